Background: an optimization exercise with open tools, aiming at small area. Do not read the settings as production practice. RTL that was checked went through simulation tests only; none was proved equivalent to the original. Runs are listed by start time; runs that overlapped did not see each other's results, and the first one shown may already differ from the original design. The series may have gaps, and a smaller design here may also do less where the tests do not look. The RTL of runs 1 to 3, 6, 7, 9 and 12 was laid out without a check of its function. Power and IR drop assume default switching activity.

File: flow/run.sh
#!/bin/bash
# synth_recipe.tcl (not shown) runs the flow's synth.tcl, then flattens the netlist and writes it again
# the make line also repeats each setting of config.mk as NAME=value (left out here)
make -C /OpenROAD-flow-scripts/flow DESIGN_CONFIG=/design/flow/config.mk WORK_HOME=/design/flow/orfs CLKGATE_MAP_FILE= SYNTH_SCRIPT=/design/flow/synth_recipe.tcl finish
File: flow/config.mk
export PLATFORM = sky130hd
export DESIGN_NAME = printer_core
export DESIGN_NICKNAME = printer_core
export VERILOG_FILES = /design/flow/design.v
export SDC_FILE = /design/flow/constraint.sdc
export NUM_CORES = 4
export LEC_CHECK = 0
export CAP_MARGIN = 20
export CORE_MARGIN = 2
export CORE_UTILIZATION = 40
export SLEW_MARGIN = 20
File: flow/constraint.sdc
create_clock -name core_clock -period 10.0 [get_ports {clk}]
set_input_delay 2.0000 -clock core_clock [delete_from_list [all_inputs] [get_ports {clk}]]
set_output_delay 2.0000 -clock core_clock [all_outputs]
set_load 0.01 [all_outputs]
File: flow/design.v
module printer_core(
	input	wire			clk,
	input	wire			rst,
	input	wire	[9:0]	flags_out,
	input	wire	[9:0]	configuration_1,
	input	wire	[31:0]	stepper_1_speed,
	input	wire	[31:0]	stepper_2_speed,
	input	wire	[31:0]	stepper_3_speed,
	input	wire	[31:0]	stepper_4_speed,
	input	wire	[31:0]	stepper_1_steps_out,
	input	wire	[31:0]	stepper_2_steps_out,
	input	wire	[31:0]	stepper_3_steps_out,
	input	wire	[31:0]	stepper_4_steps_out,
	input	wire	[11:0]	temp_bed_bottom,
	input	wire	[11:0]	temp_bed_upper,
	input	wire	[11:0]	temp_e1_bottom,
	input	wire	[11:0]	temp_e1_upper,
	input	wire	[5:0]	endstop_raw,	 
	input	wire	[11:0]	temp_e1,
	input	wire	[11:0]	temp_bed,
	output	wire	[2:0]	flags_in,
	output	wire	[5:0]	end_stop,
	output	wire	[31:0]	stepper_1_steps_in,
	output	wire	[31:0]	stepper_2_steps_in,
	output	wire	[31:0]	stepper_3_steps_in,
	output	wire	[31:0]	stepper_4_steps_in,
	output	wire	[3:0]	step,
	output	wire	[3:0]	dir,
	output	wire	[3:0]	enable,
	output	wire			heater_bed,
	output	wire			heater_e1
);
	reg		[9:0]	flags_read;
	always @(posedge clk)
	begin
		if (rst)
			flags_read <= 10'd0;
		else
			flags_read <= flags_out;
	end
	wire	[0:5]	es;
	endstop_filter ef1(.clk(clk), .rst(rst), .in(endstop_raw[0] ^ configuration_1[0]), .out(es[0]));
	endstop_filter ef2(.clk(clk), .rst(rst), .in(endstop_raw[1] ^ configuration_1[1]), .out(es[1]));
	endstop_filter ef3(.clk(clk), .rst(rst), .in(endstop_raw[2] ^ configuration_1[2]), .out(es[2]));
	endstop_filter ef4(.clk(clk), .rst(rst), .in(endstop_raw[3] ^ configuration_1[3]), .out(es[3]));
	endstop_filter ef5(.clk(clk), .rst(rst), .in(endstop_raw[4] ^ configuration_1[4]), .out(es[4]));
	endstop_filter ef6(.clk(clk), .rst(rst), .in(endstop_raw[5] ^ configuration_1[5]), .out(es[5]));
	assign end_stop = {es[5], es[4], es[3], es[2], es[1], es[0]};
	wire	[31:0]	s1 = configuration_1[6] ? (32'd0 - stepper_1_steps_out) : stepper_1_steps_out;
	wire	[31:0]	s2 = configuration_1[7] ? (32'd0 - stepper_2_steps_out) : stepper_2_steps_out;
	wire	[31:0]	s3 = configuration_1[8] ? (32'd0 - stepper_3_steps_out) : stepper_3_steps_out;
	wire	[31:0]	s4 = configuration_1[9] ? (32'd0 - stepper_4_steps_out) : stepper_4_steps_out;
	stepper_controller stepper_controller1(
		.clk(clk),
		.rst(rst),
		.stepper_step_in_1(s1),
		.stepper_speed_1(stepper_1_speed),
		.stepper_step_in_2(s2),
		.stepper_speed_2(stepper_2_speed),
		.stepper_step_in_3(s3),
		.stepper_speed_3(stepper_3_speed),
		.stepper_step_in_4(s4),
		.stepper_speed_4(stepper_4_speed),
		.stepper_enable(flags_read[0]),
		.xmin(es[0]),
		.xmax(es[1]),
		.ymin(es[2]),
		.ymax(es[3]),
		.zmin(es[4]),
		.zmax(es[5]),
		.homex(flags_read[2]),
		.homey(flags_read[3]),
		.homez(flags_read[4]),
		.start_driving(flags_read[1]),
		.start_homing(flags_read[5]),
		.step_signal_1(step[0]),
		.enable_1(enable[0]),
		.dir_1(dir[0]),
		.step_signal_2(step[1]),
		.enable_2(enable[1]),
		.dir_2(dir[1]),
		.step_signal_3(step[2]),
		.enable_3(enable[2]),
		.dir_3(dir[2]),
		.step_signal_4(step[3]),
		.enable_4(enable[3]),
		.dir_4(dir[3]),
		.steppers_driving(flags_in[0]),
		.stepper_step_out_1(stepper_1_steps_in),
		.stepper_step_out_2(stepper_2_steps_in),
		.stepper_step_out_3(stepper_3_steps_in),
		.stepper_step_out_4(stepper_4_steps_in));
	heater_control heater_bed_control(
		.clk(clk),
		.rst(rst),
		.temp(temp_bed),
		.temp_bottom(temp_bed_bottom),
		.temp_upper(temp_bed_upper),
		.control(flags_read[7:6]),
		.enable_heater(heater_bed));
	heater_control heater_e1_control(
		.clk(clk),
		.rst(rst),
		.temp(temp_e1),
		.temp_bottom(temp_e1_bottom),
		.temp_upper(temp_e1_upper),
		.control(flags_read[9:8]),
		.enable_heater(heater_e1));
	assign flags_in[1] = heater_bed;
	assign flags_in[2] = heater_e1;
endmodule
module stepper_controller(
						input 	wire 				clk,
						input		wire				rst, 
						input		wire	[31:0]	stepper_step_in_1,						
						input		wire	[31:0]	stepper_speed_1,
						input		wire	[31:0]	stepper_step_in_2,						
						input		wire	[31:0]	stepper_speed_2,
						input		wire	[31:0]	stepper_step_in_3,						
						input		wire	[31:0]	stepper_speed_3,
						input		wire	[31:0]	stepper_step_in_4,						
						input		wire	[31:0]	stepper_speed_4,
						input		wire				stepper_enable,
						input		wire				xmin,
						input		wire				xmax,
						input		wire				ymin,
						input		wire				ymax,
						input		wire				zmin,
						input		wire				zmax,
						input		wire				homex,
						input		wire				homey,
						input		wire				homez,
						input		wire 				start_driving,
						input		wire 				start_homing,
						output 	wire 				step_signal_1,
						output 	wire 				enable_1,
						output	wire				dir_1,
						output 	wire 				step_signal_2,
						output 	wire 				enable_2,
						output	wire				dir_2,
						output 	wire 				step_signal_3,
						output 	wire 				enable_3,
						output	wire				dir_3,
						output 	wire 				step_signal_4,
						output 	wire 				enable_4,
						output	wire				dir_4,
						output	wire				steppers_driving,
						output 	wire 	[31:0] 	stepper_step_out_1,
						output 	wire 	[31:0] 	stepper_step_out_2,
						output 	wire 	[31:0] 	stepper_step_out_3,
						output 	wire 	[31:0] 	stepper_step_out_4);
	wire dir_1_h;
	wire dir_2_h;
	wire dir_3_h;
	wire dir_1_d;
	wire dir_2_d;
	wire dir_3_d;
	wire dir_4_d;
	wire step_signal_1_h;
	wire step_signal_2_h;
	wire step_signal_3_h;
	wire step_signal_1_d;
	wire step_signal_2_d;
	wire step_signal_3_d;
	wire step_signal_4_d;
	wire steppers_driv_h;
	wire steppers_driv_d;
	wire steppers_driv_xy;
	wire steppers_driv_z;
	wire steppers_driv_e;
	assign steppers_driv_d = steppers_driv_xy | steppers_driv_z | steppers_driv_e;
	assign step_signal_1 		= (start_driving ^ start_homing) & ((start_driving & step_signal_1_d) | (start_homing & step_signal_1_h));
	assign enable_1 				= ~stepper_enable;
	assign dir_1 					= (start_driving ^ start_homing) & ((start_driving & dir_1_d) 			 | (start_homing & dir_1_h));
	assign step_signal_2 		= (start_driving ^ start_homing) & ((start_driving & step_signal_2_d) | (start_homing & step_signal_2_h));
	assign enable_2 				= ~stepper_enable;
	assign dir_2 					= (start_driving ^ start_homing) & ((start_driving & dir_2_d) 			 | (start_homing & dir_2_h));
	assign step_signal_3 		= (start_driving ^ start_homing) & ((start_driving & step_signal_3_d) | (start_homing & step_signal_3_h));
	assign enable_3 				= ~stepper_enable;
	assign dir_3 					= (start_driving ^ start_homing) & ((start_driving & dir_3_d) 			 | (start_homing & dir_3_h));
	assign step_signal_4 		= (start_driving ^ start_homing) & (start_driving & step_signal_4_d);
	assign enable_4 				= ~stepper_enable;
	assign dir_4 					= (start_driving ^ start_homing) & (start_driving & dir_4_d);
	assign steppers_driving 	= (start_driving ^ start_homing) & ((start_driving & steppers_driv_d) | (start_homing & steppers_driv_h));
	home_g28 home( .clk(clk), .rst(rst), 					
						.stepper_speed_1(stepper_speed_1),					
						.stepper_speed_2(stepper_speed_2),
						.stepper_speed_3(stepper_speed_3),
						.xmin(xmin),
						.ymin(ymin),
						.zmin(zmin),		
						.homex(homex),
						.homey(homey),
						.homez(homez),
						.start_driving(start_homing),
						.step_signal_1(step_signal_1_h),
						.dir_1(dir_1_h),
						.step_signal_2(step_signal_2_h),
						.dir_2(dir_2_h),
						.step_signal_3(step_signal_3_h),
						.dir_3(dir_3_h),
						.steppers_driving(steppers_driv_h));
	stepper_corexy_new corexy( .clk(clk), .rst(rst), 
										.stepper_step_in_1(stepper_step_in_1),						
										.stepper_speed_1(stepper_speed_1),
										.stepper_step_in_2(stepper_step_in_2),						
										.stepper_speed_2(stepper_speed_2),
										.xmin(xmin),
										.xmax(xmax),
										.ymin(ymin),
										.ymax(ymax),
										.start_driving(start_driving),
										.step_signal_1(step_signal_1_d), 
										.dir_1(dir_1_d),
										.step_signal_2(step_signal_2_d), 
										.dir_2(dir_2_d),
										.steppers_driving(steppers_driv_xy),
										.stepper_step_out_1(stepper_step_out_1),
										.stepper_step_out_2(stepper_step_out_2));
	stepper_z z(	.clk(clk), .rst(rst), 
						.stepper_step_in(stepper_step_in_3),						
						.stepper_speed(stepper_speed_3),
						.zmin(zmin),
						.zmax(zmax),
						.start_driving(start_driving),
						.step_signal(step_signal_3_d),
						.direction(dir_3_d),
						.stepper_driving(steppers_driv_z),
						.stepper_step_out(stepper_step_out_3));
	stepper_extruder e1( .clk(clk), .rst(rst), 
							.stepper_step_in(stepper_step_in_4),						
							.stepper_speed(stepper_speed_4),
							.start_driving(start_driving),
							.step_signal(step_signal_4_d), 
							.dir(dir_4_d),
							.stepper_driving(steppers_driv_e),
							.stepper_step_out(stepper_step_out_4));
endmodule
 module stepper_corexy_new(
						input 	wire 				clk,
						input		wire				rst, 
						input		wire	[31:0]	stepper_step_in_1,						
						input		wire	[31:0]	stepper_speed_1,
						input		wire	[31:0]	stepper_step_in_2,						
						input		wire	[31:0]	stepper_speed_2,
						input		wire				xmin,
						input		wire				xmax,
						input		wire				ymin,
						input		wire				ymax,
						input		wire 				start_driving,
						output 	wire 				step_signal_1, 
						output	wire				dir_1,
						output 	wire 				step_signal_2, 
						output	wire				dir_2,
						output	wire				steppers_driving,
						output 	wire 	[31:0] 	stepper_step_out_1,
						output 	wire 	[31:0] 	stepper_step_out_2);
	reg [30:0] 	n_1;
	reg [31:0] 	m_1;
	reg [30:0] 	n_2;
	reg [31:0] 	m_2;
	reg 			signal_1;
	reg 			signal_2;	
	reg 			direction_1;
	reg 			direction_2;		
	reg			stepper_driving_reg_1;
	reg			stepper_driving_reg_2;
	reg [31:0]	stepper_step_1;
	reg [31:0]	stepper_step_2;	
	reg [31:0]	stepper_speed_reg_1;
	reg [31:0]	stepper_speed_reg_2;
	reg [31:0]	recount;
	reg			f;
	reg [1:0]	x;  
	reg [1:0]	y;  
	assign steppers_driving = stepper_driving_reg_1 | stepper_driving_reg_2;	
	assign step_signal_1 = signal_1;	
	assign step_signal_2 = signal_2;	
	assign dir_1 = direction_1;
	assign dir_2 = direction_2;
	assign stepper_step_out_1 = stepper_step_1;
	assign stepper_step_out_2 = stepper_step_2;
	always @(posedge clk)
	if (rst)
	begin
		n_1 = 0; m_1 = 0; n_2 = 0; m_2 = 0; signal_1 = 0; signal_2 = 0; direction_1 = 0; direction_2 = 0; stepper_driving_reg_1 = 0; stepper_driving_reg_2 = 0; stepper_step_1 = 0; stepper_step_2 = 0; stepper_speed_reg_1 = 0; stepper_speed_reg_2 = 0; f = 0; x = 0; y = 0;
	end
	else
	begin	
		if (~stepper_driving_reg_1 & ~stepper_driving_reg_2)
		begin
			if (f == 0)
				if (start_driving == 1'b1)
					if ((stepper_step_in_1[30:0] != 0) | (stepper_step_in_2[30:0] != 0))
					begin
						stepper_step_1 = stepper_step_in_1;
						stepper_step_2 = stepper_step_in_2;
						stepper_speed_reg_1 = stepper_speed_1;
						stepper_speed_reg_2 = stepper_speed_2;
						stepper_driving_reg_1 = (stepper_step_in_1[30:0] != 0);
						stepper_driving_reg_2 = (stepper_step_in_2[30:0] != 0);
						signal_1 = (stepper_step_in_1[30:0] != 0);	
						signal_2 = (stepper_step_in_2[30:0] != 0);	
						n_1 = stepper_step_1[30:0];
						n_2 = stepper_step_2[30:0];
						direction_1 = stepper_step_1[31];
						direction_2 = stepper_step_2[31];
						if (stepper_step_1[31])
							n_1 = ~n_1 + 1;
						m_1 = stepper_speed_reg_1 - 1;
						if (stepper_step_2[31])
							n_2 = ~n_2 + 1;
						m_2 = stepper_speed_reg_2 - 1;
						f = 1;					
						if ((direction_1 == 0) & (direction_2 == 0))
						begin
							x = 2;
							if (n_1 > n_2)
								y = 2;
							else 
							begin
								if (n_1 == n_2)
									y = 0;
								else
									y = 1;
							end
						end
						if ((direction_1 == 0) & (direction_2 == 1))
						begin
							y = 2;
							if (n_1 > n_2)
								x = 2;
							else 
							begin
								if (n_1 == n_2)
									x = 0;
								else
									x = 1;
							end
						end
						if ((direction_1 == 1) & (direction_2 == 0))
						begin
							y = 1;
							if (n_2 > n_1)
								x = 2;
							else 
							begin
								if (n_1 == n_2)
									x = 0;
								else
									x = 1;
							end
						end
						if ((direction_1 == 1) & (direction_2 == 1))
						begin
							x = 1;
							if (n_2 > n_1)
								y = 2;
							else 
							begin
								if (n_1 == n_2)
									y = 0;
								else
									y = 1;
							end
						end
					end
		end
		else
		begin	
			if (((xmin & (x != 1)) | (xmax & (x != 2)) | (!xmin & !xmax)) & ((ymin & (y != 1)) | (ymax & (y != 2)) | (!ymin & !ymax)))
			begin
				if (stepper_driving_reg_1)
				begin
					if (n_1 != 0)
					begin
						if (m_1 != 0)
							m_1 = m_1 - 1;
						else
							begin
								signal_1 = ~signal_1;
								m_1 = stepper_speed_reg_1 - 1;
								if (signal_1 == 0)
									n_1 = n_1 - 1;
								if (direction_1 == 1'b0)
									stepper_step_1 = {direction_1, n_1};
								else
									stepper_step_1 = {direction_1, ~n_1 + 1};
							end				
					end
					else
					begin
						if (signal_1 == 1)
							n_1 = n_1 - 1;
						signal_1 = 1'b0;
						stepper_driving_reg_1 = 1'b0;
						if (direction_1 == 1'b0)
							stepper_step_1 = {direction_1, n_1};
						else
							stepper_step_1 = {direction_1, ~n_1 + 1};
					end
				end
				if (stepper_driving_reg_2)
				begin
					if (n_2 != 0)
					begin
						if (m_2 != 0)
							m_2 = m_2 - 1;
						else
							begin
								signal_2 = ~signal_2;
								m_2 = stepper_speed_reg_2 - 1;
								if (signal_2 == 0)
									n_2 = n_2 - 1;
								if (direction_2 == 1'b0)
									stepper_step_2 = {direction_2, n_2};
								else
									stepper_step_2 = {direction_2, ~n_2 + 1};
							end
					end
					else
					begin
						if (signal_2 == 1)
							n_2 = n_2 - 1;
						signal_2 = 1'b0;
						stepper_driving_reg_2 = 1'b0;
						if (direction_2 == 1'b0)
							stepper_step_2 = {direction_2, n_2};
						else
							stepper_step_2 = {direction_2, ~n_2 + 1};
					end
				end
			end
			else
			begin
				if (signal_1 == 1)
					n_1 = n_1 - 1;
				signal_1 = 1'b0;
				stepper_driving_reg_1 = 1'b0;
				if (direction_1 == 1'b0)
					stepper_step_1 = {direction_1, n_1};
				else
					stepper_step_1 = {direction_1, ~n_1 + 1};
				if (signal_2 == 1)
					n_2 = n_2 - 1;
				signal_2 = 1'b0;
				stepper_driving_reg_2 = 1'b0;
				if (direction_2 == 1'b0)
					stepper_step_2 = {direction_2, n_2};
				else
					stepper_step_2 = {direction_2, ~n_2 + 1};
			end
		end	
		if (start_driving == 0)
		begin
			f = 0;
			stepper_driving_reg_1 = 1'b0;
			stepper_driving_reg_2 = 1'b0;
			signal_1 = 1'b0;	
			signal_2 = 1'b0;
		end
	end
endmodule
 module stepper_z(
						input 	wire 				clk,
						input		wire				rst, 
						input		wire	[31:0]	stepper_step_in,						
						input		wire	[31:0]	stepper_speed,
						input		wire				zmin,
						input		wire				zmax,
						input		wire 				start_driving,
						output 	wire 				step_signal, 
						output	wire				direction,
						output	wire				stepper_driving,
						output 	wire 	[31:0] 	stepper_step_out);
	reg [31:0] 	m;	
	reg 			signal;	
	reg [30:0] 	n;	
	reg			stepper_driving_reg; 
	reg [31:0]	stepper_step;
	reg			f;
	assign stepper_driving = stepper_driving_reg;	
	assign step_signal = signal;	
	assign direction = stepper_step[31];	
	assign stepper_step_out = stepper_step;
	always @(posedge clk)
	if (rst)
	begin
		m = 0; signal = 0; n = 0; stepper_driving_reg = 0; stepper_step = 0; f = 0;
	end
	else
	begin		
		if (~stepper_driving_reg)
		begin
			if (f == 0)
				if (start_driving == 1'b1)
					if (stepper_step_in[30:0] != 0 & ((~zmin & ~zmax) | (zmin & (direction == 0)) | (zmax & (direction == 1))))
					begin
						stepper_step = stepper_step_in;
						stepper_driving_reg = 1'b1;
						signal = 1'b1;					
						n = stepper_step[30:0];
						if (stepper_step[31] == 1'b1)
							n = ~n + 1;
						m = stepper_speed - 1;
						f = 1;
					end
		end
		else
		begin		
			if (n != 0 & ((~zmin & ~zmax) | (zmin & (direction == 0)) | (zmax & (direction == 1))))
			begin
				if (m != 0)
					m = m - 1;
				else
				begin
					signal = ~signal;
					m = stepper_speed - 1;
					if (signal == 0)
						n = n - 1;
					if (stepper_step[31] == 1'b0)
						stepper_step = {stepper_step[31], n};
					else
						stepper_step = {stepper_step[31], ~n + 1};
				end				
			end
			else
			begin
				if (signal == 1)
					n = n - 1;
				signal = 1'b0;
				stepper_driving_reg = 1'b0;
				if (stepper_step[31] == 1'b0)
					stepper_step = {stepper_step[31], n};
				else
					stepper_step = {stepper_step[31], ~n + 1};
			end
		end
		if (start_driving == 0)
		begin
			f = 0;
			stepper_driving_reg = 1'b0;
			signal = 1'b0;
		end
	end
endmodule
 module stepper_extruder(
						input 	wire 				clk,
						input		wire				rst, 
						input		wire	[31:0]	stepper_step_in,						
						input		wire	[31:0]	stepper_speed,
						input		wire 				start_driving,
						output 	wire 				step_signal, 
						output	wire				dir,
						output	wire				stepper_driving,
						output 	wire 	[31:0] 	stepper_step_out);
	reg [31:0] 	m;
	reg 			signal;	
	reg [30:0] 	n;	
	reg			stepper_driving_reg; 
	reg [31:0]	stepper_step;
	reg			f;
	assign stepper_driving = stepper_driving_reg;	
	assign step_signal = signal;	
	assign dir = stepper_step[31];	
	assign stepper_step_out = stepper_step;
	always @(posedge clk)
	if (rst)
	begin
		m = 0; signal = 0; n = 0; stepper_driving_reg = 0; stepper_step = 0; f = 0;
	end
	else
	begin		
		if (~stepper_driving_reg)
		begin
			if (f == 0)
				if (start_driving == 1'b1)
					if (stepper_step_in[30:0] != 0)
					begin
						stepper_step = stepper_step_in;
						stepper_driving_reg = 1'b1;
						signal = 1'b1;					
						n = stepper_step[30:0];
						if (stepper_step[31] == 1'b1)
							n = ~n + 1;
						m = stepper_speed - 1;
						f = 1;
					end
		end
		else
		begin		
			if (n != 0)
			begin
				if (m != 0)
					m = m - 1;
				else
					begin
						signal = ~signal;
						m = stepper_speed - 1;
						if (signal == 0)
							n = n - 1;
						if (stepper_step[31] == 1'b0)
							stepper_step = {stepper_step[31], n};
						else
							stepper_step = {stepper_step[31], ~n + 1};
					end
			end
			else
			begin
				if (signal == 1)
					n = n - 1;
				signal = 1'b0;
				stepper_driving_reg = 1'b0;
				if (stepper_step[31] == 1'b0)
					stepper_step = {stepper_step[31], n};
				else
					stepper_step = {stepper_step[31], ~n + 1};
			end
		end
		if (start_driving == 0)
		begin
			f = 0;
			stepper_driving_reg = 1'b0;
			signal = 1'b0;	
		end
	end
endmodule
module home_g28(
						input 	wire 				clk,
						input		wire				rst, 					
						input		wire	[31:0]	stepper_speed_1,					
						input		wire	[31:0]	stepper_speed_2,
						input		wire	[31:0]	stepper_speed_3,
						input		wire				stepper_enable,
						input		wire				xmin,
						input		wire				ymin,
						input		wire				zmin,
						input		wire				homex,
						input		wire				homey,
						input		wire				homez,
						input		wire 				start_driving,
						output 	wire 				step_signal_1,
						output	wire				dir_1,
						output 	wire 				step_signal_2,
						output	wire				dir_2,
						output 	wire 				step_signal_3,
						output	wire				dir_3,
						output	wire				steppers_driving);
	reg [31:0] m1;
	reg [31:0] m2;
	reg [31:0] m3;
	reg [31:0] n1;
	reg [31:0] n2;
	reg [31:0] n3;
	reg [1:0] f;
	reg dir1;
	reg dir2;
	reg dir3;
	reg signal_1;
	reg signal_2;
	reg signal_3;
	assign dir_1 = dir1;
	assign dir_2 = dir2;
	assign dir_3 = dir3;
	assign step_signal_1 = signal_1;	
	assign step_signal_2 = signal_2;	
	assign step_signal_3 = signal_3;	
	assign steppers_driving = start_driving & (homex & !xmin | homey & !ymin | homez & !zmin);
	always @(posedge clk)
	if (rst)
	begin
		dir3 = 0; m3 = 0; n3 = 0; signal_3 = 0;
	end
	else
	begin		
		if (start_driving == 1)
		begin
			dir3 = 1;
			if (!zmin & homez)
			begin
				if (m3 == 0)
				begin
					m3 = stepper_speed_3;
					n3 = (m3 / 2);
					signal_3 = 1;
				end
				else
				begin
					m3 = m3 - 1;
					if (n3 == 0)
						signal_3 = 0;
					else
						n3 = n3 - 1;
				end
			end
			else
			begin
				m3 = 0;
				n3 = 0;
				signal_3 = 0;
			end
		end
	end
	always @(posedge clk)
	if (rst)
	begin
		f = 0; m1 = 0; m2 = 0; n1 = 0; n2 = 0; dir1 = 0; dir2 = 0; signal_1 = 0; signal_2 = 0;
	end
	else
	begin
		if (start_driving == 1)
		begin
			if (!xmin & !ymin & homex & homey)
			begin
				if (f != 0)
				begin
					f = 0;
					m1 = 0;
					m2 = 0;
					dir1 = 1;
					dir2 = 0;
					signal_1 = 0;
					signal_2 = 0;
				end			
				if (m1 == 0)
				begin
					m1 = stepper_speed_1;
					n1 = (m1 / 2);
					signal_1 = 1;
				end
				else
				begin
					m1 = m1 - 1;
					if (n1 == 0)
						signal_1 = 0;
					else
						n1 = n1 - 1;
				end
				signal_2 = 0;
			end
			else
			begin
				if (!xmin & homex)
				begin
					if (f != 1)
					begin
						f = 1;
						m1 = 0;
						m2 = 0;
						dir1 = 1;
						dir2 = 1;
						signal_1 = 0;
						signal_2 = 0;
					end
					if (m1 == 0)
					begin
						m1 = stepper_speed_1;
						n1 = (m1 / 2);
						signal_1 = 1;
					end
					else
					begin
						m1 = m1 - 1;
						if (n1 == 0)
							signal_1 = 0;
						else
							n1 = n1 - 1;
					end
					if (m2 == 0)
					begin
						m2 = stepper_speed_2;
						n2 = (m2 / 2);
						signal_2 = 1;
					end
					else
					begin
						m2 = m2 - 1;
						if (n2 == 0)
							signal_2 = 0;
						else
							n2 = n2 - 1;
					end
				end
				else
				begin
					if (!ymin & homey)
					begin
						if (f != 2)
						begin
							f = 2;
							m1 = 0;
							m2 = 0;
							dir1 = 1;
							dir2 = 0;
							signal_1 = 0;
							signal_2 = 0;
						end
						if (m1 == 0)
						begin
							m1 = stepper_speed_1;
							n1 = (m1 / 2);
							signal_1 = 1;
						end
						else
						begin
							m1 = m1 - 1;
							if (n1 == 0)
								signal_1 = 0;
							else
								n1 = n1 - 1;
						end
						if (m2 == 0)
						begin
							m2 = stepper_speed_2;
							n2 = (m2 / 2);
							signal_2 = 1;
						end
						else
						begin
							m2 = m2 - 1;
							if (n2 == 0)
								signal_2 = 0;
							else
								n2 = n2 - 1;
						end
					end
					else
					begin
						m1 = 0;
						m2 = 0;
						n1 = 0;
						n2 = 0;
						signal_1 = 0;
						signal_2 = 0;
					end
				end
			end
		end
	end
endmodule
module heater_control(	input 	wire 				clk,
						input		wire				rst,
								input		wire	[11:0]	temp,
								input 	wire	[11:0]	temp_bottom,
								input		wire	[11:0]	temp_upper,
								input		wire	[1:0]		control,
								output	wire				enable_heater);
	reg en;
	reg f;
	wire [11:0] temp_filter;
	assign enable_heater = en;
	analog_filter #(16) filter_1( .clk(clk), .rst(rst),
											.signal_in(temp),
											.signal_out(temp_filter));
	always @(posedge clk)
	if (rst)
	begin
		en = 1'b0; f = 1'b1;
	end
	else
	begin
		if (control[0] == 1'b0)
			f = 1'b1;
		if (control[0] == 1'b1)  
		begin
			if (f == 1'b1)
				if (temp_filter <= temp_upper)
				begin
					en = 1'b0;
					f = 1'b0;
				end
				else
					en = 1'b1;
		end
		else 
		begin 
			if (control[1] == 1'b1)  
			begin
				if (temp_filter <= temp_upper)
					en = 1'b0;
				else
					if (temp_filter >= temp_bottom)
						en = 1'b1;
			end
			else
				en = 1'b0;
		end
	end
endmodule
module analog_filter #(parameter samples = 5)(
							input 	wire				clk,
						input		wire				rst,
							input 	wire	[11:0]	signal_in,
							output	wire	[11:0]	signal_out);
	reg	[11:0] 				history [samples - 1:0];
	reg	[15:0] 				num;
	reg	[15:0] 				i;
	reg 	[11 + samples:0] 	out, out1;
	always @(posedge clk)
	if (rst)
	begin
		for (i = 0; i < samples; i = i + 1) history[i] = 0; num = 0; out <= 0;
	end
	else
	begin
		history[num] = signal_in;
		if (num < samples - 1)
			num = num + 1;
		else
			num = 0;
		out1 = 0;
		for(i = 0; i < samples; i = i + 1)
		begin
			out1 = out1 + history[i];
		end
		out <= out1 / samples;
	end
	assign	signal_out = out[11:0];
endmodule
module endstop_filter(	input 	wire	clk,
						input		wire				rst,
								input		wire	in,
								output	reg	out);
	reg [31:0] 	k;
	reg 			prev;
	always @(posedge clk)
	if (rst)
	begin
		out <= 1'b0; k = 0; prev = 0;
	end
	else
	begin
		if (in != out)
		begin
			if (k < 10000)
			begin
				if (in == prev)
					k = k + 1;
			end
			else
			begin
				if (k == 10000)
					out <= prev;
			end
		end
		else
			k = 0;		
		prev = in;
	end
endmodule
==> summary.txt, run 1 <==
Outcome
  – Status: complete, no violations

Synthesis
  – Mapped Cells: 10885
  – Sequential-to-total area share from yosys stat: 30.2%
  – Post-synth cell types: around 110
  – Async SR Flop Fraction: 0%
  – Post-Syn Area: 0.0872 mm^2
  – Synth Flop Type: dfxtp_1
  – Synthesized area per cell: 8.01 um^2
  – Synth Register Bits: between 1000 and 1500
  – Post-synth EDFFs: 0
  – Ys Warns: 9

Cells and area
  – Ratio of cells with drive above 1 in the final layout: under 10%
  – Area grow syn2layout: 14.6%
  – Non-Filler Cell Area, Final: 0.0999 mm^2
  – Nets: between 10000 and 15000
  – Post-Layout Cell Count: 13975
  – Final Util: 46.1%

Clock network
  – Max Buffers Root-to-Sink: 3
  – # clock sinks: 1314
  – Reg clk slew, reported paths: 0.06 ns
  – H-tree Lvls: 4
  – Setup Fix Bufs, Post-CTS: 0
  – Post-CTS Resized: 0
  – CTS tree: built
  – Clock Latency Late Sink: 0.82 ns
  – Clock root cell: clkbuf_16
  – Cts-stage hold buffer count: 0
  – Num CTS Buffers: 159

Power and ir drop
  – Internal: between 10 and 15 mW
  – Switching power: ~5.3 mW
  – Total power: around 16 mW
  – Sequential power share: 36.3%
  – Combinational share of power: around a quarter
  – Peak supply drop: 0.199 mV
  – PD cells: about 160 mW/mm^2
  – Switching part of the total: 33.2%
  – Clk pwr share: 39.3%
  – Leakage power: between 30 and 40 nW

STA
  – Final setup margin: about 2 ns
  – Final slew viol count: 0
  – Final period demand of the worst path: 7.95 ns
  – FMAX: roughly 0.13 GHz
  – Worst Skew: approximately 0.052 ns
  – Worst hold slack: ~0.45 ns
  – RSZ-0062 raised after global routing: false
  – Setup Viol. Count Final: 0
  – Setup TNS: 0 ns
  – Slew margin rel.: roughly 25%
  – Slew @ Worst Pin: 1.10 ns
  – Final Hold Fails: 0
  – Tcrit/Tclk final: 79.5%

Route
  – Total Routed Length: about 290000 um
  – Antenna viol nets, final: 0
  – Drt first pass iters: 6
  – Initial drt markers: 7010
  – Drt drc: 0
  – Post-DR wirelength/cell: between 20 and 25 um
  – Vias per cell: 5.78
  – Via Count: 80834

Floorplanning
  – Initial Util: roughly two fifths
  – # rows: 171
  – DIE AREA: around 0.22 mm^2
  – Die H: 471 um
  – Die width: around 470 um
  – IO Pins: ~500
  – Core Footprint: about 0.22 mm^2

Global route
  – Largest net degree at the start of global routing: 189
  – GRT Util Overall: 25.2%
  – Wire length of the first global-routing pass: 451000 um
  – Vias in the first global route: approximately 78000
  – Grt ovf: 0
  – Initial antenna violation count: 30

Setup path
  – CP delay by family, top: adder cells
  – CP Class: reg2reg
  – Crit path DAT: roughly 8.6 ns
  – Crit path capture type: flip-flop
  – R2R Setup Slk: 2.05 ns
  – Crit path max fanout: 8
  – Critical-path top delay cell: a21oi_1
  – Crit path top cell by count: fa_1
  – WP buf/inv: 4
  – Startpoint types: flip-flop
  – Required @ worst endpoint: 10.65 ns
  – Max incr delay on CP: 0.56 ns
  – Worst path cell trace: inv_1 > ha_1 > or3_1 > a21oi_1 > buf_4 > mux2_2 > fa_1 > inv_1 > fa_1 > fa_1 > inv_1 > fa_1 > fa_1 > fa_1 > ha_1 > nand3_1 > o21bai_1 > a21oi_1 > nor2b_1 > o31a_1 > o41a_1 > a311o_1 > xnor2_1 > nor2_1

Min path
  – Worst Hold Class: reg2reg

Placed design
  – DP Wirelength: 207000 um
  – Post-Place Setup Slack: 1.48 ns
  – Dpl cells: ~14000
  – PortBufs: 506
  – Post-DP Area: 0.0942 mm^2
  – Placer congestion estimate: 0.948

Flow run
  – Max cap viols: 0
-- power by group through the flow --
stage | Clock, mW | Combinational (mW) | Sequential (mW)
floorplan | 0 | 2.62 | 5.75
global placement | 0 | 3.75 | 5.84
detailed placement | 0 | 3.80 | 5.85
CTS | 6.39 | 3.82 | 5.74
global route | 6.59 | 4.24 | 5.78
finish | 6.22 | 3.87 | 5.74
-- cells by family after synthesis --
family / after synthesis / share of synthesized area (%)
and+or+nand+nor: 4093 / 22.7
AOI/OAI and AO/OA: 2516 / 18.6
DFF: 1314 / 30.2
buffers and inverters: 1283 / 5.79
xor gates and xnor gates: 742 / 7.46
adders and majority gates: 502 / 10.0
muxes: 434 / 5.24
other: 1 / 0.00430
-- per-layer routing --
metal  routed length (um)  vias to the layer above  global-route usage (%)
li1                     -                    38495                       -
met1               127000                    38975                    33.8
met2               133000                     2860                    40.8
met3                20200                      494                    4.08
met4                 9250                       10                    8.87
met5                   67                        -                       0
-- worst register-to-register path, delay by kind of cell (launching register included) --
family                   cells  cell delay, ns
flip-flops                   1            0.40
adder cells (fa/ha/maj)      8            3.55
AO/OA/AOI/OAI                6            2.00
AND/OR/NAND/NOR              4            0.73
XOR/XNOR                     1            0.14
buffers and inverters        4            0.57
multiplexers                 1            0.40
-- worst paths after layout --
check                                    start                                 end  cells past startpoint
max reg2reg  heater_e1_control.filter_1.num[0]  heater_e1_control.filter_1.out[10]                     24
min                              flags_read[6]                heater_bed_control.f                      1
max          heater_e1_control.filter_1.num[0]  heater_e1_control.filter_1.out[10]                     24
min reg2reg                      flags_read[6]                heater_bed_control.f                      1
-- final cells by class --
| type | instances | area (um^2) |
|---|---|---|
| multi-input cells | 8311 | 56200 |
| clock buffers | 221 | 4560 |
| clock inverters | 72 | 1050 |
| fillers | 21250 | 117000 |
| well taps | 2854 | 3570 |
| diodes | 18 | 45.0 |
| repair buffers | 659 | 6240 |
| flip-flops and latches | 1314 | 26300 |
| inverters | 526 | 1980 |
-- cell usage after synthesis, drive strengths merged, types with 111 or more instances --
| cell type | n | area, um^2 |
|---|---|---|
| mux2i | 257 | 2570 |
| nand4 | 113 | 726 |
| dfxtp | 1314 | 26300 |
| o31ai | 111 | 833 |
| and2 | 260 | 1630 |
| clkbuf | 616 | 2320 |
| fa | 326 | 6530 |
| xor2 | 317 | 2780 |
| inv | 526 | 1970 |
| nor2 | 1318 | 4950 |
| buf | 141 | 753 |
| xnor2 | 425 | 3720 |
| and3 | 120 | 751 |
| mux2 | 177 | 1990 |
| a21oi | 689 | 3450 |
| nand3 | 215 | 1080 |
| o21ai | 606 | 3040 |
| a211oi | 227 | 1730 |
| nand2 | 923 | 3470 |
| ha | 176 | 2200 |
| or3 | 144 | 906 |
| a31oi | 120 | 751 |
| nor3 | 378 | 1900 |
| nor4 | 204 | 1320 |
-- placed cells by master (no fill, tap or decap), types with 222 or more instances in the layout --
cell type / synthesis / final
a211oi_1: 222 / 222
a21oi_1: 689 / 684
and2_1: 259 / 259
clkdlybuf4s50_1: 0 / 505
dfxtp_1: 1314 / 1311
fa_1: 326 / 326
inv_1: 525 / 523
mux2i_1: 257 / 257
nand2_1: 922 / 921
nor2_1: 1317 / 1311
nor3_1: 376 / 376
o21ai_0: 590 / 589
xnor2_1: 425 / 418
xor2_1: 316 / 316
==> run 2: changes to the inputs <==
==> flow/design.v (replaced) <==
module printer_core(
	input	wire			clk,
	input	wire			rst,
	input	wire	[9:0]	flags_out,
	input	wire	[9:0]	configuration_1,
	input	wire	[31:0]	stepper_1_speed,
	input	wire	[31:0]	stepper_2_speed,
	input	wire	[31:0]	stepper_3_speed,
	input	wire	[31:0]	stepper_4_speed,
	input	wire	[31:0]	stepper_1_steps_out,
	input	wire	[31:0]	stepper_2_steps_out,
	input	wire	[31:0]	stepper_3_steps_out,
	input	wire	[31:0]	stepper_4_steps_out,
	input	wire	[11:0]	temp_bed_bottom,
	input	wire	[11:0]	temp_bed_upper,
	input	wire	[11:0]	temp_e1_bottom,
	input	wire	[11:0]	temp_e1_upper,
	input	wire	[5:0]	endstop_raw,	 
	input	wire	[11:0]	temp_e1,
	input	wire	[11:0]	temp_bed,
	output	wire	[2:0]	flags_in,
	output	wire	[5:0]	end_stop,
	output	wire	[31:0]	stepper_1_steps_in,
	output	wire	[31:0]	stepper_2_steps_in,
	output	wire	[31:0]	stepper_3_steps_in,
	output	wire	[31:0]	stepper_4_steps_in,
	output	wire	[3:0]	step,
	output	wire	[3:0]	dir,
	output	wire	[3:0]	enable,
	output	wire			heater_bed,
	output	wire			heater_e1
);
	reg		[9:0]	flags_read;
	always @(posedge clk)
		if (rst)
			flags_read <= 10'd0;
		else
			flags_read <= flags_out;
	wire	[5:0]	es;
	endstop_filter ef1(.clk(clk), .rst(rst), .in(endstop_raw[0] ^ configuration_1[0]), .out(es[0]));
	endstop_filter ef2(.clk(clk), .rst(rst), .in(endstop_raw[1] ^ configuration_1[1]), .out(es[1]));
	endstop_filter ef3(.clk(clk), .rst(rst), .in(endstop_raw[2] ^ configuration_1[2]), .out(es[2]));
	endstop_filter ef4(.clk(clk), .rst(rst), .in(endstop_raw[3] ^ configuration_1[3]), .out(es[3]));
	endstop_filter ef5(.clk(clk), .rst(rst), .in(endstop_raw[4] ^ configuration_1[4]), .out(es[4]));
	endstop_filter ef6(.clk(clk), .rst(rst), .in(endstop_raw[5] ^ configuration_1[5]), .out(es[5]));
	assign end_stop = es;
	wire	[31:0]	s1, s2, s3, s4;
	ripple_cneg #(32) neg1(.a(stepper_1_steps_out), .neg(configuration_1[6]), .y(s1));
	ripple_cneg #(32) neg2(.a(stepper_2_steps_out), .neg(configuration_1[7]), .y(s2));
	ripple_cneg #(32) neg3(.a(stepper_3_steps_out), .neg(configuration_1[8]), .y(s3));
	ripple_cneg #(32) neg4(.a(stepper_4_steps_out), .neg(configuration_1[9]), .y(s4));
	stepper_controller stepper_controller1(
		.clk(clk), .rst(rst),
		.stepper_step_in_1(s1), .stepper_speed_1(stepper_1_speed),
		.stepper_step_in_2(s2), .stepper_speed_2(stepper_2_speed),
		.stepper_step_in_3(s3), .stepper_speed_3(stepper_3_speed),
		.stepper_step_in_4(s4), .stepper_speed_4(stepper_4_speed),
		.stepper_enable(flags_read[0]),
		.xmin(es[0]), .xmax(es[1]), .ymin(es[2]), .ymax(es[3]), .zmin(es[4]), .zmax(es[5]),
		.homex(flags_read[2]), .homey(flags_read[3]), .homez(flags_read[4]),
		.start_driving(flags_read[1]), .start_homing(flags_read[5]),
		.step(step), .dir(dir), .enable(enable),
		.steppers_driving(flags_in[0]),
		.stepper_step_out_1(stepper_1_steps_in),
		.stepper_step_out_2(stepper_2_steps_in),
		.stepper_step_out_3(stepper_3_steps_in),
		.stepper_step_out_4(stepper_4_steps_in));
	reg		[4:0]	samples;
	wire	[4:0]	samples_inc;
	ripple_inc #(5) samples_cnt(.a(samples), .en(!samples[4]), .y(samples_inc));
	always @(posedge clk)
		if (rst)
			samples <= 5'd0;
		else
			samples <= samples_inc;
	heater_control heater_bed_control(
		.clk(clk), .rst(rst), .full(samples[4]),
		.temp(temp_bed), .temp_bottom(temp_bed_bottom), .temp_upper(temp_bed_upper),
		.control(flags_read[7:6]), .enable_heater(heater_bed));
	heater_control heater_e1_control(
		.clk(clk), .rst(rst), .full(samples[4]),
		.temp(temp_e1), .temp_bottom(temp_e1_bottom), .temp_upper(temp_e1_upper),
		.control(flags_read[9:8]), .enable_heater(heater_e1));
	assign flags_in[1] = heater_bed;
	assign flags_in[2] = heater_e1;
endmodule
module ripple_inc #(parameter W = 32) (
	input	wire	[W-1:0]	a,
	input	wire			en,
	output	wire	[W-1:0]	y);
	wire	[W:0]	c;
	assign c[0] = en;
	genvar i;
	generate for (i = 0; i < W; i = i + 1) begin : g
		assign y[i] = a[i] ^ c[i];
		assign c[i+1] = c[i] & a[i];
	end endgenerate
endmodule
module ripple_dec #(parameter W = 32) (
	input	wire	[W-1:0]	a,
	input	wire			en,
	output	wire	[W-1:0]	y);
	wire	[W:0]	c;
	assign c[0] = en;
	genvar i;
	generate for (i = 0; i < W; i = i + 1) begin : g
		assign y[i] = a[i] ^ c[i];
		assign c[i+1] = c[i] & !a[i];
	end endgenerate
endmodule
module ripple_updn #(parameter W = 32) (
	input	wire	[W-1:0]	a,
	input	wire			en,
	input	wire			down,
	output	wire	[W-1:0]	y);
	wire	[W:0]	c;
	assign c[0] = en;
	genvar i;
	generate for (i = 0; i < W; i = i + 1) begin : g
		assign y[i] = a[i] ^ c[i];
		assign c[i+1] = c[i] & (a[i] ^ down);
	end endgenerate
endmodule
module ripple_cneg #(parameter W = 32) (
	input	wire	[W-1:0]	a,
	input	wire			neg,
	output	wire	[W-1:0]	y);
	wire	[W:0]	o;
	assign o[0] = 1'b0;
	genvar i;
	generate for (i = 0; i < W; i = i + 1) begin : g
		assign y[i] = a[i] ^ (neg & o[i]);
		assign o[i+1] = o[i] | a[i];
	end endgenerate
endmodule
module ripple_gt #(parameter W = 32) (
	input	wire	[W-1:0]	a,
	input	wire	[W-1:0]	b,
	output	wire			gt);
	wire	[W:0]	g;
	assign g[0] = 1'b0;
	genvar i;
	generate for (i = 0; i < W; i = i + 1) begin : g_
		assign g[i+1] = (a[i] & !b[i]) | (!(a[i] ^ b[i]) & g[i]);
	end endgenerate
	assign gt = g[W];
endmodule
module stepper_controller(
	input	wire			clk,
	input	wire			rst,
	input	wire	[31:0]	stepper_step_in_1,
	input	wire	[31:0]	stepper_speed_1,
	input	wire	[31:0]	stepper_step_in_2,
	input	wire	[31:0]	stepper_speed_2,
	input	wire	[31:0]	stepper_step_in_3,
	input	wire	[31:0]	stepper_speed_3,
	input	wire	[31:0]	stepper_step_in_4,
	input	wire	[31:0]	stepper_speed_4,
	input	wire			stepper_enable,
	input	wire			xmin,
	input	wire			xmax,
	input	wire			ymin,
	input	wire			ymax,
	input	wire			zmin,
	input	wire			zmax,
	input	wire			homex,
	input	wire			homey,
	input	wire			homez,
	input	wire			start_driving,
	input	wire			start_homing,
	output	wire	[3:0]	step,
	output	wire	[3:0]	dir,
	output	wire	[3:0]	enable,
	output	wire			steppers_driving,
	output	wire	[31:0]	stepper_step_out_1,
	output	wire	[31:0]	stepper_step_out_2,
	output	wire	[31:0]	stepper_step_out_3,
	output	wire	[31:0]	stepper_step_out_4);
	wire	[2:0]	step_h, dir_h;
	wire	[3:0]	step_d, dir_d;
	wire			driv_h, driv_xy, driv_z, driv_e;
	wire	drive = start_driving & !start_homing;
	wire	home  = start_homing & !start_driving;
	assign step = drive ? step_d : (home ? {1'b0, step_h} : 4'd0);
	assign dir  = drive ? dir_d  : (home ? {1'b0, dir_h}  : 4'd0);
	assign enable = {4{!stepper_enable}};
	assign steppers_driving = drive ? (driv_xy | driv_z | driv_e) : (home & driv_h);
	home_g28 home_blk(.clk(clk), .rst(rst),
		.stepper_speed_1(stepper_speed_1), .stepper_speed_2(stepper_speed_2), .stepper_speed_3(stepper_speed_3),
		.xmin(xmin), .ymin(ymin), .zmin(zmin),
		.homex(homex), .homey(homey), .homez(homez),
		.start_driving(start_homing),
		.step_signal(step_h), .dir(dir_h), .steppers_driving(driv_h));
	stepper_corexy_new corexy(.clk(clk), .rst(rst),
		.stepper_step_in_1(stepper_step_in_1), .stepper_speed_1(stepper_speed_1),
		.stepper_step_in_2(stepper_step_in_2), .stepper_speed_2(stepper_speed_2),
		.xmin(xmin), .xmax(xmax), .ymin(ymin), .ymax(ymax),
		.start_driving(start_driving),
		.step_signal_1(step_d[0]), .dir_1(dir_d[0]),
		.step_signal_2(step_d[1]), .dir_2(dir_d[1]),
		.steppers_driving(driv_xy),
		.stepper_step_out_1(stepper_step_out_1),
		.stepper_step_out_2(stepper_step_out_2));
	stepper_z z(.clk(clk), .rst(rst),
		.stepper_step_in(stepper_step_in_3), .stepper_speed(stepper_speed_3),
		.zmin(zmin), .zmax(zmax),
		.start_driving(start_driving),
		.step_signal(step_d[2]), .direction(dir_d[2]),
		.stepper_driving(driv_z), .stepper_step_out(stepper_step_out_3));
	stepper_extruder e1(.clk(clk), .rst(rst),
		.stepper_step_in(stepper_step_in_4), .stepper_speed(stepper_speed_4),
		.start_driving(start_driving),
		.step_signal(step_d[3]), .dir(dir_d[3]),
		.stepper_driving(driv_e), .stepper_step_out(stepper_step_out_4));
endmodule
module stepper_corexy_new(
	input	wire			clk,
	input	wire			rst,
	input	wire	[31:0]	stepper_step_in_1,
	input	wire	[31:0]	stepper_speed_1,
	input	wire	[31:0]	stepper_step_in_2,
	input	wire	[31:0]	stepper_speed_2,
	input	wire			xmin,
	input	wire			xmax,
	input	wire			ymin,
	input	wire			ymax,
	input	wire			start_driving,
	output	wire			step_signal_1,
	output	wire			dir_1,
	output	wire			step_signal_2,
	output	wire			dir_2,
	output	wire			steppers_driving,
	output	wire	[31:0]	stepper_step_out_1,
	output	wire	[31:0]	stepper_step_out_2);
	reg		[31:0]	r_1, r_2;
	reg		[31:0]	c_1, c_2;
	reg		[31:0]	speed_1, speed_2;
	reg				signal_1, signal_2;
	reg				driving_1, driving_2;
	reg				direction_1, direction_2;
	reg				f;
	reg				x_minus, x_plus, y_minus, y_plus;	 
	assign steppers_driving = driving_1 | driving_2;
	assign step_signal_1 = signal_1;
	assign step_signal_2 = signal_2;
	assign dir_1 = direction_1;
	assign dir_2 = direction_2;
	assign stepper_step_out_1 = r_1;
	assign stepper_step_out_2 = r_2;
	wire	nz_in_1 = |stepper_step_in_1[30:0];
	wire	nz_in_2 = |stepper_step_in_2[30:0];
	wire	load = !driving_1 & !driving_2 & !f & start_driving & (nz_in_1 | nz_in_2);
	wire	d_1 = stepper_step_in_1[31];
	wire	d_2 = stepper_step_in_2[31];
	wire	[30:0]	n_1, n_2;
	wire	gt;
	ripple_cneg #(31) neg_1(.a(stepper_step_in_1[30:0]), .neg(d_1), .y(n_1));
	ripple_cneg #(31) neg_2(.a(stepper_step_in_2[30:0]), .neg(d_2), .y(n_2));
	ripple_gt #(31) cmp(.a(n_1), .b(n_2), .gt(gt));
	wire	eq = n_1 == n_2;
	wire	s_plus  = d_1 ? (!gt & !eq) : gt;
	wire	s_minus = d_1 ? gt : (!gt & !eq);
	wire	s_on_y = (d_1 == d_2);
	wire	ok = ((xmin & !x_minus) | (xmax & !x_plus) | (!xmin & !xmax)) &
				 ((ymin & !y_minus) | (ymax & !y_plus) | (!ymin & !ymax));
	wire	[31:0]	c_1_inc, c_2_inc;
	ripple_inc #(32) c_1_cnt(.a(c_1), .en(1'b1), .y(c_1_inc));
	ripple_inc #(32) c_2_cnt(.a(c_2), .en(1'b1), .y(c_2_inc));
	wire	due_1 = (c_1_inc == speed_1);
	wire	due_2 = (c_2_inc == speed_2);
	wire	run_1 = ok & (|r_1[30:0]);
	wire	run_2 = ok & (|r_2[30:0]);
	wire	done_1 = driving_1 & signal_1 & (!run_1 | due_1) | !ok & signal_1;
	wire	done_2 = driving_2 & signal_2 & (!run_2 | due_2) | !ok & signal_2;
	wire	[31:0]	r_1_step, r_2_step;
	ripple_updn #(32) r_1_cnt(.a(r_1), .en(done_1), .down(!direction_1), .y(r_1_step));
	ripple_updn #(32) r_2_cnt(.a(r_2), .en(done_2), .down(!direction_2), .y(r_2_step));
	wire	active = driving_1 | driving_2;
	wire	clear_1 = active & !ok & !(|r_1[30:0]);
	wire	clear_2 = active & !ok & !(|r_2[30:0]);
	always @(posedge clk)
	begin
		c_1 <= (load | due_1) ? 32'd0 : c_1_inc;
		c_2 <= (load | due_2) ? 32'd0 : c_2_inc;
		if (load)
		begin
			speed_1 <= stepper_speed_1;
			speed_2 <= stepper_speed_2;
		end
		if (rst)
		begin
			r_1 <= 32'd0; r_2 <= 32'd0;
			signal_1 <= 1'b0; signal_2 <= 1'b0;
			driving_1 <= 1'b0; driving_2 <= 1'b0;
			direction_1 <= 1'b0; direction_2 <= 1'b0;
			f <= 1'b0;
			x_minus <= 1'b0; x_plus <= 1'b0; y_minus <= 1'b0; y_plus <= 1'b0;
		end
		else
		begin
			r_1 <= load ? stepper_step_in_1 : {r_1_step[31] & !clear_1, r_1_step[30:0]};
			r_2 <= load ? stepper_step_in_2 : {r_2_step[31] & !clear_2, r_2_step[30:0]};
			if (load)
			begin
				driving_1 <= nz_in_1;
				driving_2 <= nz_in_2;
				signal_1 <= nz_in_1;
				signal_2 <= nz_in_2;
				direction_1 <= d_1;
				direction_2 <= d_2;
				f <= 1'b1;
				x_plus  <= s_on_y ? !d_1 : s_plus;
				x_minus <= s_on_y ?  d_1 : s_minus;
				y_plus  <= s_on_y ? s_plus  : !d_1;
				y_minus <= s_on_y ? s_minus : d_1;
			end
			else if (active)
			begin
				if (driving_1)
				begin
					if (!run_1)
					begin
						signal_1 <= 1'b0;
						driving_1 <= 1'b0;
					end
					else if (due_1)
						signal_1 <= !signal_1;
				end
				if (driving_2)
				begin
					if (!run_2)
					begin
						signal_2 <= 1'b0;
						driving_2 <= 1'b0;
					end
					else if (due_2)
						signal_2 <= !signal_2;
				end
				if (!ok)
				begin
					signal_1 <= 1'b0; driving_1 <= 1'b0;
					signal_2 <= 1'b0; driving_2 <= 1'b0;
				end
			end
			if (!start_driving)
			begin
				f <= 1'b0;
				driving_1 <= 1'b0; driving_2 <= 1'b0;
				signal_1 <= 1'b0; signal_2 <= 1'b0;
			end
		end
	end
endmodule
module stepper_z(
	input	wire			clk,
	input	wire			rst,
	input	wire	[31:0]	stepper_step_in,
	input	wire	[31:0]	stepper_speed,
	input	wire			zmin,
	input	wire			zmax,
	input	wire			start_driving,
	output	wire			step_signal,
	output	wire			direction,
	output	wire			stepper_driving,
	output	wire	[31:0]	stepper_step_out);
	reg		[31:0]	r;
	reg		[31:0]	m;
	reg				signal;
	reg				driving;
	reg				f;
	assign stepper_driving = driving;
	assign step_signal = signal;
	assign direction = r[31];
	assign stepper_step_out = r;
	wire	es_ok = (!zmin & !zmax) | (zmin & !r[31]) | (zmax & r[31]);
	wire	load = !driving & !f & start_driving & (|stepper_step_in[30:0]) & es_ok;
	wire	run = (|r[30:0]) & es_ok;
	wire	due = (m == 32'd1);
	wire	done = driving & signal & (!run | due);
	wire	[31:0]	m_dec, r_step;
	ripple_dec #(32) m_cnt(.a(m), .en(1'b1), .y(m_dec));
	ripple_updn #(32) r_cnt(.a(r), .en(done), .down(!r[31]), .y(r_step));
	always @(posedge clk)
	begin
		m <= (load | due) ? stepper_speed : m_dec;
		if (rst)
		begin
			r <= 32'd0; signal <= 1'b0; driving <= 1'b0; f <= 1'b0;
		end
		else
		begin
			r <= load ? stepper_step_in : r_step;
			if (load)
			begin
				driving <= 1'b1;
				signal <= 1'b1;
				f <= 1'b1;
			end
			else if (driving)
			begin
				if (run)
				begin
					if (due)
						signal <= !signal;
				end
				else
				begin
					signal <= 1'b0;
					driving <= 1'b0;
				end
			end
			if (!start_driving)
			begin
				f <= 1'b0;
				driving <= 1'b0;
				signal <= 1'b0;
			end
		end
	end
endmodule
module stepper_extruder(
	input	wire			clk,
	input	wire			rst,
	input	wire	[31:0]	stepper_step_in,
	input	wire	[31:0]	stepper_speed,
	input	wire			start_driving,
	output	wire			step_signal,
	output	wire			dir,
	output	wire			stepper_driving,
	output	wire	[31:0]	stepper_step_out);
	reg		[31:0]	r;
	reg		[31:0]	m;
	reg				signal;
	reg				driving;
	reg				f;
	assign stepper_driving = driving;
	assign step_signal = signal;
	assign dir = r[31];
	assign stepper_step_out = r;
	wire	es_ok = 1'b1;
	wire	load = !driving & !f & start_driving & (|stepper_step_in[30:0]) & es_ok;
	wire	run = (|r[30:0]) & es_ok;
	wire	due = (m == 32'd1);
	wire	done = driving & signal & (!run | due);
	wire	[31:0]	m_dec, r_step;
	ripple_dec #(32) m_cnt(.a(m), .en(1'b1), .y(m_dec));
	ripple_updn #(32) r_cnt(.a(r), .en(done), .down(!r[31]), .y(r_step));
	always @(posedge clk)
	begin
		m <= (load | due) ? stepper_speed : m_dec;
		if (rst)
		begin
			r <= 32'd0; signal <= 1'b0; driving <= 1'b0; f <= 1'b0;
		end
		else
		begin
			r <= load ? stepper_step_in : r_step;
			if (load)
			begin
				driving <= 1'b1;
				signal <= 1'b1;
				f <= 1'b1;
			end
			else if (driving)
			begin
				if (run)
				begin
					if (due)
						signal <= !signal;
				end
				else
				begin
					signal <= 1'b0;
					driving <= 1'b0;
				end
			end
			if (!start_driving)
			begin
				f <= 1'b0;
				driving <= 1'b0;
				signal <= 1'b0;
			end
		end
	end
endmodule
module home_g28(
	input	wire			clk,
	input	wire			rst,
	input	wire	[31:0]	stepper_speed_1,
	input	wire	[31:0]	stepper_speed_2,
	input	wire	[31:0]	stepper_speed_3,
	input	wire			xmin,
	input	wire			ymin,
	input	wire			zmin,
	input	wire			homex,
	input	wire			homey,
	input	wire			homez,
	input	wire			start_driving,
	output	wire	[2:0]	step_signal,
	output	wire	[2:0]	dir,
	output	wire			steppers_driving);
	reg		[1:0]	f;
	reg				dir1, dir3;
	assign dir = {dir3, (f == 2'd1), dir1};
	assign steppers_driving = start_driving & (homex & !xmin | homey & !ymin | homez & !zmin);
	wire	both  = !xmin & !ymin & homex & homey;
	wire	xonly = !both & !xmin & homex;
	wire	yonly = !both & !xonly & !ymin & homey;
	wire	[1:0]	mode = xonly ? 2'd1 : (yonly ? 2'd2 : 2'd0);
	wire	active = both | xonly | yonly;
	wire	change = active & (f != mode);	 
	always @(posedge clk)
		if (rst)
		begin
			f <= 2'd0; dir1 <= 1'b0; dir3 <= 1'b0;
		end
		else if (start_driving)
		begin
			dir3 <= 1'b1;
			if (change)
			begin
				f <= mode;
				dir1 <= 1'b1;
			end
		end
	home_axis axis1(.clk(clk), .rst(rst), .speed(stepper_speed_1),
		.run(start_driving & active), .restart(change),
		.clear(start_driving & !active), .mute(1'b0), .signal(step_signal[0]));
	home_axis axis2(.clk(clk), .rst(rst), .speed(stepper_speed_2),
		.run(start_driving & (xonly | yonly)), .restart(change),
		.clear(start_driving & (!active | (both & change))),
		.mute(start_driving & both), .signal(step_signal[1]));
	home_axis axis3(.clk(clk), .rst(rst), .speed(stepper_speed_3),
		.run(start_driving & !zmin & homez), .restart(1'b0),
		.clear(start_driving & !(!zmin & homez)), .mute(1'b0), .signal(step_signal[2]));
endmodule
module home_axis(
	input	wire			clk,
	input	wire			rst,
	input	wire	[31:0]	speed,
	input	wire			run,
	input	wire			restart,
	input	wire			clear,
	input	wire			mute,
	output	reg				signal);
	reg		[31:0]	m;
	reg		[30:0]	n;
	reg				z;
	wire	reload = run & (restart | z | (m == 32'd0));
	wire	count = run & !reload;
	wire	n_zero = (n == 31'd0);
	wire	[31:0]	m_dec;
	wire	[30:0]	n_dec;
	ripple_dec #(32) m_cnt(.a(m), .en(count), .y(m_dec));
	ripple_dec #(31) n_cnt(.a(n), .en(count & !n_zero), .y(n_dec));
	always @(posedge clk)
	begin
		m <= reload ? speed : m_dec;
		n <= reload ? speed[31:1] : n_dec;
		if (rst)
		begin
			z <= 1'b1; signal <= 1'b0;
		end
		else if (reload)
		begin
			z <= 1'b0; signal <= 1'b1;
		end
		else if (count)
		begin
			if (n_zero)
				signal <= 1'b0;
		end
		else if (clear)
		begin
			z <= 1'b1; signal <= 1'b0;
		end
		else if (mute)
			signal <= 1'b0;
	end
endmodule
module heater_control(
	input	wire			clk,
	input	wire			rst,
	input	wire			full,
	input	wire	[11:0]	temp,
	input	wire	[11:0]	temp_bottom,
	input	wire	[11:0]	temp_upper,
	input	wire	[1:0]	control,
	output	wire			enable_heater);
	reg en;
	reg f;
	wire [11:0] temp_filter;
	assign enable_heater = en;
	analog_filter filter_1(.clk(clk), .rst(rst), .full(full),
		.signal_in(temp), .signal_out(temp_filter));
	wire above, below;
	ripple_gt #(12) cmp_upper(.a(temp_filter), .b(temp_upper), .gt(above));
	ripple_gt #(12) cmp_bottom(.a(temp_bottom), .b(temp_filter), .gt(below));
	wire reached = !above;		 
	always @(posedge clk)
		if (rst)
		begin
			en <= 1'b0; f <= 1'b1;
		end
		else if (control[0])		 
		begin
			if (f)
			begin
				en <= !reached;
				f <= !reached;
			end
		end
		else
		begin
			f <= 1'b1;
			if (control[1])			 
			begin
				if (reached)
					en <= 1'b0;
				else if (!below)		 
					en <= 1'b1;
			end
			else
				en <= 1'b0;
		end
endmodule
module analog_filter(
	input	wire			clk,
	input	wire			rst,
	input	wire			full,
	input	wire	[11:0]	signal_in,
	output	wire	[11:0]	signal_out);
	reg		[191:0]	history;
	reg		[15:0]	sum;
	wire	[15:0]	x = sum;
	wire	[15:0]	y = {4'd0, signal_in};
	wire	[15:0]	z = {4'hf, ~(history[191:180] & {12{full}})};
	wire	[15:0]	s = x ^ y ^ z;
	wire	[16:0]	k = {(x & y) | (z & (x ^ y)), 1'b1};
	wire	[16:0]	c;
	wire	[15:0]	next;
	assign c[0] = 1'b0;
	genvar i;
	generate for (i = 0; i < 16; i = i + 1) begin : g
		assign next[i] = s[i] ^ k[i] ^ c[i];
		assign c[i+1] = (s[i] & k[i]) | (c[i] & (s[i] ^ k[i]));
	end endgenerate
	always @(posedge clk)
	begin
		history <= {history[179:0], signal_in};
		if (rst)
			sum <= 16'd0;
		else
			sum <= next;
	end
	assign signal_out = sum[15:4];
endmodule
module endstop_filter(
	input	wire	clk,
	input	wire	rst,
	input	wire	in,
	output	reg		out);
	reg		[13:0]	k;
	reg				prev;
	wire	full = (k == 14'd10000);
	wire	[13:0]	k_inc;
	ripple_inc #(14) k_cnt(.a(k), .en(!full & (in == prev)), .y(k_inc));
	always @(posedge clk)
		if (rst)
		begin
			out <= 1'b0; k <= 14'd0; prev <= 1'b0;
		end
		else
		begin
			prev <= in;
			k <= (in == out) ? 14'd0 : k_inc;
			if ((in != out) & full)
				out <= prev;
		end
endmodule
==> run 2 against run 1 <==
Net effect: clock power decreased by 32%; synthesized cell count decreased by 57%; wire length decreased by 57%; largest cell class unchanged; first-iteration DRC count decreased by 68%; total power decreased by 30%; register-to-register slack got worse by 0.74 ns; hold slack got worse by 0.15 ns; core utilization increased by 3.1 points; non-clock buffer count decreased by 122.
==> summary.txt, run 2 <==
Placed design
  – PortBufs: approximately 500
  – DP Wirelength: between 90000 and 100000 um
  – Post-DP Area: between 0.05 and 0.06 mm^2
  – Placer congestion estimate: around 0.88
  – Dpl cells: about 6500

Cells and area
  – Ratio of cells with drive above 1 in the final layout: 5.44%
  – Area grow syn2layout: 22.0%
  – Non-Filler Cell Area, Final: 0.0571 mm^2
  – Commonest non-fill, non-tap cell in the layout: dfxtp_1
  – Most frequent cells in the layout: dfxtp_1, clkdlybuf4s50_1, ha_1
  – Nets: 5998
  – Post-Layout Cell Count: 6756
  – # fillers: between 10000 and 15000

STA
  – Slew margin rel.: approximately a quarter
  – Final slew viol count: 0
  – Setup TNS: 0 ns
  – RSZ-0062 raised after global routing: false
  – Worst Skew: between 0.06 and 0.07 ns
  – Final period demand of the worst path: 8.70 ns
  – Slew @ Worst Pin: approximately 1.1 ns
  – Tcrit/Tclk final: between 80 and 90%
  – Final Hold Fails: 0
  – Setup Viol. Count Final: 0
  – FMAX: approximately 0.11 GHz

Synthesis
  – Post-synth EDFFs: 64
  – Mapped Cells: 4682
  – Commonest cells in the netlist: dfxtp_1, ha_1, inv_1, nor2_1, xnor2_1
  – Sequential-to-total area share from yosys stat: 47.0%
  – Post-synth cell types: 97
  – Synth Register Bits: 1067
  – Synthesized area per cell: 10.0 um^2
  – Async SR Flop Fraction: 0%
  – Post-Syn Area: 0.0468 mm^2
  – Most frequent cell after synthesis: dfxtp_1
  – Synth area leaders: dfxtp_1, ha_1, xnor2_1
  – Synth Flop Type: dfxtp_1
  – Synth top area share: 42.9%
  – Ys Warns: 9
  – Synth area leader: dfxtp_1

Global route
  – Initial antenna violation count: 21
  – Grt ovf: 0
  – Largest net degree at the start of global routing: 97
  – GRT Util Overall: 20.8%
  – Wire length of the first global-routing pass: 195000 um
  – Vias in the first global route: approximately 33000

Setup path
  – Crit path top cell by count: ha_1
  – CP delay by family, top: adder cells
  – Required @ worst endpoint: ~11 ns
  – Startpoint types: flip-flop
  – CP Class: reg2reg
  – Crit path DAT: 9.27 ns
  – Critical-path top delay cell: a21oi_1
  – Crit path max fanout: 17
  – WP buf/inv: 1
  – Crit path capture type: flip-flop
  – Max incr delay on CP: 0.69 ns

Outcome
  – Status: complete, no violations

Floorplanning
  – Initial Util: 40.3%
  – Die H: 346 um
  – Die width: 346 um
  – DIE AREA: 0.120 mm^2
  – IO Pins: 507
  – # rows: 125
  – Core Footprint: between 0.1 and 0.15 mm^2

Route
  – Met1 wire length: 56500 um
  – Vias per cell: 5.06
  – Via Count: 34157
  – WL met3: 8970 um
  – WL met2: 57700 um
  – Antenna viol nets, final: 0
  – Drt drc: 0
  – Total Routed Length: 126000 um
  – Max Used Layer: met5
  – Initial drt markers: 2265
  – Post-DR wirelength/cell: approximately 19 um
  – Drt first pass iters: 5

Clock network
  – Num CTS Buffers: 112
  – Clock root cell: clkbuf_16
  – Max Buffers Root-to-Sink: 3
  – Setup Fix Bufs, Post-CTS: 0
  – Clock Latency Late Sink: 0.74 ns
  – Cts-stage hold buffer count: 0
  – Post-CTS Resized: 0
  – H-tree Lvls: 3
  – CTS tree: built
  – # clock sinks: between 1000 and 1500
  – Reg clk slew, reported paths: 0.06 ns

Power and ir drop
  – PD cells: 193 mW/mm^2
  – Peak supply drop: 0.172 mV
  – Leakage power: 25.1 nW
  – Total power: 11.0 mW

Flow run
  – Max cap viols: 0

Min path
  – Worst Hold Class: reg2reg
-- run 2: changes by cell type in the layout (fill, tap and decap cells not counted), sizes merged, moves of 274 or more --
| cell | previous run | this run |
|---|---|---|
| nor2 | 1318 | 363 |
| ha | 176 | 462 |
| fa | 326 | 52 |
| nor3 | 378 | 79 |
| a21oi | 689 | 283 |
| o21ai | 606 | 160 |
| nand2 | 923 | 170 |
| dfxtp | 1314 | 1003 |
-- run 2: cell type report --
class,instances,area [um^2],area share (%)
Antenna cell,9,22.5,0.0394
Clock buffer,156,3230,5.65
Clock inverter,53,611,1.07
Inverter,391,1470,2.57
Multi-Input combinational cell,3019,22600,39.5
Sequential cell,1067,22000,38.5
Tap cell,1524,1910,3.34
Timing Repair Buffer,537,5300,9.27
-- run 2: logic make-up after synthesis --
group,Yosys count,share of synthesized area [%]
multiplexers,15,0.331
buffers and inverters,596,4.98
XOR/XNOR,423,7.91
AO/OA/AOI/OAI,762,10.4
adder cells (fa/ha/maj),514,14.6
AND/OR/NAND/NOR,1305,14.9
flip-flops,1067,47.0
-- run 2: worst paths after layout --
path | from | to | slack [ns] | cells past startpoint
worst max register to register | stepper_controller1.corexy.c_1[0] | stepper_controller1.corexy.r_1[18] | 1.30 | 38
worst min-delay path | heater_bed_control.filter_1.history[147] | heater_bed_control.filter_1.history[159] | 0.30 | 0
worst min register to register | heater_bed_control.filter_1.history[147] | heater_bed_control.filter_1.history[159] | 0.30 | 0
worst max-delay path | stepper_controller1.corexy.c_1[0] | stepper_controller1.corexy.r_1[18] | 1.30 | 38
-- run 2: power by group --
group	internal, mW	switching [mW]
registers	4.74	0.274
clock network	2.44	1.80
logic	0.856	0.932
-- run 2: metrics by stage --
step	worst slack [ns]	hold WS [ns]	util [%]
2_1_floorplan	1.89	0.310	-
3_3_place_gp	1.08	0.310	45.8
3_5_place_dp	1.04	0.312	45.8
4_1_cts	1.27	0.306	49.1
5_1_grt	0.800	0.325	49.1
6_report	1.30	0.301	49.2
-- run 2: metal layers --
layer / track usage (%) / up-vias
li1: - / 17087
met4: 5.74 / 26
met5: 0 / -
met2: 33.8 / 751
met3: 5.54 / 178
met1: 27.2 / 16115
==> run 3: changes to the inputs <==
--- a/flow/config.mk
+++ b/flow/config.mk
@@ -9,3 +9,4 @@
 export CORE_MARGIN = 2
 export CORE_UTILIZATION = 40
+export CTS_BUF_LIST = sky130_fd_sc_hd__clkbuf_4
 export SLEW_MARGIN = 20
==> run 3 against run 2 <==
Net effect: synthesized area unchanged; die area did not move; non-clock buffer count stayed put; design area decreased by 0.52%; final cell count rose by 4.2%; critical path depth is the same; critical path type unchanged; largest cell class unchanged; largest power group unchanged; highest routed layer unchanged.
==> summary.txt, run 3 <==
Setup path
  – Startpoint types: flip-flop
  – Crit. Startpoint: stepper_controller1.corexy.c_1[0]
  – Critical-path top delay cell: a21oi_1
  – Crit path DAT: 9.76 ns
  – CP Class: reg2reg
  – R2R cell count: 38
  – Worst r2r src: stepper_controller1.corexy.c_1[0]
  – Required @ worst endpoint: around 11 ns
  – R2R Setup Slk: 1.25 ns
  – Crit path max fanout: 17
  – RR Endpoint: stepper_controller1.corexy.r_1[18]
  – Crit path top cell by count: ha_1
  – Worst setup endpoint: stepper_controller1.corexy.r_1[18]
  – Max incr delay on CP: 0.70 ns
  – Crit path capture type: flip-flop

Route
  – Antenna viol nets, final: 0
  – Initial drt markers: 2013
  – Vias per cell: 5.00
  – Drt drc: 0
  – Drt first pass iters: 5
  – Via Count: 35189
  – Post-DR wirelength/cell: 18.1 um
  – Total Routed Length: 128000 um

STA
  – RSZ-0062 raised after global routing: false
  – Final setup margin: roughly 1.2 ns
  – Setup TNS: 0 ns
  – Tcrit/Tclk final: around 88%
  – Worst Skew: 0.112 ns
  – Slew @ Worst Pin: between 1 and 1.5 ns
  – Setup Viol. Count Final: 0
  – Final Hold Fails: 0
  – FMAX: 0.114 GHz
  – Final period demand of the worst path: 8.75 ns
  – Slew margin rel.: 24.3%
  – Final slew viol count: 0

Placed design
  – Post-Place Setup Slack: just over 1 ns
  – Placer congestion estimate: 0.878
  – DP Wirelength: about 96000 um
  – PortBufs: 506

Clock network
  – Reg clk slew, reported paths: ~0.060 ns
  – Setup Fix Bufs, Post-CTS: 0
  – H-tree Lvls: 5
  – Num CTS Buffers: 301
  – CTS tree: built
  – Post-CTS Resized: 0
  – # clock sinks: 1067
  – Clock Latency Late Sink: 1.21 ns
  – Cts-stage hold buffer count: 0
  – Max Buffers Root-to-Sink: 4
  – Clock root cell: clkbuf_4

Synthesis
  – Synthesized area per cell: 10.0 um^2
  – Async SR Flop Fraction: 0%
  – Post-synth EDFFs: 64
  – Ys Warns: 9
  – Commonest cells in the netlist: dfxtp_1, ha_1, inv_1, nor2_1, xnor2_1
  – Most frequent cell after synthesis: dfxtp_1
  – Sequential-to-total area share from yosys stat: 47.0%
  – Synth area leaders: dfxtp_1, ha_1, xnor2_1
  – Post-synth cell types: 97
  – Synth top area share: 42.9%
  – Synth area leader: dfxtp_1
  – Synth Register Bits: 1067
  – Mapped Cells: 4682
  – Post-Syn Area: ~0.047 mm^2
  – Synth Flop Type: dfxtp_1

Cells and area
  – Most frequent cells in the layout: dfxtp_1, clkdlybuf4s50_1, ha_1
  – Area grow syn2layout: 21.4%
  – Nets: 6187
  – Commonest non-fill, non-tap cell in the layout: dfxtp_1
  – Ratio of cells with drive above 1 in the final layout: between 9 and 10%
  – # fillers: 10926
  – Final Util: between 40% and 50%

Floorplanning
  – Core Footprint: 0.116 mm^2
  – # rows: 125
  – Die width: 346 um
  – Initial Util: 40.3%
  – IO Pins: 507
  – Die H: 346 um
  – DIE AREA: 0.120 mm^2

Outcome
  – Status: complete, no violations

Global route
  – Initial antenna violation count: 24
  – Vias in the first global route: 35044
  – Wire length of the first global-routing pass: 198000 um
  – GRT Util Overall: a little over a fifth
  – Grt ovf: 0
  – Largest net degree at the start of global routing: 97

Power and ir drop
  – Peak supply drop: 0.153 mV
  – PD cells: 186 mW/mm^2
  – Leakage power: approximately 25 nW

Min path
  – Worst Hold Class: reg2reg

Flow run
  – Max cap viols: 0
run 3: area by class of cell:
class | count | area [um^2] | area share (%)
antenna | 15 | 37.5 | 0.0660
clock buffer | 425 | 3190 | 5.61
clock inverter | 65 | 338 | 0.594
inverter | 391 | 1470 | 2.59
multi-input combinational | 3019 | 22600 | 39.7
sequential | 1067 | 22000 | 38.7
tap | 1524 | 1910 | 3.36
timing repair buffer | 537 | 5300 | 9.32
run 3: power breakdown:
group	internal (mW)	switching, mW	total [mW]
Sequential	4.74	0.274	5.02
Clock	2.02	1.76	3.78
Combinational	0.855	0.932	1.79
Total	7.61	2.97	10.6
run 3: worst min path at each step:
stage | to | cells after the start | slack, ns | start
after floorplan | heater_bed_control.filter_1.history[100] | 0 | 0.31 | heater_bed_control.filter_1.history[88]
after global placement | heater_e1_control.filter_1.history[19] | 0 | 0.31 | heater_e1_control.filter_1.history[7]
after detailed placement | heater_bed_control.filter_1.history[13] | 0 | 0.31 | heater_bed_control.filter_1.history[1]
after CTS | heater_e1_control.filter_1.history[105] | 0 | 0.28 | heater_e1_control.filter_1.history[93]
after global routing | heater_e1_control.filter_1.history[105] | 0 | 0.27 | heater_e1_control.filter_1.history[93]
final | heater_e1_control.filter_1.history[105] | 0 | 0.29 | heater_e1_control.filter_1.history[93]
run 3: routing by layer:
metal,wire (um),track usage (%)
met4,2670,6.67
met5,214,0
met1,56100,26.7
met2,58400,33.8
met3,10300,7.71
run 3: stage by stage:
| stage | total power [mW] | instances | cell area [um^2] | hold WS [ns] |
|---|---|---|---|---|
| after floorplan | 6.23 | 4682 | 46800 | 0.310 |
| after global placement | 6.85 | 6538 | 53300 | 0.310 |
| after detailed placement | 6.90 | 6538 | 53300 | 0.312 |
| after CTS | 10.8 | 7028 | 56800 | 0.276 |
| after global routing | 11.3 | 7034 | 56800 | 0.274 |
| final | 10.6 | 7043 | 56800 | 0.286 |
run 3: logic make-up (layout without fill, tap and decap cells):
kind of cell | count (synthesis) | count (layout) | synth area share, %
buf+inv | 596 | 1418 | 4.98
xor+xnor | 423 | 423 | 7.91
flops | 1067 | 1067 | 47.0
fa+ha+maj | 514 | 514 | 14.6
other cells | 0 | 15 | 0
mux | 15 | 15 | 0.331
compound gates | 762 | 762 | 10.4
simple gates | 1305 | 1305 | 14.9
run 3: critical path, delay by kind of cell (launching register included):
| family | cells | cell delay (ns) |
|---|---|---|
| compound gates | 2 | 0.82 |
| xor+xnor | 1 | 0.14 |
| fa+ha+maj | 30 | 6.08 |
| buf+inv | 1 | 0.24 |
| flops | 1 | 0.33 |
| simple gates | 4 | 0.97 |
==> run 4: changes to the inputs <==
--- a/flow/design.v
+++ b/flow/design.v
@@ -45,15 +45,11 @@
 	endstop_filter ef6(.clk(clk), .rst(rst), .in(endstop_raw[5] ^ configuration_1[5]), .out(es[5]));
 	assign end_stop = es;
-	wire	[31:0]	s1, s2, s3, s4;
-	ripple_cneg #(32) neg1(.a(stepper_1_steps_out), .neg(configuration_1[6]), .y(s1));
-	ripple_cneg #(32) neg2(.a(stepper_2_steps_out), .neg(configuration_1[7]), .y(s2));
-	ripple_cneg #(32) neg3(.a(stepper_3_steps_out), .neg(configuration_1[8]), .y(s3));
-	ripple_cneg #(32) neg4(.a(stepper_4_steps_out), .neg(configuration_1[9]), .y(s4));
 	stepper_controller stepper_controller1(
 		.clk(clk), .rst(rst),
-		.stepper_step_in_1(s1), .stepper_speed_1(stepper_1_speed),
-		.stepper_step_in_2(s2), .stepper_speed_2(stepper_2_speed),
-		.stepper_step_in_3(s3), .stepper_speed_3(stepper_3_speed),
-		.stepper_step_in_4(s4), .stepper_speed_4(stepper_4_speed),
+		.stepper_step_in_1(stepper_1_steps_out), .stepper_speed_1(stepper_1_speed),
+		.stepper_step_in_2(stepper_2_steps_out), .stepper_speed_2(stepper_2_speed),
+		.stepper_step_in_3(stepper_3_steps_out), .stepper_speed_3(stepper_3_speed),
+		.stepper_step_in_4(stepper_4_steps_out), .stepper_speed_4(stepper_4_speed),
+		.negate(configuration_1[9:6]),
 		.stepper_enable(flags_read[0]),
 		.xmin(es[0]), .xmax(es[1]), .ymin(es[2]), .ymax(es[3]), .zmin(es[4]), .zmax(es[5]),
@@ -122,4 +118,24 @@
 	end endgenerate
 endmodule
+module step_count(
+	input	wire	[31:0]	q,
+	input	wire	[31:0]	x,
+	input	wire			load,
+	input	wire			neg,
+	input	wire			done,
+	output	wire	[31:0]	q_next,
+	output	wire			dir_next);
+	wire	[31:0]	a = load ? x : q;
+	wire	[32:0]	b;
+	wire	[31:0]	t;
+	assign b[0] = load ? neg : done;
+	genvar i;
+	generate for (i = 0; i < 32; i = i + 1) begin : g
+		assign t[i] = a[i] ^ b[i];
+		assign b[i+1] = b[i] & !a[i];
+	end endgenerate
+	assign q_next = t ^ {32{load & t[31]}};
+	assign dir_next = t[31] ^ neg;
+endmodule
 module ripple_cneg #(parameter W = 32) (
 	input	wire	[W-1:0]	a,
@@ -157,4 +173,5 @@
 	input	wire	[31:0]	stepper_step_in_4,
 	input	wire	[31:0]	stepper_speed_4,
+	input	wire	[3:0]	negate,
 	input	wire			stepper_enable,
 	input	wire			xmin,
@@ -193,6 +210,6 @@
 		.step_signal(step_h), .dir(dir_h), .steppers_driving(driv_h));
 	stepper_corexy_new corexy(.clk(clk), .rst(rst),
-		.stepper_step_in_1(stepper_step_in_1), .stepper_speed_1(stepper_speed_1),
-		.stepper_step_in_2(stepper_step_in_2), .stepper_speed_2(stepper_speed_2),
+		.stepper_step_in_1(stepper_step_in_1), .negate_1(negate[0]), .stepper_speed_1(stepper_speed_1),
+		.stepper_step_in_2(stepper_step_in_2), .negate_2(negate[1]), .stepper_speed_2(stepper_speed_2),
 		.xmin(xmin), .xmax(xmax), .ymin(ymin), .ymax(ymax),
 		.start_driving(start_driving),
@@ -203,5 +220,5 @@
 		.stepper_step_out_2(stepper_step_out_2));
 	stepper_z z(.clk(clk), .rst(rst),
-		.stepper_step_in(stepper_step_in_3), .stepper_speed(stepper_speed_3),
+		.stepper_step_in(stepper_step_in_3), .negate(negate[2]), .stepper_speed(stepper_speed_3),
 		.zmin(zmin), .zmax(zmax),
 		.start_driving(start_driving),
@@ -209,5 +226,5 @@
 		.stepper_driving(driv_z), .stepper_step_out(stepper_step_out_3));
 	stepper_extruder e1(.clk(clk), .rst(rst),
-		.stepper_step_in(stepper_step_in_4), .stepper_speed(stepper_speed_4),
+		.stepper_step_in(stepper_step_in_4), .negate(negate[3]), .stepper_speed(stepper_speed_4),
 		.start_driving(start_driving),
 		.step_signal(step_d[3]), .dir(dir_d[3]),
@@ -218,6 +235,8 @@
 	input	wire			rst,
 	input	wire	[31:0]	stepper_step_in_1,
+	input	wire			negate_1,
 	input	wire	[31:0]	stepper_speed_1,
 	input	wire	[31:0]	stepper_step_in_2,
+	input	wire			negate_2,
 	input	wire	[31:0]	stepper_speed_2,
 	input	wire			xmin,
@@ -233,5 +252,5 @@
 	output	wire	[31:0]	stepper_step_out_1,
 	output	wire	[31:0]	stepper_step_out_2);
-	reg		[31:0]	r_1, r_2;
+	reg		[31:0]	q_1, q_2;		 
 	reg		[31:0]	c_1, c_2;
 	reg		[31:0]	speed_1, speed_2;
@@ -239,4 +258,6 @@
 	reg				driving_1, driving_2;
 	reg				direction_1, direction_2;
+	wire	[31:0]	r_1 = q_1 ^ {32{direction_1}};
+	wire	[31:0]	r_2 = q_2 ^ {32{direction_2}};
 	reg				f;
 	reg				x_minus, x_plus, y_minus, y_plus;	 
@@ -251,12 +272,23 @@
 	wire	nz_in_2 = |stepper_step_in_2[30:0];
 	wire	load = !driving_1 & !driving_2 & !f & start_driving & (nz_in_1 | nz_in_2);
-	wire	d_1 = stepper_step_in_1[31];
-	wire	d_2 = stepper_step_in_2[31];
-	wire	[30:0]	n_1, n_2;
-	wire	gt;
-	ripple_cneg #(31) neg_1(.a(stepper_step_in_1[30:0]), .neg(d_1), .y(n_1));
-	ripple_cneg #(31) neg_2(.a(stepper_step_in_2[30:0]), .neg(d_2), .y(n_2));
-	ripple_gt #(31) cmp(.a(n_1), .b(n_2), .gt(gt));
-	wire	eq = n_1 == n_2;
+	wire	[30:0]	a_1 = stepper_step_in_1[30:0];
+	wire	[30:0]	a_2 = stepper_step_in_2[30:0];
+	wire	b_1 = stepper_step_in_1[31] & nz_in_1;
+	wire	b_2 = stepper_step_in_2[31] & nz_in_2;
+	wire	d_1 = stepper_step_in_1[31] ^ (negate_1 & nz_in_1);
+	wire	d_2 = stepper_step_in_2[31] ^ (negate_2 & nz_in_2);
+	wire	same = (b_1 == b_2);
+	wire	[30:0]	p = a_2 ^ {31{same}};
+	wire	[30:0]	h = a_1 ^ p;
+	wire	[31:0]	g;
+	assign g[0] = same;
+	genvar i;
+	generate for (i = 0; i < 31; i = i + 1) begin : cmp
+		assign g[i+1] = (a_1[i] & p[i]) | (h[i] & g[i]);
+	end endgenerate
+	wire	[30:0]	k = {a_1[29:0] | p[29:0], same};
+	wire	eq = &(h ~^ k);
+	wire	[31:0]	carry = g;
+	wire	gt = b_1 ? !carry[31] : (carry[31] & !eq);
 	wire	s_plus  = d_1 ? (!gt & !eq) : gt;
 	wire	s_minus = d_1 ? gt : (!gt & !eq);
@@ -267,13 +299,16 @@
 	ripple_inc #(32) c_1_cnt(.a(c_1), .en(1'b1), .y(c_1_inc));
 	ripple_inc #(32) c_2_cnt(.a(c_2), .en(1'b1), .y(c_2_inc));
-	wire	due_1 = (c_1_inc == speed_1);
-	wire	due_2 = (c_2_inc == speed_2);
+	wire	due_1 = (c_1 == speed_1);
+	wire	due_2 = (c_2 == speed_2);
 	wire	run_1 = ok & (|r_1[30:0]);
 	wire	run_2 = ok & (|r_2[30:0]);
 	wire	done_1 = driving_1 & signal_1 & (!run_1 | due_1) | !ok & signal_1;
 	wire	done_2 = driving_2 & signal_2 & (!run_2 | due_2) | !ok & signal_2;
-	wire	[31:0]	r_1_step, r_2_step;
-	ripple_updn #(32) r_1_cnt(.a(r_1), .en(done_1), .down(!direction_1), .y(r_1_step));
-	ripple_updn #(32) r_2_cnt(.a(r_2), .en(done_2), .down(!direction_2), .y(r_2_step));
+	wire	[31:0]	q_1_next, q_2_next;
+	wire			dir_1_next, dir_2_next;
+	step_count r_1_cnt(.q(q_1), .x(stepper_step_in_1), .load(load), .neg(negate_1),
+		.done(done_1), .q_next(q_1_next), .dir_next(dir_1_next));
+	step_count r_2_cnt(.q(q_2), .x(stepper_step_in_2), .load(load), .neg(negate_2),
+		.done(done_2), .q_next(q_2_next), .dir_next(dir_2_next));
 	wire	active = driving_1 | driving_2;
 	wire	clear_1 = active & !ok & !(|r_1[30:0]);
@@ -281,6 +316,6 @@
 	always @(posedge clk)
 	begin
-		c_1 <= (load | due_1) ? 32'd0 : c_1_inc;
-		c_2 <= (load | due_2) ? 32'd0 : c_2_inc;
+		c_1 <= (load | due_1) ? 32'd1 : c_1_inc;
+		c_2 <= (load | due_2) ? 32'd1 : c_2_inc;
 		if (load)
 		begin
@@ -290,5 +325,5 @@
 		if (rst)
 		begin
-			r_1 <= 32'd0; r_2 <= 32'd0;
+			q_1 <= 32'd0; q_2 <= 32'd0;
 			signal_1 <= 1'b0; signal_2 <= 1'b0;
 			driving_1 <= 1'b0; driving_2 <= 1'b0;
@@ -299,6 +334,6 @@
 		else
 		begin
-			r_1 <= load ? stepper_step_in_1 : {r_1_step[31] & !clear_1, r_1_step[30:0]};
-			r_2 <= load ? stepper_step_in_2 : {r_2_step[31] & !clear_2, r_2_step[30:0]};
+			q_1 <= {clear_1 ? direction_1 : q_1_next[31], q_1_next[30:0]};
+			q_2 <= {clear_2 ? direction_2 : q_2_next[31], q_2_next[30:0]};
 			if (load)
 			begin
@@ -307,6 +342,6 @@
 				signal_1 <= nz_in_1;
 				signal_2 <= nz_in_2;
-				direction_1 <= d_1;
-				direction_2 <= d_2;
+				direction_1 <= dir_1_next;
+				direction_2 <= dir_2_next;
 				f <= 1'b1;
 				x_plus  <= s_on_y ? !d_1 : s_plus;
@@ -356,4 +391,5 @@
 	input	wire			rst,
 	input	wire	[31:0]	stepper_step_in,
+	input	wire			negate,
 	input	wire	[31:0]	stepper_speed,
 	input	wire			zmin,
@@ -364,5 +400,7 @@
 	output	wire			stepper_driving,
 	output	wire	[31:0]	stepper_step_out);
-	reg		[31:0]	r;
+	reg		[31:0]	q;
+	reg				q_dir;
+	wire	[31:0]	r = q ^ {32{q_dir}};
 	reg		[31:0]	m;
 	reg				signal;
@@ -375,10 +413,12 @@
 	wire	es_ok = (!zmin & !zmax) | (zmin & !r[31]) | (zmax & r[31]);
 	wire	load = !driving & !f & start_driving & (|stepper_step_in[30:0]) & es_ok;
-	wire	run = (|r[30:0]) & es_ok;
+	wire	run = (|r[30:0]) & es_ok;	 
 	wire	due = (m == 32'd1);
 	wire	done = driving & signal & (!run | due);
-	wire	[31:0]	m_dec, r_step;
+	wire	[31:0]	m_dec, q_next;
+	wire			dir_next;
 	ripple_dec #(32) m_cnt(.a(m), .en(1'b1), .y(m_dec));
-	ripple_updn #(32) r_cnt(.a(r), .en(done), .down(!r[31]), .y(r_step));
+	step_count r_cnt(.q(q), .x(stepper_step_in), .load(load), .neg(negate),
+		.done(done), .q_next(q_next), .dir_next(dir_next));
 	always @(posedge clk)
 	begin
@@ -386,9 +426,11 @@
 		if (rst)
 		begin
-			r <= 32'd0; signal <= 1'b0; driving <= 1'b0; f <= 1'b0;
+			q <= 32'd0; q_dir <= 1'b0; signal <= 1'b0; driving <= 1'b0; f <= 1'b0;
 		end
 		else
 		begin
-			r <= load ? stepper_step_in : r_step;
+			q <= q_next;
+			if (load)
+				q_dir <= dir_next;
 			if (load)
 			begin
@@ -423,4 +465,5 @@
 	input	wire			rst,
 	input	wire	[31:0]	stepper_step_in,
+	input	wire			negate,
 	input	wire	[31:0]	stepper_speed,
 	input	wire			start_driving,
@@ -429,5 +472,7 @@
 	output	wire			stepper_driving,
 	output	wire	[31:0]	stepper_step_out);
-	reg		[31:0]	r;
+	reg		[31:0]	q;
+	reg				q_dir;
+	wire	[31:0]	r = q ^ {32{q_dir}};
 	reg		[31:0]	m;
 	reg				signal;
@@ -440,10 +485,12 @@
 	wire	es_ok = 1'b1;
 	wire	load = !driving & !f & start_driving & (|stepper_step_in[30:0]) & es_ok;
-	wire	run = (|r[30:0]) & es_ok;
+	wire	run = (|r[30:0]) & es_ok;	 
 	wire	due = (m == 32'd1);
 	wire	done = driving & signal & (!run | due);
-	wire	[31:0]	m_dec, r_step;
+	wire	[31:0]	m_dec, q_next;
+	wire			dir_next;
 	ripple_dec #(32) m_cnt(.a(m), .en(1'b1), .y(m_dec));
-	ripple_updn #(32) r_cnt(.a(r), .en(done), .down(!r[31]), .y(r_step));
+	step_count r_cnt(.q(q), .x(stepper_step_in), .load(load), .neg(negate),
+		.done(done), .q_next(q_next), .dir_next(dir_next));
 	always @(posedge clk)
 	begin
@@ -451,9 +498,11 @@
 		if (rst)
 		begin
-			r <= 32'd0; signal <= 1'b0; driving <= 1'b0; f <= 1'b0;
+			q <= 32'd0; q_dir <= 1'b0; signal <= 1'b0; driving <= 1'b0; f <= 1'b0;
 		end
 		else
 		begin
-			r <= load ? stepper_step_in : r_step;
+			q <= q_next;
+			if (load)
+				q_dir <= dir_next;
 			if (load)
 			begin
==> flow/flow/run.sh (new file) <==
#!/bin/bash
# The standard layout (standard.sh: ORFS synthesis to final), except that the
# input and output ports get the smallest buffer, sky130_fd_sc_hd__buf_1,
# instead of the one buffer_ports picks by default. ORFS writes each step's
# log under orfs/logs; make's own output goes to standard.log.
set -euo pipefail
export BUFFER_PORTS_ARGS="-buffer_cell sky130_fd_sc_hd__buf_1"
bash standard.sh > standard.log 2>&1
==> flow/standard.sh (new file) <==
#!/bin/bash
# synth_recipe.tcl (not shown) runs the flow's synth.tcl, then flattens the netlist and writes it again
# the make line also repeats each setting of config.mk as NAME=value (left out here)
make -C /OpenROAD-flow-scripts/flow DESIGN_CONFIG=/design/flow/config.mk WORK_HOME=/design/flow/orfs CLKGATE_MAP_FILE= SYNTH_SCRIPT=/design/flow/synth_recipe.tcl "${@:-finish}"
--- a/flow/config.mk
+++ b/flow/config.mk
@@ -9,4 +9,3 @@
 export CORE_MARGIN = 2
 export CORE_UTILIZATION = 40
-export CTS_BUF_LIST = sky130_fd_sc_hd__clkbuf_4
 export SLEW_MARGIN = 20
removed: flow/run.sh
==> run 4 against run 3 <==
Net effect: sequential share of layout area increased by 1.7 points; final cell count fell by 8.1%; highest routed layer unchanged; global-route usage down 3.1 points; via count fell by 13%; critical path depth grew 6; sequential power hardly changed; register-to-register slack worse by 0.60 ns.
==> summary.txt, run 4 <==
Min path
  – Worst Hold Class: reg2reg
  – HP Start: heater_e1_control.filter_1.history[24]
  – Worst hold path depth: 0
  – WHS Endpoint: heater_e1_control.filter_1.history[36]

STA
  – Worst Skew: 0.0586 ns
  – Setup Viol. Count Final: 0
  – Final Hold Fails: 0
  – FMAX: between 0.1 and 0.15 GHz
  – Final setup margin: about 0.32 ns
  – Slew @ Worst Pin: between 1 and 1.5 ns
  – Tcrit/Tclk final: a little over nine tenths
  – Slew margin rel.: 31.0%
  – Final period demand of the worst path: 9.68 ns
  – Final slew viol count: 0

Synthesis
  – Synth Register Bits: 1069
  – Sequential-to-total area share from yosys stat: 48.6%
  – Async SR Flop Fraction: 0%
  – Post-Syn Area: 0.0453 mm^2
  – Synth Flop Type: dfxtp_1
  – Post-synth cell types: between 70 and 80
  – Synth area leaders: dfxtp_1, ha_1, xor2_1
  – Synth top area share: between 40% and 50%
  – Synth area leader: dfxtp_1
  – Ys Warns: 9
  – Post-synth EDFFs: 64
  – Synthesized area per cell: 10.7 um^2
  – Commonest cells in the netlist: dfxtp_1, ha_1, inv_1, nor2_1, xor2_1
  – Most frequent cell after synthesis: dfxtp_1
  – Mapped Cells: 4218

Global route
  – Largest net degree at the start of global routing: 104
  – Wire length of the first global-routing pass: 167000 um
  – GRT Util Overall: a little under a fifth
  – Initial antenna violation count: 14
  – Vias in the first global route: 31108
  – Grt ovf: 0

Route
  – Antenna viol nets, final: 0
  – Vias per cell: between 4 and 5
  – Via Count: 30446
  – Initial drt markers: about 1100
  – Drt drc: 0
  – Post-DR wirelength/cell: 16.6 um
  – Total Routed Length: 108000 um
  – Drt first pass iters: 5

Clock network
  – Num CTS Buffers: 111
  – CTS tree: built
  – H-tree Lvls: 3
  – Max Buffers Root-to-Sink: 3
  – # clock sinks: 1069
  – Clock root cell: clkbuf_16
  – Reg clk slew, reported paths: 0.06 ns
  – Cts-stage hold buffer count: 0
  – Clock Latency Late Sink: ~0.72 ns

Floorplanning
  – IO Pins: 507
  – Core Footprint: 0.112 mm^2
  – DIE AREA: 0.116 mm^2
  – Die H: ~340 um
  – Die width: 341 um
  – # rows: 123
  – Initial Util: roughly 40%

Placed design
  – Dpl cells: 6252
  – DP Wirelength: 82800 um
  – Post-Place Setup Slack: -0.538 ns
  – Post-DP Area: 0.0500 mm^2
  – Placer congestion estimate: 0.960
  – PortBufs: slightly above 500

Cells and area
  – Most frequent cells in the layout: dfxtp_1, ha_1, buf_1
  – Commonest non-fill, non-tap cell in the layout: dfxtp_1
  – Final Util: 48.5%
  – Ratio of cells with drive above 1 in the final layout: 9.29%
  – # fillers: 10343
  – Nets: 5897
  – Multi-input logic area: 0.0214 mm^2
  – Non-Filler Cell Area, Final: 0.0546 mm^2
  – Area grow syn2layout: 20.4%
  – Post-Layout Cell Count: 6474
  – Sequential cell area: 0.0220 mm^2

Power and ir drop
  – Total power: 11.4 mW
  – Leakage power: roughly 26 nW
  – Peak supply drop: 0.182 mV
  – PD cells: 209 mW/mm^2

Setup path
  – Worst r2r src: stepper_controller1.z.q_dir
  – Critical-path top delay cell: nor4_2
  – Crit path max fanout: 7
  – RR Endpoint: stepper_controller1.z.q[10]
  – Startpoint types: primary input
  – R2R Setup Slk: 0.65 ns
  – Crit path DAT: 10.21 ns
  – Required @ worst endpoint: 10.54 ns
  – Max incr delay on CP: 0.30 ns
  – R2R cell count: 44
  – Crit. Startpoint: stepper_3_steps_out[29]
  – Crit path capture type: flip-flop
  – CP Class: in2reg
  – Crit path top cell by count: ha_1

Flow run
  – Max cap viols: 0

Outcome
  – Status: complete, no violations
==> run 4: cell types whose count changed after synthesis, sizes merged, moves of 65 or more <==
cell    delta
mux2i    +114
xor2     +123
ha       +152
xnor2    -107
o21ai     -76
a211oi    -74
nand2     -99
clkbuf    -65
==> run 4: worst max-delay path: cells and delay by family <==
family / cells / cell delay [ns]
simple gates: 5 / 0.77
fa+ha+maj: 31 / 6.18
buf+inv: 4 / 0.61
compound gates: 1 / 0.23
xor+xnor: 2 / 0.30
mux: 1 / 0.12
==> run 4: how the worst max path moves through the flow <==
stage                                          to  depth (start not counted)
3_5_place_dp          stepper_controller1.z.q[18]                         44
3_3_place_gp          stepper_controller1.z.q[20]                         44
6_report              stepper_controller1.z.q[10]                         44
2_1_floorplan         stepper_controller1.z.q[10]                         43
4_1_cts        stepper_controller1.corexy.q_1[18]                         45
5_1_grt                stepper_controller1.z.q[5]                         44
==> run 4: layout make-up <==
cell class	instances	area share (%)
multi-input combinational	2551	39.1
clock buffer	152	5.77
tap	1500	3.44
clock inverter	57	1.73
antenna	3	0.0137
inverter	446	3.08
sequential	1069	40.4
timing repair buffer	696	6.47
==> run 4: routing by layer <==
metal / up-vias / track usage (%) / routed length, um
met5: - / 0 / 131
met4: 20 / 7.21 / 4080
met3: 219 / 3.68 / 5030
met2: 577 / 30.4 / 50400
met1: 14249 / 23.0 / 48200
li1: 15381 / - / -
==> run 4: cell families (layout without fill, tap and decap cells) <==
kind of cell / Yosys count / after routing / synth area share (%)
XOR/XNOR: 439 / 439 / 8.50
flip-flops: 1069 / 1069 / 48.6
AND/OR/NAND/NOR: 884 / 884 / 10.1
AO/OA/AOI/OAI: 437 / 437 / 5.61
buffers and inverters: 598 / 1351 / 5.20
other: 0 / 3 / 0
multiplexers: 125 / 125 / 2.76
adder cells (fa/ha/maj): 666 / 666 / 19.2
==> run 4: metrics by stage <==
stage / hold WS, ns / TNS, ns
after floorplan: 0.310 / -0.379
after global placement: 0.310 / -40.29
after detailed placement: 0.312 / -51.15
after CTS: 0.288 / 0
after global routing: 0.289 / -0.607
final: 0.287 / 0
==> run 4: what timing repair did <==
action | CTS | global route
gates resized for setup | 0 | 60
endpoints found under the setup margin | 0 | 94
setup buffers | 0 | 3
==> run 4: where the power goes <==
part / total (mW) / switching (mW) / internal (mW)
sequential: 5.04 / 0.254 / 4.78
combinational: 1.89 / 1.06 / 0.834
clock: 4.47 / 1.78 / 2.70
==> run 5: changes to the inputs <==
--- a/flow/config.mk
+++ b/flow/config.mk
@@ -9,3 +9,5 @@
 export CORE_MARGIN = 2
 export CORE_UTILIZATION = 40
+export CTS_CLUSTER_DIAMETER = 100
+export CTS_CLUSTER_SIZE = 30
 export SLEW_MARGIN = 20
==> run 5 against run 4 <==
Net effect: still clean on timing, DRC and antenna; clock-buffer cell count fell by 98; combinational power barely moved; maximum frequency fell by 0.28%; sequential share of layout area rose by 1.9 points; via count fell by 2.0%; clock skew fell by 0.0060 ns; core utilization fell by 2.2 points; first-iteration DRC count rose by 6.8%; total power fell by 18%; hold slack improved by 0.035 ns; largest cell class unchanged.
==> summary.txt, run 5 <==
Outcome
  – Status: complete, no violations

Power and ir drop
  – Clk pwr share: 25.7%
  – Switching part of the total: 29.4%
  – Sequential power share: 54.0%
  – Internal: 6.57 mW
  – Combinational share of power: 20.3%
  – Peak supply drop: 0.218 mV
  – Switching power: approximately 2.7 mW
  – PD cells: 179 mW/mm^2
  – Leakage power: 25.1 nW

Cells and area
  – Non-Filler Cell Area, Final: roughly 0.052 mm^2
  – Nets: 5835
  – Post-Layout Cell Count: 6341
  – Ratio of cells with drive above 1 in the final layout: 7.26%
  – Most frequent cells in the layout: dfxtp_1, ha_1, buf_1
  – Area grow syn2layout: 14.9%
  – Commonest non-fill, non-tap cell in the layout: dfxtp_1

Synthesis
  – Combinational family with the most area after synthesis: adder cells
  – Synth Register Bits: 1069
  – Post-synthesis xor/xnor area fraction: 8.50%
  – Post-synth cell types: 74
  – Post-Syn Area: 0.0453 mm^2
  – Synth area leader: dfxtp_1
  – Simple-gate portion of the synthesized area: 10.1%
  – Compound-Gate Fraction of Synth Area: 5.61%
  – Synth top area share: between 40% and 50%
  – Commonest cells in the netlist: dfxtp_1, ha_1, inv_1, nor2_1, xor2_1
  – Ys Warns: 9
  – Mapped Cells: 4218
  – Sequential-to-total area share from yosys stat: approximately half
  – Most frequent cell after synthesis: dfxtp_1
  – Synthesized area per cell: ~11 um^2
  – Synth area leaders: dfxtp_1, ha_1, xor2_1
  – Area share of fa/ha/maj cells after synthesis: 19.2%
  – Mux cell area share after synthesis: about 2.8%
  – Async SR Flop Fraction: 0%
  – Synth Flop Type: dfxtp_1
  – Post-synth EDFFs: 64

Setup path
  – CP Class: in2reg
  – Crit path top cell by count: ha_1
  – Crit path capture type: flip-flop
  – Crit path DAT: 10.21 ns
  – WP buf/inv: 4
  – R2R Setup Slk: 0.72 ns
  – RR Endpoint: stepper_controller1.z.q[28]
  – Worst r2r src: stepper_controller1.z.q_dir
  – Crit path max fanout: 8
  – Max incr delay on CP: 0.34 ns
  – Required @ worst endpoint: 10.51 ns
  – Startpoint types: primary input
  – R2R cell count: 44
  – CP delay by family, top: adder cells
  – Crit. Startpoint: stepper_1_steps_out[6]
  – Critical-path top delay cell: nor4_2

STA
  – Final slew viol count: 0
  – Tcrit/Tclk final: 97.0%
  – Final Hold Fails: 0
  – Worst Skew: 0.0525 ns
  – Setup Viol. Count Final: 0
  – Slew margin rel.: 31.7%
  – FMAX: between 0.1 and 0.15 GHz
  – Final period demand of the worst path: 9.70 ns
  – Slew @ Worst Pin: 1.02 ns

Clock network
  – Clock root cell: clkbuf_16
  – Max Buffers Root-to-Sink: 3
  – # clock sinks: 1069
  – CTS tree: built
  – Num CTS Buffers: 47
  – Reg clk slew, reported paths: about 0.11 ns
  – H-tree Lvls: 2
  – Clock Latency Late Sink: around 0.7 ns
  – Cts-stage hold buffer count: 0

Route
  – Post-DR wirelength/cell: between 15 and 20 um
  – Total Routed Length: 105000 um
  – Antenna viol nets, final: 0
  – Drt drc: 0
  – Drt first pass iters: 5
  – Vias per cell: 4.70
  – Via Count: 29832
  – Initial drt markers: 1213

Floorplanning
  – Die width: 341 um
  – Core Footprint: about 0.11 mm^2
  – # rows: approximately 120
  – Initial Util: about two fifths
  – DIE AREA: 0.116 mm^2
  – IO Pins: 507
  – Die H: 341 um

Placed design
  – Dpl cells: 6252
  – Post-DP Area: around 0.05 mm^2
  – PortBufs: 506
  – DP Wirelength: 82800 um
  – Placer congestion estimate: 0.960

Min path
  – HP Start: heater_bed_control.filter_1.history[156]
  – WHS Endpoint: heater_bed_control.filter_1.history[168]
  – Worst Hold Class: reg2reg
  – Worst hold path depth: 0

Global route
  – GRT Util Overall: approximately 18%
  – Initial antenna violation count: 15
  – Largest net degree at the start of global routing: roughly 100
  – Grt ovf: 0
  – Vias in the first global route: 30292
  – Wire length of the first global-routing pass: 164000 um

Flow run
  – Max cap viols: 0
run 5: cell types whose count changed in the layout (fill, tap and decap cells not counted), sizes merged:
cell      change
buf           +1
diode         +1
bufinv       -17
clkbuf       -97
clkinvlp      -5
inv           +6
clkinv       -22
run 5: area by class of cell:
type	count	area, um^2
antenna	4	10.0
clock buffer	54	1200
clock inverter	19	333
fill	10598	60400
inverter	446	1680
multi-input combinational	2551	21400
sequential	1069	22000
tap	1500	1880
timing repair buffer	698	3550
run 5: worst max-delay path by stage:
stage,slack [ns],cells after the start,end
floorplan,-0.01,43,stepper_controller1.z.q[10]
global placement,-0.54,44,stepper_controller1.z.q[20]
detailed placement,-0.54,44,stepper_controller1.z.q[18]
CTS,0.18,45,stepper_controller1.corexy.q_1[18]
global route,-0.03,46,stepper_controller1.corexy.q_2[2]
finish,0.30,46,stepper_controller1.corexy.q_2[3]
run 5: logic make-up (layout without fill, tap and decap cells):
logic type / Yosys count / after routing
adders and majority gates: 666 / 666
xor gates and xnor gates: 439 / 439
other: 0 / 4
AOI/OAI and AO/OA: 437 / 437
buffers and inverters: 598 / 1217
and+or+nand+nor: 884 / 884
muxes: 125 / 125
DFF: 1069 / 1069
run 5: repair_timing:
| action | CTS | global route |
|---|---|---|
| setup endpoints to repair | 0 | 95 |
| resized for setup | 0 | 63 |
| setup buffers | 0 | 4 |
run 5: power groups by stage:
stage | Combinational, mW | Clock [mW] | Sequential, mW
finish | 1.89 | 2.39 | 5.03
global route | 2.18 | 2.62 | 5.08
CTS | 1.89 | 2.49 | 5.03
detailed placement | 1.87 | 0 | 5.13
global placement | 1.83 | 0 | 5.12
floorplan | 1.33 | 0 | 5.04
run 5: routing by layer:
| layer | track usage (%) | part of all wire [%] |
|---|---|---|
| met5 | 0 | 0.098 |
| met1 | 22.9 | 46 |
| met2 | 29.8 | 47 |
| met3 | 2.97 | 4.1 |
| met4 | 6.31 | 3.3 |
run 5: per-stage QoR:
stage / setup TNS (ns) / hold slack, ns / setup WS, ns / util [%] / total power [mW]
floorplan: -0.379 / 0.310 / -0.0126 / - / 6.37
global placement: -40.29 / 0.310 / -0.536 / 44.5 / 6.94
detailed placement: -51.15 / 0.312 / -0.538 / 44.5 / 7.00
CTS: 0 / 0.325 / 0.184 / 45.8 / 9.41
global route: -0.336 / 0.327 / -0.0318 / 46.3 / 9.89
finish: 0 / 0.323 / 0.297 / 46.3 / 9.31
==> run 6: changes to the inputs <==
--- a/flow/design.v
+++ b/flow/design.v
@@ -403,5 +403,5 @@
 	reg				q_dir;
 	wire	[31:0]	r = q ^ {32{q_dir}};
-	reg		[31:0]	m;
+	reg		[31:0]	mi;		 
 	reg				signal;
 	reg				driving;
@@ -414,14 +414,14 @@
 	wire	load = !driving & !f & start_driving & (|stepper_step_in[30:0]) & es_ok;
 	wire	run = (|r[30:0]) & es_ok;	 
-	wire	due = (m == 32'd1);
+	wire	due = (mi == 32'hfffffffe);	 
 	wire	done = driving & signal & (!run | due);
-	wire	[31:0]	m_dec, q_next;
+	wire	[31:0]	mi_inc, q_next;
 	wire			dir_next;
-	ripple_dec #(32) m_cnt(.a(m), .en(1'b1), .y(m_dec));
+	ripple_inc #(32) m_cnt(.a(mi), .en(1'b1), .y(mi_inc));
 	step_count r_cnt(.q(q), .x(stepper_step_in), .load(load), .neg(negate),
 		.done(done), .q_next(q_next), .dir_next(dir_next));
 	always @(posedge clk)
 	begin
-		m <= (load | due) ? stepper_speed : m_dec;
+		mi <= (load | due) ? ~stepper_speed : mi_inc;
 		if (rst)
 		begin
@@ -475,5 +475,5 @@
 	reg				q_dir;
 	wire	[31:0]	r = q ^ {32{q_dir}};
-	reg		[31:0]	m;
+	reg		[31:0]	mi;		 
 	reg				signal;
 	reg				driving;
@@ -486,14 +486,14 @@
 	wire	load = !driving & !f & start_driving & (|stepper_step_in[30:0]) & es_ok;
 	wire	run = (|r[30:0]) & es_ok;	 
-	wire	due = (m == 32'd1);
+	wire	due = (mi == 32'hfffffffe);	 
 	wire	done = driving & signal & (!run | due);
-	wire	[31:0]	m_dec, q_next;
+	wire	[31:0]	mi_inc, q_next;
 	wire			dir_next;
-	ripple_dec #(32) m_cnt(.a(m), .en(1'b1), .y(m_dec));
+	ripple_inc #(32) m_cnt(.a(mi), .en(1'b1), .y(mi_inc));
 	step_count r_cnt(.q(q), .x(stepper_step_in), .load(load), .neg(negate),
 		.done(done), .q_next(q_next), .dir_next(dir_next));
 	always @(posedge clk)
 	begin
-		m <= (load | due) ? stepper_speed : m_dec;
+		mi <= (load | due) ? ~stepper_speed : mi_inc;
 		if (rst)
 		begin
@@ -593,18 +593,18 @@
 	input	wire			mute,
 	output	reg				signal);
-	reg		[31:0]	m;
-	reg		[30:0]	n;
+	reg		[31:0]	mi;
+	reg		[30:0]	ni;
 	reg				z;
-	wire	reload = run & (restart | z | (m == 32'd0));
+	wire	reload = run & (restart | z | (&mi));
 	wire	count = run & !reload;
-	wire	n_zero = (n == 31'd0);
-	wire	[31:0]	m_dec;
-	wire	[30:0]	n_dec;
-	ripple_dec #(32) m_cnt(.a(m), .en(count), .y(m_dec));
-	ripple_dec #(31) n_cnt(.a(n), .en(count & !n_zero), .y(n_dec));
+	wire	n_zero = &ni;
+	wire	[31:0]	mi_inc;
+	wire	[30:0]	ni_inc;
+	ripple_inc #(32) m_cnt(.a(mi), .en(count), .y(mi_inc));
+	ripple_inc #(31) n_cnt(.a(ni), .en(count & !n_zero), .y(ni_inc));
 	always @(posedge clk)
 	begin
-		m <= reload ? speed : m_dec;
-		n <= reload ? speed[31:1] : n_dec;
+		mi <= reload ? ~speed : mi_inc;
+		ni <= reload ? ~speed[31:1] : ni_inc;
 		if (rst)
 		begin
--- a/flow/config.mk
+++ b/flow/config.mk
@@ -8,5 +8,5 @@
 export CAP_MARGIN = 20
 export CORE_MARGIN = 2
-export CORE_UTILIZATION = 40
+export CORE_UTILIZATION = 65
 export CTS_CLUSTER_DIAMETER = 100
 export CTS_CLUSTER_SIZE = 30
==> run 6 against run 5 <==
Net effect: still clean; core utilization is 27 points higher; synthesized area shrank 1.4%; final cell count down 12%; setup slack got worse by 0.013 ns; clock-buffer cell count fell by 3; clock power fell by 13%; synthesized cell count fell by 3.6%; first-iteration DRC count is 45% higher; critical path depth is the same; critical endpoint is now stepper_controller1.corexy.q_2[15]; highest routed layer unchanged.
==> summary.txt, run 6 <==
Outcome
  – Status: complete, no violations

STA
  – Final period demand of the worst path: roughly 10 ns
  – Final slew viol count: 0
  – Slew @ Worst Pin: 0.869 ns
  – Final setup margin: 0.283 ns
  – Setup TNS: 0 ns
  – Tcrit/Tclk final: a little over nine tenths
  – Final Hold Fails: 0
  – Setup Viol. Count Final: 0
  – FMAX: 0.103 GHz
  – Slew margin rel.: 42.0%
  – Worst Skew: approximately 0.028 ns

Placed design
  – DP Wirelength: 74400 um
  – PortBufs: 506
  – Post-DP Area: a little under 0.05 mm^2
  – Placer congestion estimate: 0.934
  – Post-Place Setup Slack: -0.495 ns
  – Dpl cells: 5479

Min path
  – Worst hold path depth: 0
  – Worst Hold Class: reg2reg
  – HP Start: heater_bed_control.filter_1.history[171]

Floorplanning
  – Initial Util: 65.4%
  – Core Footprint: 0.0683 mm^2
  – DIE AREA: a little over 0.07 mm^2
  – Die H: 266 um
  – Die width: 266 um
  – # rows: 96
  – IO Pins: 507

Setup path
  – CP Class: in2reg
  – Crit path max fanout: 6
  – Startpoint types: primary input
  – Required @ worst endpoint: roughly 10 ns
  – CP delay by family, top: adder cells
  – RR Endpoint: stepper_controller1.corexy.q_2[15]
  – R2R Setup Slk: 0.59 ns
  – Worst setup endpoint: stepper_controller1.corexy.q_2[15]
  – WP buf/inv: 5
  – Critical Path Stages: 46
  – Crit path top cell by count: ha_1
  – Crit path DAT: 10.20 ns
  – Max incr delay on CP: 0.30 ns
  – Crit path capture type: flip-flop
  – Critical-path top delay cell: nor4_2
  – Crit. Startpoint: stepper_2_steps_out[14]
  – R2R cell count: 45
  – Worst r2r src: stepper_controller1.corexy.direction_2

Route
  – Via Count: 29643
  – Total Routed Length: 97300 um
  – Vias per cell: about 5.3
  – Initial drt markers: 1754
  – Antenna viol nets, final: 0
  – Drt drc: 0
  – Post-DR wirelength/cell: 17.5 um
  – Drt first pass iters: 5

Synthesis
  – Synth area leader: dfxtp_1
  – Commonest cells in the netlist: dfxtp_1, ha_1, nor2_1, xor2_1, nand2_1
  – Most frequent cell after synthesis: dfxtp_1
  – Async SR Flop Fraction: 0%
  – Ys Warns: 9
  – Post-Syn Area: 0.0447 mm^2
  – Synth Register Bits: ~1100
  – Mapped Cells: 4068
  – Sequential-to-total area share from yosys stat: 49.3%
  – Synth top area share: 45.0%
  – Synth area leaders: dfxtp_1, ha_1, xor2_1
  – Post-synth cell types: 65
  – Synthesized area per cell: roughly 11 um^2
  – Synth Flop Type: dfxtp_1
  – Post-synth EDFFs: 64

Cells and area
  – # fillers: slightly above 5000
  – Non-Filler Cell Area, Final: just over 0.05 mm^2
  – Multi-input logic area: roughly 0.022 mm^2
  – Commonest non-fill, non-tap cell in the layout: dfxtp_1
  – Nets: 5679
  – Area grow syn2layout: 12.7%
  – Post-Layout Cell Count: 5556
  – Sequential cell area: around 0.022 mm^2
  – Final Util: 73.7%
  – Most frequent cells in the layout: dfxtp_1, ha_1, buf_1
  – Ratio of cells with drive above 1 in the final layout: approximately 6.8%

Global route
  – Vias in the first global route: 28856
  – Largest net degree at the start of global routing: 173
  – Wire length of the first global-routing pass: 151000 um
  – Initial antenna violation count: 11
  – Grt ovf: 0
  – GRT Util Overall: 26.9%

Clock network
  – Clock root cell: clkbuf_16
  – CTS tree: built
  – Reg clk slew, reported paths: 0.12 ns
  – # clock sinks: 1069
  – H-tree Lvls: 2
  – Clock Latency Late Sink: between 0.6 and 0.7 ns
  – Num CTS Buffers: 42
  – Max Buffers Root-to-Sink: 3

Power and ir drop
  – PD cells: ~180 mW/mm^2
  – Leakage power: 23.9 nW
  – Peak supply drop: 0.193 mV

Flow run
  – Max cap viols: 0
==> run 6: metrics by stage <==
stage	hold WS, ns	power, mW
after CTS	0.329	9.10
after detailed placement	0.312	7.03
after floorplan	0.310	6.39
final	0.324	9.05
after global routing	0.328	9.59
after global placement	0.310	6.94
==> run 6: final cells by class <==
type	instances	area share [%]
antenna	6	0.0298
sequential	1069	43.8
timing repair buffer	705	7.34
multi-input combinational	2634	42.8
inverter	205	1.53
tap	882	2.19
clock buffer	51	2.20
clock inverter	4	0.164
==> run 6: per-layer routing <==
metal  up-vias  part of all wire (%)  global-route usage [%]  wire length [um]
met3       183                   3.8                    3.00              3740
met4        10                   3.7                    10.4              3580
met5         -                 0.064                       0                62
li1      14938                     -                       -                 -
met2       565                    49                    45.9             47300
met1     13947                    44                    35.0             42600
==> run 6: worst min path at each step <==
stage	to	slack, ns
after floorplan	heater_bed_control.filter_1.history[100]	0.31
after global placement	heater_bed_control.filter_1.history[17]	0.31
after detailed placement	heater_bed_control.filter_1.history[104]	0.31
after CTS	heater_e1_control.filter_1.history[96]	0.33
after global routing	heater_e1_control.filter_1.history[73]	0.33
final	heater_bed_control.filter_1.history[183]	0.32
==> run 6: where the power goes <==
part | leakage [nW] | internal [mW] | switching [mW]
logic | 14.3 | 0.853 | 1.05
clock network | 0.575 | 0.810 | 1.27
registers | 9.00 | 4.79 | 0.276
==> run 6: worst reg2reg max path: cells and delay by family, from the launching register on <==
family	cells	cell delay, ns
fa+ha+maj	31	6.10
simple gates	6	0.81
xor+xnor	3	0.54
compound gates	2	0.40
buf+inv	3	0.61
flops	1	0.82
==> run 6: cells by family after synthesis <==
| logic type | Yosys count | share of synthesized area [%] |
|---|---|---|
| AOI/OAI and AO/OA | 416 | 5.27 |
| xor gates and xnor gates | 438 | 8.60 |
| adders and majority gates | 666 | 19.5 |
| buffers and inverters | 365 | 3.29 |
| DFF | 1069 | 49.3 |
| muxes | 132 | 2.96 |
| and+or+nand+nor | 982 | 11.1 |
==> run 6: repair_timing <==
action                     in CTS  in global routing
resized for setup               0                 34
buffers inserted                0                  4
hold buffers                    0                  0
setup endpoints to repair       0                128
==> run 7: changes to the inputs <==
--- a/flow/config.mk
+++ b/flow/config.mk
@@ -10,4 +10,4 @@
 export CORE_UTILIZATION = 65
 export CTS_CLUSTER_DIAMETER = 100
-export CTS_CLUSTER_SIZE = 30
+export CTS_CLUSTER_SIZE = 25
 export SLEW_MARGIN = 20
==> run 7 against run 6 <==
Net effect: clock power rose by 5%; non-clock buffer count fell by 2; setup slack improved by 0.0083 ns; critical endpoint is now stepper_controller1.corexy.q_2[5]; synthesized cell count did not move; critical path type unchanged.
==> summary.txt, run 7 <==
Outcome
  – Status: complete, no violations

Min path
  – Worst Hold Class: reg2reg
  – HP Start: heater_bed_control.filter_1.history[22]

Synthesis
  – Async SR Flop Fraction: 0%
  – Post-Syn Area: ~0.045 mm^2
  – Synth top area share: 45.0%
  – Synth area leader: dfxtp_1
  – Mapped Cells: 4068
  – Commonest cells in the netlist: dfxtp_1, ha_1, nor2_1, xor2_1, nand2_1
  – Sequential-to-total area share from yosys stat: between 40 and 50%
  – Most frequent cell after synthesis: dfxtp_1
  – Post-synth EDFFs: 64
  – Synth Register Bits: between 1000 and 1500
  – Synth area leaders: dfxtp_1, ha_1, xor2_1
  – Post-synth cell types: 65
  – Synthesized area per cell: 11.0 um^2
  – Synth Flop Type: dfxtp_1
  – Ys Warns: 9

Global route
  – Grt ovf: 0
  – Wire length of the first global-routing pass: approximately 150000 um
  – Initial antenna violation count: 11
  – Vias in the first global route: 28996
  – Largest net degree at the start of global routing: 173
  – GRT Util Overall: 27.1%

Power and ir drop
  – PD cells: 181 mW/mm^2
  – Peak supply drop: 0.170 mV
  – Leakage power: 23.9 nW

Cells and area
  – Nets: 5683
  – Multi-input logic area: 0.0215 mm^2
  – Commonest non-fill, non-tap cell in the layout: dfxtp_1
  – # fillers: 5081
  – Area grow syn2layout: 12.9%
  – Post-Layout Cell Count: 5563
  – Most frequent cells in the layout: dfxtp_1, ha_1, buf_1
  – Ratio of cells with drive above 1 in the final layout: 6.76%
  – Sequential cell area: between 0.02 and 0.025 mm^2

STA
  – FMAX: 0.103 GHz
  – Final period demand of the worst path: approximately 9.7 ns
  – Slew @ Worst Pin: 0.896 ns
  – Final slew viol count: 0
  – Final Hold Fails: 0
  – Slew margin rel.: 40.3%
  – Tcrit/Tclk final: a little over nine tenths
  – Worst Skew: between 0.03 and 0.04 ns
  – Setup Viol. Count Final: 0
  – RSZ-0062 raised after global routing: true
  – Final setup margin: 0.291 ns

Clock network
  – Clock root cell: clkbuf_16
  – H-tree Lvls: 2
  – Reg clk slew, reported paths: 0.10 ns
  – # clock sinks: ~1100
  – Cts-stage hold buffer count: 0
  – Num CTS Buffers: 48
  – CTS tree: built
  – Clock Latency Late Sink: approximately 0.64 ns
  – Max Buffers Root-to-Sink: 3

Setup path
  – Max incr delay on CP: 0.29 ns
  – Crit path capture type: flip-flop
  – Crit path top cell by count: ha_1
  – Crit. Startpoint: stepper_2_steps_out[14]
  – Crit path max fanout: 6
  – Startpoint types: primary input
  – Worst r2r src: stepper_controller1.corexy.direction_2
  – CP Class: in2reg
  – Critical-path top delay cell: nor4_2
  – Crit path DAT: 10.19 ns
  – R2R Setup Slk: 0.55 ns
  – Required @ worst endpoint: 10.48 ns

Floorplanning
  – Core Footprint: 0.0683 mm^2
  – Die H: 266 um
  – Die width: 266 um
  – IO Pins: 507
  – Initial Util: 65.4%
  – # rows: 96
  – DIE AREA: just over 0.07 mm^2

Route
  – Vias per cell: 5.32
  – Drt drc: 0
  – Drt first pass iters: 5
  – Antenna viol nets, final: 0
  – Post-DR wirelength/cell: 17.5 um
  – Initial drt markers: ~1700
  – Via Count: between 20000 and 30000
  – Total Routed Length: 97300 um

Placed design
  – DP Wirelength: approximately 74000 um
  – PortBufs: 506
  – Placer congestion estimate: 0.934
  – Dpl cells: roughly 5500
  – Post-Place Setup Slack: -0.495 ns

Flow run
  – Max cap viols: 0
## run 7: cell counts after synthesis
Identical to the previous run, type by type.
## run 7: report_power, final
part | switching [mW] | internal [mW]
Clock | 1.29 | 0.896
Combinational | 1.04 | 0.848
Sequential | 0.275 | 4.79
## run 7: path summary, 6_finish.rpt
path                                                                 to  depth (start not counted)
worst min-delay path            heater_bed_control.filter_1.history[34]                          0
worst max-delay path                  stepper_controller1.corexy.q_2[5]                         46
worst min register to register  heater_bed_control.filter_1.history[34]                          0
worst max register to register        stepper_controller1.corexy.q_2[5]                         45
## run 7: cell type report
| cell class | instances | area share (%) |
|---|---|---|
| clock inverters | 4 | 0.0992 |
| diodes | 7 | 0.0347 |
| inverters | 205 | 1.53 |
| flip-flops and latches | 1069 | 43.7 |
| well taps | 882 | 2.19 |
| repair buffers | 703 | 7.27 |
| multi-input cells | 2634 | 42.7 |
| clock buffers | 59 | 2.48 |
## run 7: stage by stage
step	hold WS [ns]	power [mW]	TNS [ns]	utilization, %	instance area (um^2)
2_1_floorplan	0.310	6.39	0	-	44900
6_report	0.325	9.14	0	73.8	50400
3_5_place_dp	0.312	7.03	-51.38	71.3	48700
4_1_cts	0.327	9.19	0	73.2	50000
3_3_place_gp	0.310	6.94	-38.48	71.2	48700
5_1_grt	0.327	9.68	-1.40	73.8	50400
## run 7: layer usage
layer | vias to the layer above | track usage [%] | wire, um
met2 | 564 | 46.3 | 47300
met4 | 10 | 11.1 | 3780
met3 | 201 | 2.92 | 3660
li1 | 14949 | - | -
met1 | 13862 | 35.0 | 42500
met5 | - | 0 | 60
## run 7: repair_timing
item	CTS	global route
setup buffers	0	4
resized for setup	0	29
hold endpoints to repair	0	0
setup endpoints to repair	0	128
## run 7: logic make-up after synthesis
kind of cell,share of synthesized area [%]
flip-flops,49.3
AND/OR/NAND/NOR,11.1
adder cells (fa/ha/maj),19.5
XOR/XNOR,8.60
AO/OA/AOI/OAI,5.27
buffers and inverters,3.29
multiplexers,2.96
## run 7: worst max-delay path, delay by kind of cell
family          cells  cell delay, ns
compound gates      2            0.27
xor+xnor            2            0.29
fa+ha+maj          31            6.09
buf+inv             5            0.63
simple gates        6            0.89
==> run 8: changes to the inputs <==
--- a/flow/design.v
+++ b/flow/design.v
@@ -90,5 +90,8 @@
 	generate for (i = 0; i < W; i = i + 1) begin : g
 		assign y[i] = a[i] ^ c[i];
-		assign c[i+1] = c[i] & a[i];
+		if (W > 20 && i == W / 2 - 1)
+			assign c[i+1] = c[0] & (&a[i:0]);
+		else
+			assign c[i+1] = c[i] & a[i];
 	end endgenerate
 endmodule
@@ -133,8 +136,12 @@
 	generate for (i = 0; i < 32; i = i + 1) begin : g
 		assign t[i] = a[i] ^ b[i];
-		assign b[i+1] = b[i] & !a[i];
+		if (i == 15)
+			assign b[16] = b[0] & !(|a[15:0]);
+		else
+			assign b[i+1] = b[i] & !a[i];
 	end endgenerate
-	assign q_next = t ^ {32{load & t[31]}};
-	assign dir_next = t[31] ^ neg;
+	wire	t31 = x[31] ^ (neg & !(|x[30:0]));
+	assign q_next = t ^ {32{load & t31}};
+	assign dir_next = t31 ^ neg;
 endmodule
 module ripple_cneg #(parameter W = 32) (
==> run 8 against run 7 <==
Net effect: still clean; hold slack worse by 0.0054 ns; sequential share of layout area is 0.93 points higher; total power is 0.85% lower; maximum frequency is 24% higher; final cell count is 0.23% lower; core utilization is 2.0 points lower; clock-buffer cell count is 1 higher; design area is 2.1% lower; combinational power is 7% lower; die area is 1.4% higher.
==> summary.txt, run 8 <==
Power and ir drop
  – PD cells: 184 mW/mm^2
  – Peak supply drop: 0.195 mV
  – Leakage power: 23.1 nW

Cells and area
  – Area grow syn2layout: 8.93%
  – Post-Layout Cell Count: 5550
  – Most frequent cells in the layout: dfxtp_1, ha_1, buf_1
  – Commonest non-fill, non-tap cell in the layout: dfxtp_1
  – Non-Filler Cell Area, Final: 0.0494 mm^2
  – Ratio of cells with drive above 1 in the final layout: 2.41%
  – Nets: 5600

Synthesis
  – Ys Warns: 9
  – Post-synth EDFFs: 64
  – Synth Flop Type: dfxtp_1
  – Most frequent cell after synthesis: dfxtp_1
  – Synth top area share: between 40 and 50%
  – Post-Syn Area: 0.0453 mm^2
  – Mapped Cells: 4176
  – Synth Register Bits: 1069
  – Async SR Flop Fraction: 0%
  – Sequential-to-total area share from yosys stat: 48.6%
  – Synth area leader: dfxtp_1
  – Post-synth cell types: 66
  – Synth area leaders: dfxtp_1, ha_1, xor2_1
  – Synthesized area per cell: 10.9 um^2
  – Commonest cells in the netlist: dfxtp_1, ha_1, xor2_1, nor2_1, inv_1

Global route
  – Largest net degree at the start of global routing: 170
  – Wire length of the first global-routing pass: 153000 um
  – Initial antenna violation count: 20
  – Vias in the first global route: 28789
  – Grt ovf: 0
  – GRT Util Overall: 27.2%

Route
  – Vias per cell: ~5.3
  – Antenna viol nets, final: 0
  – Drt first pass iters: 5
  – Post-DR wirelength/cell: 17.9 um
  – Drt drc: 0
  – Via Count: a little under 30000
  – Initial drt markers: 1600
  – Total Routed Length: roughly 100000 um

Floorplanning
  – Die width: about 270 um
  – Core Footprint: 0.0688 mm^2
  – DIE AREA: 0.0719 mm^2
  – # rows: between 90 and 100
  – IO Pins: 507
  – Die H: 268 um
  – Initial Util: 65.9%

STA
  – Tcrit/Tclk final: 78.5%
  – Final period demand of the worst path: 7.85 ns
  – Worst Skew: about 0.018 ns
  – Setup Viol. Count Final: 0
  – Slew margin rel.: 29.1%
  – Worst hold slack: between 0.3 and 0.4 ns
  – RSZ-0062 raised after global routing: false
  – Slew @ Worst Pin: ~1.1 ns
  – FMAX: 0.127 GHz
  – Final slew viol count: 0
  – Final Hold Fails: 0
  – Final setup margin: approximately 2.1 ns
  – Setup TNS: 0 ns

Clock network
  – Reg clk slew, reported paths: 0.09 ns
  – Max Buffers Root-to-Sink: 3
  – Cts-stage hold buffer count: 0
  – Post-CTS Resized: 0
  – CTS tree: built
  – Clock root cell: clkbuf_16
  – # clock sinks: 1069
  – Clock Latency Late Sink: 0.63 ns
  – H-tree Lvls: 2
  – Setup Fix Bufs, Post-CTS: 0
  – Num CTS Buffers: 49

Outcome
  – Status: complete, no violations

Placed design
  – DP Wirelength: 76100 um
  – Dpl cells: 5469
  – Placer congestion estimate: 0.921
  – PortBufs: 506
  – Post-DP Area: roughly 0.048 mm^2
  – Post-Place Setup Slack: 1.49 ns

Setup path
  – CP Class: in2reg
  – Required @ worst endpoint: between 10 and 15 ns
  – Crit path DAT: 8.34 ns
  – Crit path max fanout: 2
  – R2R cell count: 22
  – Crit path capture type: flip-flop
  – Startpoint types: primary input

Flow run
  – Max cap viols: 0

Min path
  – Worst Hold Class: reg2reg
  – Worst hold path depth: 0
==> run 8: path summary, 6_finish.rpt <==
kind / from / endpoint / slack [ns]
max: temp_bed[1] / heater_bed_control.filter_1.sum[15] / 2.15
min: heater_e1_control.filter_1.history[15] / heater_e1_control.filter_1.history[27] / 0.32
max reg2reg: samples[4] / heater_bed_control.filter_1.sum[15] / 2.81
min reg2reg: heater_e1_control.filter_1.history[15] / heater_e1_control.filter_1.history[27] / 0.32
==> run 8: report_power, final <==
part | switching [mW] | leakage (nW) | total (mW) | internal (mW)
Combinational | 0.981 | 13.4 | 1.76 | 0.777
Sequential | 0.289 | 8.98 | 5.07 | 4.78
Clock | 1.31 | 0.665 | 2.24 | 0.932
Total | 2.58 | 23.1 | 9.06 | 6.49
==> run 8: cells by family (layout without fill, tap and decap cells) <==
family,Yosys count,count (layout),synth area share (%)
AO/OA/AOI/OAI,424,424,5.32
XOR/XNOR,448,448,8.68
adder cells (fa/ha/maj),652,652,18.9
buffers and inverters,378,809,3.45
flip-flops,1069,1069,48.6
multiplexers,145,145,3.20
other,0,12,0
AND/OR/NAND/NOR,1060,1060,11.9
==> run 8: cell type report <==
type,instances,area [um^2]
Tap cell,931,1160
Antenna cell,12,30.0
Timing Repair Buffer,527,2130
Fill cell,5363,19400
Multi-Input combinational cell,2729,21800
Clock buffer,60,1300
Clock inverter,6,75.1
Sequential cell,1069,22000
Inverter,216,812
==> run 8: worst max-delay path, cell delays in order <==
cell and delay, ns:
buf_1 0.09, inv_1 0.07, fa_1 0.54, inv_1 0.06, fa_1 0.43, fa_1 0.39, fa_1 0.39, fa_1 0.39
fa_1 0.39, fa_1 0.40, fa_1 0.40, fa_1 0.40, fa_1 0.41, fa_1 0.39, fa_1 0.39, fa_1 0.39
inv_1 0.09, fa_1 0.20, fa_1 0.19, xnor2_1 0.14, xnor2_1 0.14, nor2_1 0.05
==> run 8: per-stage QoR <==
stage               utilization [%]  power [mW]
floorplan                         -        6.35
global placement               69.6        6.84
detailed placement             69.6        6.90
CTS                            71.6        9.13
global route                   71.8        9.61
finish                         71.8        9.06
==> run 8: metal layers <==
layer | vias up | wire length [um] | track usage, %
met2 | 636 | 48100 | 47.3
li1 | 14965 | - | -
met4 | 24 | 2760 | 8.30
met3 | 174 | 5110 | 4.76
met1 | 13883 | 43100 | 34.5
met5 | - | 165 | 0
==> run 9: changes to the inputs <==
--- a/flow/design.v
+++ b/flow/design.v
@@ -90,8 +90,5 @@
 	generate for (i = 0; i < W; i = i + 1) begin : g
 		assign y[i] = a[i] ^ c[i];
-		if (W > 20 && i == W / 2 - 1)
-			assign c[i+1] = c[0] & (&a[i:0]);
-		else
-			assign c[i+1] = c[i] & a[i];
+		assign c[i+1] = c[i] & a[i];
 	end endgenerate
 endmodule
@@ -136,8 +133,5 @@
 	generate for (i = 0; i < 32; i = i + 1) begin : g
 		assign t[i] = a[i] ^ b[i];
-		if (i == 15)
-			assign b[16] = b[0] & !(|a[15:0]);
-		else
-			assign b[i+1] = b[i] & !a[i];
+		assign b[i+1] = b[i] & !a[i];
 	end endgenerate
 	wire	t31 = x[31] ^ (neg & !(|x[30:0]));
==> run 9 against run 8 <==
Net effect: still clean on timing, DRC and antenna; maximum frequency fell by 18%; first-iteration DRC count fell by 0.75%; sequential share of layout area fell by 0.20 points; setup slack got worse by 1.7 ns; combinational power barely moved; hold slack improved by 0.0019 ns; via count fell by 0.71%; wire length fell by 0.39%; critical endpoint is now stepper_controller1.corexy.q_1[31]; largest cell class unchanged.
==> summary.txt, run 9 <==
STA
  – Slew @ Worst Pin: between 1 and 1.5 ns
  – Setup Viol. Count Final: 0
  – Setup TNS: 0 ns
  – RSZ-0062 raised after global routing: false
  – Final slew viol count: 0
  – Worst Skew: 0.0221 ns
  – Final Hold Fails: 0
  – Tcrit/Tclk final: 95.8%
  – Final setup margin: around 0.42 ns
  – Slew margin rel.: a little under a third
  – FMAX: 0.104 GHz
  – Final period demand of the worst path: between 9 and 10 ns

Clock network
  – Max Buffers Root-to-Sink: 3
  – Num CTS Buffers: 49
  – Reg clk slew, reported paths: 0.09 ns
  – CTS tree: built
  – H-tree Lvls: 2
  – Setup Fix Bufs, Post-CTS: 0
  – Clock root cell: clkbuf_16
  – # clock sinks: approximately 1100
  – Clock Latency Late Sink: 0.64 ns

Setup path
  – Critical-path top delay cell: nor4_1
  – CP Class: in2reg
  – Crit path top cell by count: ha_1
  – Crit path capture type: flip-flop
  – Crit path DAT: 10.13 ns
  – Required @ worst endpoint: 10.55 ns
  – Max incr delay on CP: approximately 0.30 ns
  – Startpoint types: primary input
  – Crit path max fanout: 7

Floorplanning
  – Core Footprint: 0.0686 mm^2
  – Die H: 267 um
  – # rows: 96
  – DIE AREA: 0.0713 mm^2
  – IO Pins: about 510
  – Die width: around 270 um
  – Initial Util: 65.6%

Global route
  – Vias in the first global route: ~29000
  – Initial antenna violation count: 9
  – Grt ovf: 0
  – Largest net degree at the start of global routing: 168
  – Wire length of the first global-routing pass: 152000 um
  – GRT Util Overall: 27.3%

Synthesis
  – Async SR Flop Fraction: 0%
  – Sequential-to-total area share from yosys stat: 49.0%
  – Synthesized area per cell: 10.9 um^2
  – Mapped Cells: 4109
  – Commonest cells in the netlist: dfxtp_1, ha_1, nor2_1, xor2_1, inv_1
  – Synth top area share: 44.7%
  – Synth Flop Type: dfxtp_1
  – Ys Warns: 9
  – Most frequent cell after synthesis: dfxtp_1
  – Post-synth EDFFs: 64
  – Post-synth cell types: 64
  – Synth Register Bits: between 1000 and 1500
  – Synth area leaders: dfxtp_1, ha_1, xor2_1
  – Post-Syn Area: approximately 0.045 mm^2
  – Synth area leader: dfxtp_1

Power and ir drop
  – Switching power: 2.60 mW
  – Peak supply drop: 0.183 mV
  – Total power: 9.09 mW
  – PD cells: ~180 mW/mm^2
  – Leakage power: 23.3 nW
  – Combinational share of power: between 15 and 20%
  – Sequential power share: 55.7%
  – Internal: 6.48 mW
  – Switching part of the total: approximately 29%
  – Clk pwr share: roughly a quarter

Route
  – Vias per cell: 5.30
  – Drt first pass iters: 5
  – Antenna viol nets, final: 0
  – Initial drt markers: between 1500 and 2000
  – Total Routed Length: between 90000 and 100000 um
  – Post-DR wirelength/cell: around 18 um
  – Via Count: 29472
  – Drt drc: 0

Flow run
  – Max cap viols: 0

Cells and area
  – # fillers: 5192
  – Non-Filler Cell Area, Final: 0.0496 mm^2
  – Most frequent cells in the layout: dfxtp_1, ha_1, buf_1
  – Area grow syn2layout: 10.4%
  – Commonest non-fill, non-tap cell in the layout: dfxtp_1
  – Final Util: 72.4%
  – Ratio of cells with drive above 1 in the final layout: 4.00%
  – Nets: 5629

Min path
  – Worst Hold Class: reg2reg

Outcome
  – Status: complete, no violations

Placed design
  – Post-DP Area: just under 0.05 mm^2
  – PortBufs: 506
  – DP Wirelength: 76600 um
  – Post-Place Setup Slack: -0.400 ns
  – Placer congestion estimate: approximately 0.96
-- run 9: cell count changes after synthesis, sizes merged, moves of 12 or more --
cell   before  now
nand4     117   99
ha        600  614
xor2      301  276
nor2      298  318
nand2     213  191
and2      184  172
xnor2     146  160
nor4       87  100
-- run 9: worst paths after layout --
| kind | from | end | slack [ns] | cells after the start |
|---|---|---|---|---|
| worst max-delay path | stepper_2_steps_out[2] | stepper_controller1.corexy.q_1[31] | 0.42 | 44 |
| worst min register to register | heater_bed_control.filter_1.history[158] | heater_bed_control.filter_1.history[170] | 0.32 | 0 |
| worst max register to register | stepper_controller1.corexy.direction_2 | stepper_controller1.corexy.q_2[31] | 0.99 | 41 |
| worst min-delay path | heater_bed_control.filter_1.history[158] | heater_bed_control.filter_1.history[170] | 0.32 | 0 |
-- run 9: what timing repair did --
action	CTS	global route
hold buffers	0	0
setup endpoints to repair	0	4
gates resized for setup	0	6
-- run 9: per-layer routing --
metal  share of wire [%]  GRT usage (%)  vias up
li1                    -              -    14905
met1                  44           35.6    13755
met2                  48           46.4      637
met3                 4.6           3.66      169
met4                 3.5           10.2        6
met5               0.031              0        -
-- run 9: final cells by class --
cell class                 instances  area, um^2  area share [%]
multi-input combinational       2678       21600            43.5
tap                              931        1160            2.35
inverter                         205         772            1.56
sequential                      1069       22000            44.4
timing repair buffer             604        2680            5.39
clock inverter                     6         105           0.212
clock buffer                      62        1270            2.57
antenna                            7        17.5          0.0353
-- run 9: stage by stage --
step,hold slack [ns],cells
5_1_grt,0.331,5559
2_1_floorplan,0.310,4109
4_1_cts,0.322,5554
3_3_place_gp,0.310,5486
3_5_place_dp,0.312,5486
6_report,0.321,5562
-- run 9: worst max-delay path, delay by kind of cell --
kind | cells | cell delay [ns]
adder cells (fa/ha/maj) | 31 | 6.21
buffers and inverters | 5 | 0.62
AND/OR/NAND/NOR | 3 | 0.53
AO/OA/AOI/OAI | 2 | 0.37
XOR/XNOR | 2 | 0.27
multiplexers | 1 | 0.11
-- run 9: kinds of logic after synthesis --
group | count (synthesis) | share of synthesized area [%]
flops | 1069 | 49.0
compound gates | 416 | 5.23
xor+xnor | 436 | 8.51
fa+ha+maj | 666 | 19.4
buf+inv | 362 | 3.26
simple gates | 1017 | 11.4
mux | 143 | 3.18
-- run 9: power by group through the flow --
| stage | combinational, mW | clock, mW | sequential [mW] |
|---|---|---|---|
| floorplan | 1.29 | 0 | 5.05 |
| global placement | 1.73 | 0 | 5.14 |
| detailed placement | 1.78 | 0 | 5.15 |
| CTS | 1.80 | 2.30 | 5.06 |
| global route | 2.07 | 2.43 | 5.11 |
| finish | 1.79 | 2.24 | 5.06 |
==> run 10: changes to the inputs <==
--- a/flow/design.v
+++ b/flow/design.v
@@ -90,5 +90,8 @@
 	generate for (i = 0; i < W; i = i + 1) begin : g
 		assign y[i] = a[i] ^ c[i];
-		assign c[i+1] = c[i] & a[i];
+		if (W > 20 && i == W / 2 - 1)
+			assign c[i+1] = c[0] & (&a[i:0]);
+		else
+			assign c[i+1] = c[i] & a[i];
 	end endgenerate
 endmodule
@@ -133,5 +136,8 @@
 	generate for (i = 0; i < 32; i = i + 1) begin : g
 		assign t[i] = a[i] ^ b[i];
-		assign b[i+1] = b[i] & !a[i];
+		if (i == 15)
+			assign b[16] = b[0] & !(|a[15:0]);
+		else
+			assign b[i+1] = b[i] & !a[i];
 	end endgenerate
 	wire	t31 = x[31] ^ (neg & !(|x[30:0]));
==> flow/flow/run.sh (replaced) <==
#!/bin/bash
# The standard layout (standard.sh: ORFS synthesis to final) with two changes
# to how it is made:
#  - synthesis maps the logic with an area-oriented ABC script
#    (flow/abc_area.script, used through ABC_AREA=1 in config.mk) in place of
#    ORFS's; only the combinational mapping changes, so the registers, their
#    names and cell types are those of the standard synthesis;
#  - the input and output ports get the smallest buffer,
#    sky130_fd_sc_hd__buf_1, instead of the one buffer_ports picks.
# ORFS writes each step's log under orfs/logs; make's own output goes to
# standard.log.
set -euo pipefail
rm -rf scripts_area
cp -r "$FLOW_HOME/scripts" scripts_area
cp flow/abc_area.script scripts_area/abc_area.script
export BUFFER_PORTS_ARGS="-buffer_cell sky130_fd_sc_hd__buf_1"
bash standard.sh SCRIPTS_DIR="$PWD/scripts_area" finish > standard.log 2>&1
==> flow/flow/abc_area.script (new file) <==
strash
&get -n
&fraig -x
&put
scorr
dc2
strash
dch -f
amap -m -F 2 -A 8
--- a/flow/config.mk
+++ b/flow/config.mk
@@ -6,4 +6,5 @@
 export NUM_CORES = 4
 export LEC_CHECK = 0
+export ABC_AREA = 1
 export CAP_MARGIN = 20
 export CORE_MARGIN = 2
==> run 10 against run 9 <==
Net effect: synthesized cell count up 4.7%; setup slack better by 0.46 ns; wire length rose by 8.8%; synthesized area is 2.7% lower; non-clock buffer count down 46; flip-flop and latch count unchanged; total power down 1.2%; core utilization rose by 0.15 points; die area down 2.6%; clock-buffer cell count unchanged; via count grew 9.6%; global-route usage grew 3.4 points; highest routed layer unchanged.
==> summary.txt, run 10 <==
Synthesis
  – Most frequent cell after synthesis: dfxtp_1
  – Synthesized area per cell: 10.2 um^2
  – Synth Flop Type: dfxtp_1
  – Synth Register Bits: between 1000 and 1500
  – Post-synthesis xor/xnor area fraction: 0.240%
  – Mapped Cells: 4303
  – Async SR Flop Fraction: 0%
  – Simple-gate portion of the synthesized area: 14.3%
  – Commonest cells in the netlist: dfxtp_1, ha_1, o21ai_0, nand2_1, nor2_1
  – Post-synth cell types: 50
  – Synth top area share: 46.0%
  – Synth area leaders: dfxtp_1, ha_1, o21ai_0
  – Post-synth EDFFs: 64
  – Area share of fa/ha/maj cells after synthesis: 19.5%
  – Synth area leader: dfxtp_1
  – Post-Syn Area: 0.0438 mm^2
  – Sequential-to-total area share from yosys stat: 50.4%
  – Compound-Gate Fraction of Synth Area: 12.6%
  – Mux cell area share after synthesis: 0%
  – Ys Warns: 9
  – Combinational family with the most area after synthesis: adder cells

Floorplanning
  – IO Pins: 507
  – DIE AREA: 0.0694 mm^2
  – Die H: 263 um
  – # rows: 95
  – Die width: 263 um
  – Initial Util: 65.4%
  – Core Footprint: 0.0669 mm^2

Setup path
  – Startpoint types: primary input
  – Crit path max fanout: 10
  – Critical-path top delay cell: nor4_2
  – Crit path DAT: 9.61 ns
  – CP Class: in2reg
  – Required @ worst endpoint: 10.49 ns
  – Crit path top cell by count: nor2_1
  – WP buf/inv: 6
  – CP delay by family, top: simple AND/OR/NAND/NOR gates
  – Crit path capture type: flip-flop
  – Max incr delay on CP: 0.47 ns

Clock network
  – CTS tree: built
  – Max Buffers Root-to-Sink: 3
  – Num CTS Buffers: 48
  – Clock root cell: clkbuf_16
  – Reg clk slew, reported paths: 0.10 ns
  – # clock sinks: 1069
  – H-tree Lvls: 2
  – Clock Latency Late Sink: between 0.6 and 0.7 ns

STA
  – Final period demand of the worst path: about 9.1 ns
  – Tcrit/Tclk final: 91.2%
  – RSZ-0062 raised after global routing: true
  – Worst Skew: about 0.032 ns
  – Worst hold slack: around 0.32 ns
  – Setup TNS: 0 ns
  – Final slew viol count: 0
  – Slew margin rel.: 26.4%
  – FMAX: 0.110 GHz
  – Slew @ Worst Pin: approximately 1.1 ns
  – Final Hold Fails: 0
  – Setup Viol. Count Final: 0

Route
  – Initial drt markers: ~2100
  – Antenna viol nets, final: 0
  – Drt first pass iters: 6
  – Drt drc: 0
  – Post-DR wirelength/cell: 18.6 um
  – Via Count: 32316
  – Total Routed Length: ~110000 um
  – Vias per cell: 5.58

Cells and area
  – Multi-input logic area: 0.0205 mm^2
  – Nets: around 5900
  – Most frequent cells in the layout: dfxtp_1, ha_1, buf_1
  – Area grow syn2layout: 10.9%
  – Ratio of cells with drive above 1 in the final layout: under 10%
  – # fillers: 5117
  – Final Util: 72.5%
  – Sequential cell area: 0.0220 mm^2
  – Commonest non-fill, non-tap cell in the layout: dfxtp_1
  – Non-Filler Cell Area, Final: 0.0485 mm^2

Power and ir drop
  – PD cells: 185 mW/mm^2
  – Leakage power: ~21 nW
  – Total power: 8.98 mW
  – Peak supply drop: 0.162 mV

Global route
  – Largest net degree at the start of global routing: 93
  – GRT Util Overall: a little under a third
  – Initial antenna violation count: 16
  – Wire length of the first global-routing pass: ~170000 um
  – Vias in the first global route: between 30000 and 40000
  – Grt ovf: 0

Placed design
  – Placer congestion estimate: 0.945
  – Post-DP Area: 0.0471 mm^2
  – PortBufs: 506
  – DP Wirelength: 82800 um

Flow run
  – Max cap viols: 0

Outcome
  – Status: complete, no violations

Min path
  – Worst Hold Class: reg2reg
## run 10: layout make-up
class	count	area share, %
clock inverters	3	0.0928
flip-flops and latches	1069	45.4
clock buffers	62	2.65
well taps	873	2.25
diodes	7	0.0361
repair buffers	558	4.73
inverters	320	2.51
multi-input cells	2900	42.3
## run 10: cell families after synthesis
group	Yosys count
and+or+nand+nor	1299
DFF	1069
AOI/OAI and AO/OA	937
adders and majority gates	652
buffers and inverters	334
xor gates and xnor gates	12
## run 10: report_power, final
group / internal [mW] / total (mW) / switching [mW]
clock network: 0.916 / 2.22 / 1.31
logic: 0.697 / 1.72 / 1.02
registers: 4.77 / 5.03 / 0.261
total: 6.39 / 8.98 / 2.59
## run 10: final timing paths
kind | start | to | slack, ns | cells past startpoint
setup / recovery | stepper_2_steps_out[28] | stepper_controller1.corexy.y_minus | 0.88 | 75
hold / removal | heater_e1_control.filter_1.history[121] | heater_e1_control.filter_1.history[133] | 0.32 | 0
setup reg to reg | stepper_controller1.corexy.direction_2 | stepper_controller1.corexy.q_2[31] | 2.85 | 33
hold reg to reg | heater_e1_control.filter_1.history[121] | heater_e1_control.filter_1.history[133] | 0.32 | 0
## run 10: per-stage QoR
| stage | setup slack (ns) | instances |
|---|---|---|
| 2_1_floorplan | 0.0622 | 4303 |
| 5_1_grt | -0.0392 | 5792 |
| 3_5_place_dp | -0.147 | 5720 |
| 3_3_place_gp | 0.0216 | 5720 |
| 6_report | 0.878 | 5792 |
| 4_1_cts | 0.515 | 5785 |
## run 10: metal layers
metal  up-vias  global-route usage, %  wire [um]
met3       177                   6.35       7320
met2       840                   52.0      50500
met1     14895                   39.2      46200
met4        14                   9.99       3460
met5         -                      0         91
li1      16390                      -          -
## run 10: repair_timing
action                                  4_1_cts  5_1_grt
resized for setup                             0        9
endpoints found under the setup margin        0        4
hold buffers                                  0        0
setup buffers                                 0        0
==> run 11: changes to the inputs <==
==> flow/flow/run.sh (replaced) <==
#!/bin/bash
# The standard layout (standard.sh: ORFS synthesis to final) with changes to
# how it is made:
#  - synthesis maps the logic with an area-oriented ABC script
#    (flow/abc_area.script, used through ABC_AREA=1 in config.mk) in place of
#    ORFS's, and leaves adders to ABC instead of extracting full and half
#    adder cells first (ADDER_MAP_FILE empty); only the combinational
#    mapping changes, so the registers, their names and cell types are those
#    of the standard synthesis;
#  - the input and output ports get the smallest buffer,
#    sky130_fd_sc_hd__buf_1, instead of the one buffer_ports picks.
# ORFS writes each step's log under orfs/logs; make's own output goes to
# standard.log.
set -euo pipefail
rm -rf scripts_area
cp -r "$FLOW_HOME/scripts" scripts_area
cp flow/abc_area.script scripts_area/abc_area.script
export BUFFER_PORTS_ARGS="-buffer_cell sky130_fd_sc_hd__buf_1"
bash standard.sh SCRIPTS_DIR="$PWD/scripts_area" ADDER_MAP_FILE= finish > standard.log 2>&1
==> run 11 against run 10 <==
Net effect: hold slack better by 0.0028 ns; combinational power is 6% higher; clock-buffer cell count is the same; highest routed layer unchanged; sequential power is 0.8% higher; final cell count grew 11%; flip-flop and latch count unchanged; via count grew 18%; clock skew fell by 0.010 ns; maximum frequency shrank 1.1%; register-to-register slack got worse by 1.6 ns; wire length increased by 8.2%; largest power group unchanged; core utilization rose by 1.4 points.
==> summary.txt, run 11 <==
Setup path
  – CP Class: in2reg
  – Crit path DAT: 9.78 ns
  – Crit path top cell by count: nor3_1
  – Critical-path top delay cell: or4_4
  – CP delay by family, top: simple AND/OR/NAND/NOR gates
  – Crit path max fanout: 8
  – Startpoint types: primary input
  – Crit path capture type: flip-flop
  – Max incr delay on CP: 0.67 ns
  – Required @ worst endpoint: 10.56 ns
  – WP buf/inv: 6

Placed design
  – PortBufs: 506
  – Post-Place Setup Slack: -0.0834 ns
  – Placer congestion estimate: 0.984
  – DP Wirelength: 86400 um

Synthesis
  – Ys Warns: 9
  – Post-synth EDFFs: between 60 and 70
  – Commonest cells in the netlist: dfxtp_1, nor2_1, clkinv_1, o22ai_1
  – Synth Register Bits: about 1100
  – Most frequent cell after synthesis: dfxtp_1
  – Synth top area share: around half
  – Synth Flop Type: dfxtp_1
  – Async SR Flop Fraction: 0%
  – Synth area leader: dfxtp_1
  – Synthesized area per cell: 8.49 um^2
  – Post-synth cell types: 55
  – Synth area leaders: dfxtp_1, nor2_1, o22ai_1
  – Post-Syn Area: 0.0416 mm^2
  – Mapped Cells: slightly below 5000
  – Sequential-to-total area share from yosys stat: between 50% and 60%

Power and ir drop
  – Peak supply drop: 0.169 mV
  – Sequential power share: 55.5%
  – PD cells: 196 mW/mm^2
  – Switching power: roughly 2.8 mW
  – Switching part of the total: a little under a third
  – Clk pwr share: 24.4%
  – Total power: approximately 9.1 mW
  – Combinational share of power: 20.1%
  – Leakage power: 16.2 nW
  – Internal: around 6.3 mW

STA
  – FMAX: around 0.11 GHz
  – Final setup margin: 0.781 ns
  – Tcrit/Tclk final: between 90% and 100%
  – Final period demand of the worst path: 9.22 ns
  – Slew margin rel.: 31.6%
  – Setup Viol. Count Final: 0
  – Final Hold Fails: 0
  – Worst Skew: 0.0215 ns
  – Final slew viol count: 0
  – Slew @ Worst Pin: 1.02 ns

Route
  – Antenna viol nets, final: 0
  – Via Count: 38178
  – Drt drc: 0
  – Total Routed Length: 116000 um
  – Vias per cell: 5.96
  – Drt first pass iters: 5
  – Initial drt markers: roughly 3300
  – Post-DR wirelength/cell: 18.2 um

Cells and area
  – Area grow syn2layout: 12.1%
  – Sequential cell area: 0.0220 mm^2
  – Ratio of cells with drive above 1 in the final layout: 3.03%
  – Nets: 5887
  – # fillers: 4914
  – Most frequent cells in the layout: dfxtp_1, nor2_1, clkinv_1
  – Multi-input logic area: 0.0173 mm^2
  – Commonest non-fill, non-tap cell in the layout: dfxtp_1

Floorplanning
  – DIE AREA: 0.0661 mm^2
  – IO Pins: 507
  – Initial Util: 65.9%
  – Die width: 257 um
  – Die H: 257 um
  – # rows: slightly above 90
  – Core Footprint: between 0.06 and 0.07 mm^2

Clock network
  – CTS tree: built
  – Cts-stage hold buffer count: 0
  – # clock sinks: 1069
  – Clock Latency Late Sink: between 0.6 and 0.7 ns
  – Max Buffers Root-to-Sink: 3
  – H-tree Lvls: 2
  – Num CTS Buffers: 48
  – Reg clk slew, reported paths: 0.10 ns
  – Clock root cell: clkbuf_16

Global route
  – GRT Util Overall: 33.6%
  – Vias in the first global route: roughly 34000
  – Wire length of the first global-routing pass: 179000 um
  – Initial antenna violation count: 19
  – Grt ovf: 0
  – Largest net degree at the start of global routing: 168

Min path
  – Worst Hold Class: reg2reg

Flow run
  – Max cap viols: 0

Outcome
  – Status: complete, no violations
## run 11: changes by cell type after synthesis, moves of 61 or more
cell / previous run / this run
ha_1: 600 / 0
nor2_1: 344 / 738
clkinv_1: 320 / 614
a21oi_1: 97 / 312
nor2b_1: 244 / 40
o22ai_1: 188 / 376
o32ai_1: 2 / 129
nor3_1: 28 / 127
o21ai_0: 432 / 366
nand2_1: 431 / 366
and3_1: 2 / 64
and2_0: 1 / 62
## run 11: worst paths after layout
check	start	endpoint	slack, ns	depth (start not counted)
hold reg to reg	heater_e1_control.filter_1.history[176]	heater_e1_control.filter_1.history[188]	0.32	0
hold / removal	heater_e1_control.filter_1.history[176]	heater_e1_control.filter_1.history[188]	0.32	0
setup / recovery	stepper_1_steps_out[0]	stepper_controller1.corexy.y_minus	0.78	51
setup reg to reg	stepper_controller1.corexy.direction_1	stepper_controller1.corexy.q_1[31]	1.26	56
## run 11: logic make-up (layout without fill, tap and decap cells)
kind of cell	after synthesis	in the layout	synth area share (%)
buffers and inverters	628	1273	5.79
flip-flops	1069	1069	52.9
other	0	15	0
XOR/XNOR	7	7	0.147
AO/OA/AOI/OAI	1526	1526	22.9
AND/OR/NAND/NOR	1672	1672	18.2
## run 11: routing by layer
metal  vias to the layer above  routed length, um  GRT usage, %
met5                         -                 85             0
met4                        12               5940          16.1
met3                       291               8780          5.75
met2                      1341              52800          54.6
met1                     17601              48700          43.8
li1                      18933                  -             -
## run 11: final cells by class
| type | count | area share [%] |
|---|---|---|
| sequential | 1069 | 47.2 |
| multi-input combinational | 3205 | 37.1 |
| timing repair buffer | 593 | 5.50 |
| antenna | 15 | 0.0804 |
| clock inverter | 4 | 0.158 |
| clock buffer | 62 | 2.69 |
| tap | 846 | 2.27 |
| inverter | 614 | 4.96 |
## run 11: what timing repair did
item | 4_1_cts | 5_1_grt
buffers inserted | 0 | 1
resized for setup | 0 | 23
setup endpoints to repair | 0 | 9
hold endpoints to repair | 0 | 0
## run 11: power groups by stage
stage / Clock [mW] / Combinational, mW / Sequential (mW)
finish: 2.23 / 1.83 / 5.07
global route: 2.39 / 2.03 / 5.12
CTS: 2.24 / 1.80 / 5.05
detailed placement: 0 / 1.78 / 5.15
global placement: 0 / 1.73 / 5.13
floorplan: 0 / 1.26 / 5.07
## run 11: metrics by stage
stage                     hold WS (ns)  instances  TNS (ns)  util [%]  cell area [um^2]
after floorplan                  0.310       4902         0         -             41700
after global placement           0.310       6325         0      71.6             45200
after detailed placement         0.312       6325   -0.0834      71.6             45200
after CTS                        0.323       6391         0      73.7             46500
after global routing             0.324       6404   -0.0340      73.9             46700
final                            0.324       6408         0      73.9             46700
==> run 12: changes to the inputs <==
--- a/flow/design.v
+++ b/flow/design.v
@@ -90,8 +90,5 @@
 	generate for (i = 0; i < W; i = i + 1) begin : g
 		assign y[i] = a[i] ^ c[i];
-		if (W > 20 && i == W / 2 - 1)
-			assign c[i+1] = c[0] & (&a[i:0]);
-		else
-			assign c[i+1] = c[i] & a[i];
+		assign c[i+1] = c[i] & a[i];
 	end endgenerate
 endmodule
@@ -122,26 +119,25 @@
 endmodule
 module step_count(
-	input	wire	[31:0]	q,
+	input	wire	[31:0]	r,
 	input	wire	[31:0]	x,
 	input	wire			load,
 	input	wire			neg,
 	input	wire			done,
-	output	wire	[31:0]	q_next,
-	output	wire			dir_next);
-	wire	[31:0]	a = load ? x : q;
-	wire	[32:0]	b;
-	wire	[31:0]	t;
-	assign b[0] = load ? neg : done;
+	input	wire			down,
+	output	wire	[31:0]	y);
+	wire	[31:0]	a = load ? x : r;
+	wire			dn = load | down;
+	wire			inv = load & neg;
+	wire	[31:0]	p = a ^ {32{dn}};	 
+	wire	[32:0]	c;
+	assign c[0] = load ? neg : done;
 	genvar i;
 	generate for (i = 0; i < 32; i = i + 1) begin : g
-		assign t[i] = a[i] ^ b[i];
+		assign y[i] = a[i] ^ c[i] ^ inv;
 		if (i == 15)
-			assign b[16] = b[0] & !(|a[15:0]);
+			assign c[16] = c[0] & (&p[15:0]);
 		else
-			assign b[i+1] = b[i] & !a[i];
+			assign c[i+1] = c[i] & p[i];
 	end endgenerate
-	wire	t31 = x[31] ^ (neg & !(|x[30:0]));
-	assign q_next = t ^ {32{load & t31}};
-	assign dir_next = t31 ^ neg;
 endmodule
 module ripple_cneg #(parameter W = 32) (
@@ -259,5 +255,5 @@
 	output	wire	[31:0]	stepper_step_out_1,
 	output	wire	[31:0]	stepper_step_out_2);
-	reg		[31:0]	q_1, q_2;		 
+	reg		[31:0]	r_1, r_2;
 	reg		[31:0]	c_1, c_2;
 	reg		[31:0]	speed_1, speed_2;
@@ -265,6 +261,4 @@
 	reg				driving_1, driving_2;
 	reg				direction_1, direction_2;
-	wire	[31:0]	r_1 = q_1 ^ {32{direction_1}};
-	wire	[31:0]	r_2 = q_2 ^ {32{direction_2}};
 	reg				f;
 	reg				x_minus, x_plus, y_minus, y_plus;	 
@@ -312,10 +306,9 @@
 	wire	done_1 = driving_1 & signal_1 & (!run_1 | due_1) | !ok & signal_1;
 	wire	done_2 = driving_2 & signal_2 & (!run_2 | due_2) | !ok & signal_2;
-	wire	[31:0]	q_1_next, q_2_next;
-	wire			dir_1_next, dir_2_next;
-	step_count r_1_cnt(.q(q_1), .x(stepper_step_in_1), .load(load), .neg(negate_1),
-		.done(done_1), .q_next(q_1_next), .dir_next(dir_1_next));
-	step_count r_2_cnt(.q(q_2), .x(stepper_step_in_2), .load(load), .neg(negate_2),
-		.done(done_2), .q_next(q_2_next), .dir_next(dir_2_next));
+	wire	[31:0]	r_1_step, r_2_step;
+	step_count r_1_cnt(.r(r_1), .x(stepper_step_in_1), .load(load), .neg(negate_1),
+		.done(done_1), .down(!direction_1), .y(r_1_step));
+	step_count r_2_cnt(.r(r_2), .x(stepper_step_in_2), .load(load), .neg(negate_2),
+		.done(done_2), .down(!direction_2), .y(r_2_step));
 	wire	active = driving_1 | driving_2;
 	wire	clear_1 = active & !ok & !(|r_1[30:0]);
@@ -332,5 +325,5 @@
 		if (rst)
 		begin
-			q_1 <= 32'd0; q_2 <= 32'd0;
+			r_1 <= 32'd0; r_2 <= 32'd0;
 			signal_1 <= 1'b0; signal_2 <= 1'b0;
 			driving_1 <= 1'b0; driving_2 <= 1'b0;
@@ -341,6 +334,6 @@
 		else
 		begin
-			q_1 <= {clear_1 ? direction_1 : q_1_next[31], q_1_next[30:0]};
-			q_2 <= {clear_2 ? direction_2 : q_2_next[31], q_2_next[30:0]};
+			r_1 <= {r_1_step[31] & !clear_1, r_1_step[30:0]};
+			r_2 <= {r_2_step[31] & !clear_2, r_2_step[30:0]};
 			if (load)
 			begin
@@ -349,6 +342,6 @@
 				signal_1 <= nz_in_1;
 				signal_2 <= nz_in_2;
-				direction_1 <= dir_1_next;
-				direction_2 <= dir_2_next;
+				direction_1 <= d_1;
+				direction_2 <= d_2;
 				f <= 1'b1;
 				x_plus  <= s_on_y ? !d_1 : s_plus;
@@ -407,7 +400,5 @@
 	output	wire			stepper_driving,
 	output	wire	[31:0]	stepper_step_out);
-	reg		[31:0]	q;
-	reg				q_dir;
-	wire	[31:0]	r = q ^ {32{q_dir}};
+	reg		[31:0]	r;
 	reg		[31:0]	mi;		 
 	reg				signal;
@@ -420,12 +411,11 @@
 	wire	es_ok = (!zmin & !zmax) | (zmin & !r[31]) | (zmax & r[31]);
 	wire	load = !driving & !f & start_driving & (|stepper_step_in[30:0]) & es_ok;
-	wire	run = (|r[30:0]) & es_ok;	 
+	wire	run = (|r[30:0]) & es_ok;
 	wire	due = (mi == 32'hfffffffe);	 
 	wire	done = driving & signal & (!run | due);
-	wire	[31:0]	mi_inc, q_next;
-	wire			dir_next;
+	wire	[31:0]	mi_inc, r_step;
 	ripple_inc #(32) m_cnt(.a(mi), .en(1'b1), .y(mi_inc));
-	step_count r_cnt(.q(q), .x(stepper_step_in), .load(load), .neg(negate),
-		.done(done), .q_next(q_next), .dir_next(dir_next));
+	step_count r_cnt(.r(r), .x(stepper_step_in), .load(load), .neg(negate),
+		.done(done), .down(!r[31]), .y(r_step));
 	always @(posedge clk)
 	begin
@@ -433,11 +423,9 @@
 		if (rst)
 		begin
-			q <= 32'd0; q_dir <= 1'b0; signal <= 1'b0; driving <= 1'b0; f <= 1'b0;
+			r <= 32'd0; signal <= 1'b0; driving <= 1'b0; f <= 1'b0;
 		end
 		else
 		begin
-			q <= q_next;
-			if (load)
-				q_dir <= dir_next;
+			r <= r_step;
 			if (load)
 			begin
@@ -479,7 +467,5 @@
 	output	wire			stepper_driving,
 	output	wire	[31:0]	stepper_step_out);
-	reg		[31:0]	q;
-	reg				q_dir;
-	wire	[31:0]	r = q ^ {32{q_dir}};
+	reg		[31:0]	r;
 	reg		[31:0]	mi;		 
 	reg				signal;
@@ -492,12 +478,11 @@
 	wire	es_ok = 1'b1;
 	wire	load = !driving & !f & start_driving & (|stepper_step_in[30:0]) & es_ok;
-	wire	run = (|r[30:0]) & es_ok;	 
+	wire	run = (|r[30:0]) & es_ok;
 	wire	due = (mi == 32'hfffffffe);	 
 	wire	done = driving & signal & (!run | due);
-	wire	[31:0]	mi_inc, q_next;
-	wire			dir_next;
+	wire	[31:0]	mi_inc, r_step;
 	ripple_inc #(32) m_cnt(.a(mi), .en(1'b1), .y(mi_inc));
-	step_count r_cnt(.q(q), .x(stepper_step_in), .load(load), .neg(negate),
-		.done(done), .q_next(q_next), .dir_next(dir_next));
+	step_count r_cnt(.r(r), .x(stepper_step_in), .load(load), .neg(negate),
+		.done(done), .down(!r[31]), .y(r_step));
 	always @(posedge clk)
 	begin
@@ -505,11 +490,9 @@
 		if (rst)
 		begin
-			q <= 32'd0; q_dir <= 1'b0; signal <= 1'b0; driving <= 1'b0; f <= 1'b0;
+			r <= 32'd0; signal <= 1'b0; driving <= 1'b0; f <= 1'b0;
 		end
 		else
 		begin
-			q <= q_next;
-			if (load)
-				q_dir <= dir_next;
+			r <= r_step;
 			if (load)
 			begin
==> run 12 against run 11 <==
Net effect: the layout now fails its checks (negative setup slack); core utilization increased by 0.24 points; flip-flop and latch count decreased by 2; sequential power about the same; via count unchanged; hold slack got worse by 0.015 ns; clock skew decreased by 0.0012 ns; setup slack got worse by 1.2 ns; clock-buffer cell count decreased by 2.
==> summary.txt, run 12 <==
STA
  – RSZ-0062 raised after global routing: true
  – Worst Skew: 0.0204 ns
  – Slew @ Worst Pin: approximately 1 ns
  – Final slew viol count: 0
  – FMAX: around 0.096 GHz
  – Tcrit/Tclk final: 104%
  – Slew margin rel.: 32.2%
  – Final Hold Fails: 0
  – Worst hold slack: 0.308 ns
  – Final period demand of the worst path: 10.43 ns
  – Setup Viol. Count Final: 3
  – Final setup margin: -0.432 ns

Setup path
  – Required @ worst endpoint: 10.56 ns
  – R2R Setup Slk: 0.47 ns
  – CP Class: in2reg
  – CP delay by family, top: simple AND/OR/NAND/NOR gates
  – Critical-path top delay cell: or4b_4
  – Startpoint types: primary input
  – Crit path top cell by count: or3_4
  – WP buf/inv: 4
  – Max incr delay on CP: 0.52 ns
  – Crit path DAT: 10.99 ns
  – Crit path capture type: flip-flop
  – Crit path max fanout: 6

Cells and area
  – Ratio of cells with drive above 1 in the final layout: 3.77%
  – Most frequent cells in the layout: dfxtp_1, nor2_1, buf_1
  – # fillers: 4929
  – Area grow syn2layout: 12.7%
  – Commonest non-fill, non-tap cell in the layout: dfxtp_1
  – Post-Layout Cell Count: 6311
  – Nets: 5801
  – Sequential cell area: about 0.022 mm^2
  – Multi-input logic area: 0.0181 mm^2

Synthesis
  – Ys Warns: 9
  – Post-synth EDFFs: 64
  – Sequential-to-total area share from yosys stat: approximately 53%
  – Post-synth cell types: 52
  – Synth Flop Type: dfxtp_1
  – Synth Register Bits: 1067
  – Async SR Flop Fraction: 0%
  – Most frequent cell after synthesis: dfxtp_1
  – Synth area leaders: dfxtp_1, nor2_1, o22ai_1
  – Synth area leader: dfxtp_1
  – Synthesized area per cell: around 8.6 um^2
  – Mapped Cells: 4812
  – Synth top area share: about 48%
  – Post-Syn Area: 0.0416 mm^2
  – Commonest cells in the netlist: dfxtp_1, nor2_1, clkinv_1, o22ai_1, a21oi_1

Route
  – Via Count: 38178
  – Drt first pass iters: 6
  – Total Routed Length: 114000 um
  – Post-DR wirelength/cell: 18.1 um
  – Drt drc: 0
  – Antenna viol nets, final: 0
  – Vias per cell: 6.05
  – Initial drt markers: 4010

Clock network
  – H-tree Lvls: 2
  – Clock root cell: clkbuf_16
  – Reg clk slew, reported paths: around 0.1 ns
  – Clock Latency Late Sink: 0.64 ns
  – # clock sinks: 1067
  – Max Buffers Root-to-Sink: 3
  – Num CTS Buffers: 49
  – CTS tree: built
  – Cts-stage hold buffer count: 0

Global route
  – GRT Util Overall: 33.0%
  – Initial antenna violation count: 8
  – Grt ovf: 0
  – Wire length of the first global-routing pass: 178000 um
  – Vias in the first global route: 33945
  – Largest net degree at the start of global routing: 75

Floorplanning
  – Die width: around 260 um
  – Die H: about 260 um
  – Initial Util: 65.8%
  – IO Pins: approximately 510
  – Core Footprint: approximately 0.063 mm^2
  – # rows: 92
  – DIE AREA: 0.0660 mm^2

Outcome
  – Violated checks: negative setup slack
  – Status: complete, but fails checks

Placed design
  – Dpl cells: 6225
  – Placer congestion estimate: 0.985
  – DP Wirelength: 84400 um
  – PortBufs: 506

Power and ir drop
  – PD cells: 193 mW/mm^2
  – Peak supply drop: between 0.15 and 0.2 mV
  – Leakage power: around 16 nW

Min path
  – Worst Hold Class: reg2reg

Flow run
  – Max cap viols: 0
-- run 12: cell types whose count changed after synthesis, moves of 21 or more --
cell	change
nor3_1	+31
or2_0	+33
clkinv_1	-171
a211oi_1	-57
nand2_1	-58
nand4_1	-22
nand3_1	+27
nor2_1	+50
or4_1	+21
nor2b_1	+39
a21oi_1	+32
o21ai_0	-54
or3_1	+22
and3_1	-24
-- run 12: per-stage QoR --
step / instance area (um^2) / utilization (%) / TNS, ns / power [mW] / worst slack, ns
2_1_floorplan: 41800 / - / -15.64 / 6.32 / -2.74
3_3_place_gp: 45200 / 71.6 / -4.44 / 6.78 / -1.22
5_1_grt: 46800 / 74.1 / -2.26 / 9.49 / -0.702
3_5_place_dp: 45300 / 71.6 / -4.91 / 6.84 / -1.32
6_report: 46800 / 74.1 / -1.25 / 9.04 / -0.432
4_1_cts: 46800 / 74.0 / -1.21 / 9.05 / -0.418
-- run 12: path summary, 6_finish.rpt --
check / start / end / cells after the start
worst max-delay path: stepper_3_steps_out[2] / stepper_controller1.z.r[31] / 34
worst min-delay path: heater_bed_control.filter_1.history[96] / heater_bed_control.filter_1.history[108] / 0
worst max register to register: flags_read[1] / stepper_controller1.z.r[31] / 33
worst min register to register: heater_bed_control.filter_1.history[96] / heater_bed_control.filter_1.history[108] / 0
-- run 12: cell families (layout without fill, tap and decap cells) --
group | count (synthesis) | after routing | synth area share [%]
AOI/OAI and AO/OA | 1491 | 1491 | 22.7
and+or+nand+nor | 1788 | 1788 | 20.0
buffers and inverters | 457 | 1104 | 4.25
xor gates and xnor gates | 9 | 9 | 0.190
other | 0 | 6 | 0
DFF | 1067 | 1067 | 52.9
-- run 12: report_power, final --
group,total [mW],switching [mW],internal (mW)
sequential,5.07,0.311,4.76
combinational,1.73,1.05,0.682
clock,2.24,1.32,0.927
-- run 12: metal layers --
layer	vias to the layer above	track usage [%]	share of wire, %
met5	-	0	0
met4	0	9.98	3.0
met3	225	5.15	8.2
met2	1551	54.3	46
met1	17521	45.0	43
li1	18881	-	-
-- run 12: final cells by class --
class                   count  share of cell area, %
well taps                 846                   2.26
inverters                 443                   3.58
flip-flops and latches   1067                   47.0
clock buffers              60                   2.75
clock inverters             5                  0.163
diodes                      6                 0.0321
multi-input cells        3288                   38.7
repair buffers            596                   5.58
-- run 12: timing repair --
action	CTS	global route
pin swaps	6	7
gates resized for setup	21	11
endpoints found under the setup margin	4	4
buffers inserted	13	2
==> run 13: changes to the inputs <==
--- a/flow/design.v
+++ b/flow/design.v
@@ -90,5 +90,8 @@
 	generate for (i = 0; i < W; i = i + 1) begin : g
 		assign y[i] = a[i] ^ c[i];
-		assign c[i+1] = c[i] & a[i];
+		if (W > 20 && i == W / 2 - 1)
+			assign c[i+1] = c[0] & (&a[i:0]);
+		else
+			assign c[i+1] = c[i] & a[i];
 	end endgenerate
 endmodule
@@ -119,25 +122,26 @@
 endmodule
 module step_count(
-	input	wire	[31:0]	r,
+	input	wire	[31:0]	q,
 	input	wire	[31:0]	x,
 	input	wire			load,
 	input	wire			neg,
 	input	wire			done,
-	input	wire			down,
-	output	wire	[31:0]	y);
-	wire	[31:0]	a = load ? x : r;
-	wire			dn = load | down;
-	wire			inv = load & neg;
-	wire	[31:0]	p = a ^ {32{dn}};	 
-	wire	[32:0]	c;
-	assign c[0] = load ? neg : done;
+	output	wire	[31:0]	q_next,
+	output	wire			dir_next);
+	wire	[31:0]	a = load ? x : q;
+	wire	[32:0]	b;
+	wire	[31:0]	t;
+	assign b[0] = load ? neg : done;
 	genvar i;
 	generate for (i = 0; i < 32; i = i + 1) begin : g
-		assign y[i] = a[i] ^ c[i] ^ inv;
+		assign t[i] = a[i] ^ b[i];
 		if (i == 15)
-			assign c[16] = c[0] & (&p[15:0]);
+			assign b[16] = b[0] & !(|a[15:0]);
 		else
-			assign c[i+1] = c[i] & p[i];
+			assign b[i+1] = b[i] & !a[i];
 	end endgenerate
+	wire	t31 = x[31] ^ (neg & !(|x[30:0]));
+	assign q_next = t ^ {32{load & t31}};
+	assign dir_next = t31 ^ neg;
 endmodule
 module ripple_cneg #(parameter W = 32) (
@@ -255,5 +259,5 @@
 	output	wire	[31:0]	stepper_step_out_1,
 	output	wire	[31:0]	stepper_step_out_2);
-	reg		[31:0]	r_1, r_2;
+	reg		[31:0]	q_1, q_2;		 
 	reg		[31:0]	c_1, c_2;
 	reg		[31:0]	speed_1, speed_2;
@@ -261,4 +265,6 @@
 	reg				driving_1, driving_2;
 	reg				direction_1, direction_2;
+	wire	[31:0]	r_1 = q_1 ^ {32{direction_1}};
+	wire	[31:0]	r_2 = q_2 ^ {32{direction_2}};
 	reg				f;
 	reg				x_minus, x_plus, y_minus, y_plus;	 
@@ -306,9 +312,10 @@
 	wire	done_1 = driving_1 & signal_1 & (!run_1 | due_1) | !ok & signal_1;
 	wire	done_2 = driving_2 & signal_2 & (!run_2 | due_2) | !ok & signal_2;
-	wire	[31:0]	r_1_step, r_2_step;
-	step_count r_1_cnt(.r(r_1), .x(stepper_step_in_1), .load(load), .neg(negate_1),
-		.done(done_1), .down(!direction_1), .y(r_1_step));
-	step_count r_2_cnt(.r(r_2), .x(stepper_step_in_2), .load(load), .neg(negate_2),
-		.done(done_2), .down(!direction_2), .y(r_2_step));
+	wire	[31:0]	q_1_next, q_2_next;
+	wire			dir_1_next, dir_2_next;
+	step_count r_1_cnt(.q(q_1), .x(stepper_step_in_1), .load(load), .neg(negate_1),
+		.done(done_1), .q_next(q_1_next), .dir_next(dir_1_next));
+	step_count r_2_cnt(.q(q_2), .x(stepper_step_in_2), .load(load), .neg(negate_2),
+		.done(done_2), .q_next(q_2_next), .dir_next(dir_2_next));
 	wire	active = driving_1 | driving_2;
 	wire	clear_1 = active & !ok & !(|r_1[30:0]);
@@ -325,5 +332,5 @@
 		if (rst)
 		begin
-			r_1 <= 32'd0; r_2 <= 32'd0;
+			q_1 <= 32'd0; q_2 <= 32'd0;
 			signal_1 <= 1'b0; signal_2 <= 1'b0;
 			driving_1 <= 1'b0; driving_2 <= 1'b0;
@@ -334,6 +341,6 @@
 		else
 		begin
-			r_1 <= {r_1_step[31] & !clear_1, r_1_step[30:0]};
-			r_2 <= {r_2_step[31] & !clear_2, r_2_step[30:0]};
+			q_1 <= {clear_1 ? direction_1 : q_1_next[31], q_1_next[30:0]};
+			q_2 <= {clear_2 ? direction_2 : q_2_next[31], q_2_next[30:0]};
 			if (load)
 			begin
@@ -342,6 +349,6 @@
 				signal_1 <= nz_in_1;
 				signal_2 <= nz_in_2;
-				direction_1 <= d_1;
-				direction_2 <= d_2;
+				direction_1 <= dir_1_next;
+				direction_2 <= dir_2_next;
 				f <= 1'b1;
 				x_plus  <= s_on_y ? !d_1 : s_plus;
@@ -400,5 +407,7 @@
 	output	wire			stepper_driving,
 	output	wire	[31:0]	stepper_step_out);
-	reg		[31:0]	r;
+	reg		[31:0]	q;
+	reg				q_dir;
+	wire	[31:0]	r = q ^ {32{q_dir}};
 	reg		[31:0]	mi;		 
 	reg				signal;
@@ -411,11 +420,12 @@
 	wire	es_ok = (!zmin & !zmax) | (zmin & !r[31]) | (zmax & r[31]);
 	wire	load = !driving & !f & start_driving & (|stepper_step_in[30:0]) & es_ok;
-	wire	run = (|r[30:0]) & es_ok;
+	wire	run = (|r[30:0]) & es_ok;	 
 	wire	due = (mi == 32'hfffffffe);	 
 	wire	done = driving & signal & (!run | due);
-	wire	[31:0]	mi_inc, r_step;
+	wire	[31:0]	mi_inc, q_next;
+	wire			dir_next;
 	ripple_inc #(32) m_cnt(.a(mi), .en(1'b1), .y(mi_inc));
-	step_count r_cnt(.r(r), .x(stepper_step_in), .load(load), .neg(negate),
-		.done(done), .down(!r[31]), .y(r_step));
+	step_count r_cnt(.q(q), .x(stepper_step_in), .load(load), .neg(negate),
+		.done(done), .q_next(q_next), .dir_next(dir_next));
 	always @(posedge clk)
 	begin
@@ -423,9 +433,11 @@
 		if (rst)
 		begin
-			r <= 32'd0; signal <= 1'b0; driving <= 1'b0; f <= 1'b0;
+			q <= 32'd0; q_dir <= 1'b0; signal <= 1'b0; driving <= 1'b0; f <= 1'b0;
 		end
 		else
 		begin
-			r <= r_step;
+			q <= q_next;
+			if (load)
+				q_dir <= dir_next;
 			if (load)
 			begin
@@ -467,5 +479,7 @@
 	output	wire			stepper_driving,
 	output	wire	[31:0]	stepper_step_out);
-	reg		[31:0]	r;
+	reg		[31:0]	q;
+	reg				q_dir;
+	wire	[31:0]	r = q ^ {32{q_dir}};
 	reg		[31:0]	mi;		 
 	reg				signal;
@@ -478,11 +492,12 @@
 	wire	es_ok = 1'b1;
 	wire	load = !driving & !f & start_driving & (|stepper_step_in[30:0]) & es_ok;
-	wire	run = (|r[30:0]) & es_ok;
+	wire	run = (|r[30:0]) & es_ok;	 
 	wire	due = (mi == 32'hfffffffe);	 
 	wire	done = driving & signal & (!run | due);
-	wire	[31:0]	mi_inc, r_step;
+	wire	[31:0]	mi_inc, q_next;
+	wire			dir_next;
 	ripple_inc #(32) m_cnt(.a(mi), .en(1'b1), .y(mi_inc));
-	step_count r_cnt(.r(r), .x(stepper_step_in), .load(load), .neg(negate),
-		.done(done), .down(!r[31]), .y(r_step));
+	step_count r_cnt(.q(q), .x(stepper_step_in), .load(load), .neg(negate),
+		.done(done), .q_next(q_next), .dir_next(dir_next));
 	always @(posedge clk)
 	begin
@@ -490,9 +505,11 @@
 		if (rst)
 		begin
-			r <= 32'd0; signal <= 1'b0; driving <= 1'b0; f <= 1'b0;
+			q <= 32'd0; q_dir <= 1'b0; signal <= 1'b0; driving <= 1'b0; f <= 1'b0;
 		end
 		else
 		begin
-			r <= r_step;
+			q <= q_next;
+			if (load)
+				q_dir <= dir_next;
 			if (load)
 			begin
@@ -702,7 +719,6 @@
 	reg		[13:0]	k;
 	reg				prev;
-	wire	full = (k == 14'd10000);
-	wire	[13:0]	k_inc;
-	ripple_inc #(14) k_cnt(.a(k), .en(!full & (in == prev)), .y(k_inc));
+	wire	full = (k == 14'h036a);
+	wire	[13:0]	k_step = {k[12:0], !(k[13] ^ k[12] ^ k[11] ^ k[1])};
 	always @(posedge clk)
 		if (rst)
@@ -713,5 +729,8 @@
 		begin
 			prev <= in;
-			k <= (in == out) ? 14'd0 : k_inc;
+			if (in == out)
+				k <= 14'd0;
+			else if (!full & (in == prev))
+				k <= k_step;
 			if ((in != out) & full)
 				out <= prev;
--- a/flow/config.mk
+++ b/flow/config.mk
@@ -9,6 +9,7 @@
 export CAP_MARGIN = 20
 export CORE_MARGIN = 2
-export CORE_UTILIZATION = 65
-export CTS_CLUSTER_DIAMETER = 100
-export CTS_CLUSTER_SIZE = 25
+export CORE_UTILIZATION = 75
+export CTS_BUF_LIST = sky130_fd_sc_hd__clkbuf_8
+export CTS_CLUSTER_DIAMETER = 80
+export CTS_CLUSTER_SIZE = 16
 export SLEW_MARGIN = 20
==> run 13 against run 12 <==
Net effect: now clean on timing, DRC and antenna; setup slack better by 1.2 ns; total power grew 1.2%; final cell count down 1.8%; synthesized area decreased by 0.11%; wire length rose by 9.4%; flip-flop and latch count rose by 2; sequential share of layout area grew 1.1 points; maximum frequency rose by 13%; non-clock buffer count is 51 lower; hold slack lost 0.0095 ns; largest power group unchanged; highest routed layer is now met5.
==> summary.txt, run 13 <==
Outcome
  – Status: complete, no violations

Setup path
  – Crit path max fanout: 15
  – CP delay by family, top: simple AND/OR/NAND/NOR gates
  – Max incr delay on CP: 0.36 ns
  – R2R cell count: 54
  – CP Class: in2reg
  – Worst setup endpoint: stepper_controller1.corexy.q_1[31]
  – Worst r2r src: stepper_controller1.corexy.direction_2
  – WP buf/inv: 23
  – Startpoint types: primary input
  – RR Endpoint: stepper_controller1.corexy.q_2[31]
  – Critical Path Stages: 56
  – Crit path capture type: flip-flop
  – Crit path DAT: 9.82 ns
  – Critical-path top delay cell: a2111oi_1
  – Required @ worst endpoint: 10.62 ns
  – Crit. Startpoint: stepper_1_steps_out[3]
  – R2R Setup Slk: 1.00 ns

STA
  – Tcrit/Tclk final: 92.0%
  – Setup TNS: 0 ns
  – Final slew viol count: 0
  – Final period demand of the worst path: 9.20 ns
  – Slew @ Worst Pin: between 0.9 and 1 ns
  – FMAX: 0.109 GHz
  – Final Hold Fails: 0
  – Setup Viol. Count Final: 0
  – Slew margin rel.: about a third
  – Worst Skew: between 0.06 and 0.07 ns

Route
  – Total Routed Length: ~120000 um
  – Antenna viol nets, final: 0
  – WL met2: 56900 um
  – Drt drc: 0
  – Vias per cell: 6.39
  – Met1 wire length: 47500 um
  – Initial drt markers: 4343
  – Via Count: 39585
  – WL met3: 12700 um
  – Max Used Layer: met5
  – Post-DR wirelength/cell: 20.2 um
  – Drt first pass iters: 9

Synthesis
  – Mapped Cells: 4841
  – Synth area leaders: dfxtp_1, nor2_1, o22ai_1
  – Most frequent cell after synthesis: dfxtp_1
  – Synth area leader: dfxtp_1
  – Synth top area share: 48.5%
  – Synthesized area per cell: between 8 and 9 um^2
  – Synth Register Bits: roughly 1100
  – Post-synth cell types: 53
  – Sequential-to-total area share from yosys stat: 53.1%
  – Post-Syn Area: 0.0415 mm^2
  – Commonest cells in the netlist: dfxtp_1, nor2_1, clkinv_1, o22ai_1, nand2_1
  – Post-synth EDFFs: 64
  – Synth Flop Type: dfxtp_1
  – Async SR Flop Fraction: 0%
  – Ys Warns: 9

Cells and area
  – Nets: roughly 5800
  – Ratio of cells with drive above 1 in the final layout: between 2 and 3%
  – Area grow syn2layout: 10.5%
  – Commonest non-fill, non-tap cell in the layout: dfxtp_1
  – Most frequent cells in the layout: dfxtp_1, nor2_1, clkinv_1
  – Post-Layout Cell Count: 6196
  – Non-Filler Cell Area, Final: between 0.04 and 0.05 mm^2

Placed design
  – DP Wirelength: 90700 um
  – Placer congestion estimate: around 1.0
  – PortBufs: 506
  – Post-DP Area: 0.0446 mm^2
  – Dpl cells: just over 6000

Global route
  – GRT Util Overall: 42.2%
  – Wire length of the first global-routing pass: 192000 um
  – Grt ovf: 0
  – Initial antenna violation count: 16
  – Vias in the first global route: 36393
  – Largest net degree at the start of global routing: 71

Clock network
  – Reg clk slew, reported paths: 0.10 ns
  – H-tree Lvls: 3
  – Cts-stage hold buffer count: 0
  – CTS tree: built
  – Clock root cell: clkbuf_8
  – Clock Latency Late Sink: 0.74 ns
  – Max Buffers Root-to-Sink: 3
  – Num CTS Buffers: 76
  – # clock sinks: 1069

Min path
  – Worst Hold Class: reg2reg

Floorplanning
  – DIE AREA: around 0.057 mm^2
  – Die H: 239 um
  – Die width: between 200 and 250 um
  – # rows: 86
  – Initial Util: roughly 76%
  – IO Pins: 507
  – Core Footprint: 0.0549 mm^2

Power and ir drop
  – PD cells: roughly 200 mW/mm^2
  – Leakage power: 16.1 nW
  – Peak supply drop: 0.179 mV

Flow run
  – Max cap viols: 0
[run 13: cell types whose count changed after synthesis, moves of 24 or more]
cell      change
o221a_1      +33
nor3_1       -35
or4_1        -28
nor2_1       -53
o21ai_0      +27
nand2_1      +48
nor2b_1      -33
clkinv_1    +149
a211oi_1     +26
or3_1        -27
or2_0        -30
a21oi_1      -24
[run 13: per-stage QoR]
| step | utilization (%) | hold WS, ns | power (mW) | setup WS (ns) |
|---|---|---|---|---|
| after CTS | 83.4 | 0.284 | 9.06 | 0.872 |
| after global placement | 81.2 | 0.310 | 6.91 | 0.376 |
| after floorplan | - | 0.310 | 6.41 | 0.0202 |
| after detailed placement | 81.2 | 0.312 | 7.05 | 0.144 |
| after global routing | 83.6 | 0.308 | 9.54 | -0.0998 |
| final | 83.6 | 0.299 | 9.15 | 0.798 |
[run 13: area by class of cell]
| type | instances | area (um^2) |
|---|---|---|
| Inverter | 592 | 2230 |
| Antenna cell | 19 | 47.5 |
| Timing Repair Buffer | 545 | 2210 |
| Clock inverter | 23 | 144 |
| Fill cell | 3322 | 8990 |
| Clock buffer | 78 | 1070 |
| Multi-Input combinational cell | 3166 | 17300 |
| Sequential cell | 1069 | 22000 |
| Tap cell | 704 | 881 |
[run 13: metal layers]
metal	vias up	global-route usage, %
met2	2143	68.3
met4	2	23.8
met3	484	10.9
li1	18780	-
met5	-	0
met1	18176	51.4
[run 13: cells by family after synthesis]
kind of cell | Yosys count | synth area share [%]
buf+inv | 606 | 5.61
compound gates | 1528 | 23.5
simple gates | 1637 | 17.8
xor+xnor | 1 | 0.0211
flops | 1069 | 53.1
[run 13: repair_timing]
| action | 4_1_cts | 5_1_grt |
|---|---|---|
| resized for setup | 0 | 19 |
| setup endpoints to repair | 0 | 4 |
| setup buffers | 0 | 0 |
[run 13: worst register-to-register path: cells and delay by family, from the launching register on]
| family | cells | cell delay (ns) |
|---|---|---|
| flops | 1 | 0.32 |
| simple gates | 29 | 5.04 |
| compound gates | 5 | 0.97 |
| buf+inv | 20 | 2.64 |
[run 13: worst min path at each step]
stage                                             from                                  endpoint  slack, ns  depth (start not counted)
2_1_floorplan  heater_bed_control.filter_1.history[88]  heater_bed_control.filter_1.history[100]       0.31                          0
3_3_place_gp   heater_bed_control.filter_1.history[24]   heater_bed_control.filter_1.history[36]       0.31                          0
3_5_place_dp   heater_bed_control.filter_1.history[89]  heater_bed_control.filter_1.history[101]       0.31                          0
4_1_cts         heater_e1_control.filter_1.history[62]    heater_e1_control.filter_1.history[74]       0.28                          0
5_1_grt          heater_e1_control.filter_1.history[1]    heater_e1_control.filter_1.history[13]       0.31                          0
6_report        heater_e1_control.filter_1.history[62]    heater_e1_control.filter_1.history[74]       0.30                          0
[run 13: power breakdown]
| group | leakage, nW | total (mW) | internal [mW] | switching (mW) |
|---|---|---|---|---|
| combinational | 6.37 | 1.96 | 0.696 | 1.26 |
| clock | 0.689 | 2.08 | 0.728 | 1.35 |
| sequential | 9.01 | 5.11 | 4.79 | 0.326 |
| total | 16.1 | 9.15 | 6.21 | 2.94 |
==> run 14: changes to the inputs <==
--- a/flow/flow/run.sh
+++ b/flow/flow/run.sh
@@ -9,5 +9,7 @@
 #    of the standard synthesis;
 #  - the input and output ports get the smallest buffer,
-#    sky130_fd_sc_hd__buf_1, instead of the one buffer_ports picks.
+#    sky130_fd_sc_hd__buf_1, instead of the one buffer_ports picks;
+#  - clock tree synthesis (CTS_ARGS, the settings of config.mk written out)
+#    inserts no dummy loads.
 # ORFS writes each step's log under orfs/logs; make's own output goes to
 # standard.log.
@@ -17,3 +19,4 @@
 cp flow/abc_area.script scripts_area/abc_area.script
 export BUFFER_PORTS_ARGS="-buffer_cell sky130_fd_sc_hd__buf_1"
+export CTS_ARGS="-sink_clustering_enable -repair_clock_nets -sink_clustering_size 16 -sink_clustering_max_diameter 80 -buf_list sky130_fd_sc_hd__clkbuf_8 -dont_use_dummy_load"
 bash standard.sh SCRIPTS_DIR="$PWD/scripts_area" ADDER_MAP_FILE= finish > standard.log 2>&1
==> run 14 against run 13 <==
Net effect: final cell count down 0.42%; sequential power about the same; largest cell class unchanged; sequential share of layout area up 0.19 points; highest routed layer unchanged; still clean on timing, DRC and antenna; flip-flop and latch count unchanged; design area down 0.40%; largest power group unchanged; critical path type unchanged.
==> summary.txt, run 14 <==
Global route
  – Wire length of the first global-routing pass: roughly 190000 um
  – Largest net degree at the start of global routing: 71
  – GRT Util Overall: about two fifths
  – Initial antenna violation count: 17
  – Vias in the first global route: 36391
  – Grt ovf: 0

Placed design
  – Dpl cells: 6076
  – PortBufs: 506
  – DP Wirelength: slightly above 90000 um
  – Post-Place Setup Slack: 0.144 ns
  – Placer congestion estimate: between 1 and 1.5

Synthesis
  – Synth Register Bits: ~1100
  – Simple-gate portion of the synthesized area: 17.8%
  – Most frequent cell after synthesis: dfxtp_1
  – Mux cell area share after synthesis: 0%
  – Commonest cells in the netlist: dfxtp_1, nor2_1, clkinv_1, o22ai_1, nand2_1
  – Mapped Cells: 4841
  – Post-synthesis xor/xnor area fraction: 0.0211%
  – Area share of fa/ha/maj cells after synthesis: 0%
  – Synth top area share: 48.5%
  – Combinational family with the most area after synthesis: compound AO/OA/AOI/OAI gates
  – Post-synth EDFFs: between 60 and 70
  – Async SR Flop Fraction: 0%
  – Synth area leaders: dfxtp_1, nor2_1, o22ai_1
  – Ys Warns: 9
  – Synthesized area per cell: between 8 and 9 um^2
  – Synth Flop Type: dfxtp_1
  – Post-synth cell types: 53
  – Post-Syn Area: between 0.04 and 0.05 mm^2
  – Synth area leader: dfxtp_1
  – Compound-Gate Fraction of Synth Area: 23.5%
  – Sequential-to-total area share from yosys stat: between 50 and 60%

Setup path
  – Critical-path top delay cell: a2111oi_1
  – Max incr delay on CP: 0.36 ns
  – Crit path top cell by count: clkinv_1
  – Required @ worst endpoint: 10.57 ns
  – Crit path max fanout: 15
  – Crit path capture type: flip-flop
  – Crit path DAT: slightly below 10 ns
  – CP Class: in2reg
  – Startpoint types: primary input

STA
  – Slew margin rel.: 31.8%
  – Tcrit/Tclk final: around 92%
  – Worst Skew: 0.105 ns
  – FMAX: 0.109 GHz
  – Setup TNS: 0 ns
  – Final setup margin: 0.821 ns
  – Final period demand of the worst path: between 9 and 10 ns
  – Final Hold Fails: 0
  – Slew @ Worst Pin: 1.01 ns
  – Setup Viol. Count Final: 0
  – Final slew viol count: 0

Clock network
  – # clock sinks: approximately 1100
  – H-tree Lvls: 3
  – Cts-stage hold buffer count: 0
  – Clock root cell: clkbuf_8
  – Num CTS Buffers: 76
  – Max Buffers Root-to-Sink: 3
  – Reg clk slew, reported paths: 0.10 ns
  – CTS tree: built
  – Setup Fix Bufs, Post-CTS: 0
  – Post-CTS Resized: 0
  – Clock Latency Late Sink: 0.73 ns

Power and ir drop
  – Peak supply drop: 0.174 mV
  – Total power: 9.03 mW
  – Leakage power: 15.9 nW
  – PD cells: roughly 200 mW/mm^2

Route
  – Drt first pass iters: 8
  – Drt drc: 0
  – Initial drt markers: 3998
  – Via Count: 39535
  – Post-DR wirelength/cell: 20.2 um
  – Total Routed Length: 124000 um
  – Antenna viol nets, final: 0
  – Vias per cell: between 6 and 7

Cells and area
  – Ratio of cells with drive above 1 in the final layout: 2.62%
  – # fillers: between 3000 and 4000
  – Area grow syn2layout: 10.1%
  – Commonest non-fill, non-tap cell in the layout: dfxtp_1
  – Nets: 5806
  – Most frequent cells in the layout: dfxtp_1, nor2_1, clkinv_1
  – Post-Layout Cell Count: 6170

Outcome
  – Status: complete, no violations

Floorplanning
  – IO Pins: 507
  – Die width: about 240 um
  – # rows: 86
  – Die H: between 200 and 250 um
  – Initial Util: 75.7%
  – DIE AREA: 0.0573 mm^2
  – Core Footprint: 0.0549 mm^2

Flow run
  – Max cap viols: 0

Min path
  – Worst Hold Class: reg2reg
-- run 14: cell count changes in the layout (fill, tap and decap cells not counted), moves of 2 or more --
cell and change:
clkbuf_8 -2, clkinv_1 -2, clkinv_8 -2, inv_1 -17, inv_2 +2, inv_8 -2
-- run 14: cell families after synthesis --
family          Yosys count
flops                  1069
compound gates         1528
xor+xnor                  1
buf+inv                 606
simple gates           1637
-- run 14: through the flow --
| step | instance area [um^2] | utilization [%] | hold slack [ns] |
|---|---|---|---|
| floorplan | 41500 | - | 0.310 |
| global placement | 44600 | 81.2 | 0.310 |
| detailed placement | 44600 | 81.2 | 0.312 |
| CTS | 45600 | 83.1 | 0.233 |
| global route | 45700 | 83.3 | 0.258 |
| finish | 45700 | 83.3 | 0.242 |
-- run 14: area by class of cell --
type                            instances  area (um^2)  area share (%)
Multi-Input combinational cell       3166        17300            37.8
Tap cell                              704          881            1.93
Clock buffer                           76         1050            2.29
Inverter                              592         2230            4.88
Timing Repair Buffer                  545         2210            4.83
Sequential cell                      1069        22000            48.2
Antenna cell                           18         45.0          0.0986
-- run 14: layer usage --
metal	vias up	part of all wire, %	GRT usage, %
met4	2	6.7	24.5
met1	18060	38	50.5
met2	2209	45	68.0
met5	-	0.0096	0
met3	526	10	11.0
li1	18738	-	-
-- run 14: worst paths after layout --
path,startpoint,end,slack (ns),depth (start not counted)
setup / recovery,stepper_1_steps_out[5],stepper_controller1.corexy.q_1[31],0.82,56
hold / removal,heater_e1_control.filter_1.history[62],heater_e1_control.filter_1.history[74],0.24,0
setup reg to reg,stepper_controller1.corexy.direction_2,stepper_controller1.corexy.q_2[31],1.01,54
hold reg to reg,heater_e1_control.filter_1.history[62],heater_e1_control.filter_1.history[74],0.24,0
-- run 14: worst max-delay path: cells and delay by family --
family,cells,cell delay (ns)
AO/OA/AOI/OAI,4,0.74
buffers and inverters,23,2.71
AND/OR/NAND/NOR,29,4.27
-- run 14: report_power, final --
part	total (mW)	internal, mW	leakage [nW]	switching (mW)
logic	1.95	0.696	6.37	1.26
clock network	1.97	0.685	0.547	1.28
registers	5.11	4.79	9.01	0.326
==> run 15: changes to the inputs <==
--- a/flow/design.v
+++ b/flow/design.v
@@ -259,6 +259,10 @@
 	output	wire	[31:0]	stepper_step_out_1,
 	output	wire	[31:0]	stepper_step_out_2);
-	reg		[31:0]	q_1, q_2;		 
-	reg		[31:0]	c_1, c_2;
+	reg		[31:0]	qn_1, qn_2;		 
+	wire	[31:0]	q_1 = ~qn_1;
+	wire	[31:0]	q_2 = ~qn_2;
+	reg		[31:0]	cn_1, cn_2;		 
+	wire	[31:0]	c_1 = ~cn_1;
+	wire	[31:0]	c_2 = ~cn_2;
 	reg		[31:0]	speed_1, speed_2;
 	reg				signal_1, signal_2;
@@ -323,6 +327,6 @@
 	always @(posedge clk)
 	begin
-		c_1 <= (load | due_1) ? 32'd1 : c_1_inc;
-		c_2 <= (load | due_2) ? 32'd1 : c_2_inc;
+		cn_1 <= ~((load | due_1) ? 32'd1 : c_1_inc);
+		cn_2 <= ~((load | due_2) ? 32'd1 : c_2_inc);
 		if (load)
 		begin
@@ -332,5 +336,5 @@
 		if (rst)
 		begin
-			q_1 <= 32'd0; q_2 <= 32'd0;
+			qn_1 <= 32'hffffffff; qn_2 <= 32'hffffffff;
 			signal_1 <= 1'b0; signal_2 <= 1'b0;
 			driving_1 <= 1'b0; driving_2 <= 1'b0;
@@ -341,6 +345,6 @@
 		else
 		begin
-			q_1 <= {clear_1 ? direction_1 : q_1_next[31], q_1_next[30:0]};
-			q_2 <= {clear_2 ? direction_2 : q_2_next[31], q_2_next[30:0]};
+			qn_1 <= ~{clear_1 ? direction_1 : q_1_next[31], q_1_next[30:0]};
+			qn_2 <= ~{clear_2 ? direction_2 : q_2_next[31], q_2_next[30:0]};
 			if (load)
 			begin
==> run 15 against run 14 <==
Net effect: core utilization is 0.71 points higher; synthesized area is 0.59% lower; wire length is 0.10% higher; first-iteration DRC count is 18% higher; sequential share of layout area is 0.25 points higher; largest power group unchanged.
==> summary.txt, run 15 <==
Outcome
  – Status: complete, no violations

Global route
  – Met2 usage: 67.9%
  – Initial antenna violation count: 24
  – Met3 global-route usage: 7.63%
  – Wire length of the first global-routing pass: 189000 um
  – Largest net degree at the start of global routing: 93
  – Global route hottest layer: met2
  – Vias in the first global route: 36503
  – Grt met1 use: 52.2%
  – Grt ovf: 0
  – GRT Util Overall: 41.6%

Setup path
  – R2R cell count: 74
  – CP Class: in2reg
  – Crit path max fanout: 13
  – RR Endpoint: stepper_controller1.corexy.qn_1[31]
  – Startpoint types: primary input
  – Required @ worst endpoint: 10.54 ns
  – R2R Setup Slk: between 1 and 1.5 ns
  – Max incr delay on CP: 0.29 ns
  – Worst r2r src: stepper_controller1.corexy.direction_1
  – Critical-path top delay cell: a211oi_1
  – Crit path DAT: ~9.6 ns
  – Crit path capture type: flip-flop

STA
  – Final slew viol count: 0
  – Slew margin rel.: 27.1%
  – Setup TNS: 0 ns
  – Final period demand of the worst path: 9.01 ns
  – Slew @ Worst Pin: 1.09 ns
  – RSZ-0062 raised after global routing: false
  – Tcrit/Tclk final: 90.1%
  – Setup Viol. Count Final: 0
  – Worst Skew: 0.0639 ns
  – Final Hold Fails: 0
  – FMAX: 0.111 GHz

Floorplanning
  – Die H: approximately 240 um
  – # rows: 85
  – Core Footprint: around 0.054 mm^2
  – DIE AREA: 0.0569 mm^2
  – IO Pins: 507
  – Initial Util: 76.2%
  – Die width: 239 um

Clock network
  – Cts-stage hold buffer count: 0
  – Reg clk slew, reported paths: 0.10 ns
  – Clock root cell: clkbuf_8
  – Clock Latency Late Sink: 0.71 ns
  – CTS tree: built
  – # clock sinks: 1069
  – H-tree Lvls: 3
  – Max Buffers Root-to-Sink: 3
  – Num CTS Buffers: 77

Cells and area
  – Post-Layout Cell Count: 6076
  – Area grow syn2layout: 10.2%
  – Most frequent cells in the layout: dfxtp_1, nor2_1, clkinv_1
  – Nets: 5708
  – # fillers: 3177
  – Multi-input logic area: between 0.015 and 0.02 mm^2
  – Commonest non-fill, non-tap cell in the layout: dfxtp_1
  – Final Util: 84.0%
  – Sequential cell area: 0.0220 mm^2
  – Ratio of cells with drive above 1 in the final layout: 2.45%

Placed design
  – PortBufs: 506
  – Placer congestion estimate: 1.03
  – DP Wirelength: 88800 um
  – Dpl cells: 5969

Synthesis
  – Synth area leaders: dfxtp_1, nor2_1, o22ai_1
  – Commonest cells in the netlist: dfxtp_1, nor2_1, clkinv_1, nand2_1, o21ai_0
  – Post-synth cell types: 53
  – Post-Syn Area: 0.0413 mm^2
  – Async SR Flop Fraction: 0%
  – Synth Flop Type: dfxtp_1
  – Most frequent cell after synthesis: dfxtp_1
  – Sequential-to-total area share from yosys stat: between 50% and 60%
  – Synth area leader: dfxtp_1
  – Mapped Cells: 4739
  – Synth top area share: 48.7%
  – Synth Register Bits: between 1000 and 1500
  – Post-synth EDFFs: 64
  – Synthesized area per cell: 8.71 um^2
  – Ys Warns: 9

Route
  – Post-DR wirelength/cell: between 20 and 25 um
  – Initial drt markers: 4727
  – Via Count: 39648
  – Drt first pass iters: 8
  – Vias per cell: 6.53
  – Antenna viol nets, final: 0
  – Drt drc: 0
  – Total Routed Length: 125000 um

Power and ir drop
  – Internal: 6.18 mW
  – Sequential power share: 56.9%
  – Switching power: 2.84 mW
  – Clk pwr share: 22.1%
  – PD cells: around 200 mW/mm^2
  – Switching part of the total: 31.5%
  – Leakage power: roughly 16 nW
  – Peak supply drop: 0.197 mV
  – Combinational share of power: 21.1%

Min path
  – Worst hold path depth: 0
  – HP Start: heater_bed_control.filter_1.history[25]
  – WHS Endpoint: heater_bed_control.filter_1.history[37]
  – Worst Hold Class: reg2reg

Flow run
  – Max cap viols: 0
-- run 15: cell families after synthesis --
family	after synthesis	share of synthesized area, %
AOI/OAI and AO/OA	1552	24.1
and+or+nand+nor	1549	17.1
DFF	1069	53.4
buffers and inverters	560	5.22
xor gates and xnor gates	9	0.191
-- run 15: through the flow --
stage	power (mW)	setup WS [ns]	cell area [um^2]	hold slack, ns
after floorplan	6.40	0.0570	41300	0.310
after global placement	6.90	0.675	44300	0.310
after detailed placement	7.02	0.516	44300	0.312
after CTS	8.93	1.18	45400	0.300
after global routing	9.40	0.0298	45400	0.300
final	9.03	0.991	45500	0.298
-- run 15: worst max path at each step --
stage,to,depth (start not counted),from
finish,stepper_controller1.corexy.qn_1[31],75,stepper_2_steps_out[7]
global route,stepper_controller1.corexy.qn_1[31],73,stepper_2_steps_out[0]
CTS,stepper_controller1.corexy.y_plus,54,stepper_2_steps_out[7]
global placement,stepper_controller1.corexy.y_plus,53,stepper_2_steps_out[0]
detailed placement,stepper_controller1.corexy.y_plus,54,stepper_2_steps_out[7]
floorplan,stepper_controller1.corexy.qn_1[31],71,stepper_2_steps_out[0]
-- run 15: cell type report --
class	instances	area share [%]
antenna	30	0.165
clock buffer	77	2.33
inverter	546	4.52
multi-input combinational	3110	37.7
sequential	1069	48.5
tap	696	1.92
timing repair buffer	548	4.88
-- run 15: timing repair --
action                                  4_1_cts  5_1_grt
buffers inserted                              0        0
endpoints found under the setup margin        0        1
gates resized for setup                       0        2
-- run 15: power by group through the flow --
stage	clock (mW)	combinational (mW)	sequential, mW
after floorplan	0	1.29	5.11
after global placement	0	1.73	5.17
after detailed placement	0	1.82	5.20
after CTS	1.98	1.84	5.11
after global routing	2.13	2.09	5.18
final	1.99	1.90	5.13
-- run 15: per-layer routing --
metal | vias to the layer above | part of all wire (%) | wire length, um
met5 | - | 0 | 0
met4 | 0 | 6.4 | 8020
met3 | 530 | 9.6 | 11900
met2 | 2470 | 46 | 57400
met1 | 18170 | 38 | 47200
li1 | 18478 | - | -
-- run 15: critical path: cells and delay by family --
family | cells | cell delay, ns
buffers and inverters | 32 | 2.78
and+or+nand+nor | 39 | 3.97
AOI/OAI and AO/OA | 4 | 0.79
==> run 16: changes to the inputs <==
--- a/flow/design.v
+++ b/flow/design.v
@@ -692,5 +692,6 @@
 	output	wire	[11:0]	signal_out);
 	reg		[191:0]	history;
-	reg		[15:0]	sum;
+	reg		[15:0]	sum_n;		 
+	wire	[15:0]	sum = ~sum_n;
 	wire	[15:0]	x = sum;
 	wire	[15:0]	y = {4'd0, signal_in};
@@ -710,7 +711,7 @@
 		history <= {history[179:0], signal_in};
 		if (rst)
-			sum <= 16'd0;
+			sum_n <= 16'hffff;
 		else
-			sum <= next;
+			sum_n <= ~next;
 	end
 	assign signal_out = sum[15:4];
==> run 16 against run 15 <==
Net effect: still clean on timing, DRC and antenna; first-iteration DRC count decreased by 7.0%; design area decreased by 0.35%; combinational power decreased by 5%; highest routed layer is now met5.
==> summary.txt, run 16 <==
Floorplanning
  – Die H: 238 um
  – IO Pins: between 500 and 600
  – # rows: 85
  – DIE AREA: 0.0568 mm^2
  – Initial Util: 76.2%
  – Die width: roughly 240 um
  – Core Footprint: about 0.054 mm^2

STA
  – Slew margin rel.: 25.8%
  – Final setup margin: roughly 1.1 ns
  – Tcrit/Tclk final: 89.5%
  – Final period demand of the worst path: 8.95 ns
  – Final slew viol count: 0
  – Final Hold Fails: 0
  – Setup Viol. Count Final: 0
  – Worst hold slack: ~0.29 ns
  – Worst Skew: between 0.08 and 0.09 ns
  – Slew @ Worst Pin: around 1.1 ns
  – Setup TNS: 0 ns
  – RSZ-0062 raised after global routing: false
  – FMAX: around 0.11 GHz

Setup path
  – Max incr delay on CP: 0.54 ns
  – Startpoint types: primary input
  – Crit path top cell by count: nand2_1
  – CP Class: in2reg
  – Critical-path top delay cell: or4_1
  – Crit path DAT: 9.48 ns
  – Crit path max fanout: 25
  – Crit path capture type: flip-flop
  – WP buf/inv: 31
  – Critical Path Stages: 73
  – R2R cell count: 46
  – Required @ worst endpoint: 10.53 ns
  – CP delay by family, top: simple AND/OR/NAND/NOR gates

Clock network
  – # clock sinks: 1069
  – H-tree Lvls: 3
  – Num CTS Buffers: 76
  – Clock Latency Late Sink: approximately 0.72 ns
  – CTS tree: built
  – Cts-stage hold buffer count: 0
  – Clock root cell: clkbuf_8
  – Reg clk slew, reported paths: 0.10 ns
  – Max Buffers Root-to-Sink: 3

Synthesis
  – Post-synthesis xor/xnor area fraction: 0.0213%
  – Compound-Gate Fraction of Synth Area: between 20% and 30%
  – Synth Register Bits: 1069
  – Post-Syn Area: between 0.04 and 0.05 mm^2
  – Synthesized area per cell: 8.61 um^2
  – Combinational family with the most area after synthesis: compound AO/OA/AOI/OAI gates
  – Ys Warns: 9
  – Mapped Cells: 4782
  – Synth top area share: 48.9%
  – Synth area leader: dfxtp_1
  – Async SR Flop Fraction: 0%
  – Post-synth cell types: 56
  – Area share of fa/ha/maj cells after synthesis: 0%
  – Post-synth EDFFs: 64
  – Simple-gate portion of the synthesized area: 16.0%
  – Most frequent cell after synthesis: dfxtp_1
  – Sequential-to-total area share from yosys stat: 53.6%
  – Synth area leaders: dfxtp_1, o22ai_1, nor2_1
  – Commonest cells in the netlist: dfxtp_1, nor2_1, clkinv_1, nand2_1, o21ai_0
  – Synth Flop Type: dfxtp_1
  – Mux cell area share after synthesis: 0%

Route
  – Vias per cell: 6.46
  – Total Routed Length: 121000 um
  – Antenna viol nets, final: 0
  – Drt first pass iters: 9
  – Via Count: 39393
  – Post-DR wirelength/cell: 19.8 um
  – Drt drc: 0
  – Initial drt markers: 4396

Placed design
  – DP Wirelength: around 88000 um
  – PortBufs: between 500 and 600
  – Placer congestion estimate: 1.07
  – Post-Place Setup Slack: 0.476 ns
  – Post-DP Area: 0.0442 mm^2

Cells and area
  – # fillers: roughly 3300
  – Nets: 5748
  – Sequential cell area: ~0.022 mm^2
  – Area grow syn2layout: 10.1%
  – Most frequent cells in the layout: dfxtp_1, nor2_1, clkinv_1
  – Non-Filler Cell Area, Final: between 0.04 and 0.05 mm^2
  – Ratio of cells with drive above 1 in the final layout: roughly 2.4%
  – Multi-input logic area: 0.0169 mm^2
  – Final Util: 83.9%
  – Commonest non-fill, non-tap cell in the layout: dfxtp_1

Global route
  – Wire length of the first global-routing pass: 187000 um
  – Vias in the first global route: 36920
  – Initial antenna violation count: 19
  – Grt ovf: 0
  – Largest net degree at the start of global routing: 76
  – GRT Util Overall: between 40% and 50%

Power and ir drop
  – Switching power: around 2.8 mW
  – Clk pwr share: 22.0%
  – Peak supply drop: 0.149 mV
  – PD cells: 197 mW/mm^2
  – Sequential power share: 57.7%
  – Internal: 6.12 mW
  – Leakage power: 16.1 nW
  – Combinational share of power: 20.3%
  – Switching part of the total: 31.5%

Outcome
  – Status: complete, no violations

Min path
  – Worst Hold Class: reg2reg
  – Worst hold path depth: 0

Flow run
  – Max cap viols: 0
run 16: cell types whose count changed after synthesis, moves of 22 or more:
cell,delta
nor2_1,-43
o211ai_1,+35
nand2_1,+78
and2_0,-35
a21oi_1,+27
o21ai_0,+55
clkinv_1,+39
nor4_1,-22
run 16: routing by layer:
metal	GRT usage, %	vias up	share of wire, %
li1	-	18552	-
met1	49.8	18079	37
met2	68.3	2218	46
met3	8.82	530	9.7
met4	23.7	14	6.5
met5	0	-	0.062
run 16: cell type report:
type                       count  area share [%]
inverter                     585            4.90
sequential                  1069            48.6
multi-input combinational   3114            37.2
clock buffer                  76            2.31
antenna                       14          0.0773
timing repair inverter         1          0.0249
tap                          696            1.92
timing repair buffer         545            4.88
run 16: stage by stage:
stage | std cells | total power [mW]
6_report | 6100 | 8.94
5_1_grt | 6096 | 9.31
4_1_cts | 6083 | 8.86
3_5_place_dp | 6007 | 6.95
3_3_place_gp | 6007 | 6.83
2_1_floorplan | 4782 | 6.34
run 16: timing repair:
| action | in CTS | in global routing |
|---|---|---|
| setup buffers | 0 | 2 |
| gates resized for setup | 0 | 1 |
| endpoints found under the setup margin | 0 | 2 |
run 16: worst paths after layout:
| check | endpoint | from | slack, ns |
|---|---|---|---|
| worst max-delay path | stepper_controller1.corexy.qn_2[30] | stepper_1_steps_out[8] | 1.05 |
| worst min-delay path | heater_e1_control.filter_1.history[177] | heater_e1_control.filter_1.history[165] | 0.29 |
| worst max register to register | stepper_controller1.z.q[31] | stepper_controller1.z.q_dir | 1.61 |
| worst min register to register | heater_e1_control.filter_1.history[177] | heater_e1_control.filter_1.history[165] | 0.29 |
run 16: logic make-up (layout without fill, tap and decap cells):
family	count (synthesis)	in the layout
compound gates	1624	1624
xor+xnor	1	1
buf+inv	599	1207
flops	1069	1069
other cells	0	14
simple gates	1489	1489
run 16: power groups by stage:
| stage | sequential, mW | combinational (mW) | clock (mW) |
|---|---|---|---|
| CTS | 5.13 | 1.76 | 1.97 |
| global placement | 5.20 | 1.63 | 0 |
| global route | 5.20 | 1.99 | 2.13 |
| floorplan | 5.12 | 1.22 | 0 |
| detailed placement | 5.22 | 1.73 | 0 |
| finish | 5.15 | 1.81 | 1.97 |

-- re-timing with driven ports --
Ports are ideal in the flow. The routed layouts listed here were re-timed in OpenROAD.
Step 1: set_driving_cell puts a clkbuf_16 on clk and a buf_2 on each other input, an assumption about the parent block.
Step 2 times the ports against the registers' clock, not the clock port: input delays grow and output delays shrink by t, the midpoint of the rising clock arrivals with the driver on.
a / b / c = ideal ports / drivers / drivers and shift; a / b = the first two.
| run | t, ns | setup WS [ns] | hold slack, ns | worst setup path at the end | worst register clock-pin slew, ns |
|---|---|---|---|---|---|
| run 1 | 0.871 | 2.045 / 2.045 / 1.443 | 0.446 / 0.446 / 0.446 | input to register | 0.07 / 0.07 |
| run 2 | 0.772 | 1.301 / 1.301 / 1.101 | 0.301 / 0.301 / 0.301 | input to register | 0.07 / 0.07 |
| run 3 | 1.215 | 1.245 / 1.245 / 1.127 | 0.286 / 0.286 / 0.286 | input to register | 0.07 / 0.07 |
| run 4 | 0.761 | 0.324 / 0.371 / -0.390 | 0.287 / 0.287 / 0.287 | input to register | 0.07 / 0.07 |
| run 5 | 0.725 | 0.297 / 0.339 / -0.386 | 0.323 / 0.323 / 0.323 | input to register | 0.12 / 0.12 |
| run 6 | 0.675 | 0.283 / 0.327 / -0.349 | 0.324 / 0.324 / 0.324 | input to register | 0.12 / 0.12 |
| run 7 | 0.695 | 0.291 / 0.337 / -0.357 | 0.325 / 0.325 / 0.325 | input to register | 0.11 / 0.11 |
| run 8 | 0.690 | 2.147 / 2.189 / 1.499 | 0.319 / 0.319 / 0.319 | input to register | 0.10 / 0.10 |
| run 9 | 0.698 | 0.421 / 0.455 / -0.243 | 0.321 / 0.321 / 0.321 | input to register | 0.10 / 0.10 |
| run 10 | 0.703 | 0.878 / 0.927 / 0.224 | 0.321 / 0.321 / 0.321 | input to register | 0.11 / 0.11 |
| run 11 | 0.704 | 0.781 / 0.830 / 0.126 | 0.324 / 0.324 / 0.324 | input to register | 0.11 / 0.11 |
| run 12 | 0.700 | -0.432 / -0.415 / -1.115 | 0.308 / 0.308 / 0.308 | input to register | 0.10 / 0.10 |
| run 13 | 0.764 | 0.798 / 0.799 / 0.034 | 0.299 / 0.299 / 0.299 | input to register | 0.11 / 0.11 |
| run 14 | 0.735 | 0.821 / 0.839 / 0.105 | 0.242 / 0.242 / 0.242 | input to register | 0.11 / 0.11 |
| run 15 | 0.751 | 0.991 / 1.013 / 0.262 | 0.298 / 0.298 / 0.298 | input to register | 0.11 / 0.11 |
| run 16 | 0.744 | 1.053 / 1.096 / 0.352 | 0.288 / 0.288 / 0.288 | input to register | 0.11 / 0.11 |
With both steps, setup timing fails in 5 of these runs, where it was met with ideal ports. The setup slack of run 13, which loses most, moves by +0.001 ns with the drivers and by -0.764 ns with both steps.
